From an optimization exercise on the open Yosys and OpenROAD flow, aimed at small area; shortcuts taken in it are not production practice.
At most, simulation tests tie the RTL to the original design; equivalence was not proved.
Order is by start time. A run may have started before the one above it ended, and the first run may already hold edits.
The series may have gaps, and a smaller design here may also do less where the tests do not look.
For runs 1 and 3 to 6, only the layout was checked, not whether the RTL still works.
Power and IR drop assume default switching activity. No driver is modelled on the clock port, so clocking that relies on it looks cheaper here than on a real chip.

`flow/config.mk`:
```
export PLATFORM = sky130hd
export DESIGN_NAME = mem_tester
export DESIGN_NICKNAME = mem_tester
export VERILOG_FILES = /design/flow/design.v
export SDC_FILE = /design/flow/constraint.sdc
export NUM_CORES = 4
export LEC_CHECK = 0
export CAP_MARGIN = 20
export CORE_MARGIN = 2
export CORE_UTILIZATION = 40
export PLACE_DENSITY = 0.6
export SLEW_MARGIN = 20
```
`flow/constraint.sdc`:
```
create_clock -name core_clock -period 5.0 [get_ports {clk}]
set_input_delay 1.0000 -clock core_clock [delete_from_list [all_inputs] [get_ports {clk}]]
set_output_delay 1.0000 -clock core_clock [all_outputs]
set_load 0.01 [all_outputs]
```
`flow/design.v`:
```
module rnd_vec_gen(
	clk,
	init,
	save,
	restore,
	next,
	out
);
parameter OUT_SIZE = 16;  
parameter LFSR_LENGTH   = 55;  
parameter LFSR_FEEDBACK = 24;  
	input clk;
	input init;  
	input save,restore,next;  
	output  [OUT_SIZE-1:0] out;
	wire    [OUT_SIZE-1:0] out;
	reg [OUT_SIZE-1:0] rndbase_main  [0:LFSR_LENGTH-1];
	reg [OUT_SIZE-1:0] rndbase_store [0:LFSR_LENGTH-1];
	assign out = rndbase_main[0];
	integer i;
	integer j;
	function [OUT_SIZE-1:0] seed_word;
		input integer k;
		reg [31:0] t;
		begin
			t = (k + 1) * 32'h9E3779B1;
			seed_word = t[31:32-OUT_SIZE] | ((k == 0) ? 1 : 0);
		end
	endfunction
	reg [OUT_SIZE-1:0] sum;
	reg [LFSR_LENGTH-1:0] lsbs;
	integer ti;
	always @(posedge clk)
	begin
		if( init )  
		begin
			for(i=0;i<LFSR_LENGTH;i=i+1)
				rndbase_main[i] <= seed_word(i);
			lsbs <= {LFSR_LENGTH{1'b1}};
		end
		else  
		begin
			if( restore )  
			begin
				for(i=0;i<LFSR_LENGTH;i=i+1)
					rndbase_main[i] <= rndbase_store[i];
			end
			else
			begin
				if( next )  
				begin
					shift_lfsr;
				end
				if( save )  
				begin
					for(j=0;j<LFSR_LENGTH;j=j+1)
						rndbase_store[j] <= rndbase_main[j];
				end
			end
		end
	end
	task shift_lfsr;
	begin
		for(ti=0;ti<LFSR_LENGTH;ti=ti+1)
			lsbs[ti] <= rndbase_main[ti][0];
		sum = rndbase_main[LFSR_LENGTH-1] + rndbase_main[LFSR_FEEDBACK-1];
		for(ti=1;ti<LFSR_LENGTH;ti=ti+1)
			rndbase_main[ti] <= rndbase_main[ti-1];
		rndbase_main[0] <= { sum[OUT_SIZE-1:1], (|lsbs)?sum[0]:1'b1 };
	end
	endtask
endmodule
module sdram_control
#(
parameter DRAM_DATA_SIZE = 16,
parameter DRAM_COL_SIZE = 9,
parameter DRAM_ROW_SIZE = 13,
parameter DRAM_BNK_SIZE = 2,
parameter DRAM_ROWBNK = DRAM_ROW_SIZE + DRAM_BNK_SIZE,  
parameter cmdNOP  = 3'b111,  
parameter cmdMRS  = 3'b000,  
parameter cmdACT  = 3'b011,  
parameter cmdREAD = 3'b101,  
parameter cmdWRIT = 3'b100,  
parameter cmdPRE  = 3'b010,  
parameter cmdBST  = 3'b110,  
parameter cmdREF  = 3'b001,  
parameter mrsMODE = 14'b00000000110111,  
parameter CTR200US_SIZE = 15  
)
(
input clk,
input rst_n,  
input start,  
output reg done,  
input rnw,  
output reg ready,  
output DRAM_LDQM,DRAM_UDQM,
output DRAM_WE_N,
output DRAM_CAS_N,
output DRAM_RAS_N,
output DRAM_CS_N,
output DRAM_BA_0,
output DRAM_BA_1,
input      [DRAM_DATA_SIZE-1:0] wdat,
output reg [DRAM_DATA_SIZE-1:0] rdat,
input  wire [DRAM_DATA_SIZE-1:0] DRAM_DQ_I,  
output wire [DRAM_DATA_SIZE-1:0] DRAM_DQ_O,  
output wire                      DRAM_DQ_OE,  
output wire [DRAM_ROW_SIZE-1:0] DRAM_ADDR,
output [5:0] sdram_state
);
reg [DRAM_ROW_SIZE-1:0] da;  
reg [2:0] dcmd;  
reg       dcsn;  
reg [1:0] dba;  
reg       dqm;  
assign DRAM_ADDR                         = da;
assign {DRAM_RAS_N,DRAM_CAS_N,DRAM_WE_N} = dcmd;
assign DRAM_CS_N                         = dcsn;
assign {DRAM_BA_1,DRAM_BA_0}             = dba;
assign DRAM_LDQM                         = dqm;
assign DRAM_UDQM                         = dqm;
assign sdram_state = state;
reg [5:0] state;
reg [CTR200US_SIZE:0] ctr;  
reg ctr_init;
reg [DRAM_ROWBNK:0] actr;  
reg actr_rst;
reg actr_inc;
reg busin;  
localparam RESET        = 6'd00;
localparam RST2         = 6'd01;
localparam W200US1      = 6'd02;
localparam W200US2      = 6'd03;
localparam IPREA1       = 6'd04;
localparam IPREA2       = 6'd05;
localparam IREF1        = 6'd06;
localparam IREF2        = 6'd07;
localparam IREF3        = 6'd08;
localparam IREF4        = 6'd09;
localparam IREF5        = 6'd10;
localparam IREF6        = 6'd11;
localparam IREF7        = 6'd12;
localparam IMRS         = 6'd13;
localparam IDLE         = 6'd14;
localparam RD_BEGIN1    = 6'd15;
localparam RD_BEGIN2    = 6'd16;
localparam RD_CHKEND    = 6'd17;
localparam RD_COL1      = 6'd18;
localparam RD_COL2      = 6'd19;
localparam RD_COL3      = 6'd20;
localparam RD_COL4      = 6'd21;
localparam RD_COL4_1    = 6'd22;
localparam RD_COL5      = 6'd23;
localparam RD_COL6      = 6'd24;
localparam RD_WAIT      = 6'd25;
localparam RD_PRE       = 6'd26;
localparam RD_END1      = 6'd27;
localparam RD_END2      = 6'd28;
localparam WR_BEGIN1    = 6'd29;
localparam WR_BEGIN2    = 6'd30;
localparam WR_CHKEND    = 6'd31;
localparam WR_COL1      = 6'd32;
localparam WR_COL2      = 6'd33;
localparam WR_COL3      = 6'd34;
localparam WR_WAIT1     = 6'd35;
localparam WR_WAIT2     = 6'd36;
localparam WR_BST       = 6'd37;
localparam WR_PRE       = 6'd38;
localparam WR_END1      = 6'd39;
always @(posedge clk) begin
	if (!rst_n) state <= RESET;
	else
	case( state )
		RESET:     state <= RST2;
		RST2:      state <= W200US1;
		W200US1:   state <= W200US2;
		W200US2:
			if( ctr[CTR200US_SIZE] )
				state <= IPREA1;
			else
				state <= W200US2;
		IPREA1:    state <= IPREA2;
		IPREA2:    state <= IREF1;
		IREF1:     state <= IREF2;
		IREF2:     state <= IREF3;
		IREF3:     state <= IREF4;
		IREF4:     state <= IREF5;
		IREF5:     state <= IREF6;
		IREF6:     state <= IREF7;
		IREF7:
			if( ctr[7] ) state <= IMRS;
				else state <= IREF1;
		IMRS:   state <= IDLE;
		IDLE:
			begin
				if( start ) begin
					if( rnw ) state <= RD_BEGIN1;
						else state <= WR_BEGIN1;
				end
					else state <= IDLE;
			end
		RD_BEGIN1: state <= RD_BEGIN2;
		RD_BEGIN2: state <= RD_CHKEND;
		RD_CHKEND:
			begin
				if( actr[DRAM_ROWBNK] )
					state <= IDLE;
				else
					state <= RD_COL1;
			end
		RD_COL1:   state <= RD_COL2;
		RD_COL2:   state <= RD_COL3;
		RD_COL3:   state <= RD_COL4;
		RD_COL4:   state <= mrsMODE[4] ? RD_COL4_1 : RD_COL5;
		RD_COL4_1: state <= RD_COL5;
		RD_COL5:   state <= RD_COL6;
		RD_COL6:   state <= RD_WAIT;
		RD_WAIT:
			begin
				if( ctr[DRAM_COL_SIZE] )
					state <= RD_PRE;
				else
					state <= RD_WAIT;
			end
		RD_PRE:    state <= RD_END1;
		RD_END1:   state <= RD_END2;
		RD_END2:   state <= RD_CHKEND;
		WR_BEGIN1: state <= WR_BEGIN2;
		WR_BEGIN2: state <= WR_CHKEND;
		WR_CHKEND:
			begin
				if( actr[DRAM_ROWBNK] )
					state <= IDLE;
				else
					state <= WR_COL1;
			end
		WR_COL1:   state <= WR_COL2;
		WR_COL2:   state <= WR_COL3;
		WR_COL3:   state <= WR_WAIT1;
		WR_WAIT1:
			begin
				if( ctr[DRAM_COL_SIZE] )
					state <= WR_WAIT2;
				else
					state <= WR_WAIT1;
			end
		WR_WAIT2:  state <= WR_BST;
		WR_BST:    state <= WR_PRE;
		WR_PRE:    state <= WR_END1;
		WR_END1:   state <= WR_CHKEND;
	endcase
end
always @(posedge clk) begin
	if( !rst_n ) begin
		dcsn  <= 1'b1;
		done  <= 1'b0;
		busin <= 1'b1;
		dcmd  <= cmdNOP;
		da    <= 0;
		dba   <= 0;
		dqm   <= 1'b1;
		ready <= 1'b0;
		ctr_init <= 1'b1;
		actr_rst <= 1'b0;
		actr_inc <= 1'b0;
	end
	else  
	begin
		case( state )
			RST2: begin
				dcsn <= 1'b0;
				dcmd <= cmdNOP;
				dqm <= 1'b1;
				ctr_init <= 1'b1;  
				ready <= 1'b0;
			end
			W200US1:  
				ctr_init <= 1'b0;
			IPREA1: begin  
				dcmd <= cmdPRE; da[10] <= 1'b1;  
			end
			IPREA2: begin  
				dcmd <= cmdNOP;
				ctr_init <= 1'b1;  
			end
			IREF1: begin
				ctr_init <= 1'b0;
				dcmd <= cmdREF;  
			end
			IREF2: begin
				dcmd <= cmdNOP;
			end
			IMRS: begin
				dcmd <= cmdMRS;
				{dba,da} <= mrsMODE;
			end
			IDLE: begin
				dcmd  <= cmdNOP;
				dqm   <= 1'b0;  
				done  <= 1'b1;
				busin <= 1'b1;
				ready <= 1'b0;
			end
			RD_BEGIN1: begin
				busin <= 1'b1;
				done <= 1'b0;
				actr_rst <= 1'b1;  
			end
			RD_BEGIN2: begin
				actr_rst <= 1'b0;  
			end
			RD_CHKEND: begin
				ctr_init <= ~mrsMODE[4];
				ready <= 1'b0;
			end
			RD_COL1: begin
				dcmd <= cmdACT;
				da   <= actr[DRAM_ROWBNK-1:DRAM_BNK_SIZE];  
				dba  <= actr[DRAM_BNK_SIZE-1:0];
				ctr_init <= mrsMODE[4];
			end
			RD_COL2: begin
				dcmd <= cmdNOP;
				ctr_init <= 0;
			end
			RD_COL3: begin
				dcmd <= cmdREAD;
				da   <= 0;
				dba  <= actr[DRAM_BNK_SIZE-1:0];
			end
			RD_COL4: begin
				dcmd <= cmdNOP;
			end
			RD_COL6: begin
				ready <= 1'b1;
			end
			RD_PRE: begin
				dcmd <= cmdPRE;
				da   <= 0;
				dba  <= actr[DRAM_BNK_SIZE-1:0];
			end
			RD_END1: begin
				dcmd <= cmdNOP;
				actr_inc <= 1'b1;
			end
			RD_END2: begin
				actr_inc <= 1'b0;
			end
			WR_BEGIN1: begin
				busin <= 1'b0;
				actr_rst <= 1'b1;
				done <= 1'b0;
			end
			WR_BEGIN2: begin
				actr_rst <= 1'b0;
				ctr_init <= 1'b1;
			end
			WR_CHKEND: begin
				ctr_init <= 1'b0;
			end
			WR_COL1: begin
				dcmd <= cmdACT;
				da   <= actr[DRAM_ROWBNK-1:DRAM_BNK_SIZE];  
				dba  <= actr[DRAM_BNK_SIZE-1:0];
			end
			WR_COL2: begin
				dcmd <= cmdNOP;
				ready <= 1'b1;
			end
			WR_COL3: begin
				dcmd <= cmdWRIT;
				da   <= 0;
				dba  <= actr[DRAM_BNK_SIZE-1:0];
			end
			WR_WAIT1: begin
				dcmd <= cmdNOP;
			end
			WR_WAIT2: begin
				ready <= 1'b0;
			end
			WR_BST: begin
				dcmd <= cmdBST;
			end
			WR_PRE: begin
				dcmd <= cmdPRE;
				da   <= 0;
				dba  <= actr[DRAM_BNK_SIZE-1:0];
				actr_inc <= 1'b1;
			end
			WR_END1: begin
				dcmd <= cmdNOP;
				actr_inc <= 1'b0;
				ctr_init <= 1'b1;
			end
		endcase
	end
end
reg [DRAM_DATA_SIZE-1:0] R_DRAM_DQ;
assign DRAM_DQ_O  = R_DRAM_DQ;
assign DRAM_DQ_OE = ~busin;
always @(posedge clk) begin 
	rdat <= DRAM_DQ_I;
	R_DRAM_DQ <= wdat;
end
always @(posedge clk) begin
	if( ctr_init ) ctr <= 0;
		else ctr <= ctr + 1'd1;
end
always @(posedge clk) begin
	if( actr_rst ) actr <= 0;
		else if( actr_inc ) actr <= actr + 1'd1;
end
endmodule
module mem_tester
#(
  parameter DRAM_DATA_SIZE = 16,
  parameter DRAM_COL_SIZE = 9,
  parameter DRAM_ROW_SIZE = 13,
  parameter DRAM_TEST_ROWBNK = 7  
)
(
	input clk,
	input rst_n,
	output reg [31:0] passcount,
	output reg [31:0] failcount,
	input  [DRAM_DATA_SIZE-1:0] DRAM_DQ_I,
	output [DRAM_DATA_SIZE-1:0] DRAM_DQ_O,
	output DRAM_DQ_OE,
	output [DRAM_ROW_SIZE-1:0] DRAM_ADDR,
	output DRAM_LDQM,DRAM_UDQM,
	output DRAM_WE_N,
	output DRAM_CAS_N,
	output DRAM_RAS_N,
	output DRAM_CS_N,
	output DRAM_BA_0,
	output DRAM_BA_1
);
reg inc_pass_ctr;  
reg inc_err_ctr;   
reg check_in_progress;  
always @(posedge clk, negedge rst_n)
	if( !rst_n ) passcount <= 32'd0;
		else if( inc_pass_ctr ) passcount <= passcount + 32'd1;
always @(posedge clk,negedge rst_n)
	if ( !rst_n ) failcount <= 32'd0;
		else if( inc_err_ctr ) failcount <= failcount + 32'd1;
reg rnd_init,rnd_save,rnd_restore;  
wire [DRAM_DATA_SIZE-1:0] rnd_out;  
wire dram_ready;
rnd_vec_gen my_rnd
(
	.clk(clk),
	.init(rnd_init),
	.next(dram_ready),
	.save(rnd_save),
	.restore(rnd_restore),
	.out(rnd_out)
);
defparam my_rnd.OUT_SIZE = DRAM_DATA_SIZE;
reg dram_start,dram_rnw;
wire dram_done;
wire [DRAM_DATA_SIZE-1:0] dram_rdat;
wire [5:0] sdram_state;
sdram_control my_dram
(
	.rst_n(rst_n),
	.clk(clk),
	.start(dram_start),
	.rnw(dram_rnw),
	.done(dram_done),
	.ready(dram_ready),
	.rdat(dram_rdat),
	.wdat(rnd_out),
	.sdram_state(sdram_state),
	.DRAM_DQ_I(DRAM_DQ_I),
	.DRAM_DQ_O(DRAM_DQ_O),
	.DRAM_DQ_OE(DRAM_DQ_OE),
	.DRAM_ADDR(DRAM_ADDR),
	.DRAM_CS_N(DRAM_CS_N),
	.DRAM_RAS_N(DRAM_RAS_N),
	.DRAM_CAS_N(DRAM_CAS_N),
	.DRAM_WE_N(DRAM_WE_N),
	.DRAM_LDQM(DRAM_LDQM),
	.DRAM_UDQM(DRAM_UDQM),
	.DRAM_BA_0(DRAM_BA_0),
	.DRAM_BA_1(DRAM_BA_1)
);
defparam my_dram.DRAM_DATA_SIZE = DRAM_DATA_SIZE;
defparam my_dram.DRAM_COL_SIZE  = DRAM_COL_SIZE;
defparam my_dram.DRAM_ROW_SIZE  = DRAM_ROW_SIZE;
defparam my_dram.DRAM_ROWBNK    = DRAM_TEST_ROWBNK;
reg [3:0] curr_state,next_state;
parameter RESET        = 4'h0;
parameter INIT1        = 4'h1;
parameter INIT2        = 4'h2;
parameter BEGIN_WRITE1 = 4'h3;
parameter BEGIN_WRITE2 = 4'h4;
parameter BEGIN_WRITE3 = 4'h5;
parameter BEGIN_WRITE4 = 4'h6;
parameter WRITE        = 4'h7;
parameter BEGIN_READ1  = 4'h8;
parameter BEGIN_READ2  = 4'h9;
parameter BEGIN_READ3  = 4'hA;
parameter BEGIN_READ4  = 4'hB;
parameter READ         = 4'hC;
parameter END_READ     = 4'hD;
parameter INC_PASSES1  = 4'hE;
parameter INC_PASSES2  = 4'hF;
always @* begin
	case( curr_state )
		RESET:        next_state <= INIT1;
		INIT1:
				if( dram_done )
					next_state <= INIT2;
				else
					next_state <= INIT1;
		INIT2:        next_state <= BEGIN_WRITE1;
		BEGIN_WRITE1: next_state <= BEGIN_WRITE2;
		BEGIN_WRITE2: next_state <= BEGIN_WRITE3;
		BEGIN_WRITE3: next_state <= BEGIN_WRITE4;
		BEGIN_WRITE4: next_state <= WRITE;
		WRITE:
				if( dram_done )
					next_state <= BEGIN_READ1;
				else
					next_state <= WRITE;
		BEGIN_READ1: next_state <= BEGIN_READ2;
		BEGIN_READ2: next_state <= BEGIN_READ3;
		BEGIN_READ3: next_state <= BEGIN_READ4;
		BEGIN_READ4: next_state <= READ;
		READ:
				if( dram_done )
				  next_state <= END_READ;
				else
				  next_state <= READ;
		END_READ:    next_state <= INC_PASSES1;
		INC_PASSES1: next_state <= INC_PASSES2;
		INC_PASSES2: next_state <= BEGIN_WRITE1;
		default: next_state <= RESET;
	endcase
end
always @(posedge clk,negedge rst_n)
begin
	if( !rst_n )
		curr_state <= RESET;
	else
		curr_state <= next_state;
end
always @(posedge clk) begin
    case( curr_state )
    RESET:
    begin
      inc_pass_ctr <= 1'b0;
      check_in_progress <= 1'b0;
      rnd_init <= 1'b1;  
      rnd_save <= 1'b0;
      rnd_restore <= 1'b0;
      dram_start <= 1'b0;
    end
    INIT1:
    begin
      dram_start <= 1'b0;  
    end
    INIT2:
    begin
      rnd_init <= 1'b0;  
    end
    BEGIN_WRITE1:
    begin
      rnd_save <= 1'b1;
      dram_rnw <= 1'b0;
    end
    BEGIN_WRITE2:
    begin
      rnd_save   <= 1'b0;
      dram_start <= 1'b1;
    end
    BEGIN_WRITE3:
    begin
      dram_start <= 1'b0;
    end
    BEGIN_READ1:
    begin
      rnd_restore <= 1'b1;
      dram_rnw <= 1'b1;
    end
    BEGIN_READ2:
    begin
      rnd_restore <= 1'b0;
      dram_start <= 1'b1;
    end
    BEGIN_READ3:
    begin
      dram_start <= 1'b0;
      check_in_progress <= 1'b1;
    end
    END_READ:
    begin
      check_in_progress <= 1'b0;
    end
    INC_PASSES1:
    begin
      inc_pass_ctr <= 1'b1;
    end
    INC_PASSES2:
    begin
      inc_pass_ctr <= 1'b0;
    end
    endcase
end
always @(posedge clk) inc_err_ctr <= check_in_progress & dram_ready & (( dram_rdat==rnd_out )?1'b0:1'b1);
endmodule
```
`flow/run.sh`:
```
#!/bin/bash
# synth_recipe.tcl (not shown) runs the flow's synth.tcl, then flattens the netlist and writes it again
# the make line also repeats each setting of config.mk as NAME=value (left out here)
make -C /OpenROAD-flow-scripts/flow DESIGN_CONFIG=/design/flow/config.mk WORK_HOME=/design/flow/orfs CLKGATE_MAP_FILE= SYNTH_SCRIPT=/design/flow/synth_recipe.tcl finish
```
==> results of run 1 <==
==> stage by stage <==
step / instance area, um^2 / power, uW / hold slack, ps / utilization / setup slack, ps
2_1_floorplan: 77600 / 17500 / 372 / - / -2500
3_3_place_gp: 81000 / 17600 / 415 / 0.421 / 1990
3_5_place_dp: 81000 / 17700 / 418 / 0.421 / 1980
4_1_cts: 87700 / 32700 / 64.3 / 0.455 / 1940
5_1_grt: 87700 / 33400 / 90.9 / 0.455 / 1730
6_report: 87700 / 32200 / 127 / 0.455 / 1910
==> worst max path at each step <==
stage,to,cells after the start
after global routing,my_rnd.rndbase_main[2][6],6
after floorplan,my_rnd.rndbase_store[0][0],6
after CTS,passcount[8],1
after detailed placement,my_rnd.rndbase_main[10][0],6
final,my_rnd.rndbase_main[10][0],6
after global placement,my_rnd.rndbase_main[33][0],6
==> worst max-delay path, stage by stage, from the launching register on <==
cell and delay, ps:
edfxtp_1 430, buf_12 530, buf_12 740, buf_4 640
nor2_1 100, a21oi_1 140, nor2_1 60
==> cell usage in the layout, fill, tap and decap left out, types with 12 or more instances in the layout <==
master and instances:
mux2i_1 875, a31oi_1 12, nand2_1 183, or3_1 12, and3_1 14, buf_4 38
nor2b_1 13, clkdlybuf4s50_1 112, nor3_1 21, nand3b_1 57, clkinv_2 27, nand4_1 34
mux2_2 443, nand3_1 41, edfxtp_1 887, ha_1 19, nor2_1 936, clkbuf_16 208
a211oi_1 12, xor2_1 58, a21oi_1 460, nor4_1 24, dfxtp_1 1017, nand2b_1 458
xnor2_1 45, inv_1 23, buf_12 29, clkinv_1 15, clkbuf_8 31, o21ai_0 52
dfrtp_1 68, clkbuf_1 76
==> cell families (layout without fill, tap and decap cells) <==
kind of cell	after synthesis	in the layout	share of synthesized area
AOI/OAI and AO/OA	603	603	0.0424
xor gates and xnor gates	104	104	0.0119
adders and majority gates	20	20	0.00333
buffers and inverters	433	587	0.0230
DFF	1973	1973	0.629
muxes	1318	1318	0.177
other	1	7	0.0000484
and+or+nand+nor	1841	1841	0.113
==> metal layers <==
layer / global-route usage / up-vias / part of all wire
met5: 0 / - / 0
met1: 0.200 / 21800 / 0.50
met4: 0.0392 / 0 / 0.020
met2: 0.219 / 484 / 0.44
met3: 0.0249 / 222 / 0.032
li1: - / 22100 / -
==> sequential cells by signal, indices dropped and copies added (netlist names), 2 cells and up <==
signal,cells
my_rnd.rndbase_main,880
my_rnd.rndbase_store,880
my_rnd.lsbs,55
failcount,32
passcount,32
my_dram.R_DRAM_DQ,16
my_dram.ctr,16
my_dram.rdat,16
my_dram.actr,8
my_dram.da,7
my_dram.state,6
curr_state,4
my_dram.dcmd,3
my_dram.dba,2
==> power by group <==
| group | internal (uW) | switching (uW) | leakage (uW) | total, uW |
|---|---|---|---|---|
| combinational | 191 | 247 | 0.00951 | 437 |
| sequential | 16800 | 90.1 | 0.0159 | 16900 |
| clock | 8540 | 6320 | 0.00323 | 14900 |
| total | 25500 | 6650 | 0.0287 | 32200 |
==> layout make-up <==
cell class,instances,area (um^2)
repair buffers,181,2030
clock inverters,68,719
diodes,1,2.50
inverters,23,86.3
well taps,2526,3160
multi-input cells,3892,27000
flip-flops and latches,1973,48700
clock buffers,315,5920
fillers,17400,105000
==> run_results.csv, run 1 <==
group,metric,value,unit
worst_setup_path,arrival,3780,ps
global_routing,antenna_found_initial,4,
global_routing,grt-ovfl-total,0,
clocking,cts_buffers,202,
logic_synthesis,ys_warn_count,5,
layout,finalNetCount,6311,
clocking,clock_sinks,1973,
hold_path,hp-class,"primary input to async pin",
routing,firstDrtPassIters,5,
logic_synthesis,syn_area,0.0775,mm^2
routing,drc,0,
clocking,cts-root-buf,"clkbuf_16",
floorplan,die_w,444,um
clocking,clk_latency,840,ps
timing,fin_crit,3090,ps
logic_synthesis,synth_edf_count,887,
outcome,status,"finished clean",
timing,fin_crit_sh,0.618,
logic_synthesis,synth_most_common_cell,"dfxtp_1",
logic_synthesis,syn_area_per_cell,12.3,um^2
floorplan,start_util,0.402,
clocking,clock_path_buffers,3,
floorplan,die_area,0.197,mm^2
placed_design,io_buffers,113,
routing,vias,44700,
logic_synthesis,synth.top_cell.area_share,0.344,
timing,slew_headroom,0.276,
clocking,hold_buffers,0,
timing,worstMarginPinSlew,1090,ps
logic_synthesis,synth.top_cells.by_area,"edfxtp_1 (34%), dfxtp_1 (26%), mux2i_1 (11%), mux2_2 (6.4%), nor2_1 (4.5%)",
timing,clock_skew,45.0,ps
worst_setup_path,reg2regPathDepth,6,
logic_synthesis,synth_top_cell_by_area,"edfxtp_1",
routing,wl_per_cell,15.7,um
logic_synthesis,ys_ff_latch,1973,
floorplan,coreArea,0.193,mm^2
clocking,cts_resized,0,
floorplan,rows,161,
global_routing,grt_usage,0.140,
timing,setup_viol_count_final,0,
worst_setup_path,r2r_end,"my_rnd.rndbase_main[10][0]",
clocking,cts_tree,"done",
floorplan,die_h,444,um
timing,rsz0062_at_grt,"no",
worst_setup_path,required,5690,ps
logic_synthesis,synth_flop_cell,"dfxtp_1",
worst_setup_path,critPathLaunchType,"flop",
timing,timing.setup.tns,0,ps
routing,ant_nets,0,
worst_setup_path,startpoint,"rnd_restore",
logic_synthesis,synth_common_cells,"dfxtp_1 (1018), nor2_1 (937), edfxtp_1 (887)",
logic_synthesis,yosysSeqAreaShare,0.629,
layout,drive_gt1_frac,0.128,
worst_setup_path,path_class,"flop to flop",
global_routing,grt_max_degree,194,
timing,hold_violations,0,
routing,drt-initial-drc-count,2715,
flow_run,drv_cap,0,
global_routing,grt_pass1_wl,234,mm
power_and_ir_drop,p_leak,0.0287,uW
layout,synthToLayoutAreaGrowth,13.1,%
routing,finalWirelength,141,mm
placed_design,dp_cells,8595,
clocking,htreeDepth,4,
worst_setup_path,critPathMaxFanout,193,
timing,slew_viol_final,0,
worst_setup_path,cp-end-kind,"flop",
logic_synthesis,async_flop_share,0.0345,
global_routing,grt_pass1_vias,44400,
floorplan,io_pins,120,
power_and_ir_drop,p_per_area,367,mW/mm^2
logic_synthesis,postSynthCellCount,6293,
routing,viasPerCell,4.98,
logic_synthesis,netlist-cell-type-count,72,
placed_design,gp_congestion,0.763,
power_and_ir_drop,ir_drop,0.000352,V
clocking,cts_setup_buffers,0,
layout,instances_no_fill,8979,
timing,clock.fmax,324,MHz
worst_setup_path,r2r_start,"rnd_restore",
worst_setup_path,reg2reg_slack,1910,ps
clocking,clk_pin_slew,60,ps
placed_design,place_hpwl,75.2,mm
==> run 2, diff against run 1 <==
--- a/flow/design.v
+++ b/flow/design.v
@@ -1,72 +1,126 @@
-module rnd_vec_gen(
-	clk,
-	init,
-	save,
-	restore,
-	next,
-	out
+module rnd_vec_gen
+(
+	input clk,
+	input next,        
+	input rnw,         
+	input wr_state,    
+	input rd_state,    
+	input inj_a,       
+	input inj_b,       
+	input [5:0] rom_idx,
+	output [15:0] wr_out_d,  
+	output [15:0] rd_out     
 );
-parameter OUT_SIZE = 16;  
-parameter LFSR_LENGTH   = 55;  
-parameter LFSR_FEEDBACK = 24;  
-	input clk;
-	input init;  
-	input save,restore,next;  
-	output  [OUT_SIZE-1:0] out;
-	wire    [OUT_SIZE-1:0] out;
-	reg [OUT_SIZE-1:0] rndbase_main  [0:LFSR_LENGTH-1];
-	reg [OUT_SIZE-1:0] rndbase_store [0:LFSR_LENGTH-1];
-	assign out = rndbase_main[0];
-	integer i;
-	integer j;
-	function [OUT_SIZE-1:0] seed_word;
-		input integer k;
-		reg [31:0] t;
-		begin
-			t = (k + 1) * 32'h9E3779B1;
-			seed_word = t[31:32-OUT_SIZE] | ((k == 0) ? 1 : 0);
-		end
-	endfunction
-	reg [OUT_SIZE-1:0] sum;
-	reg [LFSR_LENGTH-1:0] lsbs;
-	integer ti;
+	localparam LA = 70;    
+	localparam LB = 62;    
+	localparam GA = 6;     
+	localparam GB = 7;     
+	localparam FA = 10;    
+	localparam PA = 69;
+	localparam PB = 55;
+	localparam [15:0] W0 = 16'h9e37;  
+	reg [15:0] ra [0:LA-1];
+	reg [15:0] rb [0:LB-1];
+	reg [15:0] rom;
+	always @* begin
+		case (rom_idx)
+		6'd0: rom = 16'hfdeb;
+		6'd1: rom = 16'hfdeb;
+		6'd2: rom = 16'hfdeb;
+		6'd3: rom = 16'hfdeb;
+		6'd4: rom = 16'hfdeb;
+		6'd5: rom = 16'hfdeb;
+		6'd6: rom = 16'hfdeb;
+		6'd7: rom = 16'hfdeb;
+		6'd8: rom = 16'hfdeb;
+		6'd9: rom = 16'hfdeb;
+		6'd10: rom = 16'h5fb3;
+		6'd11: rom = 16'hc17c;
+		6'd12: rom = 16'h2344;
+		6'd13: rom = 16'h850d;
+		6'd14: rom = 16'he6d5;
+		6'd15: rom = 16'h489e;
+		6'd16: rom = 16'haa66;
+		6'd17: rom = 16'h0c2f;
+		6'd18: rom = 16'h6df7;
+		6'd19: rom = 16'hcfc0;
+		6'd20: rom = 16'h3188;
+		6'd21: rom = 16'h9351;
+		6'd22: rom = 16'hf519;
+		6'd23: rom = 16'h56e2;
+		6'd24: rom = 16'hb8ab;
+		6'd25: rom = 16'h1a73;
+		6'd26: rom = 16'h7c3c;
+		6'd27: rom = 16'hde04;
+		6'd28: rom = 16'h3fcd;
+		6'd29: rom = 16'ha195;
+		6'd30: rom = 16'h035e;
+		6'd31: rom = 16'h6526;
+		6'd32: rom = 16'hc6ef;
+		6'd33: rom = 16'h28b7;
+		6'd34: rom = 16'h8a80;
+		6'd35: rom = 16'hec48;
+		6'd36: rom = 16'h4e11;
+		6'd37: rom = 16'hafd9;
+		6'd38: rom = 16'h11a2;
+		6'd39: rom = 16'h736a;
+		6'd40: rom = 16'hd533;
+		6'd41: rom = 16'h36fb;
+		6'd42: rom = 16'h98c4;
+		6'd43: rom = 16'hfa8c;
+		6'd44: rom = 16'h5c55;
+		6'd45: rom = 16'hbe1e;
+		6'd46: rom = 16'h1fe6;
+		6'd47: rom = 16'h81af;
+		6'd48: rom = 16'he377;
+		6'd49: rom = 16'h4540;
+		6'd50: rom = 16'ha708;
+		6'd51: rom = 16'h08d1;
+		6'd52: rom = 16'h6a99;
+		6'd53: rom = 16'hcc62;
+		6'd54: rom = 16'h2e2a;
+		6'd55: rom = 16'h8ff3;
+		6'd56: rom = 16'hf1bb;
+		6'd57: rom = 16'h5384;
+		6'd58: rom = 16'hb54c;
+		6'd59: rom = 16'h1715;
+		6'd60: rom = 16'h78dd;
+		6'd61: rom = 16'hdaa6;
+		6'd62: rom = 16'h3c6e;
+		6'd63: rom = 16'h9e37;
+		endcase
+	end
+	reg [5:0] j;
 	always @(posedge clk)
-	begin
-		if( init )  
-		begin
-			for(i=0;i<LFSR_LENGTH;i=i+1)
-				rndbase_main[i] <= seed_word(i);
-			lsbs <= {LFSR_LENGTH{1'b1}};
-		end
-		else  
-		begin
-			if( restore )  
-			begin
-				for(i=0;i<LFSR_LENGTH;i=i+1)
-					rndbase_main[i] <= rndbase_store[i];
-			end
-			else
-			begin
-				if( next )  
-				begin
-					shift_lfsr;
-				end
-				if( save )  
-				begin
-					for(j=0;j<LFSR_LENGTH;j=j+1)
-						rndbase_store[j] <= rndbase_main[j];
-				end
-			end
-		end
+		if (!next) j <= 6'd0;
+		else if (j != 6'd55) j <= j + 6'd1;
+	wire le23 = (j <= 6'd23);
+	wire le54 = (j <= 6'd54);
+	wire step_a = next & ~rnw;
+	wire step_b = next &  rnw;
+	reg first_a, first_b;  
+	wire loop_a = ~step_a & ~wr_state;
+	wire loop_b = ~step_b & (~rd_state | (first_b & (j == 6'd0)));
+	wire row_end = ~next & (j != 6'd0);
+	always @(posedge clk) begin
+		first_a <= loop_a | (first_a & ~row_end);
+		first_b <= loop_b | (first_b & ~row_end);
 	end
-	task shift_lfsr;
-	begin
-		for(ti=0;ti<LFSR_LENGTH;ti=ti+1)
-			lsbs[ti] <= rndbase_main[ti][0];
-		sum = rndbase_main[LFSR_LENGTH-1] + rndbase_main[LFSR_FEEDBACK-1];
-		for(ti=1;ti<LFSR_LENGTH;ti=ti+1)
-			rndbase_main[ti] <= rndbase_main[ti-1];
-		rndbase_main[0] <= { sum[OUT_SIZE-1:1], (|lsbs)?sum[0]:1'b1 };
+	wire [15:0] a54 = le54 ? (first_a ? ra[54+FA] : ra[54+GA]) : ra[54];
+	wire [15:0] a23 = le23 ? (first_a ? ra[23+FA] : ra[23+GA]) : ra[23];
+	wire [15:0] b54 = (le54 & ~first_b) ? rb[54+GB] : rb[54];
+	wire [15:0] b23 = (le23 & ~first_b) ? rb[23+GB] : rb[23];
+	integer i;
+	always @(posedge clk) begin
+		ra[0] <= step_a ? a54 + a23 : (inj_a ? W0 : ra[0]);
+		ra[1] <= inj_a ? rom : (loop_a ? ra[PA] : ra[0]);
+		for (i = 2; i < LA; i = i + 1)
+			ra[i] <= ra[i-1];
+		rb[0] <= step_b ? b54 + b23 : (inj_b ? W0 : rb[0]);
+		rb[1] <= inj_b ? rom : (loop_b ? rb[PB] : rb[0]);
+		for (i = 2; i < LB; i = i + 1)
+			rb[i] <= rb[i-1];
 	end
-	endtask
+	assign wr_out_d = ra[1];
+	assign rd_out   = rb[0];
 endmodule
@@ -104,9 +158,12 @@
 output DRAM_BA_1,
-input      [DRAM_DATA_SIZE-1:0] wdat,
 output reg [DRAM_DATA_SIZE-1:0] rdat,
 input  wire [DRAM_DATA_SIZE-1:0] DRAM_DQ_I,  
-output wire [DRAM_DATA_SIZE-1:0] DRAM_DQ_O,  
 output wire                      DRAM_DQ_OE,  
 output wire [DRAM_ROW_SIZE-1:0] DRAM_ADDR,
-output [5:0] sdram_state
+output [5:0] sdram_state,
+output wr_state,  
+output rd_state,  
+output inj_a,     
+output inj_b,
+output [5:0] rom_idx
 );
@@ -399,4 +456,2 @@
 end
-reg [DRAM_DATA_SIZE-1:0] R_DRAM_DQ;
-assign DRAM_DQ_O  = R_DRAM_DQ;
 assign DRAM_DQ_OE = ~busin;
@@ -404,4 +459,8 @@
 	rdat <= DRAM_DQ_I;
-	R_DRAM_DQ <= wdat;
 end
+assign wr_state = (state >= WR_BEGIN1);
+assign rd_state = (state >= RD_BEGIN1) && (state <= RD_END2);
+assign inj_a   = (state == W200US2) && (ctr[CTR200US_SIZE:6] == 10'd83);
+assign inj_b   = (state == W200US2) && (ctr[CTR200US_SIZE:6] == 10'd25);
+assign rom_idx = ctr[5:0];
 always @(posedge clk) begin
@@ -448,5 +507,7 @@
 		else if( inc_err_ctr ) failcount <= failcount + 32'd1;
-reg rnd_init,rnd_save,rnd_restore;  
 wire [DRAM_DATA_SIZE-1:0] rnd_out;  
 wire dram_ready;
+reg dram_start,dram_rnw;
+wire wr_state, rd_state, inj_a, inj_b;
+wire [5:0] rom_idx;
 rnd_vec_gen my_rnd
@@ -454,10 +515,12 @@
 	.clk(clk),
-	.init(rnd_init),
 	.next(dram_ready),
-	.save(rnd_save),
-	.restore(rnd_restore),
-	.out(rnd_out)
+	.rnw(dram_rnw),
+	.wr_state(wr_state),
+	.rd_state(rd_state),
+	.inj_a(inj_a),
+	.inj_b(inj_b),
+	.rom_idx(rom_idx),
+	.wr_out_d(DRAM_DQ_O),
+	.rd_out(rnd_out)
 );
-defparam my_rnd.OUT_SIZE = DRAM_DATA_SIZE;
-reg dram_start,dram_rnw;
 wire dram_done;
@@ -474,6 +537,9 @@
 	.rdat(dram_rdat),
-	.wdat(rnd_out),
 	.sdram_state(sdram_state),
+	.wr_state(wr_state),
+	.rd_state(rd_state),
+	.inj_a(inj_a),
+	.inj_b(inj_b),
+	.rom_idx(rom_idx),
 	.DRAM_DQ_I(DRAM_DQ_I),
-	.DRAM_DQ_O(DRAM_DQ_O),
 	.DRAM_DQ_OE(DRAM_DQ_OE),
@@ -556,5 +622,2 @@
       check_in_progress <= 1'b0;
-      rnd_init <= 1'b1;  
-      rnd_save <= 1'b0;
-      rnd_restore <= 1'b0;
       dram_start <= 1'b0;
@@ -567,3 +630,2 @@
     begin
-      rnd_init <= 1'b0;  
     end
@@ -571,3 +633,2 @@
     begin
-      rnd_save <= 1'b1;
       dram_rnw <= 1'b0;
@@ -576,3 +637,2 @@
     begin
-      rnd_save   <= 1'b0;
       dram_start <= 1'b1;
@@ -585,3 +645,2 @@
     begin
-      rnd_restore <= 1'b1;
       dram_rnw <= 1'b1;
@@ -590,3 +649,2 @@
     begin
-      rnd_restore <= 1'b0;
       dram_start <= 1'b1;
==> run 2 against run 1 <==
Largest power group unchanged. Flip-flop and latch count increased by 302. Synthesized cell count is 43% lower. Critical path depth grew 5. Global-route usage decreased by 1.8 points. Still clean on timing, DRC and antenna.
==> run_results.csv, run 2 <==
group,metric,value,unit
outcome,status,"finished clean",
layout,largest_reg_flops,1120,
clocking,cts_setup_buffers,0,
routing,viasPerCell,4.28,
timing,fin_crit,4100,ps
logic_synthesis,ys_ff_latch,2275,
floorplan,rows,135,
flow_run,drv_cap,0,
floorplan,die_area,0.140,mm^2
worst_setup_path,reg2reg_slack,900,ps
layout,layout_common_cells,"dfxtp_1 (2170), clkbuf_16 (205), nand2_1 (162)",
floorplan,coreArea,0.136,mm^2
worst_setup_path,crit_chain,"ha_1, and4b_1, or2_1, o21ai_0, ha_1, a211oi_1, nor4b_1, nor4_1, o31ai_1, xnor2_1, nand2_1",
logic_synthesis,synth_most_common_cell,"dfxtp_1",
logic_synthesis,synth_top_cell_by_area,"dfxtp_1",
timing,slew_headroom,0.362,
timing,hold_violations,0,
hold_path,hp-class,"primary input to async pin",
layout,finalNetCount,3928,
clocking,clock_path_buffers,3,
logic_synthesis,synth_edf_count,36,
timing,setup_viol_count_final,0,
timing,worstMarginPinSlew,954,ps
logic_synthesis,synth_flop_cell,"dfxtp_1",
power_and_ir_drop,switching_share,0.196,
clocking,clk_latency,780,ps
timing,clock_skew,25.9,ps
layout,n_fill_cell,11500,
logic_synthesis,synth.top_cells.by_area,"dfxtp_1 (79%), dfrtp_1 (3.1%), edfxtp_1 (2.0%), mux2i_1 (1.3%), xnor2_1 (1.2%)",
layout,seq_area,0.0462,mm^2
floorplan,start_util,0.404,
clocking,htreeDepth,4,
global_routing,grt_max_degree,42,
power_and_ir_drop,power_frac_clock,0.459,
floorplan,io_pins,120,
worst_setup_path,path_common_cell,"ha_1",
clocking,cts_tree,"done",
logic_synthesis,ys_warn_count,5,
power_and_ir_drop,p_leak,0.0262,uW
timing,timing.setup.tns,0,ps
worst_setup_path,critPathLaunchType,"flop",
layout,largestRegisters,"my_rnd.ra (1120), my_rnd.rb (992)",
logic_synthesis,netlist-cell-type-count,89,
clocking,cts_resized,0,
logic_synthesis,syn_area_per_cell,15.2,um^2
logic_synthesis,postSynthCellCount,3610,
worst_setup_path,cpMaxStageDelayCell,"nor4_1",
routing,firstDrtPassIters,5,
clocking,cts_buffers,199,
placed_design,gp_congestion,0.821,
logic_synthesis,syn_area,0.0548,mm^2
timing,hold_ws,208,ps
worst_setup_path,critPathMaxFanout,15,
global_routing,grt-ovfl-total,0,
routing,wl_per_cell,14.8,um
floorplan,die_w,374,um
routing,drt-initial-drc-count,1471,
layout,drive_gt1_frac,0.106,
clocking,clock_sinks,2275,
worst_setup_path,arrival,4590,ps
logic_synthesis,synth.top_cell.area_share,0.793,
global_routing,grt_pass1_wl,136,mm
timing,clock.fmax,244,MHz
clocking,hold_buffers,0,
placed_design,place_hpwl,52.7,mm
worst_setup_path,path_delay_family,"simple AND/OR/NAND/NOR gates",
layout,regMostFlops,"my_rnd.ra",
worst_setup_path,required,5490,ps
routing,drc,0,
power_and_ir_drop,p_switching,6810,uW
placed_design,io_buffers,113,
routing,finalWirelength,85.9,mm
power_and_ir_drop,power_frac_seq,0.527,
global_routing,grt_usage,0.123,
floorplan,die_h,374,um
routing,ant_nets,0,
power_and_ir_drop,ir_drop,0.000348,V
global_routing,antenna_found_initial,2,
worst_setup_path,cp_num_buf_inv,0,
layout,instances_no_fill,5807,
placed_design,dp_cells,5438,
worst_setup_path,max_stage_delay,760,ps
clocking,cts-root-buf,"clkbuf_16",
power_and_ir_drop,p_per_area,535,mW/mm^2
worst_setup_path,startpoint,"my_rnd.j[1]",
worst_setup_path,cp-end-kind,"flop",
timing,rsz0062_at_grt,"no",
worst_setup_path,r2r_start,"my_rnd.j[1]",
timing,fin_crit_sh,0.821,
timing,slew_viol_final,0,
logic_synthesis,synth_common_cells,"dfxtp_1 (2171), nand2_1 (162), nor2_1 (133)",
global_routing,grt_pass1_vias,24200,
power_and_ir_drop,internal-power,28000,uW
layout,mostFrequentLayoutCell,"dfxtp_1",
layout,synthToLayoutAreaGrowth,18.5,%
power_and_ir_drop,combinationalPowerShare,0.014,
logic_synthesis,async_flop_share,0.0299,
worst_setup_path,path_class,"flop to flop",
clocking,clk_pin_slew,70,ps
layout,multi_input_area,0.00794,mm^2
routing,vias,24900,
logic_synthesis,yosysSeqAreaShare,0.844,
-- run 2: changes by cell type in the layout (fill, tap and decap cells not counted), sizes merged, moves of 409 or more --
cell,before,now
mux2i,875,74
nand2b,459,15
mux2,443,34
dfxtp,1018,2171
nor2,941,136
edfxtp,887,36
-- run 2: through the flow --
stage                     utilization  setup slack [ps]  cell area (um^2)  power, uW
after floorplan                     -              1450             54800      19000
after global placement          0.426               939             57800      19200
after detailed placement        0.426               870             57800      19200
after CTS                       0.479               860             64900      35200
after global routing            0.479               613             64900      36000
final                           0.479               897             65000      34800
-- run 2: worst paths after layout --
path                                      to  cells past startpoint
max                         my_rnd.ra[0][15]                     11
min                            failcount[24]                      1
max reg2reg                 my_rnd.ra[0][15]                     11
min reg2reg                my_rnd.rb[33][14]                      0
max in group asynchronous      passcount[16]                      2
min in group core_clock    my_rnd.rb[33][14]                      0
-- run 2: power groups by stage --
stage / Clock, uW / Sequential, uW / Combinational (uW)
floorplan: 0 / 18700 / 311
global placement: 0 / 18700 / 489
detailed placement: 0 / 18700 / 489
CTS: 16400 / 18300 / 491
global route: 17100 / 18300 / 541
finish: 16000 / 18300 / 491
-- run 2: final cells by class --
type                    count  share of cell area
flip-flops and latches   2275               0.712
multi-input cells        1209               0.122
clock buffers             282              0.0902
well taps                1781              0.0343
repair buffers            138              0.0203
clock inverters            86              0.0190
inverters                  35             0.00202
diodes                      1           0.0000385
-- run 2: kinds of logic after synthesis --
family,count (synthesis),share of synthesized area
flip-flops,2275,0.844
AND/OR/NAND/NOR,552,0.0497
AO/OA/AOI/OAI,362,0.0403
buffers and inverters,131,0.0119
XOR/XNOR,129,0.0210
multiplexers,108,0.0210
adder cells (fa/ha/maj),52,0.0121
other,1,0.0000684
-- run 2: routing by layer --
| metal | wire length, um | global-route usage | part of all wire | vias to the layer above |
|---|---|---|---|---|
| met5 | 0 | 0 | 0 | - |
| li1 | - | - | - | 12400 |
| met4 | 1880 | 0.0420 | 0.022 | 0 |
| met2 | 37600 | 0.186 | 0.44 | 437 |
| met1 | 42600 | 0.171 | 0.50 | 11800 |
| met3 | 3840 | 0.0299 | 0.045 | 163 |
==> run 3, diff against run 2 <==
--- a/flow/design.v
+++ b/flow/design.v
@@ -7,2 +7,3 @@
 	input rd_state,    
+	input long_loop,   
 	input inj_a,       
@@ -11,5 +12,5 @@
 	output [15:0] wr_out_d,  
-	output [15:0] rd_out     
+	output [15:0] rd_out_nx  
 );
-	localparam LA = 70;    
+	localparam LA = 61;    
 	localparam LB = 62;    
@@ -17,4 +18,3 @@
 	localparam GB = 7;     
-	localparam FA = 10;    
-	localparam PA = 69;
+	localparam PA = 59;
 	localparam PB = 55;
@@ -100,3 +100,3 @@
 	wire step_b = next &  rnw;
-	reg first_a, first_b;  
+	reg first_b;  
 	wire loop_a = ~step_a & ~wr_state;
@@ -105,9 +105,9 @@
 	always @(posedge clk) begin
-		first_a <= loop_a | (first_a & ~row_end);
 		first_b <= loop_b | (first_b & ~row_end);
 	end
-	wire [15:0] a54 = le54 ? (first_a ? ra[54+FA] : ra[54+GA]) : ra[54];
-	wire [15:0] a23 = le23 ? (first_a ? ra[23+FA] : ra[23+GA]) : ra[23];
+	wire [15:0] a54 = le54 ? ra[54+GA] : ra[54];
+	wire [15:0] a23 = le23 ? ra[23+GA] : ra[23];
 	wire [15:0] b54 = (le54 & ~first_b) ? rb[54+GB] : rb[54];
 	wire [15:0] b23 = (le23 & ~first_b) ? rb[23+GB] : rb[23];
+	wire [15:0] rb0_nx = step_b ? b54 + b23 : (inj_b ? W0 : rb[0]);
 	integer i;
@@ -115,6 +115,6 @@
 		ra[0] <= step_a ? a54 + a23 : (inj_a ? W0 : ra[0]);
-		ra[1] <= inj_a ? rom : (loop_a ? ra[PA] : ra[0]);
+		ra[1] <= inj_a ? rom : (loop_a ? (long_loop ? ra[PA+1] : ra[PA]) : ra[0]);
 		for (i = 2; i < LA; i = i + 1)
 			ra[i] <= ra[i-1];
-		rb[0] <= step_b ? b54 + b23 : (inj_b ? W0 : rb[0]);
+		rb[0] <= rb0_nx;
 		rb[1] <= inj_b ? rom : (loop_b ? rb[PB] : rb[0]);
@@ -124,3 +124,3 @@
 	assign wr_out_d = ra[1];
-	assign rd_out   = rb[0];
+	assign rd_out_nx = rb0_nx;
 endmodule
@@ -158,3 +158,2 @@
 output DRAM_BA_1,
-output reg [DRAM_DATA_SIZE-1:0] rdat,
 input  wire [DRAM_DATA_SIZE-1:0] DRAM_DQ_I,  
@@ -165,2 +164,3 @@
 output rd_state,  
+output long_loop,  
 output inj_a,     
@@ -457,8 +457,6 @@
 assign DRAM_DQ_OE = ~busin;
-always @(posedge clk) begin 
-	rdat <= DRAM_DQ_I;
-end
 assign wr_state = (state >= WR_BEGIN1);
 assign rd_state = (state >= RD_BEGIN1) && (state <= RD_END2);
-assign inj_a   = (state == W200US2) && (ctr[CTR200US_SIZE:6] == 10'd83);
+assign long_loop = rd_state && (actr >= 8'd45) && (actr < 8'd122);
+assign inj_a   = (state == W200US2) && (ctr[CTR200US_SIZE:6] == 10'd44);
 assign inj_b   = (state == W200US2) && (ctr[CTR200US_SIZE:6] == 10'd25);
@@ -507,6 +505,6 @@
 		else if( inc_err_ctr ) failcount <= failcount + 32'd1;
-wire [DRAM_DATA_SIZE-1:0] rnd_out;  
+wire [DRAM_DATA_SIZE-1:0] rnd_out_nx;  
 wire dram_ready;
 reg dram_start,dram_rnw;
-wire wr_state, rd_state, inj_a, inj_b;
+wire wr_state, rd_state, long_loop, inj_a, inj_b;
 wire [5:0] rom_idx;
@@ -519,2 +517,3 @@
 	.rd_state(rd_state),
+	.long_loop(long_loop),
 	.inj_a(inj_a),
@@ -523,6 +522,5 @@
 	.wr_out_d(DRAM_DQ_O),
-	.rd_out(rnd_out)
+	.rd_out_nx(rnd_out_nx)
 );
 wire dram_done;
-wire [DRAM_DATA_SIZE-1:0] dram_rdat;
 wire [5:0] sdram_state;
@@ -536,3 +534,2 @@
 	.ready(dram_ready),
-	.rdat(dram_rdat),
 	.sdram_state(sdram_state),
@@ -540,2 +537,3 @@
 	.rd_state(rd_state),
+	.long_loop(long_loop),
 	.inj_a(inj_a),
@@ -670,3 +668,5 @@
 end
-always @(posedge clk) inc_err_ctr <= check_in_progress & dram_ready & (( dram_rdat==rnd_out )?1'b0:1'b1);
+reg rd_mismatch;
+always @(posedge clk) rd_mismatch <= (DRAM_DQ_I != rnd_out_nx);
+always @(posedge clk) inc_err_ctr <= check_in_progress & dram_ready & rd_mismatch;
 endmodule
--- a/flow/config.mk
+++ b/flow/config.mk
@@ -9,4 +9,7 @@
 export CORE_MARGIN = 2
-export CORE_UTILIZATION = 40
-export PLACE_DENSITY = 0.6
+export CORE_UTILIZATION = 55
+export CTS_BUF_LIST = sky130_fd_sc_hd__clkbuf_8
+export CTS_CLUSTER_DIAMETER = 50
+export CTS_CLUSTER_SIZE = 16
+export PLACE_DENSITY = 0.75
 export SLEW_MARGIN = 20
==> run 3 against run 2 <==
Setup slack worse by 440 ps. Clock skew rose by 33 ps. Register-to-register slack got worse by 440 ps. Wire length is 8.6% lower. Highest routed layer is now met5. Sequential share of layout area increased by 4.2 points. Maximum frequency decreased by 9.7%. Area after synthesis decreased by 5.9%. Critical path type unchanged. Design area decreased by 12%. Still clean on timing, DRC and antenna. Worst hold slack worse by 39 ps. Flip-flop and latch count down 160. Largest cell class unchanged.
==> run_results.csv, run 3 <==
group,metric,value,unit
global_routing,grt_max_degree,54,
logic_synthesis,synth_common_cells,"dfxtp_1 (2027), nand2_1 (148), nor2_1 (121)",
timing,clock_skew,59.0,ps
layout,drive_gt1_frac,0.0902,
routing,drt-initial-drc-count,1421,
layout,synthToLayoutAreaGrowth,10.3,%
timing,slew_headroom,0.360,
logic_synthesis,netlist-cell-type-count,88,
global_routing,grt_pass1_wl,124,mm
clocking,cts_tree,"done",
logic_synthesis,ys_warn_count,5,
layout,n_fill_cell,6958,
timing,fin_crit,4540,ps
floorplan,die_w,310,um
logic_synthesis,synth_top_family_by_area,"simple AND/OR/NAND/NOR gates",
worst_setup_path,critPathLaunchType,"flop",
timing,timing.setup.tns,0,ps
flow_run,drv_cap,0,
clocking,htreeDepth,4,
logic_synthesis,synth.top_cells.by_area,"dfxtp_1 (79%), dfrtp_1 (3.3%), mux2_2 (1.7%), ha_1 (1.3%), xnor2_1 (1.2%)",
logic_synthesis,synth_flop_cell,"dfxtp_1",
clocking,clock_sinks,2115,
layout,largest_reg_flops,992,
logic_synthesis,yosysSeqAreaShare,0.832,
worst_setup_path,r2r_end,"rd_mismatch",
floorplan,io_pins,120,
floorplan,rows,112,
power_and_ir_drop,total_power,25800,uW
worst_setup_path,startpoint,"my_rnd.j[1]",
worst_setup_path,reg2reg_slack,460,ps
worst_setup_path,arrival,5270,ps
placed_design,gp_congestion,0.873,
global_routing,grt-ovfl-total,0,
worst_setup_path,cp-end-kind,"flop",
global_routing,antenna_found_initial,10,
clocking,clk_pin_slew,90,ps
timing,hold_violations,0,
layout,finalNetCount,3721,
logic_synthesis,synth_edf_count,20,
routing,finalWirelength,78.5,mm
placed_design,place_area,0.0540,mm^2
routing,wl_per_cell,15.8,um
placed_design,place_hpwl,49.9,mm
layout,seq_area,0.0429,mm^2
logic_synthesis,synth.top_cell.area_share,0.787,
worst_setup_path,reg2regPathDepth,15,
logic_synthesis,synth-compound-area-share,0.0475,
clocking,clock_path_buffers,3,
timing,setup_viol_count_final,0,
layout,layout_common_cells,"dfxtp_1 (2027), clkbuf_8 (164), nand2_1 (148)",
logic_synthesis,synth-xor-area-share,0.0207,
floorplan,coreArea,0.0930,mm^2
global_routing,grt_pass1_vias,23100,
logic_synthesis,synth_top_cell_by_area,"dfxtp_1",
layout,post-route-cell-area,0.0569,mm^2
floorplan,start_util,0.554,
worst_setup_path,path_class,"flop to flop",
routing,viasPerCell,4.78,
floorplan,die_area,0.0962,mm^2
clocking,cts_setup_buffers,0,
floorplan,die_h,310,um
clocking,cts_buffers,162,
hold_path,hp-class,"primary input to async pin",
logic_synthesis,postSynthCellCount,3443,
logic_synthesis,synth_most_common_cell,"dfxtp_1",
timing,rsz0062_at_grt,"no",
power_and_ir_drop,ir_drop,0.000364,V
clocking,hold_buffers,0,
timing,worstMarginPinSlew,958,ps
logic_synthesis,syn_area,0.0515,mm^2
routing,drc,0,
power_and_ir_drop,p_leak,0.0228,uW
outcome,status,"finished clean",
layout,mostFrequentLayoutCell,"dfxtp_1",
power_and_ir_drop,p_per_area,455,mW/mm^2
timing,fin_crit_sh,0.909,
timing,slew_viol_final,0,
placed_design,dp_cells,4739,
layout,largestRegisters,"my_rnd.rb (992), my_rnd.ra (976)",
global_routing,grt_usage,0.166,
worst_setup_path,required,5720,ps
routing,ant_nets,0,
timing,clock.fmax,220,MHz
clocking,clk_latency,870,ps
clocking,cts_resized,0,
clocking,cts-root-buf,"clkbuf_8",
routing,vias,23700,
layout,instances_no_fill,4960,
logic_synthesis,syn_area_per_cell,15.0,um^2
logic_synthesis,ys_ff_latch,2115,
logic_synthesis,muxShareOfSynthArea,0.0260,
logic_synthesis,yosys.area_share.adder,0.0134,
layout,multi_input_area,0.00809,mm^2
placed_design,io_buffers,113,
logic_synthesis,async_flop_share,0.0322,
worst_setup_path,r2r_start,"my_rnd.j[1]",
worst_setup_path,critPathMaxFanout,8,
timing,hold_ws,169,ps
logic_synthesis,yosys.area_share.simple,0.0486,
routing,firstDrtPassIters,5,
layout,regMostFlops,"my_rnd.rb",
[run 3: changes by cell type in the layout (fill, tap and decap cells not counted), moves of 33 or more]
cell | previous run | this run
clkbuf_1 | 33 | 0
mux2_2 | 34 | 79
clkbuf_8 | 44 | 164
clkbuf_16 | 205 | 0
a21oi_1 | 121 | 79
dfxtp_1 | 2170 | 2027
[run 3: worst max-delay path by stage]
stage / cells past startpoint / slack, ps / to
after floorplan: 17 / 310 / rd_mismatch
after global placement: 15 / 580 / rd_mismatch
after detailed placement: 15 / 440 / rd_mismatch
after CTS: 15 / 440 / rd_mismatch
after global routing: 15 / 210 / rd_mismatch
final: 15 / 460 / rd_mismatch
[run 3: cells by family (layout without fill, tap and decap cells)]
| group | after synthesis | count (layout) |
|---|---|---|
| buffers and inverters | 147 | 400 |
| other | 1 | 11 |
| AOI/OAI and AO/OA | 372 | 372 |
| xor gates and xnor gates | 120 | 120 |
| and+or+nand+nor | 511 | 511 |
| adders and majority gates | 54 | 54 |
| DFF | 2115 | 2115 |
| muxes | 123 | 123 |
[run 3: area by class of cell]
type                       count  area share
sequential                  2115       0.754
multi-input combinational   1186       0.142
tap                         1254      0.0276
inverter                      44     0.00290
clock buffer                 164      0.0397
timing repair buffer         140      0.0234
clock inverter                52     0.00986
antenna                        5    0.000220
[run 3: per-stage QoR]
| step | setup slack, ps | utilization |
|---|---|---|
| 2_1_floorplan | 315 | - |
| 3_3_place_gp | 579 | 0.581 |
| 3_5_place_dp | 443 | 0.581 |
| 4_1_cts | 445 | 0.611 |
| 5_1_grt | 211 | 0.611 |
| 6_report | 457 | 0.611 |
[run 3: metal layers]
layer  vias up  GRT usage  routed length [um]  part of all wire
met2       553      0.246               34000              0.43
met5         -          0                  53           0.00068
met4         8     0.0626                2200             0.028
met3       167     0.0391                4030             0.051
met1     11200      0.236               38200              0.49
li1      11800          -                   -                 -
[run 3: where the power goes]
group          leakage (uW)  total [uW]  switching [uW]  internal [uW]
logic               0.00389         468             268            200
registers            0.0174       17000            86.1          16900
clock network       0.00147        8390            5130           3260
total                0.0228       25800            5480          20400
[run 3: worst max-delay path: stages, from the launching register on]
cell and delay (ps):
dfxtp_1 450, ha_1 210, nor2_1 70, o21ai_2 120, nor2b_1 330, buf_4 240
mux2_2 370, fa_1 440, a211oi_1 450, nor4b_1 110, o31ai_1 420, and3b_1 220
o2111ai_1 100, or4b_1 490, nor4_1 280, nand4_1 140
==> run 4, diff against run 3 <==
--- a/flow/config.mk
+++ b/flow/config.mk
@@ -10,5 +10,5 @@
 export CORE_UTILIZATION = 55
-export CTS_BUF_LIST = sky130_fd_sc_hd__clkbuf_8
-export CTS_CLUSTER_DIAMETER = 50
-export CTS_CLUSTER_SIZE = 16
+export CTS_BUF_LIST = sky130_fd_sc_hd__clkbuf_16
+export CTS_CLUSTER_DIAMETER = 60
+export CTS_CLUSTER_SIZE = 24
 export PLACE_DENSITY = 0.75
==> run 4 against run 3 <==
Via count shrank 0.88%. Clock skew shrank 31 ps. Cell count shrank 1.3%. Clock power grew 14%. Largest power group unchanged. Non-clock buffer count is the same. Critical path type unchanged. Wire length grew 2.3%. Utilization grew 0.58 points. Clock-buffer cell count shrank 49. Critical path depth is the same. Synthesized cell count is the same. Largest cell class unchanged. Critical endpoint unchanged. Design area grew 0.95%.
==> run_results.csv, run 4 <==
group,metric,value,unit
logic_synthesis,synth_common_cells,"dfxtp_1 (2027), nand2_1 (148), nor2_1 (121)",
hold_path,hold_end,"my_rnd.ra[53][4]",
logic_synthesis,syn_area_per_cell,15.0,um^2
worst_setup_path,cp-end-kind,"flop",
global_routing,grt_usage,0.168,
worst_setup_path,critPathMaxFanout,8,
timing,slew_viol_final,0,
power_and_ir_drop,p_leak,0.0230,uW
routing,wl_per_cell,16.4,um
routing,ant_nets,0,
hold_path,hold_path_depth,0,
layout,layout_common_cells,"dfxtp_1 (2027), nand2_1 (148), nor2_1 (120)",
worst_setup_path,critPathLaunchType,"flop",
timing,fin_crit_sh,0.912,
timing,rsz0062_at_grt,"no",
logic_synthesis,synth_edf_count,20,
clocking,cts_resized,0,
logic_synthesis,ys_ff_latch,2115,
timing,timing.setup.tns,0,ps
worst_setup_path,required,5570,ps
routing,firstDrtPassIters,5,
hold_path,hold_path.startpoint,"my_rnd.ra[52][4]",
routing,drt-initial-drc-count,1503,
hold_path,hp-class,"flop to flop",
global_routing,antenna_found_initial,7,
floorplan,io_pins,120,
logic_synthesis,async_flop_share,0.0322,
routing,vias,23500,
routing,viasPerCell,4.80,
power_and_ir_drop,ir_drop,0.000357,V
layout,largest_reg_flops,992,
floorplan,die_w,310,um
worst_setup_path,path_class,"flop to flop",
placed_design,io_buffers,113,
outcome,status,"finished clean",
routing,finalWirelength,80.3,mm
layout,drive_gt1_frac,0.0761,
clocking,cts_setup_buffers,0,
logic_synthesis,syn_area,0.0515,mm^2
floorplan,coreArea,0.0930,mm^2
clocking,htreeDepth,3,
logic_synthesis,netlist-cell-type-count,88,
floorplan,die_h,310,um
clocking,hold_buffers,0,
floorplan,rows,112,
placed_design,place_area,0.0540,mm^2
timing,clock_skew,28.4,ps
placed_design,place_hpwl,49.9,mm
global_routing,grt_max_degree,54,
layout,mostFrequentLayoutCell,"dfxtp_1",
worst_setup_path,r2r_end,"rd_mismatch",
logic_synthesis,synth.top_cells.by_area,"dfxtp_1 (79%), dfrtp_1 (3.3%), mux2_2 (1.7%), ha_1 (1.3%), xnor2_1 (1.2%)",
logic_synthesis,synth_most_common_cell,"dfxtp_1",
worst_setup_path,reg2regPathDepth,15,
global_routing,grt_pass1_wl,126,mm
placed_design,gp_congestion,0.873,
logic_synthesis,postSynthCellCount,3443,
clocking,clk_latency,690,ps
routing,drc,0,
layout,n_fill_cell,6863,
timing,clock.fmax,219,MHz
power_and_ir_drop,p_per_area,470,mW/mm^2
floorplan,start_util,0.554,
timing,hold_ws,302,ps
worst_setup_path,reg2reg_slack,440,ps
timing,slew_headroom,0.337,
flow_run,drv_cap,0,
logic_synthesis,yosysSeqAreaShare,0.832,
layout,finalNetCount,3669,
timing,worstMarginPinSlew,993,ps
layout,post-route-cell-area,0.0574,mm^2
timing,fin_crit,4560,ps
layout,regMostFlops,"my_rnd.rb",
layout,largestRegisters,"my_rnd.rb (992), my_rnd.ra (976)",
worst_setup_path,r2r_start,"my_rnd.j[1]",
worst_setup_path,arrival,5130,ps
logic_synthesis,ys_warn_count,5,
timing,setup_viol_count_final,0,
clocking,cts_buffers,110,
logic_synthesis,synth.top_cell.area_share,0.787,
global_routing,grt-ovfl-total,0,
layout,synthToLayoutAreaGrowth,11.4,%
clocking,cts_tree,"done",
clocking,cts-root-buf,"clkbuf_16",
logic_synthesis,synth_top_cell_by_area,"dfxtp_1",
clocking,clock_sinks,2115,
clocking,clk_pin_slew,80,ps
logic_synthesis,synth_flop_cell,"dfxtp_1",
floorplan,die_area,0.0962,mm^2
clocking,clock_path_buffers,3,
global_routing,grt_pass1_vias,22900,
timing,hold_violations,0,
[run 4: layer usage]
| metal | GRT usage | vias to the layer above | share of wire |
|---|---|---|---|
| li1 | - | 11700 | - |
| met1 | 0.241 | 11200 | 0.48 |
| met2 | 0.256 | 473 | 0.44 |
| met3 | 0.0327 | 140 | 0.049 |
| met4 | 0.0599 | 8 | 0.027 |
| met5 | 0 | - | 0.00066 |
[run 4: per-stage QoR]
step | power, uW | setup slack [ps] | util | cells
after floorplan | 17700 | 315 | - | 3448
after global placement | 17800 | 579 | 0.581 | 4739
after global routing | 27900 | 174 | 0.617 | 4895
final | 27000 | 440 | 0.617 | 4898
after detailed placement | 17800 | 443 | 0.581 | 4739
after CTS | 27300 | 413 | 0.617 | 4895
[run 4: logic make-up after synthesis]
family / after synthesis / share of synthesized area
and+or+nand+nor: 511 / 0.0486
DFF: 2115 / 0.832
muxes: 123 / 0.0260
buffers and inverters: 147 / 0.0118
AOI/OAI and AO/OA: 372 / 0.0475
xor gates and xnor gates: 120 / 0.0207
other: 1 / 0.0000728
adders and majority gates: 54 / 0.0134
[run 4: power breakdown]
group | switching (uW) | internal, uW
Combinational | 268 | 200
Sequential | 86.0 | 16900
Clock | 5160 | 4380
Total | 5510 | 21500
[run 4: critical path, stage by stage (launching register included)]
cell and delay, ps:
dfxtp_1 460, ha_1 210, nor2_1 70, o21ai_2 120, nor2b_1 320, buf_4 230
mux2_2 370, fa_1 440, a211oi_1 450, nor4b_1 110, o31ai_1 420, and3b_1 220
o2111ai_1 100, or4b_1 490, nor4_1 280, nand4_1 140
[run 4: final cells by class]
| class | count | area [um^2] | area share |
|---|---|---|---|
| flip-flops and latches | 2115 | 42900 | 0.747 |
| multi-input cells | 1186 | 8090 | 0.141 |
| clock buffers | 115 | 2880 | 0.0501 |
| well taps | 1254 | 1570 | 0.0273 |
| repair buffers | 140 | 1330 | 0.0232 |
| clock inverters | 41 | 487 | 0.00848 |
| inverters | 44 | 165 | 0.00288 |
| diodes | 3 | 7.51 | 0.000131 |
[run 4: how the worst max path moves through the flow]
stage	slack, ps	to	from	depth (start not counted)
detailed placement	440	rd_mismatch	my_rnd.j[1]	15
floorplan	310	rd_mismatch	my_rnd.j[1]	17
global route	170	rd_mismatch	my_rnd.j[1]	15
global placement	580	rd_mismatch	my_rnd.j[1]	15
finish	440	rd_mismatch	my_rnd.j[1]	15
CTS	410	rd_mismatch	my_rnd.j[1]	15
==> run 5, diff against run 4 <==
--- a/flow/design.v
+++ b/flow/design.v
@@ -23,71 +23,13 @@
 	reg [15:0] rb [0:LB-1];
-	reg [15:0] rom;
+	reg c_lo;
 	always @* begin
 		case (rom_idx)
-		6'd0: rom = 16'hfdeb;
-		6'd1: rom = 16'hfdeb;
-		6'd2: rom = 16'hfdeb;
-		6'd3: rom = 16'hfdeb;
-		6'd4: rom = 16'hfdeb;
-		6'd5: rom = 16'hfdeb;
-		6'd6: rom = 16'hfdeb;
-		6'd7: rom = 16'hfdeb;
-		6'd8: rom = 16'hfdeb;
-		6'd9: rom = 16'hfdeb;
-		6'd10: rom = 16'h5fb3;
-		6'd11: rom = 16'hc17c;
-		6'd12: rom = 16'h2344;
-		6'd13: rom = 16'h850d;
-		6'd14: rom = 16'he6d5;
-		6'd15: rom = 16'h489e;
-		6'd16: rom = 16'haa66;
-		6'd17: rom = 16'h0c2f;
-		6'd18: rom = 16'h6df7;
-		6'd19: rom = 16'hcfc0;
-		6'd20: rom = 16'h3188;
-		6'd21: rom = 16'h9351;
-		6'd22: rom = 16'hf519;
-		6'd23: rom = 16'h56e2;
-		6'd24: rom = 16'hb8ab;
-		6'd25: rom = 16'h1a73;
-		6'd26: rom = 16'h7c3c;
-		6'd27: rom = 16'hde04;
-		6'd28: rom = 16'h3fcd;
-		6'd29: rom = 16'ha195;
-		6'd30: rom = 16'h035e;
-		6'd31: rom = 16'h6526;
-		6'd32: rom = 16'hc6ef;
-		6'd33: rom = 16'h28b7;
-		6'd34: rom = 16'h8a80;
-		6'd35: rom = 16'hec48;
-		6'd36: rom = 16'h4e11;
-		6'd37: rom = 16'hafd9;
-		6'd38: rom = 16'h11a2;
-		6'd39: rom = 16'h736a;
-		6'd40: rom = 16'hd533;
-		6'd41: rom = 16'h36fb;
-		6'd42: rom = 16'h98c4;
-		6'd43: rom = 16'hfa8c;
-		6'd44: rom = 16'h5c55;
-		6'd45: rom = 16'hbe1e;
-		6'd46: rom = 16'h1fe6;
-		6'd47: rom = 16'h81af;
-		6'd48: rom = 16'he377;
-		6'd49: rom = 16'h4540;
-		6'd50: rom = 16'ha708;
-		6'd51: rom = 16'h08d1;
-		6'd52: rom = 16'h6a99;
-		6'd53: rom = 16'hcc62;
-		6'd54: rom = 16'h2e2a;
-		6'd55: rom = 16'h8ff3;
-		6'd56: rom = 16'hf1bb;
-		6'd57: rom = 16'h5384;
-		6'd58: rom = 16'hb54c;
-		6'd59: rom = 16'h1715;
-		6'd60: rom = 16'h78dd;
-		6'd61: rom = 16'hdaa6;
-		6'd62: rom = 16'h3c6e;
-		6'd63: rom = 16'h9e37;
+			6'd2, 6'd5, 6'd7, 6'd9, 6'd11, 6'd13, 6'd15, 6'd17, 6'd19, 6'd21,
+			6'd24, 6'd26, 6'd28, 6'd30, 6'd32, 6'd34, 6'd36, 6'd38, 6'd40, 6'd42,
+			6'd45, 6'd47, 6'd49, 6'd51, 6'd53, 6'd55, 6'd57, 6'd59, 6'd61: c_lo = 1'b1;
+			default: c_lo = 1'b0;
 		endcase
 	end
+	wire [15:0] seed_nx = (rom_idx == 6'd0) ? 16'hefa6 : ra[0] - 16'h9e37 - {15'd0, c_lo};
+	wire seed_a = inj_a & (rom_idx != 6'd63);
 	reg [5:0] j;
@@ -101,3 +43,3 @@
 	reg first_b;  
-	wire loop_a = ~step_a & ~wr_state;
+	wire loop_a = ~step_a & ~wr_state & ~inj_a;
 	wire loop_b = ~step_b & (~rd_state | (first_b & (j == 6'd0)));
@@ -114,4 +56,4 @@
 	always @(posedge clk) begin
-		ra[0] <= step_a ? a54 + a23 : (inj_a ? W0 : ra[0]);
-		ra[1] <= inj_a ? rom : (loop_a ? (long_loop ? ra[PA+1] : ra[PA]) : ra[0]);
+		ra[0] <= step_a ? a54 + a23 : (seed_a ? seed_nx : ra[0]);
+		ra[1] <= loop_a ? (long_loop ? ra[PA+1] : ra[PA]) : ra[0];
 		for (i = 2; i < LA; i = i + 1)
@@ -119,3 +61,3 @@
 		rb[0] <= rb0_nx;
-		rb[1] <= inj_b ? rom : (loop_b ? rb[PB] : rb[0]);
+		rb[1] <= inj_b ? ra[3] : (loop_b ? rb[PB] : rb[0]);
 		for (i = 2; i < LB; i = i + 1)
@@ -461,3 +403,3 @@
 assign inj_a   = (state == W200US2) && (ctr[CTR200US_SIZE:6] == 10'd44);
-assign inj_b   = (state == W200US2) && (ctr[CTR200US_SIZE:6] == 10'd25);
+assign inj_b   = (state == W200US2) && (ctr[CTR200US_SIZE:6] == 10'd80);
 assign rom_idx = ctr[5:0];
==> flow/flow/run.sh (new file) <==
#!/bin/bash
# Own layout flow: the standard flow (standard.sh, unchanged synthesis) with
#  - port buffers of the smallest buffer cell instead of the default choice,
#  - clock tree built from clkbuf_8 clusters without dummy loads.
# The full output of the ORFS run is kept in standard.log; ORFS's per-step logs
# are under orfs/logs/.
set -euo pipefail
export BUFFER_PORTS_ARGS="-buffer_cell sky130_fd_sc_hd__buf_1"
export CTS_ARGS="-sink_clustering_enable -repair_clock_nets -sink_clustering_size 16 -sink_clustering_max_diameter 50 -buf_list sky130_fd_sc_hd__clkbuf_8 -dont_use_dummy_load"
bash standard.sh > standard.log 2>&1
==> flow/standard.sh (new file) <==
#!/bin/bash
# synth_recipe.tcl (not shown) runs the flow's synth.tcl, then flattens the netlist and writes it again
# the make line also repeats each setting of config.mk as NAME=value (left out here)
make -C /OpenROAD-flow-scripts/flow DESIGN_CONFIG=/design/flow/config.mk WORK_HOME=/design/flow/orfs CLKGATE_MAP_FILE= SYNTH_SCRIPT=/design/flow/synth_recipe.tcl "${@:-finish}"
--- a/flow/config.mk
+++ b/flow/config.mk
@@ -10,5 +10,5 @@
 export CORE_UTILIZATION = 55
-export CTS_BUF_LIST = sky130_fd_sc_hd__clkbuf_16
-export CTS_CLUSTER_DIAMETER = 60
-export CTS_CLUSTER_SIZE = 24
+export CTS_BUF_LIST = sky130_fd_sc_hd__clkbuf_8
+export CTS_CLUSTER_DIAMETER = 50
+export CTS_CLUSTER_SIZE = 16
 export PLACE_DENSITY = 0.75
removed: flow/run.sh
==> run 5 against run 4 <==
Still clean on timing, DRC and antenna. Combinational power decreased by 34%. Design area decreased by 5.0%. Sequential power about the same. Via count decreased by 4.9%. Synthesized cell count decreased by 3.9%. Clock-buffer cell count increased by 45. Critical path type unchanged.
==> run_results.csv, run 5 <==
group,metric,value,unit
layout,layout_common_cells,"dfxtp_1 (2011), clkbuf_8 (160), nand2_1 (132)",
routing,vias,22400,
timing,clock_skew,89.7,ps
clocking,hold_buffers,0,
worst_setup_path,cp-end-kind,"flop",
layout,finalNetCount,3619,
timing,fin_crit,4670,ps
worst_setup_path,crit_chain,"ha_1, and3b_1, nor2_1, or2_2, nor2b_2, buf_4, mux2_2, fa_1, a211oi_1, nor2_1, a41oi_1, a31oi_1, a211o_1, mux2_2, a211oi_1, nand3_1",
clocking,clock_path_buffers,3,
floorplan,io_pins,120,
timing,setup_viol_count_final,0,
logic_synthesis,ys_warn_count,5,
layout,drive_gt1_frac,0.0780,
worst_setup_path,path_class,"flop to flop",
global_routing,antenna_found_initial,9,
placed_design,gp_congestion,0.852,
routing,firstDrtPassIters,5,
logic_synthesis,synth_edf_count,20,
clocking,clk_latency,840,ps
logic_synthesis,synth.top_cell.area_share,0.798,
power_and_ir_drop,p_leak,0.0219,uW
logic_synthesis,netlist-cell-type-count,80,
floorplan,coreArea,0.0914,mm^2
worst_setup_path,max_stage_delay,460,ps
hold_path,hp-class,"flop to flop",
worst_setup_path,required,5670,ps
timing,hold_violations,0,
logic_synthesis,synth_top_cell_by_area,"dfxtp_1",
logic_synthesis,synth_most_common_cell,"dfxtp_1",
flow_run,drv_cap,0,
layout,synthToLayoutAreaGrowth,7.98,%
clocking,htreeDepth,4,
routing,drt-initial-drc-count,1270,
clocking,cts_tree,"done",
floorplan,die_h,307,um
outcome,status,"finished clean",
clocking,cts-root-buf,"clkbuf_8",
layout,largest_reg_flops,992,
timing,clock.fmax,214,MHz
worst_setup_path,critPathMaxFanout,7,
timing,slew_headroom,0.289,
logic_synthesis,ys_ff_latch,2100,
power_and_ir_drop,ir_drop,0.000374,V
placed_design,place_hpwl,48.4,mm
routing,ant_nets,0,
timing,rsz0062_at_grt,"no",
power_and_ir_drop,p_per_area,452,mW/mm^2
layout,regMostFlops,"my_rnd.rb",
logic_synthesis,syn_area_per_cell,15.3,um^2
placed_design,dp_cells,4566,
power_and_ir_drop,internal-power,19800,uW
clocking,clock_sinks,2100,
routing,wl_per_cell,15.8,um
layout,n_fill_cell,6763,
worst_setup_path,arrival,5340,ps
power_and_ir_drop,power_frac_seq,0.685,
routing,finalWirelength,74.9,mm
global_routing,grt_max_degree,79,
timing,worstMarginPinSlew,1070,ps
logic_synthesis,async_flop_share,0.0324,
worst_setup_path,cpMaxStageDelayCell,"fa_1",
logic_synthesis,syn_area,0.0505,mm^2
global_routing,grt_usage,0.159,
routing,drc,0,
clocking,cts_buffers,160,
floorplan,rows,111,
clocking,clk_pin_slew,90,ps
worst_setup_path,critPathLaunchType,"flop",
placed_design,io_buffers,113,
layout,mostFrequentLayoutCell,"dfxtp_1",
power_and_ir_drop,total_power,24700,uW
global_routing,grt_pass1_wl,116,mm
power_and_ir_drop,p_switching,4850,uW
logic_synthesis,synth_flop_cell,"dfxtp_1",
logic_synthesis,synth_common_cells,"dfxtp_1 (2012), nand2_1 (132), nor2_1 (121)",
power_and_ir_drop,switching_share,0.197,
power_and_ir_drop,combinationalPowerShare,0.012,
timing,timing.setup.tns,0,ps
routing,viasPerCell,4.73,
power_and_ir_drop,power_frac_clock,0.302,
floorplan,die_area,0.0943,mm^2
layout,instances_no_fill,4730,
logic_synthesis,yosysSeqAreaShare,0.843,
clocking,cts_setup_buffers,0,
worst_setup_path,reg2regPathDepth,16,
hold_path,hold_path_depth,0,
layout,largestRegisters,"my_rnd.rb (992), my_rnd.ra (976)",
logic_synthesis,postSynthCellCount,3309,
global_routing,grt-ovfl-total,0,
global_routing,grt_pass1_vias,21900,
timing,slew_viol_final,0,
floorplan,start_util,0.553,
timing,fin_crit_sh,0.934,
floorplan,die_w,307,um
logic_synthesis,synth.top_cells.by_area,"dfxtp_1 (80%), dfrtp_1 (3.4%), ha_1 (1.4%), mux2_2 (1.4%), xnor2_1 (1.4%)",
[run 5: layer usage]
layer  up-vias  wire length [um]  part of all wire  GRT usage
met5         -                13           0.00017          0
met4         2              1910             0.026     0.0632
met1     10600             37700              0.50      0.227
met2       419             31800              0.42      0.237
li1      11200                 -                 -          -
met3       141              3440             0.046     0.0330
[run 5: worst paths after layout]
| path | startpoint | end | slack (ps) |
|---|---|---|---|
| min | my_rnd.rb[4][14] | my_rnd.rb[5][14] | 270 |
| min in group asynchronous | rst_n | passcount[29] | 380 |
| max reg2reg | my_rnd.j[1] | rd_mismatch | 330 |
| min reg2reg | my_rnd.rb[4][14] | my_rnd.rb[5][14] | 270 |
| max in group asynchronous | rst_n | passcount[4] | 3740 |
| max | my_rnd.j[1] | rd_mismatch | 330 |
[run 5: cell families (layout without fill, tap and decap cells)]
kind of cell | count (synthesis) | in the layout | synth area share
adder cells (fa/ha/maj) | 59 | 59 | 0.0149
other | 1 | 10 | 0.0000743
AND/OR/NAND/NOR | 480 | 480 | 0.0466
AO/OA/AOI/OAI | 325 | 325 | 0.0414
flip-flops | 2100 | 2100 | 0.843
multiplexers | 104 | 104 | 0.0222
buffers and inverters | 115 | 341 | 0.00971
XOR/XNOR | 125 | 125 | 0.0220
[run 5: timing repair]
item / in CTS / in global routing
hold endpoints to repair: 0 / 0
endpoints found under the setup margin: 0 / 2
resized for setup: 0 / 4
[run 5: power by group through the flow]
stage	sequential, uW	combinational (uW)	clock, uW
2_1_floorplan	17300	222	0
3_3_place_gp	17300	300	0
3_5_place_dp	17300	306	0
4_1_cts	16900	307	7720
5_1_grt	16900	346	8320
6_report	16900	308	7450
[run 5: worst max-delay path: cells and delay by family, from the launching register on]
| kind | cells | cell delay, ps |
|---|---|---|
| buffers and inverters | 1 | 230 |
| AO/OA/AOI/OAI | 5 | 1500 |
| multiplexers | 2 | 650 |
| adder cells (fa/ha/maj) | 2 | 640 |
| flip-flops | 1 | 450 |
| AND/OR/NAND/NOR | 6 | 1050 |
[run 5: area by class of cell]
class / instances / area (um^2) / area share
tap: 1186 / 1480 / 0.0272
timing repair buffer: 142 / 646 / 0.0118
inverter: 39 / 146 / 0.00268
sequential: 2100 / 42600 / 0.781
antenna: 4 / 10.0 / 0.000184
clock buffer: 160 / 2200 / 0.0404
multi-input combinational: 1099 / 7450 / 0.137
[run 5: through the flow]
step	setup WS (ps)	cell area, um^2	utilization	hold WS [ps]
after floorplan	189	50500	-	310
after global placement	185	52300	0.572	310
after detailed placement	139	52300	0.572	312
after CTS	63.3	54500	0.596	263
after global routing	39.3	54500	0.597	252
final	330	54500	0.597	269
==> run 6, diff against run 5 <==
==> flow/run.sh (new file) <==
#!/bin/bash
# synth_recipe.tcl (not shown) runs the flow's synth.tcl, then flattens the netlist and writes it again
# the make line also repeats each setting of config.mk as NAME=value (left out here)
make -C /OpenROAD-flow-scripts/flow DESIGN_CONFIG=/design/flow/config.mk WORK_HOME=/design/flow/orfs CLKGATE_MAP_FILE= SYNTH_SCRIPT=/design/flow/synth_recipe.tcl finish
removed: flow/flow/run.sh
removed: flow/standard.sh
==> run 6 against run 5 <==
Via count grew 0.46%. Non-clock buffer count fell by 5. Power up 2.7%. Clock-buffer cell count rose by 5. Flip-flop and latch count is the same. Critical path type unchanged. Largest cell class unchanged.
==> run_results.csv, run 6 <==
group,metric,value,unit
logic_synthesis,synth-compound-area-share,0.0414,
logic_synthesis,synth_most_common_cell,"dfxtp_1",
logic_synthesis,synth_common_cells,"dfxtp_1 (2012), nand2_1 (132), nor2_1 (121)",
floorplan,die_area,0.0943,mm^2
logic_synthesis,synth.top_cell.area_share,0.798,
clocking,cts_buffers,162,
timing,setup_viol_count_final,0,
placed_design,place_hpwl,48.6,mm
floorplan,start_util,0.553,
power_and_ir_drop,power_frac_seq,0.667,
logic_synthesis,yosysSeqAreaShare,0.843,
logic_synthesis,muxShareOfSynthArea,0.0222,
routing,wl_per_cell,15.7,um
worst_setup_path,cp-end-kind,"flop",
worst_setup_path,crit_path_end,"rd_mismatch",
power_and_ir_drop,combinationalPowerShare,0.014,
logic_synthesis,postSynthCellCount,3309,
routing,drt-initial-drc-count,1465,
timing,timing.setup.tns,0,ps
logic_synthesis,async_flop_share,0.0324,
floorplan,die_h,307,um
worst_setup_path,crit_chain,"ha_1, and3b_1, nor2_1, or2_2, nor2b_2, buf_4, mux2_2, fa_1, a211oi_1, nor2_1, a41oi_2, a31oi_1, a211o_1, mux2_2, a211oi_1, nand3_1",
power_and_ir_drop,switching_share,0.207,
timing,hold_ws,284,ps
timing,hold_violations,0,
floorplan,rows,111,
clocking,cts-root-buf,"clkbuf_8",
worst_setup_path,arrival,5370,ps
hold_path,hp-class,"primary input to async pin",
worst_setup_path,cp.depth,16,
global_routing,grt-ovfl-total,0,
power_and_ir_drop,p_per_area,455,mW/mm^2
power_and_ir_drop,internal-power,20100,uW
layout,synthToLayoutAreaGrowth,10.2,%
layout,finalNetCount,3616,
clocking,clk_pin_slew,90,ps
worst_setup_path,r2r_end,"rd_mismatch",
routing,viasPerCell,4.70,
layout,largestRegisters,"my_rnd.rb (992), my_rnd.ra (976)",
floorplan,io_pins,120,
worst_setup_path,max_stage_delay,460,ps
flow_run,drv_cap,0,
routing,finalWirelength,75.2,mm
logic_synthesis,synth_flop_cell,"dfxtp_1",
timing,rsz0062_at_grt,"no",
logic_synthesis,synth_top_family_by_area,"simple AND/OR/NAND/NOR gates",
logic_synthesis,ys_warn_count,5,
layout,post-route-cell-area,0.0557,mm^2
placed_design,io_buffers,113,
timing,setup_slack,355,ps
floorplan,coreArea,0.0914,mm^2
global_routing,grt_usage,0.161,
layout,largest_reg_flops,992,
worst_setup_path,critPathLaunchType,"flop",
logic_synthesis,synth_top_cell_by_area,"dfxtp_1",
global_routing,grt_max_degree,72,
routing,firstDrtPassIters,6,
global_routing,antenna_found_initial,7,
logic_synthesis,synth-xor-area-share,0.0220,
power_and_ir_drop,ir_drop,0.000354,V
layout,layout_common_cells,"dfxtp_1 (2012), clkbuf_8 (165), nand2_1 (132)",
routing,ant_nets,0,
layout,regMostFlops,"my_rnd.rb",
logic_synthesis,ys_ff_latch,2100,
placed_design,place_area,0.0530,mm^2
layout,drive_gt1_frac,0.0858,
worst_setup_path,startpoint,"my_rnd.j[1]",
global_routing,grt_pass1_vias,22200,
worst_setup_path,r2r_start,"my_rnd.j[1]",
timing,slew_viol_final,0,
clocking,cts_tree,"done",
worst_setup_path,required,5720,ps
logic_synthesis,syn_area_per_cell,15.3,um^2
worst_setup_path,path_delay_family,"compound AO/OA/AOI/OAI gates",
worst_setup_path,cp_num_buf_inv,1,
clocking,clock_path_buffers,3,
clocking,clk_latency,850,ps
logic_synthesis,synth.top_cells.by_area,"dfxtp_1 (80%), dfrtp_1 (3.4%), ha_1 (1.4%), mux2_2 (1.4%), xnor2_1 (1.4%)",
timing,slew_headroom,0.252,
worst_setup_path,reg2reg_slack,360,ps
routing,drc,0,
power_and_ir_drop,p_leak,0.0224,uW
placed_design,dpl_worst_slack,94.8,ps
power_and_ir_drop,p_switching,5240,uW
routing,vias,22500,
timing,fin_crit,4640,ps
logic_synthesis,syn_area,0.0505,mm^2
timing,worstMarginPinSlew,1120,ps
power_and_ir_drop,total_power,25300,uW
logic_synthesis,yosys.area_share.simple,0.0466,
floorplan,die_w,307,um
placed_design,gp_congestion,0.861,
global_routing,grt_pass1_wl,118,mm
worst_setup_path,critPathMaxFanout,11,
worst_setup_path,cpMaxStageDelayCell,"dfxtp_1",
layout,mostFrequentLayoutCell,"dfxtp_1",
logic_synthesis,synth_edf_count,20,
clocking,cts_setup_buffers,0,
power_and_ir_drop,power_frac_clock,0.319,
logic_synthesis,yosys.area_share.adder,0.0149,
clocking,hold_buffers,0,
logic_synthesis,netlist-cell-type-count,80,
timing,clock_skew,44.2,ps
outcome,status,"finished clean",
timing,fin_crit_sh,0.929,
clocking,htreeDepth,4,
timing,clock.fmax,215,MHz
worst_setup_path,reg2regPathDepth,16,
worst_setup_path,path_class,"flop to flop",
clocking,clock_sinks,2100,
-- run 6: cell types whose count changed in the layout (fill, tap and decap cells not counted), moves of 2 or more --
cell	previous run	this run
clkinv_8	0	8
buf_4	29	25
diode_2	4	6
inv_1	38	53
buf_1	112	0
clkinv_4	0	3
inv_6	0	10
clkinvlp_4	0	6
clkbuf_8	160	165
inv_8	0	4
clkdlybuf4s50_1	0	112
-- run 6: timing repair --
| item | CTS | global route |
|---|---|---|
| hold endpoints to repair | 0 | 0 |
| resized for setup | 0 | 3 |
| endpoints found under the setup margin | 0 | 1 |
-- run 6: routing by layer --
metal,part of all wire,up-vias,GRT usage
met5,0,-,0
met1,0.50,10600,0.229
li1,-,11300,-
met4,0.021,0,0.0566
met2,0.44,463,0.243
met3,0.045,126,0.0344
-- run 6: layout make-up --
type / instances / area [um^2]
sequential: 2100 / 42600
fill: 6718 / 35700
multi-input combinational: 1099 / 7460
clock buffer: 165 / 2270
tap: 1186 / 1480
timing repair buffer: 137 / 1310
clock inverter: 48 / 402
inverter: 39 / 146
antenna: 6 / 15.0
-- run 6: power groups by stage --
stage	clock network [uW]	registers (uW)	logic (uW)
6_report	8080	16900	347
5_1_grt	8950	16900	381
4_1_cts	8370	16900	347
3_5_place_dp	0	17300	345
3_3_place_gp	0	17300	340
2_1_floorplan	0	17300	222
-- run 6: through the flow --
stage          cells   util
6_report        4780  0.609
5_1_grt         4776  0.609
4_1_cts         4774  0.609
3_5_place_dp    4561  0.580
3_3_place_gp    4561  0.580
2_1_floorplan   3314      -
-- run 6: worst reg2reg max path: cells and delay by family, from the launching register on --
family | cells | cell delay, ps
adder cells (fa/ha/maj) | 2 | 650
AND/OR/NAND/NOR | 6 | 1090
buffers and inverters | 1 | 290
AO/OA/AOI/OAI | 5 | 1360
multiplexers | 2 | 670
flip-flops | 1 | 460
-- run 6: how the worst min path moves through the flow --
stage               slack, ps          endpoint             start
floorplan                 310  my_rnd.ra[10][0]   my_rnd.ra[9][0]
global placement          310  my_rnd.rb[58][3]  my_rnd.rb[57][3]
detailed placement        310  my_rnd.ra[19][1]  my_rnd.ra[18][1]
CTS                       210     curr_state[0]             rst_n
global route              290     curr_state[1]             rst_n
finish                    280     passcount[20]             rst_n
-- run 6: cell families after synthesis --
| kind of cell | count (synthesis) |
|---|---|
| muxes | 104 |
| AOI/OAI and AO/OA | 325 |
| DFF | 2100 |
| xor gates and xnor gates | 125 |
| other | 1 |
| and+or+nand+nor | 480 |
| buffers and inverters | 115 |
| adders and majority gates | 59 |
==> run 7, diff against run 6 <==
--- a/flow/design.v
+++ b/flow/design.v
@@ -5,4 +5,4 @@
 	input rnw,         
-	input wr_state,    
 	input rd_state,    
+	input hold_a,      
 	input long_loop,   
@@ -14,11 +14,8 @@
 );
-	localparam LA = 61;    
-	localparam LB = 62;    
 	localparam GA = 6;     
 	localparam GB = 7;     
-	localparam PA = 59;
-	localparam PB = 55;
 	localparam [15:0] W0 = 16'h9e37;  
-	reg [15:0] ra [0:LA-1];
-	reg [15:0] rb [0:LB-1];
+	reg [15:0] ra [0:55];
+	reg [15:0] rb [0:55];
+	reg [15:0] tl [56:61];
 	reg c_lo;
@@ -26,5 +23,5 @@
 		case (rom_idx)
-			6'd2, 6'd5, 6'd7, 6'd9, 6'd11, 6'd13, 6'd15, 6'd17, 6'd19, 6'd21,
-			6'd24, 6'd26, 6'd28, 6'd30, 6'd32, 6'd34, 6'd36, 6'd38, 6'd40, 6'd42,
-			6'd45, 6'd47, 6'd49, 6'd51, 6'd53, 6'd55, 6'd57, 6'd59, 6'd61: c_lo = 1'b1;
+			6'd1, 6'd3, 6'd6, 6'd8, 6'd10, 6'd12, 6'd14, 6'd16, 6'd18, 6'd20,
+			6'd22, 6'd25, 6'd27, 6'd29, 6'd31, 6'd33, 6'd35, 6'd37, 6'd39, 6'd41,
+			6'd43, 6'd46, 6'd48, 6'd50, 6'd52, 6'd54, 6'd56, 6'd58, 6'd60, 6'd62: c_lo = 1'b1;
 			default: c_lo = 1'b0;
@@ -32,4 +29,3 @@
 	end
-	wire [15:0] seed_nx = (rom_idx == 6'd0) ? 16'hefa6 : ra[0] - 16'h9e37 - {15'd0, c_lo};
-	wire seed_a = inj_a & (rom_idx != 6'd63);
+	wire [15:0] seed_nx = (rom_idx == 6'd0) ? 16'h8dde : ra[0] - 16'h9e37 - {15'd0, c_lo};
 	reg [5:0] j;
@@ -43,11 +39,10 @@
 	reg first_b;  
-	wire loop_a = ~step_a & ~wr_state & ~inj_a;
+	wire loop_a = hold_a & ~inj_a;
 	wire loop_b = ~step_b & (~rd_state | (first_b & (j == 6'd0)));
 	wire row_end = ~next & (j != 6'd0);
-	always @(posedge clk) begin
+	always @(posedge clk)
 		first_b <= loop_b | (first_b & ~row_end);
-	end
-	wire [15:0] a54 = le54 ? ra[54+GA] : ra[54];
+	wire [15:0] a54 = le54 ? tl[54+GA] : ra[54];
 	wire [15:0] a23 = le23 ? ra[23+GA] : ra[23];
-	wire [15:0] b54 = (le54 & ~first_b) ? rb[54+GB] : rb[54];
+	wire [15:0] b54 = (le54 & ~first_b) ? tl[54+GB] : rb[54];
 	wire [15:0] b23 = (le23 & ~first_b) ? rb[23+GB] : rb[23];
@@ -56,12 +51,17 @@
 	always @(posedge clk) begin
-		ra[0] <= step_a ? a54 + a23 : (seed_a ? seed_nx : ra[0]);
-		ra[1] <= loop_a ? (long_loop ? ra[PA+1] : ra[PA]) : ra[0];
-		for (i = 2; i < LA; i = i + 1)
+		ra[0] <= step_a ? a54 + a23 : (inj_a ? seed_nx : ra[0]);
+		ra[1] <= loop_a ? (long_loop ? ra[55] : ra[54]) : ra[0];
+		for (i = 2; i < 56; i = i + 1)
 			ra[i] <= ra[i-1];
 		rb[0] <= rb0_nx;
-		rb[1] <= inj_b ? ra[3] : (loop_b ? rb[PB] : rb[0]);
-		for (i = 2; i < LB; i = i + 1)
+		rb[1] <= inj_b ? ra[19] : (loop_b ? rb[55] : rb[0]);
+		for (i = 2; i < 56; i = i + 1)
 			rb[i] <= rb[i-1];
+		tl[56] <= rnw ? rb[55] : ra[55];
+		for (i = 57; i < 62; i = i + 1)
+			tl[i] <= tl[i-1];
 	end
-	assign wr_out_d = ra[1];
+	reg a_looped;
+	always @(posedge clk) a_looped <= loop_a;
+	assign wr_out_d  = a_looped ? ra[0] : ra[1];
 	assign rd_out_nx = rb0_nx;
@@ -104,5 +104,5 @@
 output [5:0] sdram_state,
-output wr_state,  
 output rd_state,  
-output long_loop,  
+output hold_a,    
+output reg long_loop,  
 output inj_a,     
@@ -399,7 +399,12 @@
 assign DRAM_DQ_OE = ~busin;
-assign wr_state = (state >= WR_BEGIN1);
+wire wr_state = (state >= WR_BEGIN1);
 assign rd_state = (state >= RD_BEGIN1) && (state <= RD_END2);
-assign long_loop = rd_state && (actr >= 8'd45) && (actr < 8'd122);
-assign inj_a   = (state == W200US2) && (ctr[CTR200US_SIZE:6] == 10'd44);
-assign inj_b   = (state == W200US2) && (ctr[CTR200US_SIZE:6] == 10'd80);
+wire last_gap = ((state >= WR_BST) && (&actr[DRAM_ROWBNK-1:0])) ||
+                ((state == WR_CHKEND) && actr[DRAM_ROWBNK]);
+assign hold_a = ~(ready & ~rnw) & (~wr_state | last_gap) & ~((state == IDLE) & start & ~rnw);
+always @(posedge clk)
+	long_loop <= rd_state & (((actr == 0) && (ctr[9:0] == 10'd39)) ||
+	                         (long_loop & ~((actr == 3) && (ctr[9:0] == 10'd187))));
+assign inj_a   = (state == W200US2) && (ctr[CTR200US_SIZE:6] == 10'd23);
+assign inj_b   = (state == W200US2) && (ctr[CTR200US_SIZE:6] == 10'd25);
 assign rom_idx = ctr[5:0];
@@ -450,3 +455,3 @@
 reg dram_start,dram_rnw;
-wire wr_state, rd_state, long_loop, inj_a, inj_b;
+wire rd_state, hold_a, long_loop, inj_a, inj_b;
 wire [5:0] rom_idx;
@@ -457,4 +462,4 @@
 	.rnw(dram_rnw),
-	.wr_state(wr_state),
 	.rd_state(rd_state),
+	.hold_a(hold_a),
 	.long_loop(long_loop),
@@ -477,4 +482,4 @@
 	.sdram_state(sdram_state),
-	.wr_state(wr_state),
 	.rd_state(rd_state),
+	.hold_a(hold_a),
 	.long_loop(long_loop),
==> flow/flow/run.sh (new file) <==
#!/bin/bash
# Own layout flow: the standard flow (standard.sh, unchanged synthesis) with
#  - port buffers of the smallest buffer cell instead of the default choice,
#  - clock tree built from clkbuf_8 clusters without dummy loads.
# The full output of the ORFS run is kept in standard.log; ORFS's per-step logs
# are under orfs/logs/.
set -euo pipefail
export BUFFER_PORTS_ARGS="-buffer_cell sky130_fd_sc_hd__buf_1"
export CTS_ARGS="-sink_clustering_enable -repair_clock_nets -sink_clustering_size 16 -sink_clustering_max_diameter 50 -buf_list sky130_fd_sc_hd__clkbuf_8 -dont_use_dummy_load"
bash standard.sh > standard.log 2>&1
==> flow/standard.sh (new file) <==
#!/bin/bash
# synth_recipe.tcl (not shown) runs the flow's synth.tcl, then flattens the netlist and writes it again
# the make line also repeats each setting of config.mk as NAME=value (left out here)
make -C /OpenROAD-flow-scripts/flow DESIGN_CONFIG=/design/flow/config.mk WORK_HOME=/design/flow/orfs CLKGATE_MAP_FILE= SYNTH_SCRIPT=/design/flow/synth_recipe.tcl "${@:-finish}"
removed: flow/run.sh
==> run 7 against run 6 <==
Wire length rose by 2.4%. Register-to-register slack better by 140 ps. Setup slack better by 140 ps. Utilization fell by 1.3 points. Non-clock buffer count increased by 1. Clock-buffer cell count decreased by 13. Die area is 2.0% lower. Clock skew is 60 ps higher. Power decreased by 6.2%.
==> run_results.csv, run 7 <==
group,metric,value,unit
floorplan,die_h,304,um
timing,timing.setup.tns,0,ps
worst_setup_path,arrival,5240,ps
timing,hold_ws,219,ps
clocking,hold_buffers,0,
timing,fin_crit,4500,ps
routing,wl_per_cell,16.4,um
logic_synthesis,synth_most_common_cell,"dfxtp_1",
timing,fin_crit_sh,0.901,
routing,drc,0,
worst_setup_path,reg2reg_slack,500,ps
power_and_ir_drop,internal-power,19000,uW
logic_synthesis,async_flop_share,0.0336,
placed_design,dp_cells,4533,
power_and_ir_drop,p_switching,4700,uW
placed_design,gp_congestion,0.890,
global_routing,grt_pass1_wl,119,mm
power_and_ir_drop,power_frac_seq,0.686,
logic_synthesis,ys_warn_count,6,
global_routing,grt-ovfl-total,0,
global_routing,grt_pass1_vias,21700,
timing,setup_viol_count_final,0,
worst_setup_path,startpoint,"my_rnd.j[1]",
timing,slew_headroom,0.354,
timing,worstMarginPinSlew,967,ps
logic_synthesis,synth_top_cell_by_area,"dfxtp_1",
worst_setup_path,path_class,"flop to flop",
logic_synthesis,postSynthCellCount,3296,
worst_setup_path,reg2regPathDepth,15,
global_routing,grt_usage,0.167,
floorplan,start_util,0.552,
logic_synthesis,synth.top_cell.area_share,0.783,
clocking,cts-root-buf,"clkbuf_8",
clocking,clk_pin_slew,90,ps
clocking,cts_setup_buffers,0,
logic_synthesis,netlist-cell-type-count,82,
logic_synthesis,synth_edf_count,20,
worst_setup_path,critPathMaxFanout,15,
timing,hold_violations,0,
floorplan,die_w,304,um
outcome,status,"finished clean",
hold_path,hp-class,"primary input to async pin",
power_and_ir_drop,p_per_area,445,mW/mm^2
layout,layout_common_cells,"dfxtp_1 (1933), clkbuf_8 (152), nor2_1 (144)",
timing,clock.fmax,222,MHz
clocking,cts_tree,"done",
worst_setup_path,cp-end-kind,"flop",
floorplan,die_area,0.0924,mm^2
logic_synthesis,synth_common_cells,"dfxtp_1 (1934), nor2_1 (144), nand2_1 (113)",
clocking,clock_sinks,2022,
routing,vias,22500,
routing,firstDrtPassIters,5,
power_and_ir_drop,p_leak,0.0214,uW
routing,viasPerCell,4.79,
placed_design,io_buffers,113,
layout,n_fill_cell,6676,
routing,finalWirelength,77.0,mm
floorplan,io_pins,120,
power_and_ir_drop,switching_share,0.198,
logic_synthesis,syn_area_per_cell,15.0,um^2
logic_synthesis,ys_ff_latch,2022,
clocking,cts_buffers,152,
timing,slew_viol_final,0,
routing,ant_nets,0,
layout,finalNetCount,3586,
logic_synthesis,synth_flop_cell,"dfxtp_1",
worst_setup_path,critPathLaunchType,"flop",
power_and_ir_drop,combinationalPowerShare,0.014,
worst_setup_path,r2r_end,"rd_mismatch",
clocking,cts_resized,0,
layout,instances_no_fill,4690,
logic_synthesis,syn_area,0.0495,mm^2
clocking,htreeDepth,4,
floorplan,rows,110,
global_routing,grt_max_degree,56,
routing,drt-initial-drc-count,1579,
layout,synthToLayoutAreaGrowth,7.88,%
worst_setup_path,required,5740,ps
flow_run,drv_cap,0,
timing,rsz0062_at_grt,"no",
logic_synthesis,synth.top_cells.by_area,"dfxtp_1 (78%), dfrtp_1 (3.4%), mux2_2 (2.2%), ha_1 (1.4%), xnor2_1 (1.3%)",
logic_synthesis,yosysSeqAreaShare,0.829,
floorplan,coreArea,0.0896,mm^2
clocking,clk_latency,850,ps
power_and_ir_drop,ir_drop,0.000361,V
layout,drive_gt1_frac,0.0849,
power_and_ir_drop,power_frac_clock,0.301,
placed_design,place_hpwl,51.8,mm
global_routing,antenna_found_initial,8,
worst_setup_path,crit_path_end,"rd_mismatch",
clocking,clock_path_buffers,3,
worst_setup_path,r2r_start,"my_rnd.j[1]",
timing,clock_skew,104,ps
layout,mostFrequentLayoutCell,"dfxtp_1",
layout,largestRegisters,"my_rnd.ra (896), my_rnd.rb (896), my_rnd.tl (96)",
-- run 7: cell types whose count changed in the layout (fill, tap and decap cells not counted), sizes merged, moves of 13 or more --
cell | before | now
nand2 | 132 | 113
inv | 68 | 44
o21ai | 84 | 67
nor2 | 121 | 144
mux2 | 63 | 98
dfxtp | 2012 | 1934
clkinv | 13 | 0
clkdlybuf4s50 | 112 | 0
buf | 25 | 137
-- run 7: layer usage --
layer,part of all wire,track usage,vias to the layer above
li1,-,-,11200
met1,0.50,0.244,10700
met2,0.43,0.246,440
met3,0.048,0.0359,132
met4,0.023,0.0587,0
met5,0,0,-
-- run 7: per-stage QoR --
step / total power [uW] / utilization / setup WS [ps] / cell area (um^2)
2_1_floorplan: 16800 / - / 652 / 49500
3_3_place_gp: 17000 / 0.572 / 522 / 51300
3_5_place_dp: 17000 / 0.572 / 471 / 51300
4_1_cts: 24000 / 0.596 / 501 / 53400
5_1_grt: 24600 / 0.596 / 190 / 53400
6_report: 23700 / 0.596 / 497 / 53400
-- run 7: how the worst min path moves through the flow --
stage	cells after the start	endpoint
floorplan	0	my_rnd.ra[10][0]
global placement	0	my_rnd.rb[33][12]
detailed placement	0	my_rnd.ra[14][9]
CTS	1	passcount[1]
global route	1	passcount[1]
finish	1	passcount[5]
-- run 7: layout make-up --
class,instances,area (um^2),share of cell area
Antenna cell,5,12.5,0.000234
Clock buffer,152,2090,0.0392
Inverter,44,165,0.00309
Multi-Input combinational cell,1153,7990,0.150
Sequential cell,2022,41000,0.769
Tap cell,1176,1470,0.0276
Timing Repair Buffer,138,616,0.0115
-- run 7: critical path, cell delays in order, from the launching register on --
cell and delay, ps:
dfxtp_1 420, ha_1 170, and3b_1 180, o211ai_2 150, nor2b_1 220, buf_4 300, mux2_2 380, ha_1 410
nand4_1 150, nor4_2 480, nor4b_1 170, o311ai_1 470, xnor3_1 480, o21ai_1 180, xnor2_1 160, nand3b_1 90
-- run 7: logic make-up (layout without fill, tap and decap cells) --
kind of cell,after synthesis,count (layout),share of synthesized area
AND/OR/NAND/NOR,514,514,0.0510
flip-flops,2022,2022,0.829
multiplexers,140,140,0.0308
adder cells (fa/ha/maj),57,57,0.0147
other,1,11,0.0000758
AO/OA/AOI/OAI,313,313,0.0419
XOR/XNOR,123,123,0.0221
buffers and inverters,126,334,0.0103
-- run 7: power groups by stage --
stage	Sequential, uW	Combinational [uW]	Clock [uW]
after floorplan	16600	216	0
after global placement	16600	316	0
after detailed placement	16700	319	0
after CTS	16300	321	7400
after global routing	16300	356	7990
final	16300	321	7140
==> run 8, diff against run 7 <==
--- a/flow/flow/run.sh
+++ b/flow/flow/run.sh
@@ -8,3 +8,3 @@
 export BUFFER_PORTS_ARGS="-buffer_cell sky130_fd_sc_hd__buf_1"
-export CTS_ARGS="-sink_clustering_enable -repair_clock_nets -sink_clustering_size 16 -sink_clustering_max_diameter 50 -buf_list sky130_fd_sc_hd__clkbuf_8 -dont_use_dummy_load"
+export CTS_ARGS="-sink_clustering_enable -repair_clock_nets -sink_clustering_size 22 -sink_clustering_max_diameter 40 -buf_list sky130_fd_sc_hd__clkbuf_8 -dont_use_dummy_load"
 bash standard.sh > standard.log 2>&1
--- a/flow/config.mk
+++ b/flow/config.mk
@@ -9,3 +9,3 @@
 export CORE_MARGIN = 2
-export CORE_UTILIZATION = 55
+export CORE_UTILIZATION = 65
 export CTS_BUF_LIST = sky130_fd_sc_hd__clkbuf_8
@@ -13,3 +13,3 @@
 export CTS_CLUSTER_SIZE = 16
-export PLACE_DENSITY = 0.75
+export PLACE_DENSITY = 0.85
 export SLEW_MARGIN = 20
==> run 8 against run 7 <==
Still clean on timing, DRC and antenna. Clock skew rose by 32 ps. Worst hold slack gained 23 ps. Combinational power rose by 3%. Die area fell by 15%. Cell count decreased by 4.5%. Design area fell by 0.67%. Largest power group unchanged.
==> run_results.csv, run 8 <==
group,metric,value,unit
placed_design,gp_congestion,0.888,
worst_setup_path,arrival,5260,ps
clocking,htreeDepth,4,
worst_setup_path,crit_chain,"inv_1, ha_1, and3b_1, o211ai_2, nor2b_1, buf_4, mux2_2, fa_1, a211oi_1, o21ai_0, a21o_1, o31a_1, a2111oi_0, o2111ai_1, nor3_1, nand3b_1",
timing,fin_crit_sh,0.913,
global_routing,antenna_found_initial,7,
worst_setup_path,critPathMaxFanout,15,
floorplan,die_area,0.0783,mm^2
floorplan,die_h,280,um
clocking,cts-root-buf,"clkbuf_8",
global_routing,grt_pass1_vias,23200,
worst_setup_path,cp-end-kind,"flop",
layout,drive_gt1_frac,0.0823,
routing,dr.max_layer_used,"met5",
power_and_ir_drop,p_per_area,447,mW/mm^2
worst_setup_path,path_class,"flop to flop",
timing,clock_skew,136,ps
routing,wl_met1,38.4,mm
outcome,status,"finished clean",
clocking,clk_latency,820,ps
logic_synthesis,netlist-cell-type-count,82,
routing,wl_met3,4.48,mm
clocking,cts_buffers,147,
worst_setup_path,cpMaxStageDelayCell,"a211oi_1",
flow_run,drv_cap,0,
floorplan,io_pins,120,
logic_synthesis,synth.top_cells.by_area,"dfxtp_1 (78%), dfrtp_1 (3.4%), mux2_2 (2.2%), ha_1 (1.4%), xnor2_1 (1.3%)",
routing,viasPerCell,5.13,
clocking,cts_resized,0,
timing,rsz0062_at_grt,"no",
layout,synthToLayoutAreaGrowth,7.16,%
power_and_ir_drop,p_leak,0.0213,uW
clocking,cts_setup_buffers,0,
routing,drc,0,
worst_setup_path,path_delay_family,"compound AO/OA/AOI/OAI gates",
logic_synthesis,yosysSeqAreaShare,0.829,
routing,drt-initial-drc-count,1635,
logic_synthesis,ys_warn_count,6,
logic_synthesis,synth_top_cell_by_area,"dfxtp_1",
floorplan,start_util,0.654,
worst_setup_path,max_stage_delay,630,ps
timing,clock.fmax,219,MHz
clocking,clk_pin_slew,110,ps
placed_design,io_buffers,113,
clocking,clock_sinks,2022,
timing,setup_viol_count_final,0,
timing,hold_violations,0,
timing,timing.setup.tns,0,ps
layout,largestRegisters,"my_rnd.ra (896), my_rnd.rb (896), my_rnd.tl (96)",
floorplan,die_w,280,um
power_and_ir_drop,ir_drop,0.000498,V
logic_synthesis,syn_area_per_cell,15.0,um^2
routing,wl_per_cell,18.5,um
worst_setup_path,cp_num_buf_inv,2,
placed_design,place_hpwl,55.3,mm
layout,post-route-cell-area,0.0530,mm^2
floorplan,coreArea,0.0757,mm^2
timing,slew_headroom,0.282,
timing,fin_crit,4560,ps
routing,finalWirelength,83.0,mm
routing,ant_nets,0,
hold_path,hp-class,"flop to flop",
logic_synthesis,async_flop_share,0.0336,
clocking,hold_buffers,0,
floorplan,rows,101,
layout,mostFrequentLayoutCell,"dfxtp_1",
logic_synthesis,synth_edf_count,20,
layout,finalNetCount,3577,
global_routing,grt_usage,0.213,
routing,firstDrtPassIters,5,
global_routing,grt-ovfl-total,0,
worst_setup_path,critPathLaunchType,"flop",
logic_synthesis,synth_flop_cell,"dfxtp_1",
clocking,cts_tree,"done",
placed_design,place_area,0.0510,mm^2
logic_synthesis,synth_most_common_cell,"dfxtp_1",
timing,worstMarginPinSlew,1080,ps
timing,slew_viol_final,0,
logic_synthesis,ys_ff_latch,2022,
logic_synthesis,postSynthCellCount,3296,
routing,vias,23000,
clocking,clock_path_buffers,3,
worst_setup_path,required,5700,ps
logic_synthesis,synth.top_cell.area_share,0.783,
global_routing,grt_pass1_wl,127,mm
layout,layout_common_cells,"dfxtp_1 (1934), clkbuf_8 (147), nor2_1 (144)",
routing,wl_met2,38.1,mm
logic_synthesis,synth_common_cells,"dfxtp_1 (1934), nor2_1 (144), nand2_1 (113)",
layout,n_fill_cell,4721,
global_routing,grt_max_degree,53,
logic_synthesis,syn_area,0.0495,mm^2
[run 8: cell types whose count changed in the layout (fill, tap and decap cells not counted)]
cell,change
dfxtp_2,-1
dfxtp_1,+1
buf_4,-4
diode_2,-3
clkbuf_8,-5
[run 8: per-layer routing]
| metal | track usage | up-vias |
|---|---|---|
| met2 | 0.340 | 557 |
| met3 | 0.0478 | 157 |
| met4 | 0.0679 | 2 |
| met5 | 0 | - |
| li1 | - | 11200 |
| met1 | 0.293 | 11100 |
[run 8: power by group]
| part | leakage, uW | total [uW] | internal, uW | switching [uW] |
|---|---|---|---|---|
| Combinational | 0.00356 | 331 | 117 | 214 |
| Clock | 0.00106 | 7060 | 2640 | 4430 |
| Sequential | 0.0167 | 16300 | 16200 | 75.3 |
[run 8: layout make-up]
cell class	count	area, um^2	share of cell area
diodes	2	5.00	0.0000944
multi-input cells	1153	7990	0.151
clock buffers	147	2020	0.0382
flip-flops and latches	2022	41000	0.774
inverters	44	165	0.00312
repair buffers	134	586	0.0110
well taps	978	1220	0.0231
[run 8: through the flow]
stage	worst slack, ps	power [uW]	std cells	util	hold WS (ps)
final	435	23700	4480	0.700	243
after global routing	65.6	24500	4480	0.700	211
after CTS	548	23800	4478	0.700	182
after detailed placement	511	17000	4331	0.674	312
after global placement	584	17000	4331	0.674	310
after floorplan	652	16800	3301	-	310
[run 8: kinds of logic after synthesis]
kind of cell | synth area share
compound gates | 0.0419
xor+xnor | 0.0221
fa+ha+maj | 0.0147
buf+inv | 0.0103
flops | 0.829
mux | 0.0308
other cells | 0.0000758
simple gates | 0.0510
[run 8: worst register-to-register path: stages, from the launching register on]
cell	delay [ps]
dfxtp_1	350
inv_1	100
ha_1	130
and3b_1	180
o211ai_2	160
nor2b_1	210
buf_4	300
mux2_2	400
fa_1	440
a211oi_1	630
o21ai_0	190
a21o_1	220
o31a_1	110
a2111oi_0	430
o2111ai_1	210
nor3_1	320
nand3b_1	110
[run 8: worst paths after layout]
check / from / end / slack (ps) / depth (start not counted)
worst max register to register: my_rnd.j[0] / rd_mismatch / 440 / 16
max in group asynchronous: rst_n / failcount[29] / 3690 / 2
worst min register to register: my_rnd.ra[12][7] / my_rnd.ra[13][7] / 240 / 0
min in group asynchronous: rst_n / passcount[16] / 250 / 1
worst max-delay path: my_rnd.j[0] / rd_mismatch / 440 / 16
worst min-delay path: my_rnd.ra[12][7] / my_rnd.ra[13][7] / 240 / 0
==> run 9, diff against run 8 <==
==> flow/design.v (replaced) <==
module rnd_vec_gen
(
	input clk,
	input next,        
	input rnw,         
	input rd_state,    
	input hold_a,      
	input long_loop,   
	input inj_a,       
	input inj_b,       
	input [5:0] rom_idx,
	output [15:0] wr_out_d,  
	output [15:0] rd_out_nx  
);
	localparam GA = 6;     
	localparam GB = 7;     
	localparam [15:0] W0 = 16'h9e37;  
	reg [15:0] ra [0:55];
	reg [15:0] rb [0:55];
	reg [15:0] tl [56:61];
	reg c_lo;
	always @* begin
		case (rom_idx)
			6'd1, 6'd3, 6'd6, 6'd8, 6'd10, 6'd12, 6'd14, 6'd16, 6'd18, 6'd20,
			6'd22, 6'd25, 6'd27, 6'd29, 6'd31, 6'd33, 6'd35, 6'd37, 6'd39, 6'd41,
			6'd43, 6'd46, 6'd48, 6'd50, 6'd52, 6'd54, 6'd56, 6'd58, 6'd60, 6'd62: c_lo = 1'b1;
			default: c_lo = 1'b0;
		endcase
	end
	wire [15:0] seed_nx = (rom_idx == 6'd0) ? 16'h8dde : ra[0] - 16'h9e37 - {15'd0, c_lo};
	reg [5:0] j;
	always @(posedge clk)
		if (!next) j <= 6'd0;
		else if (j != 6'd55) j <= j + 6'd1;
	wire le23 = (j <= 6'd23);
	wire le54 = (j <= 6'd54);
	wire step_a = next & ~rnw;
	wire step_b = next &  rnw;
	reg first_b;  
	wire loop_a = hold_a & ~inj_a;
	wire loop_b = ~step_b & (~rd_state | (first_b & (j == 6'd0)));
	wire row_end = ~next & (j != 6'd0);
	always @(posedge clk)
		first_b <= loop_b | (first_b & ~row_end);
	wire [15:0] a54 = le54 ? tl[54+GA] : ra[54];
	wire [15:0] a23 = le23 ? ra[23+GA] : ra[23];
	wire [15:0] b54 = (le54 & ~first_b) ? tl[54+GB] : rb[54];
	wire [15:0] b23 = (le23 & ~first_b) ? rb[23+GB] : rb[23];
	wire [15:0] rb0_nx = step_b ? b54 + b23 : (inj_b ? W0 : rb[0]);
	integer i;
	always @(posedge clk) begin
		ra[0] <= step_a ? a54 + a23 : (inj_a ? seed_nx : ra[0]);
		ra[1] <= loop_a ? (long_loop ? ra[55] : ra[54]) : ra[0];
		for (i = 2; i < 56; i = i + 1)
			ra[i] <= ra[i-1];
		rb[0] <= rb0_nx;
		rb[1] <= inj_b ? ra[19] : (loop_b ? rb[55] : rb[0]);
		for (i = 2; i < 56; i = i + 1)
			rb[i] <= rb[i-1];
		tl[56] <= rnw ? rb[55] : ra[55];
		for (i = 57; i < 62; i = i + 1)
			tl[i] <= tl[i-1];
	end
	reg a_looped;
	always @(posedge clk) a_looped <= loop_a;
	assign wr_out_d  = a_looped ? ra[0] : ra[1];
	assign rd_out_nx = rb0_nx;
endmodule
module sdram_control
#(
parameter DRAM_DATA_SIZE = 16,
parameter DRAM_COL_SIZE = 9,
parameter DRAM_ROW_SIZE = 13,
parameter DRAM_BNK_SIZE = 2,
parameter DRAM_ROWBNK = DRAM_ROW_SIZE + DRAM_BNK_SIZE,  
parameter cmdNOP  = 3'b111,  
parameter cmdMRS  = 3'b000,  
parameter cmdACT  = 3'b011,  
parameter cmdREAD = 3'b101,  
parameter cmdWRIT = 3'b100,  
parameter cmdPRE  = 3'b010,  
parameter cmdBST  = 3'b110,  
parameter cmdREF  = 3'b001,  
parameter mrsMODE = 14'b00000000110111,  
parameter CTR200US_SIZE = 15  
)
(
input clk,
input rst_n,  
input start,  
output reg done,  
input rnw,  
output reg ready,  
output DRAM_LDQM,DRAM_UDQM,
output DRAM_WE_N,
output DRAM_CAS_N,
output DRAM_RAS_N,
output DRAM_CS_N,
output DRAM_BA_0,
output DRAM_BA_1,
input  wire [DRAM_DATA_SIZE-1:0] DRAM_DQ_I,  
output wire                      DRAM_DQ_OE,  
output wire [DRAM_ROW_SIZE-1:0] DRAM_ADDR,
output rd_state,  
output hold_a,    
output reg long_loop,  
output inj_a,     
output inj_b,
output [5:0] rom_idx
);
localparam RESET        = 6'd00;
localparam RST2         = 6'd01;
localparam W200US1      = 6'd02;
localparam W200US2      = 6'd03;
localparam IPREA1       = 6'd04;
localparam IPREA2       = 6'd05;
localparam IREF1        = 6'd06;
localparam IREF2        = 6'd07;
localparam IREF7        = 6'd12;
localparam IMRS         = 6'd13;
localparam IDLE         = 6'd14;
localparam RD_BEGIN1    = 6'd15;
localparam RD_BEGIN2    = 6'd16;
localparam RD_CHKEND    = 6'd17;
localparam RD_COL1      = 6'd18;
localparam RD_COL2      = 6'd19;
localparam RD_COL3      = 6'd20;
localparam RD_COL4      = 6'd21;
localparam RD_COL6      = 6'd24;
localparam RD_WAIT      = 6'd25;
localparam RD_PRE       = 6'd26;
localparam RD_END1      = 6'd27;
localparam RD_END2      = 6'd28;
localparam WR_BEGIN1    = 6'd29;
localparam WR_BEGIN2    = 6'd30;
localparam WR_CHKEND    = 6'd31;
localparam WR_COL1      = 6'd32;
localparam WR_COL2      = 6'd33;
localparam WR_COL3      = 6'd34;
localparam WR_WAIT1     = 6'd35;
localparam WR_WAIT2     = 6'd36;
localparam WR_BST       = 6'd37;
localparam WR_PRE       = 6'd38;
localparam WR_END1      = 6'd39;
reg [5:0] state;
reg [CTR200US_SIZE:0] ctr;    
reg ctr_init;
reg [DRAM_ROWBNK:0] actr;     
reg busin;                    
reg [DRAM_ROW_SIZE-1:0] da;   
reg [2:0] dcmd;               
reg       dcsn;               
reg [1:0] dba;                
reg       dqm;                
assign DRAM_ADDR                         = da;
assign {DRAM_RAS_N,DRAM_CAS_N,DRAM_WE_N} = dcmd;
assign DRAM_CS_N                         = dcsn;
assign {DRAM_BA_1,DRAM_BA_0}             = dba;
assign DRAM_LDQM                         = dqm;
assign DRAM_UDQM                         = dqm;
assign DRAM_DQ_OE                        = ~busin;
wire s_idle  = (state == IDLE);
wire s_col1  = (state == RD_COL1) | (state == WR_COL1);
wire s_col3  = (state == RD_COL3) | (state == WR_COL3);
wire s_pre   = (state == RD_PRE)  | (state == WR_PRE);
wire s_chk   = (state == RD_CHKEND) | (state == WR_CHKEND);
wire s_beg1  = (state == RD_BEGIN1) | (state == WR_BEGIN1);
always @(posedge clk) begin
	if (!rst_n)
		state <= RESET;
	else if (((state == W200US2) & ~ctr[CTR200US_SIZE]) |
	         (((state == RD_WAIT) | (state == WR_WAIT1)) & ~ctr[DRAM_COL_SIZE]) |
	         (s_idle & ~start))
		state <= state;
	else if ((state == IREF7) & ~ctr[7])
		state <= IREF1;
	else if (s_idle & ~rnw)
		state <= WR_BEGIN1;
	else if (s_chk & actr[DRAM_ROWBNK])
		state <= IDLE;
	else if (state == RD_END2)
		state <= RD_CHKEND;
	else if (state == WR_END1)
		state <= WR_CHKEND;
	else
		state <= state + 6'd1;
end
always @(posedge clk) begin
	if (!rst_n) begin
		dcsn     <= 1'b1;
		done     <= 1'b0;
		busin    <= 1'b1;
		dcmd     <= cmdNOP;
		da       <= 0;
		dba      <= 0;
		dqm      <= 1'b1;
		ready    <= 1'b0;
		ctr_init <= 1'b1;
	end else begin
		dcmd <= ((state == IPREA1) | s_pre) ? cmdPRE :
		        (state == IREF1) ? cmdREF :
		        (state == IMRS)  ? cmdMRS :
		        s_col1 ? cmdACT :
		        (state == RD_COL3) ? cmdREAD :
		        (state == WR_COL3) ? cmdWRIT :
		        (state == WR_BST)  ? cmdBST : cmdNOP;
		if (state == RST2) dcsn <= 1'b0;
		if (state == IPREA1) da[10] <= 1'b1;  
		if (state == IMRS) {dba,da} <= mrsMODE;
		if (s_col1) da <= actr[DRAM_ROWBNK-1:DRAM_BNK_SIZE];  
		if (s_col3 | s_pre) da <= 0;
		if (s_col1 | s_col3 | s_pre) dba <= actr[DRAM_BNK_SIZE-1:0];
		if (s_idle) dqm <= 1'b0;
		if (s_idle) done <= 1'b1;
		else if (s_beg1) done <= 1'b0;
		if (s_idle | (state == RD_BEGIN1)) busin <= 1'b1;
		else if (state == WR_BEGIN1) busin <= 1'b0;
		if ((state == RD_COL6) | (state == WR_COL2)) ready <= 1'b1;
		else if (s_idle | (state == RD_CHKEND) | (state == WR_WAIT2)) ready <= 1'b0;
		if ((state == RST2) | (state == IPREA2) | (state == RD_COL1) |
		    (state == WR_BEGIN2) | (state == WR_END1))
			ctr_init <= 1'b1;
		else if ((state == W200US1) | (state == IREF1) | s_chk | (state == RD_COL2))
			ctr_init <= 1'b0;
	end
end
always @(posedge clk)
	if (ctr_init) ctr <= 0;
	else ctr <= ctr + 1'd1;
always @(posedge clk)
	if ((state == RD_BEGIN2) | (state == WR_BEGIN2)) actr <= 0;
	else if ((state == RD_END2) | (state == WR_END1)) actr <= actr + 1'd1;
wire wr_state = (state >= WR_BEGIN1);
assign rd_state = (state >= RD_BEGIN1) && (state <= RD_END2);
wire last_gap = ((state >= WR_BST) && (&actr[DRAM_ROWBNK-1:0])) ||
                ((state == WR_CHKEND) && actr[DRAM_ROWBNK]);
assign hold_a = ~(ready & ~rnw) & (~wr_state | last_gap) & ~(s_idle & start & ~rnw);
always @(posedge clk)
	long_loop <= rd_state & (((actr == 0) && (ctr[9:0] == 10'd39)) ||
	                         (long_loop & ~((actr == 3) && (ctr[9:0] == 10'd187))));
assign inj_a   = (state == W200US2) && (ctr[CTR200US_SIZE:6] == 10'd23);
assign inj_b   = (state == W200US2) && (ctr[CTR200US_SIZE:6] == 10'd25);
assign rom_idx = ctr[5:0];
endmodule
module mem_tester
#(
  parameter DRAM_DATA_SIZE = 16,
  parameter DRAM_COL_SIZE = 9,
  parameter DRAM_ROW_SIZE = 13,
  parameter DRAM_TEST_ROWBNK = 7  
)
(
	input clk,
	input rst_n,
	output reg [31:0] passcount,
	output reg [31:0] failcount,
	input  [DRAM_DATA_SIZE-1:0] DRAM_DQ_I,
	output [DRAM_DATA_SIZE-1:0] DRAM_DQ_O,
	output DRAM_DQ_OE,
	output [DRAM_ROW_SIZE-1:0] DRAM_ADDR,
	output DRAM_LDQM,DRAM_UDQM,
	output DRAM_WE_N,
	output DRAM_CAS_N,
	output DRAM_RAS_N,
	output DRAM_CS_N,
	output DRAM_BA_0,
	output DRAM_BA_1
);
reg inc_pass_ctr;  
reg inc_err_ctr;   
reg check_in_progress;  
always @(posedge clk)
	if( !rst_n ) passcount <= 32'd0;
		else if( inc_pass_ctr ) passcount <= passcount + 32'd1;
always @(posedge clk)
	if ( !rst_n ) failcount <= 32'd0;
		else if( inc_err_ctr ) failcount <= failcount + 32'd1;
wire [DRAM_DATA_SIZE-1:0] rnd_out_nx;  
wire dram_ready;
reg dram_start,dram_rnw;
wire rd_state, hold_a, long_loop, inj_a, inj_b;
wire [5:0] rom_idx;
rnd_vec_gen my_rnd
(
	.clk(clk),
	.next(dram_ready),
	.rnw(dram_rnw),
	.rd_state(rd_state),
	.hold_a(hold_a),
	.long_loop(long_loop),
	.inj_a(inj_a),
	.inj_b(inj_b),
	.rom_idx(rom_idx),
	.wr_out_d(DRAM_DQ_O),
	.rd_out_nx(rnd_out_nx)
);
wire dram_done;
sdram_control my_dram
(
	.rst_n(rst_n),
	.clk(clk),
	.start(dram_start),
	.rnw(dram_rnw),
	.done(dram_done),
	.ready(dram_ready),
	.rd_state(rd_state),
	.hold_a(hold_a),
	.long_loop(long_loop),
	.inj_a(inj_a),
	.inj_b(inj_b),
	.rom_idx(rom_idx),
	.DRAM_DQ_I(DRAM_DQ_I),
	.DRAM_DQ_OE(DRAM_DQ_OE),
	.DRAM_ADDR(DRAM_ADDR),
	.DRAM_CS_N(DRAM_CS_N),
	.DRAM_RAS_N(DRAM_RAS_N),
	.DRAM_CAS_N(DRAM_CAS_N),
	.DRAM_WE_N(DRAM_WE_N),
	.DRAM_LDQM(DRAM_LDQM),
	.DRAM_UDQM(DRAM_UDQM),
	.DRAM_BA_0(DRAM_BA_0),
	.DRAM_BA_1(DRAM_BA_1)
);
defparam my_dram.DRAM_DATA_SIZE = DRAM_DATA_SIZE;
defparam my_dram.DRAM_COL_SIZE  = DRAM_COL_SIZE;
defparam my_dram.DRAM_ROW_SIZE  = DRAM_ROW_SIZE;
defparam my_dram.DRAM_ROWBNK    = DRAM_TEST_ROWBNK;
reg [3:0] curr_state,next_state;
parameter RESET        = 4'h0;
parameter INIT1        = 4'h1;
parameter INIT2        = 4'h2;
parameter BEGIN_WRITE1 = 4'h3;
parameter BEGIN_WRITE2 = 4'h4;
parameter BEGIN_WRITE3 = 4'h5;
parameter BEGIN_WRITE4 = 4'h6;
parameter WRITE        = 4'h7;
parameter BEGIN_READ1  = 4'h8;
parameter BEGIN_READ2  = 4'h9;
parameter BEGIN_READ3  = 4'hA;
parameter BEGIN_READ4  = 4'hB;
parameter READ         = 4'hC;
parameter END_READ     = 4'hD;
parameter INC_PASSES1  = 4'hE;
parameter INC_PASSES2  = 4'hF;
always @* begin
	if( ((curr_state == INIT1) | (curr_state == WRITE) | (curr_state == READ)) & ~dram_done )
		next_state = curr_state;
	else if( curr_state == INC_PASSES2 )
		next_state = BEGIN_WRITE1;
	else
		next_state = curr_state + 4'd1;
end
always @(posedge clk,negedge rst_n)
begin
	if( !rst_n )
		curr_state <= RESET;
	else
		curr_state <= next_state;
end
always @* begin
	dram_start        = (curr_state == BEGIN_WRITE3) | (curr_state == BEGIN_READ3);
	dram_rnw          = (curr_state >= BEGIN_READ2);    
	check_in_progress = (curr_state >= BEGIN_READ4) & (curr_state <= END_READ);
	inc_pass_ctr      = (curr_state == INC_PASSES2);
end
reg rd_mismatch;
always @(posedge clk) rd_mismatch <= (DRAM_DQ_I != rnd_out_nx);
always @(posedge clk) inc_err_ctr <= check_in_progress & dram_ready & rd_mismatch;
endmodule
--- a/flow/flow/run.sh
+++ b/flow/flow/run.sh
@@ -8,3 +8,3 @@
 export BUFFER_PORTS_ARGS="-buffer_cell sky130_fd_sc_hd__buf_1"
-export CTS_ARGS="-sink_clustering_enable -repair_clock_nets -sink_clustering_size 22 -sink_clustering_max_diameter 40 -buf_list sky130_fd_sc_hd__clkbuf_8 -dont_use_dummy_load"
+export CTS_ARGS="-sink_clustering_enable -repair_clock_nets -sink_clustering_size 16 -sink_clustering_max_diameter 50 -buf_list sky130_fd_sc_hd__clkbuf_8 -dont_use_dummy_load"
 bash standard.sh > standard.log 2>&1
--- a/flow/config.mk
+++ b/flow/config.mk
@@ -9,3 +9,3 @@
 export CORE_MARGIN = 2
-export CORE_UTILIZATION = 65
+export CORE_UTILIZATION = 55
 export CTS_BUF_LIST = sky130_fd_sc_hd__clkbuf_8
@@ -13,3 +13,3 @@
 export CTS_CLUSTER_SIZE = 16
-export PLACE_DENSITY = 0.85
+export PLACE_DENSITY = 0.75
 export SLEW_MARGIN = 20
==> run 9 against run 8 <==
First-iteration DRC count is 16% lower. Setup slack better by 26 ps. Worst hold slack worse by 85 ps. Global-route usage is 5.0 points lower. Largest cell class unchanged. Design area is 1.1% lower. Highest routed layer unchanged. Area after synthesis is 1.7% lower. Clock-buffer cell count is 7 higher. Sequential power hardly changed. Flip-flop and latch count is 6 lower.
==> run_results.csv, run 9 <==
group,metric,value,unit
worst_setup_path,cpMaxStageDelayCell,"or4_1",
floorplan,rows,109,
power_and_ir_drop,p_per_area,452,mW/mm^2
power_and_ir_drop,power_frac_seq,0.681,
worst_setup_path,path_class,"flop to flop",
clocking,cts_tree,"done",
layout,multi_input_area,0.00763,mm^2
timing,clock.fmax,220,MHz
worst_setup_path,arrival,5170,ps
worst_setup_path,max_stage_delay,480,ps
timing,timing.setup.tns,0,ps
worst_setup_path,path_delay_family,"compound AO/OA/AOI/OAI gates",
floorplan,die_h,301,um
worst_setup_path,cp_num_buf_inv,1,
logic_synthesis,synth.top_cells.by_area,"dfxtp_1 (82%), mux2_2 (2.2%), ha_1 (1.7%), xor2_1 (1.4%), nor2_1 (1.1%)",
layout,seq_area,0.0405,mm^2
floorplan,io_pins,120,
layout,n_fill_cell,6585,
timing,fin_crit,4540,ps
clocking,cts_setup_buffers,0,
clocking,cts-root-buf,"clkbuf_8",
logic_synthesis,netlist-cell-type-count,82,
logic_synthesis,synth.top_cell.area_share,0.822,
placed_design,dp_cells,4451,
logic_synthesis,synth_top_cell_by_area,"dfxtp_1",
worst_setup_path,critPathMaxFanout,15,
floorplan,start_util,0.553,
timing,slew_viol_final,0,
global_routing,grt_usage,0.164,
timing,fin_crit_sh,0.908,
clocking,cts_resized,0,
routing,finalWirelength,74.0,mm
logic_synthesis,ys_warn_count,6,
routing,firstDrtPassIters,5,
logic_synthesis,synth_most_common_cell,"dfxtp_1",
clocking,clock_sinks,2016,
routing,viasPerCell,4.70,
timing,clock_skew,79.3,ps
clocking,clock_path_buffers,3,
clocking,hold_buffers,0,
logic_synthesis,yosysSeqAreaShare,0.834,
layout,fin_util,0.596,
power_and_ir_drop,switching_share,0.199,
timing,hold_violations,0,
power_and_ir_drop,combinationalPowerShare,0.016,
timing,slew_headroom,0.298,
routing,drc,0,
layout,instances_no_fill,4610,
worst_setup_path,crit_chain,"ha_1, and3b_1, o211ai_2, nor2b_1, buf_4, mux2_2, fa_1, a211oi_2, o211ai_1, a221oi_2, o21bai_1, a21o_1, xnor2_1, o21ai_0, xor2_1, or4_1",
routing,vias,21700,
global_routing,grt_pass1_vias,21200,
logic_synthesis,synth_flop_cell,"dfxtp_1",
clocking,htreeDepth,4,
power_and_ir_drop,internal-power,19000,uW
logic_synthesis,syn_area,0.0486,mm^2
floorplan,die_w,301,um
power_and_ir_drop,p_switching,4730,uW
outcome,status,"finished clean",
layout,synthToLayoutAreaGrowth,7.88,%
layout,layout_common_cells,"dfxtp_1 (1996), clkbuf_8 (154), nor2_1 (145)",
logic_synthesis,syn_area_per_cell,15.1,um^2
clocking,clk_latency,830,ps
timing,rsz0062_at_grt,"no",
logic_synthesis,synth_edf_count,16,
hold_path,hp-class,"primary input to async pin",
logic_synthesis,synth_common_cells,"dfxtp_1 (1996), nor2_1 (146), nand2_1 (121)",
layout,finalNetCount,3527,
floorplan,die_area,0.0908,mm^2
placed_design,gp_congestion,0.861,
routing,ant_nets,0,
power_and_ir_drop,p_leak,0.0207,uW
logic_synthesis,postSynthCellCount,3227,
layout,mostFrequentLayoutCell,"dfxtp_1",
timing,worstMarginPinSlew,1050,ps
global_routing,grt_pass1_wl,115,mm
worst_setup_path,cp-end-kind,"flop",
timing,setup_viol_count_final,0,
routing,wl_per_cell,16.1,um
clocking,clk_pin_slew,90,ps
floorplan,coreArea,0.0880,mm^2
placed_design,io_buffers,113,
routing,drt-initial-drc-count,1366,
power_and_ir_drop,ir_drop,0.000347,V
layout,drive_gt1_frac,0.0831,
logic_synthesis,async_flop_share,0.00198,
layout,largestRegisters,"my_rnd.ra (896), my_rnd.rb (896), my_rnd.tl (96)",
global_routing,grt-ovfl-total,0,
power_and_ir_drop,power_frac_clock,0.303,
global_routing,antenna_found_initial,3,
placed_design,place_hpwl,48.9,mm
flow_run,drv_cap,0,
global_routing,grt_max_degree,54,
logic_synthesis,ys_ff_latch,2016,
worst_setup_path,critPathLaunchType,"flop",
worst_setup_path,required,5630,ps
clocking,cts_buffers,154,
==> run 9: changes by cell type after synthesis, moves of 7 or more <==
| cell | delta |
|---|---|
| nor3_1 | -22 |
| nand3_1 | -11 |
| nor4_1 | -9 |
| nand2_1 | +8 |
| xnor2_1 | -14 |
| a21oi_1 | -10 |
| ha_1 | +10 |
| nand2b_1 | -8 |
| clkbuf_1 | -10 |
| dfxtp_1 | +62 |
| o32ai_1 | -8 |
| xor2_1 | +24 |
| dfrtp_1 | -64 |
| o21ai_1 | +7 |
==> run 9: area by class of cell <==
| cell class | instances | share of cell area |
|---|---|---|
| inverters | 41 | 0.00293 |
| clock buffers | 154 | 0.0404 |
| well taps | 1165 | 0.0278 |
| repair buffers | 128 | 0.0102 |
| flip-flops and latches | 2016 | 0.773 |
| multi-input cells | 1101 | 0.146 |
| diodes | 5 | 0.000239 |
==> run 9: worst paths after layout <==
path / from / end / slack (ps) / depth (start not counted)
setup / recovery: my_rnd.j[1] / rd_mismatch / 460 / 16
hold / removal: rst_n / curr_state[2] / 160 / 2
setup reg to reg: my_rnd.j[1] / rd_mismatch / 460 / 16
hold reg to reg: my_rnd.rb[43][0] / my_rnd.rb[44][0] / 270 / 0
max in group asynchronous: rst_n / curr_state[3] / 4600 / 2
min in group core_clock: my_rnd.rb[43][0] / my_rnd.rb[44][0] / 270 / 0
==> run 9: power by group through the flow <==
stage / sequential, uW / clock, uW / combinational, uW
2_1_floorplan: 16500 / 0 / 312
3_5_place_dp: 16600 / 0 / 368
6_report: 16200 / 7190 / 373
4_1_cts: 16200 / 7460 / 371
3_3_place_gp: 16500 / 0 / 360
5_1_grt: 16200 / 8040 / 420
==> run 9: stage by stage <==
stage          hold WS, ps  total power, uW  area, um^2  worst slack [ps]
2_1_floorplan          310            16800       48600               223
3_3_place_gp           310            16900       50300               546
3_5_place_dp           312            16900       50300               473
4_1_cts               83.4            24000       52400               411
5_1_grt                112            24600       52400              57.2
6_report               158            23700       52500               462
==> run 9: per-layer routing <==
layer,vias up,global-route usage,share of wire
li1,10900,-,-
met4,2,0.0593,0.023
met1,10300,0.240,0.51
met5,-,0,0.00018
met3,130,0.0357,0.044
met2,420,0.240,0.42
==> run 9: kinds of logic after synthesis <==
kind of cell,count (synthesis),share of synthesized area
DFF,2016,0.834
and+or+nand+nor,488,0.0493
AOI/OAI and AO/OA,273,0.0354
muxes,135,0.0302
xor gates and xnor gates,132,0.0238
buffers and inverters,115,0.0100
adders and majority gates,67,0.0175
other,1,0.0000771
==> run 10, diff against run 9 <==
--- a/flow/flow/run.sh
+++ b/flow/flow/run.sh
@@ -8,3 +8,3 @@
 export BUFFER_PORTS_ARGS="-buffer_cell sky130_fd_sc_hd__buf_1"
-export CTS_ARGS="-sink_clustering_enable -repair_clock_nets -sink_clustering_size 16 -sink_clustering_max_diameter 50 -buf_list sky130_fd_sc_hd__clkbuf_8 -dont_use_dummy_load"
+export CTS_ARGS="-sink_clustering_enable -repair_clock_nets -sink_clustering_size 36 -sink_clustering_max_diameter 45 -buf_list sky130_fd_sc_hd__clkbuf_16 -dont_use_dummy_load"
 bash standard.sh > standard.log 2>&1
--- a/flow/config.mk
+++ b/flow/config.mk
@@ -9,7 +9,4 @@
 export CORE_MARGIN = 2
-export CORE_UTILIZATION = 55
-export CTS_BUF_LIST = sky130_fd_sc_hd__clkbuf_8
-export CTS_CLUSTER_DIAMETER = 50
-export CTS_CLUSTER_SIZE = 16
-export PLACE_DENSITY = 0.75
+export CORE_UTILIZATION = 65
+export PLACE_DENSITY = 0.85
 export SLEW_MARGIN = 20
==> run 10 against run 9 <==
Still clean. Design area increased by 1.0%. Setup slack worse by 130 ps. Non-clock buffer count is the same. Utilization grew 12 points. Global-route usage grew 5.1 points. Clock power rose by 21%. Power is 6.6% higher. Combinational power grew 4%. Sequential share of layout area down 0.77 points. Largest cell class unchanged. Largest power group unchanged. Highest routed layer unchanged.
==> run_results.csv, run 10 <==
group,metric,value,unit
layout,drive_gt1_frac,0.0729,
flow_run,drv_cap,0,
worst_setup_path,max_stage_delay,540,ps
worst_setup_path,critPathLaunchType,"flop",
clocking,cts_buffers,116,
worst_setup_path,r2r_start,"my_rnd.j[0]",
logic_synthesis,postSynthCellCount,3227,
timing,hold_ws,285,ps
floorplan,coreArea,0.0742,mm^2
timing,setup_slack,331,ps
outcome,status,"finished clean",
power_and_ir_drop,p_leak,0.0210,uW
floorplan,die_area,0.0770,mm^2
clocking,clk_pin_slew,100,ps
timing,worstMarginPinSlew,1110,ps
global_routing,grt-ovfl-total,0,
logic_synthesis,synth_common_cells,"dfxtp_1 (1996), nor2_1 (146), nand2_1 (121)",
worst_setup_path,arrival,5170,ps
worst_setup_path,cp.depth,17,
worst_setup_path,crit_chain,"inv_1, ha_1, and3b_1, o211ai_2, nor2b_2, mux2_2, ha_1, fa_1, a211oi_2, o211ai_1, a221oi_2, o21ai_1, a21o_1, xor2_1, xnor2_1, a31oi_1, or4_1",
clocking,clock_path_buffers,3,
timing,clock.fmax,214,MHz
floorplan,rows,100,
logic_synthesis,ys_warn_count,6,
routing,drt-initial-drc-count,1662,
routing,vias,22300,
hold_path,hp-class,"flop to flop",
clocking,clk_latency,690,ps
routing,drc,0,
power_and_ir_drop,p_per_area,477,mW/mm^2
hold_path,hold_path.startpoint,"my_rnd.rb[33][15]",
layout,mostFrequentLayoutCell,"dfxtp_1",
layout,post-route-cell-area,0.0530,mm^2
logic_synthesis,synth.top_cells.by_area,"dfxtp_1 (82%), mux2_2 (2.2%), ha_1 (1.7%), xor2_1 (1.4%), nor2_1 (1.1%)",
routing,firstDrtPassIters,5,
power_and_ir_drop,total_power,25300,uW
global_routing,antenna_found_initial,2,
global_routing,grt_pass1_wl,127,mm
global_routing,grt_pass1_vias,22600,
global_routing,grt_max_degree,65,
logic_synthesis,synth_top_cell_by_area,"dfxtp_1",
placed_design,place_hpwl,51.8,mm
logic_synthesis,yosysSeqAreaShare,0.834,
floorplan,start_util,0.655,
worst_setup_path,cp_num_buf_inv,1,
power_and_ir_drop,ir_drop,0.000482,V
layout,largestRegisters,"my_rnd.ra (896), my_rnd.rb (896), my_rnd.tl (96)",
global_routing,grt_usage,0.215,
logic_synthesis,synth.top_cell.area_share,0.822,
layout,synthToLayoutAreaGrowth,8.96,%
timing,timing.setup.tns,0,ps
timing,fin_crit,4670,ps
logic_synthesis,synth_flop_cell,"dfxtp_1",
floorplan,die_w,278,um
routing,viasPerCell,5.10,
worst_setup_path,cpMaxStageDelayCell,"or4_1",
placed_design,gp_congestion,0.883,
clocking,htreeDepth,3,
worst_setup_path,critPathMaxFanout,5,
logic_synthesis,synth_most_common_cell,"dfxtp_1",
placed_design,dpl_worst_slack,311,ps
worst_setup_path,path_common_cell,"ha_1",
logic_synthesis,syn_area,0.0486,mm^2
routing,finalWirelength,82.6,mm
timing,hold_violations,0,
timing,slew_headroom,0.261,
worst_setup_path,reg2regPathDepth,17,
clocking,clock_sinks,2016,
logic_synthesis,async_flop_share,0.00198,
worst_setup_path,path_class,"flop to flop",
routing,ant_nets,0,
clocking,cts_tree,"done",
routing,wl_per_cell,18.9,um
placed_design,place_area,0.0501,mm^2
floorplan,io_pins,120,
worst_setup_path,reg2reg_slack,330,ps
logic_synthesis,ys_ff_latch,2016,
placed_design,io_buffers,113,
layout,layout_common_cells,"dfxtp_1 (1996), nor2_1 (145), nand2_1 (121)",
worst_setup_path,cp-end-kind,"flop",
logic_synthesis,synth_edf_count,16,
floorplan,die_h,278,um
clocking,hold_buffers,0,
logic_synthesis,syn_area_per_cell,15.1,um^2
layout,num_antenna_cells,0,
layout,finalNetCount,3489,
clocking,cts-root-buf,"clkbuf_16",
worst_setup_path,required,5500,ps
timing,setup_viol_count_final,0,
hold_path,hold_path_depth,0,
layout,n_fill_cell,4526,
hold_path,hold_end,"my_rnd.rb[34][15]",
timing,clock_skew,72.9,ps
worst_setup_path,r2r_end,"rd_mismatch",
timing,slew_viol_final,0,
timing,fin_crit_sh,0.934,
logic_synthesis,netlist-cell-type-count,82,
timing,rsz0062_at_grt,"no",
worst_setup_path,path_delay_family,"compound AO/OA/AOI/OAI gates",
[run 10: worst max-delay path by stage]
stage,end,from,slack (ps)
global route,rd_mismatch,my_rnd.j[0],30
CTS,rd_mismatch,my_rnd.j[0],210
global placement,rd_mismatch,my_rnd.j[1],410
floorplan,rd_mismatch,my_rnd.j[0],220
finish,rd_mismatch,my_rnd.j[0],330
detailed placement,rd_mismatch,my_rnd.j[1],310
[run 10: kinds of logic after synthesis]
| family | share of synthesized area |
|---|---|
| flip-flops | 0.834 |
| AND/OR/NAND/NOR | 0.0493 |
| AO/OA/AOI/OAI | 0.0354 |
| multiplexers | 0.0302 |
| XOR/XNOR | 0.0238 |
| buffers and inverters | 0.0100 |
| adder cells (fa/ha/maj) | 0.0175 |
| other | 0.0000771 |
[run 10: power by group]
part           total (uW)  switching [uW]  internal (uW)
Combinational         387             248            139
Sequential          16200            69.8          16100
Clock                8720            4630           4090
Total               25300            4950          20300
[run 10: routing by layer]
metal,track usage,up-vias,wire [um]
li1,-,10800,-
met1,0.297,10800,37600
met2,0.351,563,39200
met3,0.0359,160,3840
met4,0.0617,2,1990
met5,0,-,12
[run 10: through the flow]
step	instances	util
final	4371	0.714
after global placement	4255	0.675
after detailed placement	4255	0.675
after CTS	4371	0.714
after global routing	4371	0.714
after floorplan	3232	-
[run 10: timing repair]
action	in CTS	in global routing
endpoints found under the hold margin	0	0
gates resized for setup	0	1
endpoints found under the setup margin	0	1
buffers inserted	0	0
[run 10: area by class of cell]
cell class / count / area [um^2] / area share
multi-input cells: 1101 / 7630 / 0.144
inverters: 41 / 155 / 0.00293
flip-flops and latches: 2016 / 40500 / 0.765
clock buffers: 116 / 2900 / 0.0548
well taps: 969 / 1210 / 0.0229
repair buffers: 128 / 537 / 0.0101
==> run 11, diff against run 10 <==
--- a/flow/flow/run.sh
+++ b/flow/flow/run.sh
@@ -8,3 +8,3 @@
 export BUFFER_PORTS_ARGS="-buffer_cell sky130_fd_sc_hd__buf_1"
-export CTS_ARGS="-sink_clustering_enable -repair_clock_nets -sink_clustering_size 36 -sink_clustering_max_diameter 45 -buf_list sky130_fd_sc_hd__clkbuf_16 -dont_use_dummy_load"
+export CTS_ARGS="-sink_clustering_enable -repair_clock_nets -sink_clustering_size 9 -sink_clustering_max_diameter 50 -buf_list sky130_fd_sc_hd__clkbuf_4 -dont_use_dummy_load"
 bash standard.sh > standard.log 2>&1
--- a/flow/config.mk
+++ b/flow/config.mk
@@ -9,4 +9,7 @@
 export CORE_MARGIN = 2
-export CORE_UTILIZATION = 65
-export PLACE_DENSITY = 0.85
+export CORE_UTILIZATION = 55
+export CTS_BUF_LIST = sky130_fd_sc_hd__clkbuf_8
+export CTS_CLUSTER_DIAMETER = 50
+export CTS_CLUSTER_SIZE = 16
+export PLACE_DENSITY = 0.75
 export SLEW_MARGIN = 20
==> run 11 against run 10 <==
Sequential share of layout area rose by 0.80 points. Non-clock buffer count rose by 1. Maximum frequency is 4.7% higher. Synthesized cell count unchanged. Area after synthesis stayed put. Clock skew is 21 ps higher. Power fell by 6.4%. Critical path depth shrank 1. Clock-buffer cell count up 160. Still clean.
==> run_results.csv, run 11 <==
group,metric,value,unit
worst_setup_path,critPathLaunchType,"flop",
floorplan,rows,109,
logic_synthesis,ys_warn_count,6,
logic_synthesis,ys_ff_latch,2016,
routing,vias,22400,
hold_path,hp-class,"flop to flop",
timing,worstMarginPinSlew,1050,ps
routing,drc,0,
timing,setup_slack,541,ps
logic_synthesis,synth.top_cells.by_area,"dfxtp_1 (82%), mux2_2 (2.2%), ha_1 (1.7%), xor2_1 (1.4%), nor2_1 (1.1%)",
timing,slew_headroom,0.300,
logic_synthesis,syn_area_per_cell,15.1,um^2
layout,instances_no_fill,4739,
clocking,cts_buffers,276,
clocking,hold_buffers,1,
power_and_ir_drop,p_per_area,451,mW/mm^2
placed_design,gp_congestion,0.861,
timing,fin_crit,4460,ps
timing,slew_viol_final,0,
layout,finalNetCount,3650,
global_routing,grt-ovfl-total,0,
clocking,clock_path_buffers,4,
flow_run,drv_cap,0,
clocking,cts_resized,0,
worst_setup_path,max_stage_delay,470,ps
worst_setup_path,required,6010,ps
placed_design,io_buffers,113,
power_and_ir_drop,p_leak,0.0209,uW
layout,mostFrequentLayoutCell,"dfxtp_1",
timing,hold_ws,268,ps
timing,hold_violations,0,
logic_synthesis,yosysSeqAreaShare,0.834,
outcome,status,"finished clean",
clocking,cts_setup_buffers,0,
routing,finalWirelength,74.5,mm
worst_setup_path,critPathMaxFanout,15,
routing,ant_nets,0,
routing,wl_per_cell,15.7,um
worst_setup_path,cp-end-kind,"flop",
clocking,cts_tree,"done",
worst_setup_path,crit_chain,"ha_1, and3b_1, o211ai_2, nor2b_1, buf_4, mux2_2, fa_1, a211oi_2, o211ai_1, a221oi_2, o21bai_1, a21o_1, xnor2_1, o21ai_0, xor2_1, or4_1",
logic_synthesis,synth_top_cell_by_area,"dfxtp_1",
worst_setup_path,arrival,5470,ps
worst_setup_path,cpMaxStageDelayCell,"or4_1",
global_routing,antenna_found_initial,4,
global_routing,grt_pass1_wl,116,mm
floorplan,die_area,0.0908,mm^2
clocking,clock_sinks,2016,
layout,largestRegisters,"my_rnd.ra (896), my_rnd.rb (896), my_rnd.tl (96)",
worst_setup_path,path_delay_family,"compound AO/OA/AOI/OAI gates",
routing,firstDrtPassIters,5,
timing,fin_crit_sh,0.892,
power_and_ir_drop,switching_share,0.205,
logic_synthesis,async_flop_share,0.00198,
timing,rsz0062_at_grt,"no",
logic_synthesis,synth_most_common_cell,"dfxtp_1",
routing,drt-initial-drc-count,1230,
worst_setup_path,cp_num_buf_inv,1,
clocking,clk_latency,1150,ps
logic_synthesis,syn_area,0.0486,mm^2
clocking,cts-root-buf,"clkbuf_4",
timing,setup_viol_count_final,0,
power_and_ir_drop,combinationalPowerShare,0.016,
logic_synthesis,synth_edf_count,16,
floorplan,die_w,301,um
floorplan,coreArea,0.0880,mm^2
clocking,clk_pin_slew,100,ps
power_and_ir_drop,p_switching,4860,uW
routing,viasPerCell,4.73,
global_routing,grt_max_degree,54,
logic_synthesis,synth_flop_cell,"dfxtp_1",
layout,layout_common_cells,"dfxtp_1 (1996), clkbuf_4 (276), nor2_1 (145)",
placed_design,place_hpwl,48.9,mm
power_and_ir_drop,power_frac_seq,0.683,
timing,clock.fmax,224,MHz
timing,clock_skew,93.6,ps
worst_setup_path,path_class,"flop to flop",
power_and_ir_drop,internal-power,18800,uW
global_routing,grt_pass1_vias,22200,
placed_design,dpl_worst_slack,473,ps
logic_synthesis,netlist-cell-type-count,82,
logic_synthesis,synth.top_cell.area_share,0.822,
timing,timing.setup.tns,0,ps
floorplan,start_util,0.553,
power_and_ir_drop,total_power,23700,uW
floorplan,die_h,301,um
power_and_ir_drop,power_frac_clock,0.301,
floorplan,io_pins,120,
placed_design,dp_cells,4451,
clocking,htreeDepth,5,
power_and_ir_drop,ir_drop,0.000317,V
logic_synthesis,postSynthCellCount,3227,
logic_synthesis,synth_common_cells,"dfxtp_1 (1996), nor2_1 (146), nand2_1 (121)",
global_routing,grt_usage,0.165,
layout,drive_gt1_frac,0.115,
layout,synthToLayoutAreaGrowth,7.83,%
-- run 11: power groups by stage --
stage | Combinational, uW | Clock (uW) | Sequential [uW]
detailed placement | 368 | 0 | 16600
finish | 370 | 7120 | 16200
global placement | 360 | 0 | 16500
floorplan | 312 | 0 | 16500
global route | 420 | 8110 | 16200
CTS | 371 | 7430 | 16200
-- run 11: kinds of logic after synthesis --
| kind of cell | count (synthesis) | synth area share |
|---|---|---|
| AND/OR/NAND/NOR | 488 | 0.0493 |
| AO/OA/AOI/OAI | 273 | 0.0354 |
| adder cells (fa/ha/maj) | 67 | 0.0175 |
| other | 1 | 0.0000771 |
| multiplexers | 135 | 0.0302 |
| XOR/XNOR | 132 | 0.0238 |
| buffers and inverters | 115 | 0.0100 |
| flip-flops | 2016 | 0.834 |
-- run 11: worst paths after layout --
path / slack [ps] / from / cells after the start / to
max reg2reg: 540 / my_rnd.j[1] / 16 / rd_mismatch
min in group asynchronous: 420 / rst_n / 3 / curr_state[0]
min reg2reg: 270 / my_rnd.tl[57][10] / 0 / my_rnd.tl[58][10]
min: 270 / my_rnd.tl[57][10] / 0 / my_rnd.tl[58][10]
max in group asynchronous: 4320 / rst_n / 3 / curr_state[3]
max: 540 / my_rnd.j[1] / 16 / rd_mismatch
-- run 11: cell type report --
class / instances / area, um^2
Inverter: 41 / 154
Fill cell: 6650 / 35500
Tap cell: 1165 / 1460
Clock buffer: 276 / 2070
Sequential cell: 2016 / 40500
Multi-Input combinational cell: 1101 / 7630
Timing Repair Buffer: 129 / 547
Antenna cell: 11 / 27.5
-- run 11: layer usage --
layer	track usage	share of wire	vias up
met5	0	0.00017	-
met4	0.0701	0.023	2
met3	0.0424	0.047	149
met2	0.237	0.43	491
met1	0.238	0.50	10500
li1	-	-	11200
-- run 11: per-stage QoR --
stage | cell area (um^2) | utilization
global route | 52400 | 0.596
global placement | 50300 | 0.572
detailed placement | 50300 | 0.572
CTS | 52400 | 0.596
floorplan | 48600 | -
finish | 52400 | 0.596
==> run 12, diff against run 11 <==
--- a/flow/flow/run.sh
+++ b/flow/flow/run.sh
@@ -8,3 +8,3 @@
 export BUFFER_PORTS_ARGS="-buffer_cell sky130_fd_sc_hd__buf_1"
-export CTS_ARGS="-sink_clustering_enable -repair_clock_nets -sink_clustering_size 9 -sink_clustering_max_diameter 50 -buf_list sky130_fd_sc_hd__clkbuf_4 -dont_use_dummy_load"
+export CTS_ARGS="-sink_clustering_enable -repair_clock_nets -sink_clustering_size 19 -sink_clustering_max_diameter 60 -buf_list sky130_fd_sc_hd__clkbuf_8 -dont_use_dummy_load"
 bash standard.sh > standard.log 2>&1
==> run 12 against run 11 <==
Still clean. Synthesized cell count did not move. Wire length fell by 1.8%. Clock skew fell by 0.90 ps. Area after synthesis did not move. Power fell by 1.8%. Utilization fell by 0.34 points. Design area fell by 0.57%. Clock power fell by 6.2%. Flip-flop and latch count did not move. Critical endpoint unchanged. Largest cell class unchanged.
==> run_results.csv, run 12 <==
group,metric,value,unit
power_and_ir_drop,combinationalPowerShare,0.016,
timing,setup_viol_count_final,0,
logic_synthesis,syn_area_per_cell,15.1,um^2
logic_synthesis,synth.top_cell.area_share,0.822,
layout,largestRegisters,"my_rnd.ra (896), my_rnd.rb (896), my_rnd.tl (96)",
global_routing,grt_use_met3,0.0331,
power_and_ir_drop,power_frac_seq,0.696,
global_routing,grt_usage,0.162,
power_and_ir_drop,p_leak,0.0205,uW
clocking,cts_buffers,131,
clocking,cts_setup_buffers,0,
routing,vias,21600,
layout,layout_common_cells,"dfxtp_1 (1996), nor2_1 (145), clkbuf_8 (131)",
logic_synthesis,postSynthCellCount,3227,
global_routing,grt_max_degree,54,
clocking,cts_resized,0,
flow_run,drv_cap,0,
placed_design,dpl_worst_slack,473,ps
floorplan,die_w,301,um
power_and_ir_drop,p_per_area,446,mW/mm^2
power_and_ir_drop,switching_share,0.199,
global_routing,grt-busiest-layer,"met1",
hold_path,hp-class,"primary input to async pin",
floorplan,die_area,0.0908,mm^2
clocking,clock_sinks,2016,
clocking,htreeDepth,4,
clocking,clk_latency,820,ps
worst_setup_path,cp-end-kind,"flop",
logic_synthesis,synth.top_cells.by_area,"dfxtp_1 (82%), mux2_2 (2.2%), ha_1 (1.7%), xor2_1 (1.4%), nor2_1 (1.1%)",
routing,wl_per_cell,16.0,um
outcome,status,"finished clean",
logic_synthesis,async_flop_share,0.00198,
timing,worstMarginPinSlew,1060,ps
logic_synthesis,synth_edf_count,16,
clocking,clock_path_buffers,3,
timing,rsz0062_at_grt,"no",
worst_setup_path,critPathMaxFanout,15,
timing,setup_slack,428,ps
floorplan,start_util,0.553,
global_routing,grt.met2_usage,0.238,
global_routing,grtUsageMet1,0.240,
clocking,clk_pin_slew,100,ps
routing,firstDrtPassIters,5,
worst_setup_path,critPathLaunchType,"flop",
logic_synthesis,ys_ff_latch,2016,
layout,mostFrequentLayoutCell,"dfxtp_1",
power_and_ir_drop,p_switching,4610,uW
layout,finalNetCount,3504,
timing,fin_crit_sh,0.914,
global_routing,grt-ovfl-total,0,
clocking,cts_tree,"done",
routing,finalWirelength,73.2,mm
logic_synthesis,synth_common_cells,"dfxtp_1 (1996), nor2_1 (146), nand2_1 (121)",
logic_synthesis,yosysSeqAreaShare,0.834,
layout,drive_gt1_frac,0.0770,
power_and_ir_drop,ir_drop,0.000351,V
floorplan,rows,109,
worst_setup_path,path_class,"flop to flop",
clocking,hold_buffers,0,
layout,synthToLayoutAreaGrowth,7.22,%
routing,ant_nets,0,
power_and_ir_drop,internal-power,18600,uW
worst_setup_path,arrival,5180,ps
placed_design,gp_congestion,0.861,
routing,drt-initial-drc-count,1316,
timing,clock.fmax,219,MHz
timing,slew_viol_final,0,
logic_synthesis,synth_most_common_cell,"dfxtp_1",
global_routing,antenna_found_initial,3,
logic_synthesis,synth_top_cell_by_area,"dfxtp_1",
floorplan,coreArea,0.0880,mm^2
placed_design,place_hpwl,48.9,mm
routing,drc,0,
logic_synthesis,syn_area,0.0486,mm^2
power_and_ir_drop,power_frac_clock,0.288,
timing,timing.setup.tns,0,ps
logic_synthesis,ys_warn_count,6,
routing,viasPerCell,4.70,
global_routing,grt_pass1_vias,20900,
timing,slew_headroom,0.294,
worst_setup_path,required,5600,ps
clocking,cts-root-buf,"clkbuf_8",
timing,fin_crit,4570,ps
global_routing,grt_pass1_wl,114,mm
logic_synthesis,netlist-cell-type-count,82,
timing,hold_violations,0,
logic_synthesis,synth_flop_cell,"dfxtp_1",
timing,clock_skew,92.7,ps
floorplan,io_pins,120,
placed_design,io_buffers,113,
floorplan,die_h,301,um
run 12: cell types whose count changed in the layout (fill, tap and decap cells not counted), sizes merged:
cell | before | now
clkbuf | 276 | 131
diode | 11 | 4
dlygate4sd3 | 1 | 0
run 12: path summary, 6_finish.rpt:
check | endpoint | cells after the start | slack, ps | start
max | rd_mismatch | 16 | 430 | my_rnd.j[1]
min | curr_state[0] | 2 | 160 | rst_n
max reg2reg | rd_mismatch | 16 | 430 | my_rnd.j[1]
min reg2reg | my_rnd.rb[47][2] | 0 | 270 | my_rnd.rb[46][2]
max in group asynchronous | curr_state[2] | 2 | 4600 | rst_n
min in group core_clock | my_rnd.rb[47][2] | 0 | 270 | my_rnd.rb[46][2]
run 12: final cells by class:
type                       instances  area (um^2)
timing repair buffer             128          537
fill                            6577        35800
sequential                      2016        40500
tap                             1165         1460
multi-input combinational       1101         7630
inverter                          41          154
antenna                            4         10.0
clock buffer                     131         1800
run 12: critical path: stages, from the launching register on:
cell,delay [ps]
dfxtp_1,430
ha_1,170
and3b_1,190
o211ai_2,150
nor2b_1,200
buf_4,260
mux2_2,390
fa_1,440
a211oi_2,320
o211ai_1,160
a221oi_2,400
o21bai_1,110
a21o_1,190
xnor2_1,120
o21ai_0,280
xor2_1,110
or4_1,480
run 12: per-stage QoR:
step	total power (uW)	std cells	hold slack [ps]	area, um^2	utilization
after detailed placement	16900	4451	312	50300	0.572
after global placement	16900	4451	310	50300	0.572
final	23200	4586	163	52100	0.593
after global routing	24100	4583	125	52100	0.593
after CTS	23500	4582	99.2	52100	0.593
after floorplan	16800	3232	310	48600	-
run 12: cell families (layout without fill, tap and decap cells):
kind of cell               Yosys count  count (layout)  synth area share
xor gates and xnor gates           132             132            0.0238
adders and majority gates           67              67            0.0175
muxes                              135             135            0.0302
DFF                               2016            2016             0.834
buffers and inverters              115             300            0.0100
and+or+nand+nor                    488             488            0.0493
AOI/OAI and AO/OA                  273             273            0.0354
other                                1              10         0.0000771
run 12: power by group through the flow:
| stage | Clock [uW] | Combinational, uW | Sequential (uW) |
|---|---|---|---|
| after floorplan | 0 | 312 | 16500 |
| after global placement | 0 | 360 | 16500 |
| after detailed placement | 0 | 368 | 16600 |
| after CTS | 6930 | 371 | 16200 |
| after global routing | 7500 | 419 | 16200 |
| final | 6680 | 371 | 16200 |
run 12: layer usage:
layer | up-vias | share of wire
met1 | 10200 | 0.51
met3 | 126 | 0.043
met2 | 399 | 0.42
met4 | 2 | 0.023
li1 | 10800 | -
met5 | - | 0.00018
==> run 13, diff against run 12 <==
--- a/flow/flow/run.sh
+++ b/flow/flow/run.sh
@@ -3,3 +3,4 @@
 #  - port buffers of the smallest buffer cell instead of the default choice,
-#  - clock tree built from clkbuf_8 clusters without dummy loads.
+#  - clock tree built from clkbuf_8 clusters of up to 19 flip-flops, without
+#    dummy loads.
 # The full output of the ORFS run is kept in standard.log; ORFS's per-step logs
==> run 13 against run 12 <==
Still clean on timing, DRC and antenna. Clock-buffer cell count unchanged. Via count unchanged. Power unchanged. Highest routed layer unchanged.
==> run_results.csv, run 13 <==
group,metric,value,unit
outcome,status,"finished clean",
hold_path,hp-class,"primary input to async pin",
layout,seq_area,0.0405,mm^2
logic_synthesis,postSynthCellCount,3227,
global_routing,grt_pass1_vias,20900,
worst_setup_path,max_stage_delay,480,ps
clocking,htreeDepth,4,
timing,clock_skew,92.7,ps
clocking,clock_sinks,2016,
power_and_ir_drop,p_leak,0.0205,uW
logic_synthesis,netlist-cell-type-count,82,
global_routing,grt_max_degree,54,
floorplan,rows,109,
clocking,cts_tree,"done",
layout,largestRegisters,"my_rnd.ra (896), my_rnd.rb (896), my_rnd.tl (96)",
worst_setup_path,critPathMaxFanout,15,
timing,clock.fmax,219,MHz
routing,ant_nets,0,
worst_setup_path,crit_chain,"ha_1, and3b_1, o211ai_2, nor2b_1, buf_4, mux2_2, fa_1, a211oi_2, o211ai_1, a221oi_2, o21bai_1, a21o_1, xnor2_1, o21ai_0, xor2_1, or4_1",
worst_setup_path,cpMaxStageDelayCell,"or4_1",
power_and_ir_drop,total_power,23200,uW
floorplan,die_h,301,um
power_and_ir_drop,p_per_area,446,mW/mm^2
power_and_ir_drop,ir_drop,0.000351,V
timing,timing.setup.tns,0,ps
clocking,cts_buffers,131,
clocking,cts_resized,0,
logic_synthesis,synth.top_cell.area_share,0.822,
logic_synthesis,syn_area,0.0486,mm^2
placed_design,place_hpwl,48.9,mm
logic_synthesis,synth_flop_cell,"dfxtp_1",
flow_run,drv_cap,0,
worst_setup_path,path_class,"flop to flop",
timing,setup_viol_count_final,0,
clocking,cts-root-buf,"clkbuf_8",
global_routing,grt-ovfl-total,0,
clocking,hold_buffers,0,
layout,layout_common_cells,"dfxtp_1 (1996), nor2_1 (145), clkbuf_8 (131)",
logic_synthesis,ys_warn_count,6,
floorplan,die_w,301,um
floorplan,start_util,0.553,
layout,fin_util,0.593,
logic_synthesis,ys_ff_latch,2016,
routing,wl_per_cell,16.0,um
placed_design,dpl_worst_slack,473,ps
layout,finalNetCount,3504,
routing,firstDrtPassIters,5,
floorplan,io_pins,120,
global_routing,antenna_found_initial,3,
clocking,clk_latency,820,ps
logic_synthesis,syn_area_per_cell,15.1,um^2
clocking,cts_setup_buffers,0,
clocking,clock_path_buffers,3,
logic_synthesis,async_flop_share,0.00198,
placed_design,gp_congestion,0.861,
timing,slew_headroom,0.294,
worst_setup_path,startpoint,"my_rnd.j[1]",
timing,fin_crit_sh,0.914,
routing,drt-initial-drc-count,1316,
logic_synthesis,synth_most_common_cell,"dfxtp_1",
worst_setup_path,critPathLaunchType,"flop",
global_routing,grt_usage,0.162,
worst_setup_path,arrival,5180,ps
worst_setup_path,required,5600,ps
routing,drc,0,
floorplan,coreArea,0.0880,mm^2
timing,setup_slack,428,ps
timing,slew_viol_final,0,
layout,synthToLayoutAreaGrowth,7.22,%
logic_synthesis,synth.top_cells.by_area,"dfxtp_1 (82%), mux2_2 (2.2%), ha_1 (1.7%), xor2_1 (1.4%), nor2_1 (1.1%)",
timing,hold_violations,0,
logic_synthesis,yosysSeqAreaShare,0.834,
timing,hold_ws,163,ps
routing,finalWirelength,73.2,mm
logic_synthesis,synth_top_cell_by_area,"dfxtp_1",
worst_setup_path,cp-end-kind,"flop",
floorplan,die_area,0.0908,mm^2
routing,vias,21600,
worst_setup_path,r2r_start,"my_rnd.j[1]",
placed_design,io_buffers,113,
timing,fin_crit,4570,ps
layout,n_fill_cell,6577,
logic_synthesis,synth_common_cells,"dfxtp_1 (1996), nor2_1 (146), nand2_1 (121)",
logic_synthesis,synth_edf_count,16,
routing,viasPerCell,4.70,
timing,rsz0062_at_grt,"no",
global_routing,grt_pass1_wl,114,mm
layout,multi_input_area,0.00763,mm^2
clocking,clk_pin_slew,100,ps
layout,mostFrequentLayoutCell,"dfxtp_1",
layout,drive_gt1_frac,0.0770,
timing,worstMarginPinSlew,1060,ps
-- run 13: cell counts in the layout (fill, tap and decap cells not counted) --
No cell type changed its count.
-- run 13: critical path: cells and delay by family, from the launching register on --
family          cells  cell delay, ps
xor+xnor            2             230
flops               1             430
buf+inv             1             260
mux                 1             390
compound gates      7            1610
simple gates        3             870
fa+ha+maj           2             610
-- run 13: worst paths after layout --
path                                     to  slack, ps  cells after the start
setup / recovery                rd_mismatch        430                     16
hold reg to reg            my_rnd.rb[47][2]        270                      0
max in group asynchronous     curr_state[2]       4600                      2
min in group core_clock    my_rnd.rb[47][2]        270                      0
setup reg to reg                rd_mismatch        430                     16
hold / removal                curr_state[0]        160                      2
-- run 13: where the power goes --
part / internal (uW) / switching (uW)
combinational: 138 / 233
clock: 2370 / 4310
sequential: 16100 / 66.1
total: 18600 / 4610
-- run 13: kinds of logic after synthesis --
| logic type | share of synthesized area |
|---|---|
| fa+ha+maj | 0.0175 |
| compound gates | 0.0354 |
| mux | 0.0302 |
| other cells | 0.0000771 |
| xor+xnor | 0.0238 |
| buf+inv | 0.0100 |
| flops | 0.834 |
| simple gates | 0.0493 |
-- run 13: layout make-up --
type	instances	share of cell area
clock buffers	131	0.0346
repair buffers	128	0.0103
diodes	4	0.000192
well taps	1165	0.0280
inverters	41	0.00295
multi-input cells	1101	0.146
flip-flops and latches	2016	0.778
-- run 13: routing by layer --
metal	GRT usage	part of all wire	wire [um]
met1	0.240	0.51	37500
met2	0.238	0.42	30800
met3	0.0331	0.043	3140
met4	0.0527	0.023	1660
met5	0	0.00018	13
-- run 13: through the flow --
step | instances | cell area [um^2]
2_1_floorplan | 3232 | 48600
3_3_place_gp | 4451 | 50300
3_5_place_dp | 4451 | 50300
4_1_cts | 4582 | 52100
5_1_grt | 4583 | 52100
6_report | 4586 | 52100
==> run 14, diff against run 13 <==
==> flow/flow/run.sh (replaced) <==
#!/bin/bash
# Own layout flow: the standard flow (standard.sh, unchanged synthesis) with
#  - port buffers of the smallest buffer cell instead of the default choice,
#  - clock tree built from clkbuf_8 clusters without dummy loads.
# The full output of the ORFS run is kept in standard.log; ORFS's per-step logs
# are under orfs/logs/.
set -euo pipefail
export BUFFER_PORTS_ARGS="-buffer_cell sky130_fd_sc_hd__buf_1"
export CTS_ARGS="-sink_clustering_enable -repair_clock_nets -sink_clustering_size 34 -sink_clustering_max_diameter 100 -buf_list sky130_fd_sc_hd__clkbuf_16 -dont_use_dummy_load"
bash standard.sh > standard.log 2>&1
==> run 14 against run 13 <==
Clock skew shrank 31 ps. Critical path depth is the same. Largest power group unchanged. Global-route usage shrank 0.24 points. Wire length is essentially flat. Sequential share of layout area grew 0.12 points. Via count shrank 1.5%. Cell count shrank 1.4%. Combinational power is essentially flat. First-iteration DRC count shrank 0.91%. Non-clock buffer count is the same.
==> run_results.csv, run 14 <==
group,metric,value,unit
routing,ant_nets,0,
routing,firstDrtPassIters,5,
clocking,cts-root-buf,"clkbuf_16",
hold_path,hp-class,"flop to flop",
logic_synthesis,synth_flop_cell,"dfxtp_1",
worst_setup_path,path_class,"flop to flop",
layout,synthToLayoutAreaGrowth,7.05,%
clocking,cts_resized,0,
timing,rsz0062_at_grt,"no",
timing,hold_violations,0,
routing,viasPerCell,4.70,
timing,clock.fmax,222,MHz
worst_setup_path,cp-end-kind,"flop",
flow_run,drv_cap,0,
power_and_ir_drop,power_frac_clock,0.290,
placed_design,dpl_worst_slack,473,ps
routing,vias,21200,
timing,fin_crit_sh,0.902,
logic_synthesis,postSynthCellCount,3227,
layout,mostFrequentLayoutCell,"dfxtp_1",
layout,finalNetCount,3442,
power_and_ir_drop,p_per_area,448,mW/mm^2
routing,drt-initial-drc-count,1304,
worst_setup_path,required,5540,ps
clocking,cts_buffers,69,
clocking,clock_sinks,2016,
floorplan,die_w,301,um
layout,n_fill_cell,6616,
placed_design,gp_congestion,0.861,
global_routing,grt_pass1_wl,112,mm
logic_synthesis,async_flop_share,0.00198,
logic_synthesis,synth_common_cells,"dfxtp_1 (1996), nor2_1 (146), nand2_1 (121)",
logic_synthesis,netlist-cell-type-count,82,
clocking,clock_path_buffers,3,
floorplan,start_util,0.553,
timing,slew_viol_final,0,
logic_synthesis,synth.top_cell.area_share,0.822,
layout,layout_common_cells,"dfxtp_1 (1996), nor2_1 (145), nand2_1 (121)",
global_routing,antenna_found_initial,1,
placed_design,place_hpwl,48.9,mm
logic_synthesis,synth_most_common_cell,"dfxtp_1",
power_and_ir_drop,power_frac_seq,0.694,
logic_synthesis,ys_ff_latch,2016,
worst_setup_path,reg2regPathDepth,16,
power_and_ir_drop,p_switching,4530,uW
floorplan,coreArea,0.0880,mm^2
global_routing,grt_max_degree,54,
logic_synthesis,synth_edf_count,16,
layout,largestRegisters,"my_rnd.ra (896), my_rnd.rb (896), my_rnd.tl (96)",
power_and_ir_drop,ir_drop,0.000379,V
logic_synthesis,yosysSeqAreaShare,0.834,
worst_setup_path,r2r_end,"rd_mismatch",
worst_setup_path,r2r_start,"my_rnd.j[1]",
clocking,clk_latency,670,ps
outcome,status,"finished clean",
global_routing,grt_usage,0.159,
timing,slew_headroom,0.308,
global_routing,grt_pass1_vias,20500,
worst_setup_path,critPathLaunchType,"flop",
routing,finalWirelength,73.1,mm
global_routing,grt-ovfl-total,0,
clocking,cts_setup_buffers,0,
routing,drc,0,
hold_path,hold_path_depth,0,
worst_setup_path,reg2reg_slack,490,ps
timing,setup_viol_count_final,0,
power_and_ir_drop,p_leak,0.0204,uW
floorplan,io_pins,120,
clocking,hold_buffers,0,
floorplan,rows,109,
timing,timing.setup.tns,0,ps
clocking,clk_pin_slew,120,ps
worst_setup_path,critPathMaxFanout,15,
power_and_ir_drop,switching_share,0.194,
logic_synthesis,syn_area,0.0486,mm^2
placed_design,io_buffers,113,
timing,setup_slack,491,ps
floorplan,die_area,0.0908,mm^2
logic_synthesis,ys_warn_count,6,
logic_synthesis,syn_area_per_cell,15.1,um^2
clocking,cts_tree,"done",
clocking,htreeDepth,3,
timing,worstMarginPinSlew,1040,ps
timing,clock_skew,61.9,ps
worst_setup_path,crit_path_end,"rd_mismatch",
worst_setup_path,startpoint,"my_rnd.j[1]",
logic_synthesis,synth_top_cell_by_area,"dfxtp_1",
routing,wl_per_cell,16.2,um
layout,drive_gt1_frac,0.0599,
floorplan,die_h,301,um
power_and_ir_drop,internal-power,18800,uW
worst_setup_path,arrival,5050,ps
power_and_ir_drop,combinationalPowerShare,0.016,
logic_synthesis,synth.top_cells.by_area,"dfxtp_1 (82%), mux2_2 (2.2%), ha_1 (1.7%), xor2_1 (1.4%), nor2_1 (1.1%)",
timing,fin_crit,4510,ps
[run 14: cell counts after synthesis]
No cell type changed its count.
[run 14: final cells by class]
class	instances	area (um^2)	area share
clock buffers	69	1730	0.0332
diodes	2	5.00	0.0000961
flip-flops and latches	2016	40500	0.779
inverters	41	154	0.00296
repair buffers	128	537	0.0103
well taps	1165	1460	0.0280
multi-input cells	1101	7630	0.147
[run 14: how the worst min path moves through the flow]
stage | from | endpoint | slack [ps]
finish | my_rnd.ra[37][9] | my_rnd.ra[38][9] | 290
global route | my_rnd.ra[37][9] | my_rnd.ra[38][9] | 290
CTS | rst_n | curr_state[3] | 300
detailed placement | my_rnd.ra[5][5] | my_rnd.ra[6][5] | 310
global placement | my_rnd.rb[35][9] | my_rnd.rb[36][9] | 310
floorplan | my_rnd.ra[9][0] | my_rnd.ra[10][0] | 310
[run 14: per-stage QoR]
| step | cell area (um^2) | total power (uW) | hold WS, ps | utilization | instances |
|---|---|---|---|---|---|
| 3_3_place_gp | 50300 | 16900 | 310 | 0.572 | 4451 |
| 6_report | 52100 | 23300 | 291 | 0.592 | 4522 |
| 2_1_floorplan | 48600 | 16800 | 310 | - | 3232 |
| 5_1_grt | 52000 | 24100 | 292 | 0.592 | 4520 |
| 4_1_cts | 52000 | 23500 | 296 | 0.592 | 4520 |
| 3_5_place_dp | 50300 | 16900 | 312 | 0.572 | 4451 |
[run 14: cell families after synthesis]
family | synth area share
other | 0.0000771
and+or+nand+nor | 0.0493
AOI/OAI and AO/OA | 0.0354
muxes | 0.0302
DFF | 0.834
adders and majority gates | 0.0175
buffers and inverters | 0.0100
xor gates and xnor gates | 0.0238
[run 14: metal layers]
| layer | global-route usage | vias up | wire length, um |
|---|---|---|---|
| met5 | 0 | - | 13 |
| met2 | 0.242 | 309 | 31500 |
| met4 | 0.0435 | 2 | 1590 |
| met3 | 0.0210 | 101 | 2360 |
| met1 | 0.240 | 10100 | 37700 |
| li1 | - | 10700 | - |
[run 14: worst max-delay path, cell delays in order, from the launching register on]
cell and delay, ps:
dfxtp_1 440, ha_1 180, and3b_1 190, o211ai_2 150
nor2b_1 200, buf_4 260, mux2_2 400, fa_1 440
a211oi_2 310, o211ai_1 160, a221oi_2 400, o21bai_1 110
a21o_1 190, xnor2_1 120, o21ai_0 280, xor2_1 110
or4_1 480
[run 14: power by group through the flow]
| stage | clock network [uW] | registers (uW) | logic (uW) |
|---|---|---|---|
| finish | 6750 | 16200 | 370 |
| global route | 7450 | 16200 | 419 |
| CTS | 6950 | 16200 | 370 |
| detailed placement | 0 | 16600 | 368 |
| global placement | 0 | 16500 | 360 |
| floorplan | 0 | 16500 | 312 |
==> run 15, diff against run 14 <==
--- a/flow/design.v
+++ b/flow/design.v
@@ -23,5 +23,5 @@
 		case (rom_idx)
-			6'd1, 6'd3, 6'd6, 6'd8, 6'd10, 6'd12, 6'd14, 6'd16, 6'd18, 6'd20,
-			6'd22, 6'd25, 6'd27, 6'd29, 6'd31, 6'd33, 6'd35, 6'd37, 6'd39, 6'd41,
-			6'd43, 6'd46, 6'd48, 6'd50, 6'd52, 6'd54, 6'd56, 6'd58, 6'd60, 6'd62: c_lo = 1'b1;
+			6'd1, 6'd4, 6'd6, 6'd8, 6'd10, 6'd12, 6'd14, 6'd16, 6'd18, 6'd20,
+			6'd23, 6'd25, 6'd27, 6'd29, 6'd31, 6'd33, 6'd35, 6'd37, 6'd39, 6'd41,
+			6'd44, 6'd46, 6'd48, 6'd50, 6'd52, 6'd54, 6'd56, 6'd58, 6'd60: c_lo = 1'b1;
 			default: c_lo = 1'b0;
@@ -29,3 +29,3 @@
 	end
-	wire [15:0] seed_nx = (rom_idx == 6'd0) ? 16'h8dde : ra[0] - 16'h9e37 - {15'd0, c_lo};
+	wire [15:0] seed_nx = (rom_idx == 6'd0) ? 16'h516f : ra[0] - 16'h9e37 - {15'd0, c_lo};
 	reg [5:0] j;
@@ -40,2 +40,3 @@
 	wire loop_a = hold_a & ~inj_a;
+	wire seed_a = inj_a & (rom_idx != 6'd62);
 	wire loop_b = ~step_b & (~rd_state | (first_b & (j == 6'd0)));
@@ -51,8 +52,9 @@
 	always @(posedge clk) begin
-		ra[0] <= step_a ? a54 + a23 : (inj_a ? seed_nx : ra[0]);
-		ra[1] <= loop_a ? (long_loop ? ra[55] : ra[54]) : ra[0];
-		for (i = 2; i < 56; i = i + 1)
+		ra[0] <= step_a ? a54 + a23 : (seed_a ? seed_nx : ra[0]);
+		ra[1] <= (loop_a &  long_loop) ? ra[55] : ra[0];
+		ra[2] <= (loop_a & ~long_loop) ? ra[55] : ra[1];
+		for (i = 3; i < 56; i = i + 1)
 			ra[i] <= ra[i-1];
 		rb[0] <= rb0_nx;
-		rb[1] <= inj_b ? ra[19] : (loop_b ? rb[55] : rb[0]);
+		rb[1] <= inj_b ? ra[29] : (loop_b ? rb[55] : rb[0]);
 		for (i = 2; i < 56; i = i + 1)
@@ -63,5 +65,3 @@
 	end
-	reg a_looped;
-	always @(posedge clk) a_looped <= loop_a;
-	assign wr_out_d  = a_looped ? ra[0] : ra[1];
+	assign wr_out_d  = ra[1];
 	assign rd_out_nx = rb0_nx;
@@ -234,10 +234,10 @@
 assign rd_state = (state >= RD_BEGIN1) && (state <= RD_END2);
-wire last_gap = ((state >= WR_BST) && (&actr[DRAM_ROWBNK-1:0])) ||
+wire last_gap = ((state >= WR_PRE) && (&actr[DRAM_ROWBNK-1:0])) ||
                 ((state == WR_CHKEND) && actr[DRAM_ROWBNK]);
-assign hold_a = ~(ready & ~rnw) & (~wr_state | last_gap) & ~(s_idle & start & ~rnw);
+assign hold_a = ~(ready & ~rnw) & (~wr_state | last_gap);
 always @(posedge clk)
-	long_loop <= rd_state & (((actr == 0) && (ctr[9:0] == 10'd39)) ||
-	                         (long_loop & ~((actr == 3) && (ctr[9:0] == 10'd187))));
-assign inj_a   = (state == W200US2) && (ctr[CTR200US_SIZE:6] == 10'd23);
-assign inj_b   = (state == W200US2) && (ctr[CTR200US_SIZE:6] == 10'd25);
+	long_loop <= rd_state & (((actr == 0) && (ctr[9:0] == 10'd40)) ||
+	                         (long_loop & ~((actr == 3) && (ctr[9:0] == 10'd188))));
+assign inj_a   = (state == W200US2) && (ctr[CTR200US_SIZE:6] == 10'd34) && ~&ctr[5:0];
+assign inj_b   = (state == W200US2) && (ctr[CTR200US_SIZE:6] == 10'd80);
 assign rom_idx = ctr[5:0];
==> flow/flow/run.sh (replaced) <==
#!/bin/bash
# Own layout flow: the standard flow (standard.sh, unchanged synthesis) with
#  - port buffers of the smallest buffer cell instead of the default choice,
#  - clock tree built from clkbuf_8 clusters of up to 19 flip-flops, without
#    dummy loads.
# The full output of the ORFS run is kept in standard.log; ORFS's per-step logs
# are under orfs/logs/.
set -euo pipefail
export BUFFER_PORTS_ARGS="-buffer_cell sky130_fd_sc_hd__buf_1"
export CTS_ARGS="-sink_clustering_enable -repair_clock_nets -sink_clustering_size 19 -sink_clustering_max_diameter 60 -buf_list sky130_fd_sc_hd__clkbuf_8 -dont_use_dummy_load"
bash standard.sh > standard.log 2>&1
==> run 15 against run 14 <==
Design area decreased by 0.11%. Utilization is 0.58 points higher. Power fell by 0.54%. Critical path type unchanged. Via count down 0.21%. Register-to-register slack improved by 160 ps. Synthesized cell count decreased by 1.3%. Clock skew rose by 35 ps. Wire length is 4.1% lower. Maximum frequency rose by 3.6%. Critical path depth stayed put. Cell count is 0.51% higher. First-iteration DRC count shrank 2.5%.
==> run_results.csv, run 15 <==
group,metric,value,unit
outcome,status,"finished clean",
floorplan,coreArea,0.0870,mm^2
routing,drc,0,
timing,clock.fmax,230,MHz
worst_setup_path,crit_chain,"ha_1, nor2_1, o211ai_2, and2_1, buf_4, mux2_2, fa_1, a211o_1, a21oi_1, o21ai_1, a311oi_2, xor2_1, a221oi_1, o21ai_0, nor4_1, o2111ai_1",
logic_synthesis,postSynthCellCount,3184,
logic_synthesis,syn_area,0.0484,mm^2
clocking,cts_resized,0,
global_routing,grt.met2_usage,0.229,
clocking,hold_buffers,0,
routing,ant_nets,0,
timing,fin_crit_sh,0.870,
timing,clock_skew,96.9,ps
timing,setup_slack,649,ps
global_routing,grt_max_degree,65,
floorplan,rows,108,
layout,post-route-cell-area,0.0520,mm^2
worst_setup_path,arrival,5010,ps
floorplan,die_area,0.0905,mm^2
clocking,cts_buffers,131,
layout,largestRegisters,"my_rnd.ra (896), my_rnd.rb (896), my_rnd.tl (96)",
worst_setup_path,critPathMaxFanout,15,
clocking,clock_path_buffers,3,
layout,seq_area,0.0405,mm^2
logic_synthesis,netlist-cell-type-count,77,
timing,setup_viol_count_final,0,
layout,synthToLayoutAreaGrowth,7.34,%
worst_setup_path,max_stage_delay,440,ps
flow_run,drv_cap,0,
worst_setup_path,path_class,"flop to flop",
global_routing,grt_pass1_wl,110,mm
layout,multi_input_area,0.00751,mm^2
timing,slew_viol_final,0,
logic_synthesis,ys_warn_count,6,
routing,viasPerCell,4.66,
logic_synthesis,synth_flop_cell,"dfxtp_1",
floorplan,die_h,301,um
global_routing,grt-ovfl-total,0,
floorplan,io_pins,120,
layout,fin_util,0.597,
routing,drt-initial-drc-count,1271,
routing,wl_per_cell,15.4,um
layout,n_fill_cell,6554,
timing,slew_headroom,0.393,
timing,hold_violations,0,
layout,drive_gt1_frac,0.0794,
placed_design,dpl_worst_slack,662,ps
floorplan,die_w,301,um
timing,fin_crit,4350,ps
routing,firstDrtPassIters,5,
timing,rsz0062_at_grt,"no",
global_routing,grt_use_met3,0.0375,
worst_setup_path,required,5660,ps
worst_setup_path,cpMaxStageDelayCell,"dfxtp_1",
global_routing,antenna_found_initial,8,
global_routing,grt-busiest-layer,"met2",
logic_synthesis,syn_area_per_cell,15.2,um^2
power_and_ir_drop,ir_drop,0.000358,V
clocking,clock_sinks,2015,
placed_design,place_area,0.0502,mm^2
clocking,clk_pin_slew,110,ps
routing,finalWirelength,70.1,mm
clocking,cts_setup_buffers,0,
logic_synthesis,synth_edf_count,16,
timing,hold_ws,233,ps
placed_design,io_buffers,113,
clocking,cts_tree,"done",
logic_synthesis,ys_ff_latch,2015,
logic_synthesis,synth_top_cell_by_area,"dfxtp_1",
logic_synthesis,async_flop_share,0.00199,
logic_synthesis,yosysSeqAreaShare,0.836,
power_and_ir_drop,p_leak,0.0206,uW
placed_design,place_hpwl,46.9,mm
logic_synthesis,synth_most_common_cell,"dfxtp_1",
floorplan,start_util,0.557,
global_routing,grt_usage,0.157,
clocking,clk_latency,810,ps
layout,mostFrequentLayoutCell,"dfxtp_1",
clocking,htreeDepth,4,
hold_path,hp-class,"flop to flop",
worst_setup_path,cp-end-kind,"flop",
global_routing,grtUsageMet1,0.229,
timing,timing.setup.tns,0,ps
worst_setup_path,critPathLaunchType,"flop",
clocking,cts-root-buf,"clkbuf_8",
global_routing,grt_pass1_vias,20400,
routing,vias,21200,
logic_synthesis,synth.top_cell.area_share,0.824,
layout,layout_common_cells,"dfxtp_1 (1995), nor2_1 (147), clkbuf_8 (131)",
logic_synthesis,synth.top_cells.by_area,"dfxtp_1 (82%), mux2_2 (2.4%), ha_1 (1.8%), xor2_1 (1.4%), nor2_1 (1.1%)",
layout,finalNetCount,3477,
logic_synthesis,synth_common_cells,"dfxtp_1 (1995), nor2_1 (147), nand2_1 (104)",
placed_design,gp_congestion,0.831,
timing,worstMarginPinSlew,910,ps
power_and_ir_drop,p_per_area,446,mW/mm^2
[run 15: critical path, delay by kind of cell (launching register included)]
kind | cells | cell delay, ps
fa+ha+maj | 2 | 620
xor+xnor | 1 | 150
mux | 1 | 390
compound gates | 8 | 1860
simple gates | 3 | 520
buf+inv | 1 | 260
flops | 1 | 440
[run 15: area by class of cell]
type	count	share of cell area
Inverter	45	0.00327
Sequential cell	2015	0.779
Antenna cell	3	0.000144
Clock buffer	131	0.0347
Tap cell	1155	0.0278
Multi-Input combinational cell	1067	0.144
Timing Repair Buffer	129	0.0105
[run 15: power breakdown]
| part | switching [uW] | internal [uW] | total [uW] | leakage (uW) |
|---|---|---|---|---|
| combinational | 217 | 139 | 356 | 0.00338 |
| clock | 4310 | 2370 | 6670 | 0.000942 |
| sequential | 55.7 | 16100 | 16200 | 0.0163 |
[run 15: metrics by stage]
step | total power [uW] | instances
CTS | 23500 | 4542
global placement | 16900 | 4411
global route | 24100 | 4544
finish | 23200 | 4545
floorplan | 16800 | 3189
detailed placement | 16900 | 4411
[run 15: worst paths after layout]
kind | slack (ps) | cells after the start | endpoint | from
setup / recovery | 650 | 16 | rd_mismatch | my_rnd.j[1]
hold / removal | 230 | 0 | my_rnd.rb[48][13] | my_rnd.rb[47][13]
setup reg to reg | 650 | 16 | rd_mismatch | my_rnd.j[1]
hold reg to reg | 230 | 0 | my_rnd.rb[48][13] | my_rnd.rb[47][13]
max in group asynchronous | 4510 | 2 | curr_state[3] | rst_n
min in group asynchronous | 250 | 2 | curr_state[1] | rst_n
[run 15: per-layer routing]
| metal | vias to the layer above | wire, um | part of all wire |
|---|---|---|---|
| li1 | 10700 | - | - |
| met1 | 9994 | 35400 | 0.50 |
| met2 | 367 | 29500 | 0.42 |
| met3 | 113 | 3700 | 0.053 |
| met4 | 2 | 1490 | 0.021 |
| met5 | - | 13 | 0.00019 |
[run 15: logic make-up after synthesis]
family          Yosys count  synth area share
simple gates            473            0.0480
mux                     132            0.0299
compound gates          253            0.0338
buf+inv                 107           0.00940
other cells               1         0.0000774
fa+ha+maj                70            0.0184
xor+xnor                133            0.0240
flops                  2015             0.836
==> run 16, diff against run 15 <==
--- a/flow/flow/run.sh
+++ b/flow/flow/run.sh
@@ -9,3 +9,3 @@
 export BUFFER_PORTS_ARGS="-buffer_cell sky130_fd_sc_hd__buf_1"
-export CTS_ARGS="-sink_clustering_enable -repair_clock_nets -sink_clustering_size 19 -sink_clustering_max_diameter 60 -buf_list sky130_fd_sc_hd__clkbuf_8 -dont_use_dummy_load"
+export CTS_ARGS="-sink_clustering_enable -repair_clock_nets -sink_clustering_size 20 -sink_clustering_max_diameter 60 -buf_list sky130_fd_sc_hd__clkbuf_8 -dont_use_dummy_load"
 bash standard.sh > standard.log 2>&1
--- a/flow/config.mk
+++ b/flow/config.mk
@@ -9,7 +9,4 @@
 export CORE_MARGIN = 2
-export CORE_UTILIZATION = 55
-export CTS_BUF_LIST = sky130_fd_sc_hd__clkbuf_8
-export CTS_CLUSTER_DIAMETER = 50
-export CTS_CLUSTER_SIZE = 16
-export PLACE_DENSITY = 0.75
+export CORE_UTILIZATION = 70
+export PLACE_DENSITY = 0.9
 export SLEW_MARGIN = 20
==> run 16 against run 15 <==
Via count increased by 3.3%. Wire length is 14% higher. Utilization is 15 points higher. Synthesized cell count unchanged. Critical endpoint unchanged. Largest cell class unchanged. Largest power group unchanged. Highest routed layer unchanged.
==> run_results.csv, run 16 <==
group,metric,value,unit
layout,synthToLayoutAreaGrowth,6.26,%
clocking,cts-root-buf,"clkbuf_8",
timing,hold_violations,0,
worst_setup_path,cp-end-kind,"flop",
routing,vias,21900,
placed_design,gp_congestion,0.831,
layout,mostFrequentLayoutCell,"dfxtp_1",
worst_setup_path,required,5610,ps
timing,setup_viol_count_final,0,
timing,clock.fmax,217,MHz
floorplan,die_w,267,um
clocking,hold_buffers,0,
floorplan,die_area,0.0713,mm^2
routing,wl_per_cell,18.6,um
logic_synthesis,syn_area_per_cell,15.2,um^2
layout,drive_gt1_frac,0.0748,
global_routing,grt_pass1_vias,22200,
global_routing,grt_pass1_wl,121,mm
floorplan,die_h,267,um
timing,slew_viol_final,0,
logic_synthesis,syn_area,0.0484,mm^2
clocking,clk_pin_slew,110,ps
timing,fin_crit_sh,0.921,
worst_setup_path,crit_chain,"ha_1, nor2_1, o211ai_2, and2_1, buf_4, mux2_2, fa_1, a211o_1, a21oi_1, o21ai_1, a311oi_2, xor2_1, a221oi_1, o21ai_0, nor4_1, o2111ai_1",
flow_run,drv_cap,0,
global_routing,grt_max_degree,65,
logic_synthesis,netlist-cell-type-count,77,
timing,worstMarginPinSlew,988,ps
timing,timing.setup.tns,0,ps
worst_setup_path,path_class,"flop to flop",
clocking,cts_resized,0,
clocking,cts_tree,"done",
worst_setup_path,critPathLaunchType,"flop",
logic_synthesis,synth_common_cells,"dfxtp_1 (1995), nor2_1 (147), nand2_1 (104)",
logic_synthesis,synth.top_cell.area_share,0.824,
placed_design,place_hpwl,54.0,mm
clocking,cts_buffers,113,
logic_synthesis,synth_edf_count,16,
routing,firstDrtPassIters,6,
hold_path,hp-class,"primary input to async pin",
global_routing,antenna_found_initial,16,
worst_setup_path,max_stage_delay,440,ps
timing,rsz0062_at_grt,"no",
timing,slew_headroom,0.341,
floorplan,coreArea,0.0686,mm^2
logic_synthesis,postSynthCellCount,3184,
floorplan,start_util,0.706,
power_and_ir_drop,p_leak,0.0205,uW
timing,clock_skew,77.5,ps
clocking,cts_setup_buffers,0,
routing,viasPerCell,5.09,
clocking,clk_latency,780,ps
clocking,clock_path_buffers,3,
timing,hold_ws,171,ps
layout,largestRegisters,"my_rnd.ra (896), my_rnd.rb (896), my_rnd.tl (96)",
worst_setup_path,startpoint,"my_rnd.j[1]",
power_and_ir_drop,ir_drop,0.000379,V
clocking,htreeDepth,3,
outcome,status,"finished clean",
logic_synthesis,synth_flop_cell,"dfxtp_1",
logic_synthesis,ys_ff_latch,2015,
timing,fin_crit,4610,ps
worst_setup_path,critPathMaxFanout,15,
worst_setup_path,arrival,5220,ps
layout,finalNetCount,3460,
global_routing,grt_usage,0.225,
routing,drc,0,
power_and_ir_drop,p_per_area,444,mW/mm^2
logic_synthesis,synth_top_cell_by_area,"dfxtp_1",
floorplan,rows,96,
global_routing,grt-ovfl-total,0,
routing,ant_nets,0,
routing,drt-initial-drc-count,1621,
floorplan,io_pins,120,
logic_synthesis,synth.top_cells.by_area,"dfxtp_1 (82%), mux2_2 (2.4%), ha_1 (1.8%), xor2_1 (1.4%), nor2_1 (1.1%)",
logic_synthesis,yosysSeqAreaShare,0.836,
worst_setup_path,cpMaxStageDelayCell,"dfxtp_1",
layout,layout_common_cells,"dfxtp_1 (1995), nor2_1 (147), clkbuf_8 (113), buf_1 (113), nand2_1 (104)",
worst_setup_path,r2r_start,"my_rnd.j[1]",
clocking,clock_sinks,2015,
logic_synthesis,async_flop_share,0.00199,
placed_design,io_buffers,113,
logic_synthesis,ys_warn_count,6,
logic_synthesis,synth_most_common_cell,"dfxtp_1",
routing,finalWirelength,80.0,mm
-- run 16: cell types whose count changed in the layout (fill, tap and decap cells not counted), sizes merged --
| cell | delta |
|---|---|
| clkbuf | -18 |
| diode | -1 |
| buf | +1 |
-- run 16: cell families after synthesis --
group                      synth area share
DFF                                   0.836
buffers and inverters               0.00940
xor gates and xnor gates             0.0240
other                             0.0000774
AOI/OAI and AO/OA                    0.0338
adders and majority gates            0.0184
and+or+nand+nor                      0.0480
muxes                                0.0299
-- run 16: per-layer routing --
| metal | track usage | vias up | part of all wire | wire (um) |
|---|---|---|---|---|
| met5 | 0 | - | 0.00034 | 27 |
| met4 | 0.0808 | 4 | 0.028 | 2240 |
| met3 | 0.0392 | 155 | 0.051 | 4050 |
| met2 | 0.376 | 561 | 0.48 | 38600 |
| met1 | 0.298 | 10500 | 0.44 | 35100 |
| li1 | - | 10700 | - | - |
-- run 16: metrics by stage --
step / util / setup WS, ps / instances / area (um^2) / power (uW)
after global routing: 0.750 / 118 / 4302 / 51500 / 23600
final: 0.750 / 394 / 4303 / 51500 / 22900
after CTS: 0.750 / 428 / 4301 / 51500 / 23000
after global placement: 0.728 / 542 / 4188 / 49900 / 16900
after detailed placement: 0.728 / 512 / 4188 / 49900 / 16900
after floorplan: - / 484 / 3189 / 48500 / 16800
-- run 16: critical path: cells and delay by family (launching register included) --
kind            cells  cell delay, ps
compound gates      8            2000
xor+xnor            1             160
fa+ha+maj           2             620
buf+inv             1             270
flops               1             440
mux                 1             400
simple gates        3             580
-- run 16: layout make-up --
cell class,instances,area [um^2]
Sequential cell,2015,40500
Fill cell,3890,17100
Multi-Input combinational cell,1067,7510
Clock buffer,113,1560
Tap cell,931,1160
Timing Repair Buffer,130,552
Inverter,45,170
Antenna cell,2,5.00
-- run 16: final timing paths --
path	slack (ps)	depth (start not counted)	to
max	390	16	rd_mismatch
min	170	2	curr_state[2]
max reg2reg	390	16	rd_mismatch
min reg2reg	270	0	my_rnd.rb[23][15]
max in group asynchronous	4540	2	curr_state[0]
min in group core_clock	270	0	my_rnd.rb[23][15]
-- run 16: report_power, final --
group | internal, uW | total (uW) | switching, uW | leakage, uW
clock | 2040 | 6330 | 4290 | 0.000812
sequential | 16100 | 16200 | 63.2 | 0.0163
combinational | 144 | 384 | 240 | 0.00338
total | 18300 | 22900 | 4590 | 0.0205
==> run 17, diff against run 16 <==
--- a/flow/flow/run.sh
+++ b/flow/flow/run.sh
@@ -9,3 +9,3 @@
 export BUFFER_PORTS_ARGS="-buffer_cell sky130_fd_sc_hd__buf_1"
-export CTS_ARGS="-sink_clustering_enable -repair_clock_nets -sink_clustering_size 20 -sink_clustering_max_diameter 60 -buf_list sky130_fd_sc_hd__clkbuf_8 -dont_use_dummy_load"
+export CTS_ARGS="-sink_clustering_enable -repair_clock_nets -sink_clustering_size 18 -sink_clustering_max_diameter 60 -buf_list sky130_fd_sc_hd__clkbuf_8 -dont_use_dummy_load"
 bash standard.sh > standard.log 2>&1
==> run 17 against run 16 <==
Non-clock buffer count did not move. Sequential share of layout area fell by 0.40 points. Global-route usage rose by 0.43 points. Clock-buffer cell count rose by 19. Register-to-register slack improved by 20 ps. Critical path depth did not move. Maximum frequency rose by 0.50%. Utilization rose by 0.38 points. Critical path type unchanged.
==> run_results.csv, run 17 <==
group,metric,value,unit
outcome,status,"finished clean",
clocking,clk_pin_slew,120,ps
worst_setup_path,reg2reg_slack,420,ps
worst_setup_path,required,5660,ps
clocking,cts-root-buf,"clkbuf_8",
global_routing,grt_pass1_wl,123,mm
routing,firstDrtPassIters,5,
worst_setup_path,critPathMaxFanout,15,
floorplan,start_util,0.706,
timing,worstMarginPinSlew,971,ps
logic_synthesis,syn_area_per_cell,15.2,um^2
routing,vias,22000,
clocking,hold_buffers,0,
flow_run,drv_cap,0,
global_routing,grt_max_degree,65,
timing,slew_viol_final,0,
logic_synthesis,ys_ff_latch,2015,
layout,drive_gt1_frac,0.0800,
clocking,cts_buffers,132,
timing,clock_skew,82.3,ps
logic_synthesis,synth_flop_cell,"dfxtp_1",
power_and_ir_drop,internal-power,18600,uW
power_and_ir_drop,total_power,23300,uW
logic_synthesis,synth.top_cells.by_area,"dfxtp_1 (82%), mux2_2 (2.4%), ha_1 (1.8%), xor2_1 (1.4%), nor2_1 (1.1%)",
placed_design,place_hpwl,54.0,mm
worst_setup_path,critPathLaunchType,"flop",
layout,synthToLayoutAreaGrowth,6.80,%
logic_synthesis,synth.top_cell.area_share,0.824,
logic_synthesis,synth_top_cell_by_area,"dfxtp_1",
global_routing,grt-ovfl-total,0,
placed_design,gp_congestion,0.831,
timing,setup_viol_count_final,0,
layout,layout_common_cells,"dfxtp_1 (1995), nor2_1 (147), clkbuf_8 (132)",
routing,drc,0,
power_and_ir_drop,p_leak,0.0206,uW
global_routing,grt_pass1_vias,22500,
logic_synthesis,synth_common_cells,"dfxtp_1 (1995), nor2_1 (147), nand2_1 (104)",
layout,finalNetCount,3479,
routing,finalWirelength,81.1,mm
floorplan,die_h,267,um
timing,fin_crit,4580,ps
logic_synthesis,syn_area,0.0484,mm^2
timing,clock.fmax,218,MHz
power_and_ir_drop,power_frac_seq,0.692,
power_and_ir_drop,power_frac_clock,0.291,
global_routing,grt_usage,0.230,
floorplan,die_w,267,um
clocking,cts_resized,0,
worst_setup_path,r2r_end,"rd_mismatch",
power_and_ir_drop,p_per_area,451,mW/mm^2
clocking,clock_sinks,2015,
routing,ant_nets,0,
power_and_ir_drop,ir_drop,0.000386,V
timing,fin_crit_sh,0.917,
power_and_ir_drop,combinationalPowerShare,0.016,
logic_synthesis,ys_warn_count,6,
global_routing,antenna_found_initial,14,
clocking,cts_setup_buffers,0,
timing,hold_violations,0,
logic_synthesis,postSynthCellCount,3184,
routing,wl_per_cell,18.8,um
floorplan,coreArea,0.0686,mm^2
floorplan,rows,96,
worst_setup_path,reg2regPathDepth,16,
timing,rsz0062_at_grt,"no",
placed_design,io_buffers,113,
timing,slew_headroom,0.353,
clocking,htreeDepth,4,
floorplan,die_area,0.0713,mm^2
timing,timing.setup.tns,0,ps
logic_synthesis,synth_most_common_cell,"dfxtp_1",
logic_synthesis,synth_edf_count,16,
logic_synthesis,yosysSeqAreaShare,0.836,
power_and_ir_drop,p_switching,4710,uW
routing,drt-initial-drc-count,1572,
layout,post-route-cell-area,0.0517,mm^2
floorplan,io_pins,120,
worst_setup_path,r2r_start,"my_rnd.j[1]",
layout,mostFrequentLayoutCell,"dfxtp_1",
clocking,clock_path_buffers,3,
worst_setup_path,arrival,5240,ps
hold_path,hp-class,"primary input to async pin",
worst_setup_path,path_class,"flop to flop",
logic_synthesis,netlist-cell-type-count,77,
layout,largestRegisters,"my_rnd.ra (896), my_rnd.rb (896), my_rnd.tl (96)",
power_and_ir_drop,switching_share,0.202,
worst_setup_path,cp-end-kind,"flop",
clocking,clk_latency,780,ps
logic_synthesis,async_flop_share,0.00199,
placed_design,place_area,0.0499,mm^2
routing,viasPerCell,5.10,
clocking,cts_tree,"done",
-- run 17: cell counts after synthesis --
Identical to the previous run, type by type.
-- run 17: cell type report --
type                    count  area [um^2]
diodes                      2         5.00
clock buffers             132         1820
fillers                  3831        16900
inverters                  45          170
multi-input cells        1067         7510
flip-flops and latches   2015        40500
well taps                 931         1160
repair buffers            130          552
-- run 17: logic make-up (layout without fill, tap and decap cells) --
family | after synthesis | count (layout) | synth area share
multiplexers | 132 | 132 | 0.0299
AO/OA/AOI/OAI | 253 | 253 | 0.0338
flip-flops | 2015 | 2015 | 0.836
other | 1 | 8 | 0.0000774
adder cells (fa/ha/maj) | 70 | 70 | 0.0184
XOR/XNOR | 133 | 133 | 0.0240
buffers and inverters | 107 | 307 | 0.00940
AND/OR/NAND/NOR | 473 | 473 | 0.0480
-- run 17: per-layer routing --
layer | track usage | routed length (um)
met1 | 0.296 | 35400
met5 | 0 | 12
met2 | 0.383 | 39100
met4 | 0.0908 | 2570
met3 | 0.0468 | 4050
-- run 17: worst max-delay path, stage by stage (launching register included) --
cell and delay [ps]:
dfxtp_1 440, ha_1 190, nor2_1 50, o211ai_2 330, and2_1 250, buf_4 270
mux2_2 400, fa_1 430, a211o_1 320, a21oi_1 240, o21ai_1 170, a311oi_2 370
xor2_1 160, a221oi_1 310, o21ai_0 130, nor4_1 270, o2111ai_1 150
-- run 17: power by group through the flow --
stage	Sequential (uW)	Clock, uW	Combinational (uW)
finish	16200	6800	382
global route	16200	7460	418
CTS	16200	6940	377
detailed placement	16500	0	372
global placement	16500	0	353
floorplan	16500	0	301
-- run 17: worst max-delay path by stage --
stage,from,end,slack [ps],cells past startpoint
2_1_floorplan,my_rnd.j[1],rd_mismatch,480,18
3_3_place_gp,my_rnd.j[1],rd_mismatch,540,16
3_5_place_dp,my_rnd.j[1],rd_mismatch,510,16
4_1_cts,my_rnd.j[1],rd_mismatch,460,16
5_1_grt,my_rnd.j[0],rd_mismatch,130,17
6_report,my_rnd.j[1],rd_mismatch,420,16
-- run 17: through the flow --
| stage | hold WS [ps] | utilization | std cells | worst slack [ps] |
|---|---|---|---|---|
| 5_1_grt | 132 | 0.754 | 4321 | 132 |
| 6_report | 161 | 0.754 | 4322 | 417 |
| 4_1_cts | 94.3 | 0.754 | 4320 | 463 |
| 2_1_floorplan | 310 | - | 3189 | 484 |
| 3_3_place_gp | 309 | 0.728 | 4188 | 542 |
| 3_5_place_dp | 312 | 0.728 | 4188 | 512 |
==> run 18, diff against run 17 <==
==> flow/flow/run.sh (replaced) <==
#!/bin/bash
# Own layout flow: the standard flow (standard.sh, unchanged synthesis) with
#  - port buffers of the smallest buffer cell instead of the default choice,
#  - clock tree built from clkbuf_8 clusters of up to 20 flip-flops, without
#    dummy loads.
# The full output of the ORFS run is kept in standard.log; ORFS's per-step logs
# are under orfs/logs/.
set -euo pipefail
export BUFFER_PORTS_ARGS="-buffer_cell sky130_fd_sc_hd__buf_1"
export CTS_ARGS="-sink_clustering_enable -repair_clock_nets -sink_clustering_size 20 -sink_clustering_max_diameter 60 -buf_list sky130_fd_sc_hd__clkbuf_8 -dont_use_dummy_load"
bash standard.sh > standard.log 2>&1
==> run 18 against run 17 <==
Still clean on timing, DRC and antenna. Worst hold slack improved by 9.2 ps. Setup slack got worse by 23 ps. Global-route usage decreased by 0.43 points. Combinational power about the same. Power decreased by 2.0%. Critical path depth unchanged. Utilization decreased by 0.38 points. Clock-buffer cell count decreased by 19. Sequential share of layout area increased by 0.40 points.
==> run_results.csv, run 18 <==
group,metric,value,unit
outcome,status,"finished clean",
worst_setup_path,startpoint,"my_rnd.j[1]",
logic_synthesis,syn_area_per_cell,15.2,um^2
worst_setup_path,crit_chain,"ha_1, nor2_1, o211ai_2, and2_1, buf_4, mux2_2, fa_1, a211o_1, a21oi_1, o21ai_1, a311oi_2, xor2_1, a221oi_1, o21ai_0, nor4_1, o2111ai_1",
logic_synthesis,synth_common_cells,"dfxtp_1 (1995), nor2_1 (147), nand2_1 (104)",
clocking,htreeDepth,3,
logic_synthesis,ys_ff_latch,2015,
routing,ant_nets,0,
global_routing,grt-ovfl-total,0,
timing,hold_ws,171,ps
timing,fin_crit_sh,0.921,
routing,finalWirelength,80.0,mm
routing,drc,0,
global_routing,antenna_found_initial,16,
clocking,cts_tree,"done",
timing,setup_slack,394,ps
clocking,clk_pin_slew,110,ps
floorplan,rows,96,
layout,largestRegisters,"my_rnd.ra (896), my_rnd.rb (896), my_rnd.tl (96)",
logic_synthesis,synth_flop_cell,"dfxtp_1",
floorplan,die_w,267,um
logic_synthesis,ys_warn_count,6,
worst_setup_path,r2r_end,"rd_mismatch",
logic_synthesis,synth_top_cell_by_area,"dfxtp_1",
global_routing,grt_usage,0.225,
hold_path,hp-class,"primary input to async pin",
worst_setup_path,critPathLaunchType,"flop",
floorplan,io_pins,120,
global_routing,grt_pass1_vias,22200,
power_and_ir_drop,p_per_area,444,mW/mm^2
routing,firstDrtPassIters,6,
routing,wl_per_cell,18.6,um
clocking,clock_sinks,2015,
routing,drt-initial-drc-count,1621,
timing,timing.setup.tns,0,ps
worst_setup_path,cp-end-kind,"flop",
logic_synthesis,synth.top_cells.by_area,"dfxtp_1 (82%), mux2_2 (2.4%), ha_1 (1.8%), xor2_1 (1.4%), nor2_1 (1.1%)",
floorplan,coreArea,0.0686,mm^2
flow_run,drv_cap,0,
worst_setup_path,cpMaxStageDelayCell,"dfxtp_1",
floorplan,die_h,267,um
layout,layout_common_cells,"dfxtp_1 (1995), nor2_1 (147), clkbuf_8 (113), buf_1 (113), nand2_1 (104)",
logic_synthesis,synth.top_cell.area_share,0.824,
floorplan,start_util,0.706,
layout,synthToLayoutAreaGrowth,6.26,%
clocking,cts_setup_buffers,0,
timing,clock_skew,77.5,ps
timing,slew_headroom,0.341,
logic_synthesis,postSynthCellCount,3184,
worst_setup_path,path_class,"flop to flop",
worst_setup_path,required,5610,ps
clocking,hold_buffers,0,
global_routing,grt_max_degree,65,
worst_setup_path,r2r_start,"my_rnd.j[1]",
clocking,clk_latency,780,ps
timing,clock.fmax,217,MHz
timing,slew_viol_final,0,
logic_synthesis,synth_edf_count,16,
timing,setup_viol_count_final,0,
timing,rsz0062_at_grt,"no",
timing,fin_crit,4610,ps
clocking,cts-root-buf,"clkbuf_8",
worst_setup_path,critPathMaxFanout,15,
clocking,cts_resized,0,
worst_setup_path,reg2regPathDepth,16,
floorplan,die_area,0.0713,mm^2
timing,worstMarginPinSlew,988,ps
power_and_ir_drop,p_leak,0.0205,uW
routing,vias,21900,
routing,viasPerCell,5.09,
layout,n_fill_cell,3890,
layout,finalNetCount,3460,
placed_design,dpl_worst_slack,512,ps
placed_design,io_buffers,113,
placed_design,place_hpwl,54.0,mm
worst_setup_path,reg2reg_slack,390,ps
clocking,clock_path_buffers,3,
logic_synthesis,async_flop_share,0.00199,
logic_synthesis,synth_most_common_cell,"dfxtp_1",
logic_synthesis,netlist-cell-type-count,77,
timing,hold_violations,0,
worst_setup_path,arrival,5220,ps
power_and_ir_drop,ir_drop,0.000379,V
placed_design,gp_congestion,0.831,
layout,mostFrequentLayoutCell,"dfxtp_1",
logic_synthesis,syn_area,0.0484,mm^2
global_routing,grt_pass1_wl,121,mm
clocking,cts_buffers,113,
layout,drive_gt1_frac,0.0748,
worst_setup_path,max_stage_delay,440,ps
logic_synthesis,yosysSeqAreaShare,0.836,
run 18: cell counts after synthesis:
Identical to the previous run, type by type.
run 18: final cells by class:
class / count / area [um^2] / share of cell area
sequential: 2015 / 40500 / 0.787
timing repair buffer: 130 / 552 / 0.0107
clock buffer: 113 / 1560 / 0.0302
tap: 931 / 1160 / 0.0226
multi-input combinational: 1067 / 7510 / 0.146
antenna: 2 / 5.00 / 0.0000972
inverter: 45 / 170 / 0.00331
run 18: worst max-delay path: cells and delay by family (launching register included):
family          cells  cell delay (ps)
fa+ha+maj           2              620
xor+xnor            1              160
simple gates        3              580
flops               1              440
compound gates      8             2000
buf+inv             1              270
mux                 1              400
run 18: kinds of logic (layout without fill, tap and decap cells):
logic type,after synthesis,count (layout),synth area share
other cells,1,8,0.0000774
simple gates,473,473,0.0480
compound gates,253,253,0.0338
buf+inv,107,288,0.00940
fa+ha+maj,70,70,0.0184
flops,2015,2015,0.836
mux,132,132,0.0299
xor+xnor,133,133,0.0240
run 18: power by group:
part | internal (uW) | switching, uW
registers | 16100 | 63.2
logic | 144 | 240
clock network | 2040 | 4290
total | 18300 | 4590
run 18: worst max-delay path by stage:
stage | endpoint
after floorplan | rd_mismatch
after global placement | rd_mismatch
after detailed placement | rd_mismatch
after CTS | rd_mismatch
after global routing | rd_mismatch
final | rd_mismatch
run 18: layer usage:
metal	track usage	routed length (um)	up-vias	share of wire
li1	-	-	10700	-
met4	0.0808	2240	4	0.028
met1	0.298	35100	10500	0.44
met5	0	27	-	0.00034
met3	0.0392	4050	155	0.051
met2	0.376	38600	561	0.48
run 18: per-stage QoR:
step                instance area (um^2)  instances   util  total power (uW)
floorplan                          48500       3189      -             16800
global placement                   49900       4188  0.728             16900
detailed placement                 49900       4188  0.728             16900
CTS                                51500       4301  0.750             23000
global route                       51500       4302  0.750             23600
finish                             51500       4303  0.750             22900

==> separate check: timing with driven ports <==
How much do the figures lean on ideal ports? The routed layouts below were timed once more, with nothing changed but the port constraints.
Step 1 assumes that a clkbuf_16 drives the clock port and a buf_2 every other input.
Step 2 times the ports against the registers' clock, not the clock port: input delays grow and output delays shrink by t, the midpoint of the rising clock arrivals with the driver on.
a / b / c = ideal / step 1 / step 2; a / b = the first two.
| run | t, ns | setup WS [ns] | worst setup path after step 2 | slew at the worst register clock pin (ns) |
|---|---|---|---|---|
| run 1 | 0.889 | 1.910 / 1.910 / 1.910 | register to register | 0.06 / 0.06 |
| run 2 | 0.842 | 0.897 / 0.897 / 0.897 | register to register | 0.07 / 0.07 |
| run 3 | 0.904 | 0.457 / 0.457 / 0.457 | register to register | 0.10 / 0.10 |
| run 4 | 0.746 | 0.440 / 0.440 / 0.440 | register to register | 0.09 / 0.09 |
| run 5 | 0.853 | 0.330 / 0.330 / 0.330 | register to register | 0.10 / 0.10 |
| run 6 | 0.889 | 0.355 / 0.355 / 0.355 | register to register | 0.10 / 0.10 |
| run 7 | 0.863 | 0.497 / 0.497 / 0.497 | register to register | 0.10 / 0.10 |
| run 8 | 0.815 | 0.435 / 0.435 / 0.435 | register to register | 0.13 / 0.13 |
| run 9 | 0.846 | 0.462 / 0.462 / 0.462 | register to register | 0.10 / 0.10 |
| run 10 | 0.731 | 0.331 / 0.331 / 0.331 | register to register | 0.11 / 0.11 |
| run 11 | 1.156 | 0.541 / 0.541 / 0.541 | register to register | 0.11 / 0.11 |
| run 12 | 0.834 | 0.428 / 0.428 / 0.428 | register to register | 0.12 / 0.12 |
| run 13 | 0.834 | 0.428 / 0.428 / 0.428 | register to register | 0.12 / 0.12 |
| run 14 | 0.701 | 0.491 / 0.491 / 0.491 | register to register | 0.12 / 0.12 |
| run 15 | 0.814 | 0.649 / 0.649 / 0.649 | register to register | 0.12 / 0.12 |
| run 16 | 0.806 | 0.394 / 0.394 / 0.394 | register to register | 0.12 / 0.12 |
| run 17 | 0.816 | 0.417 / 0.417 / 0.417 | register to register | 0.12 / 0.12 |
| run 18 | 0.806 | 0.394 / 0.394 / 0.394 | register to register | 0.12 / 0.12 |
After both steps every run listed still meets setup and hold.
